Background: an optimization exercise with open tools, aiming at small area. Do not read the settings as production practice. Where RTL was checked, it was by simulation tests only, not by an equivalence proof against the original. Runs are listed by start time; runs that overlapped did not see each other's results, and the first one shown may already differ from the original design. Some runs may be left out. An edit can pass the tests and still lose a function that they never use. Only the layout flow was run in runs 3 and 6; the RTL was not checked for function there. No activity file was given, so power comes from the tool's default toggle rates. The clock port is modelled as an ideal driver; clocking choices that lean on that would not hold on a real chip.

$ cat flow/design.v
`timescale 1ns / 1ps
module fifo #(
    parameter DATA_WIDTH = 8,
    parameter DEPTH_EXP = 8,
    parameter WRITE_WHEN_FULL = 1
) (
    input clk,
    input resetn,
    input in_tvalid,
    output in_tready,
    input [DATA_WIDTH-1:0] in_tdata,
    input in_tlast,
    output out_tvalid,
    input out_tready,
    output [DATA_WIDTH-1:0] out_tdata,
    output out_tlast,
    output [DEPTH_EXP-1:0] num_free,
    output [DEPTH_EXP-1:0] num_used
);
    reg [DATA_WIDTH - 1:0] mem [0: 2**DEPTH_EXP - 1];
    reg tlast [0:2**DEPTH_EXP - 1];
    reg [DEPTH_EXP - 1:0] top;
    reg [DEPTH_EXP - 1:0] bottom;
    assign num_used = top - bottom;
    assign num_free = 2**DEPTH_EXP - num_used - 1;
    assign in_tready = num_free > 0 || WRITE_WHEN_FULL;
    assign out_tvalid = num_used > 0;
    assign out_tdata = mem[bottom];
    assign out_tlast = tlast[bottom];
    always @(posedge clk)
    begin
        if (!resetn)
        begin
            top <= 0;
            bottom <= 0;
        end
        else
        begin
            if (in_tvalid && in_tready)
            begin
                mem[top] <= in_tdata;
                tlast[top] <= in_tlast;
                top <= top + 1;
                if (!num_free)
                    bottom <= bottom + 1;
            end
            if (out_tvalid && out_tready)
            begin
                bottom <= bottom + 1;
            end
        end
    end
endmodule
module axi_lite_split (
    input clk,
    input resetn,
    input         s_awvalid,
    output        s_awready,
    input  [6:0]  s_awaddr,
    input         s_wvalid,
    output        s_wready,
    input  [31:0] s_wdata,
    output        s_bvalid,
    input         s_bready,
    output [1:0]  s_bresp,
    input         s_arvalid,
    output        s_arready,
    input  [6:0]  s_araddr,
    output        s_rvalid,
    input         s_rready,
    output [31:0] s_rdata,
    output [1:0]  s_rresp,
    output [2:0]  m_awvalid,
    input  [2:0]  m_awready,
    output [4:0]  m_awaddr,
    output [2:0]  m_wvalid,
    input  [2:0]  m_wready,
    output [31:0] m_wdata,
    input  [2:0]  m_bvalid,
    output [2:0]  m_bready,
    input  [5:0]  m_bresp,
    output [2:0]  m_arvalid,
    input  [2:0]  m_arready,
    output [4:0]  m_araddr,
    input  [2:0]  m_rvalid,
    output [2:0]  m_rready,
    input  [95:0] m_rdata,
    input  [5:0]  m_rresp
);
    reg aw_full;
    reg w_full;
    reg [6:0] aw_addr;
    reg [31:0] w_data;
    reg aw_sent;
    reg w_sent;
    reg ar_full;
    reg [6:0] ar_addr;
    reg ar_sent;
    wire [1:0] wsel = aw_addr[6:5];
    wire [1:0] rsel = ar_addr[6:5];
    wire wr_unmapped = (wsel == 2'd3);
    wire rd_unmapped = (rsel == 2'd3);
    wire wr_ready_to_issue = aw_full && w_full && !wr_unmapped;
    wire rd_ready_to_issue = ar_full && !rd_unmapped;
    assign s_awready = !aw_full;
    assign s_wready = !w_full;
    assign s_arready = !ar_full;
    genvar i;
    generate
        for (i = 0; i < 3; i = i + 1)
        begin : port
            assign m_awvalid[i] = wr_ready_to_issue && !aw_sent && (wsel == i);
            assign m_wvalid[i] = wr_ready_to_issue && !w_sent && (wsel == i);
            assign m_bready[i] = aw_sent && w_sent && s_bready && (wsel == i);
            assign m_arvalid[i] = rd_ready_to_issue && !ar_sent && (rsel == i);
            assign m_rready[i] = ar_sent && s_rready && (rsel == i);
        end
    endgenerate
    assign m_awaddr = aw_addr[4:0];
    assign m_wdata = w_data;
    assign m_araddr = ar_addr[4:0];
    wire sel_bvalid = (wsel == 2'd0) ? m_bvalid[0] : (wsel == 2'd1) ? m_bvalid[1] : m_bvalid[2];
    wire [1:0] sel_bresp = (wsel == 2'd0) ? m_bresp[1:0] : (wsel == 2'd1) ? m_bresp[3:2] : m_bresp[5:4];
    wire sel_rvalid = (rsel == 2'd0) ? m_rvalid[0] : (rsel == 2'd1) ? m_rvalid[1] : m_rvalid[2];
    wire [31:0] sel_rdata = (rsel == 2'd0) ? m_rdata[31:0] : (rsel == 2'd1) ? m_rdata[63:32] : m_rdata[95:64];
    wire [1:0] sel_rresp = (rsel == 2'd0) ? m_rresp[1:0] : (rsel == 2'd1) ? m_rresp[3:2] : m_rresp[5:4];
    assign s_bvalid = wr_unmapped ? (aw_full && w_full) : (aw_sent && w_sent && sel_bvalid);
    assign s_bresp = wr_unmapped ? 2'b11 : sel_bresp;
    assign s_rvalid = rd_unmapped ? ar_full : (ar_sent && sel_rvalid);
    assign s_rdata = rd_unmapped ? 32'h0 : sel_rdata;
    assign s_rresp = rd_unmapped ? 2'b11 : sel_rresp;
    wire aw_issue = |(m_awvalid & m_awready);
    wire w_issue = |(m_wvalid & m_wready);
    wire ar_issue = |(m_arvalid & m_arready);
    always @(posedge clk)
    begin
        if (!resetn)
        begin
            aw_full <= 0;
            w_full <= 0;
            aw_sent <= 0;
            w_sent <= 0;
            ar_full <= 0;
            ar_sent <= 0;
        end
        else
        begin
            if (s_awvalid && s_awready)
            begin
                aw_full <= 1;
                aw_addr <= s_awaddr;
            end
            if (s_wvalid && s_wready)
            begin
                w_full <= 1;
                w_data <= s_wdata;
            end
            if (aw_issue)
                aw_sent <= 1;
            if (w_issue)
                w_sent <= 1;
            if (s_bvalid && s_bready)
            begin
                aw_full <= 0;
                w_full <= 0;
                aw_sent <= 0;
                w_sent <= 0;
            end
            if (s_arvalid && s_arready)
            begin
                ar_full <= 1;
                ar_addr <= s_araddr;
            end
            if (ar_issue)
                ar_sent <= 1;
            if (s_rvalid && s_rready)
            begin
                ar_full <= 0;
                ar_sent <= 0;
            end
        end
    end
endmodule
module axi_esdi_cmd_controller #(
    parameter DATA_SETUP = 6,  
    parameter ACK_TO_NREQ = 6,  
    parameter BIT_TIMEOUT = 10_000_00  
) (
    input csr_aclk,
    input csr_aresetn,
    input csr_awvalid,
    output csr_awready,
    input [4:0] csr_awaddr,
    input [2:0] csr_awprot,
    input csr_wvalid,
    output csr_wready,
    input [31:0] csr_wdata,
    input [3:0] csr_wstrb,
    output reg csr_bvalid,
    input csr_bready,
    output reg [1:0] csr_bresp,
    input csr_arvalid,
    output csr_arready,
    input [4:0] csr_araddr,
    input [2:0] csr_arprot,
    output reg csr_rvalid,
    input csr_rready,
    output reg [31:0] csr_rdata,
    output reg [1:0] csr_rresp,
    output reg esdi_transfer_req,
    output reg esdi_command_data,
    input esdi_transfer_ack,
    input esdi_confstat_data,
    input esdi_command_complete,
    input esdi_attention,
    input esdi_ready,
    input esdi_drive_selected,
    output reg [2:0] esdi_drive_select,
    output reg [3:0] esdi_head_select
);
    reg write_addr_valid;
    reg write_data_valid;
    reg [4:0] write_addr;
    reg [31:0] write_data;
    assign csr_awready = !write_addr_valid;
    assign csr_wready = !write_data_valid;
    assign csr_arready = !csr_rvalid || csr_rready;
    reg [31:0] control_register;
    reg buffered_data_out_valid;
    reg [31:0] buffered_data_out;
    reg buffered_data_in_valid;
    reg [31:0] buffered_data_in;
    reg [2:0] state;
    reg reading;
    reg [5:0] bit_count;
    reg [31:0] cycle_count;
    reg [16:0] data_out;     
    reg is_query;            
    reg [16:0] data_in;
    reg [2:0] esdi_transfer_ack_shift;
    reg [2:0] esdi_confstat_data_shift;
    reg [2:0] esdi_command_complete_shift;
    reg [2:0] esdi_attention_shift;
    reg [2:0] esdi_ready_shift;
    reg [2:0] esdi_drive_selected_shift;
    always @(posedge csr_aclk)
    begin
        if (!csr_aresetn)
        begin
            esdi_transfer_req <= 1;
            esdi_command_data <= 1;
            state <= 0;
            buffered_data_out_valid <= 0;
            buffered_data_in_valid <= 0;
            buffered_data_in <= 0;
            esdi_drive_select <= 0;
            esdi_head_select <= 0;
            esdi_transfer_ack_shift <= 0;
            esdi_confstat_data_shift <= 0;
            esdi_command_complete_shift <= 0;
            esdi_attention_shift <= 0;
            esdi_ready_shift <= 0;
            esdi_drive_selected_shift <= 0;
            write_addr_valid <= 0;
            write_data_valid <= 0;
            csr_bvalid <= 0;
            csr_rvalid <= 0;
        end
        else
        begin
            cycle_count <= cycle_count + 1;
            esdi_transfer_ack_shift <= {esdi_transfer_ack, esdi_transfer_ack_shift[2:1]};
            esdi_confstat_data_shift <= {esdi_confstat_data, esdi_confstat_data_shift[2:1]};
            esdi_command_complete_shift <= {esdi_command_complete, esdi_command_complete_shift[2:1]};
            esdi_attention_shift <= {esdi_attention, esdi_attention_shift[2:1]};
            esdi_ready_shift <= {esdi_ready, esdi_ready_shift[2:1]};
            esdi_drive_selected_shift <= {esdi_drive_selected, esdi_drive_selected_shift[2:1]};
            if (state == 0)
            begin
                if (buffered_data_out_valid)
                begin
                    buffered_data_out_valid <= 0;
                    data_out <= {buffered_data_out[15:0], ~^buffered_data_out[15:0]};
                    is_query <= buffered_data_out[16];
                    state <= 1;
                    reading <= 0;
                    bit_count <= 0;
                    cycle_count <= 0;
                end
                esdi_transfer_req <= 1;
                esdi_command_data <= 1;
            end
            else if (state == 1)
            begin
                if (cycle_count == 0)
                begin
                    if (!reading)
                    begin
                        esdi_command_data <= !data_out[16];
                        data_out <= data_out << 1;
                    end
                    bit_count <= bit_count + 1;
                end
                else if (cycle_count == DATA_SETUP)
                begin
                    esdi_transfer_req <= 0;
                    state <= 2;
                    cycle_count <= 0;
                end
            end
            else if (state == 2)
            begin
                if (!esdi_transfer_ack_shift[0])
                begin
                    state <= 3;
                    cycle_count <= 0;
                    if (reading)
                    begin
                        data_in <= {data_in[15:0], !esdi_confstat_data_shift[0]};
                    end
                end
                else if (cycle_count == BIT_TIMEOUT)
                begin
                    state <= 0;
                    if (is_query)
                    begin
                        buffered_data_in_valid <= 1;
                        buffered_data_in <= {15'h1, 17'h0};
                    end
                end
            end
            else if (state == 3)
            begin
                if (cycle_count == ACK_TO_NREQ)
                begin
                    esdi_transfer_req <= 1;
                    state <= 4;
                    cycle_count <= 0;
                end
            end
            else if (state == 4)
            begin
                if (esdi_transfer_ack_shift[0])
                begin
                    if (bit_count == 17)
                    begin
                        if (is_query)
                        begin
                            if (!reading)
                            begin
                                state <= 1;
                                reading <= 1;
                                bit_count <= 0;
                                cycle_count <= 0;
                            end
                            else
                            begin
                                state <= 0;
                                buffered_data_in_valid <= 1;
                                buffered_data_in <= {15'h0, (~^data_in[16:1] != data_in[0]), data_in[16:1]};
                            end
                        end
                        else
                        begin
                            state <= 0;
                        end
                    end
                    else
                    begin
                        state <= 1;
                        cycle_count <= 0;
                    end
                end
                else if (cycle_count == BIT_TIMEOUT)
                begin
                    state <= 0;
                    if (is_query)
                    begin
                        buffered_data_in_valid <= 1;
                        buffered_data_in <= {15'h1, 17'h0};
                    end
                end
            end
            if (csr_bready)
                csr_bvalid <= 0;
            if (csr_rready)
                csr_rvalid <= 0;
            if (csr_awvalid && csr_awready)
            begin
                write_addr_valid <= 1;
                write_addr <= csr_awaddr;
            end
            if (csr_wvalid && csr_wready)
            begin
                write_data_valid <= 1;
                write_data <= csr_wdata;
            end
            if (write_addr_valid && write_data_valid && (!csr_bvalid || csr_bready))
            begin
                write_addr_valid <= 0;
                write_data_valid <= 0;
                case (write_addr[4:2])
                    0 : control_register <= write_data;
                    1 : begin
                        buffered_data_out_valid <= 1;
                        buffered_data_out <= write_data;
                    end
                    2 : esdi_drive_select <= write_data[2:0];
                    3 : esdi_head_select <= write_data[3:0];
                endcase
                csr_bvalid <= 1;
                csr_bresp <= 2'b00;
            end
            if (csr_arvalid && (!csr_rvalid || csr_rready))
            begin
                case (csr_araddr[4:2])
                    0 : csr_rdata <= {30'h0, buffered_data_in_valid, buffered_data_out_valid};
                    1 : begin
                        csr_rdata <= buffered_data_in;
                        buffered_data_in_valid <= 0;
                    end
                    2 : csr_rdata <= {29'h0, esdi_drive_select};
                    3 : csr_rdata <= {28'h0, esdi_head_select};
                    4 : csr_rdata <= {28'h0, esdi_drive_selected_shift[0], esdi_command_complete_shift[0], esdi_attention_shift[0], esdi_ready_shift[0]};
                endcase
                csr_rvalid <= 1;
                csr_rresp <= 2'b00;
            end
        end
    end
endmodule
module axi_esdi_sector_timing (
    input csr_aclk,
    input csr_aresetn,
    input csr_awvalid,
    output csr_awready,
    input [4:0] csr_awaddr,
    input [2:0] csr_awprot,
    input csr_wvalid,
    output csr_wready,
    input [31:0] csr_wdata,
    input [3:0] csr_wstrb,
    output reg csr_bvalid,
    input csr_bready,
    output reg [1:0] csr_bresp,
    input csr_arvalid,
    output csr_arready,
    input [4:0] csr_araddr,
    input [2:0] csr_arprot,
    output reg csr_rvalid,
    input csr_rready,
    output reg [31:0] csr_rdata,
    output reg [1:0] csr_rresp,
    input esdi_index,
    input esdi_sector,
    output reg esdi_read_gate,
    output reg esdi_address_mark_enable
);
    reg write_addr_valid;
    reg write_data_valid;
    reg [4:0] write_addr;
    reg [31:0] write_data;
    assign csr_awready = !write_addr_valid;
    assign csr_wready = !write_data_valid;
    assign csr_arready = !csr_rvalid || csr_rready;
    reg [4:0] index_shift_reg;
    reg [4:0] sector_shift_reg;
    reg [31:0] control_register;
    reg [31:0] address_assert;
    reg [31:0] address_deassert;
    reg [31:0] data_area_assert;
    reg [31:0] data_area_deassert;
    reg [31:0] cycle_count;
    reg [15:0] sector_counter;
    reg [15:0] next_sector_counter;
    reg [31:0] next_ame_countdown;       
    reg sector_reached;
    wire enable;
    wire soft_reset;
    wire read_address_area;
    wire read_data_areas;
    wire read_without_tasking;
    wire soft_sector_enable;
    assign enable = control_register[0];
    assign soft_reset = control_register[1];
    assign read_address_area = control_register[2];
    assign read_data_areas = control_register[3];
    assign read_without_tasking = control_register[4];
    assign soft_sector_enable = control_register[5];
    reg task_write_valid;
    wire task_write_ready;
    reg [15:0] task_write_data;
    wire buffered_task_valid;
    wire [15:0] buffered_task_data;
    wire [6:0] tasks_pending;
    wire [5:0] fifo_num_used;
    assign tasks_pending = {1'b0, fifo_num_used};
    reg current_task_valid;
    reg [15:0] current_task_data;
    reg [15:0] max_sector_seen;
    wire filtered_esdi_index =  (index_shift_reg[1] && index_shift_reg[2]) ||
                                (index_shift_reg[1] && index_shift_reg[3]) ||
                                (index_shift_reg[2] && index_shift_reg[3]);
    wire filtered_esdi_sector = (sector_shift_reg[1] && sector_shift_reg[2]) ||
                                (sector_shift_reg[1] && sector_shift_reg[3]) ||
                                (sector_shift_reg[2] && sector_shift_reg[3]);
    fifo #(16, 6, 0) tasking_fifo (
        .clk            (csr_aclk),
        .resetn         (!(!csr_aresetn || soft_reset)),
        .in_tvalid      (task_write_valid),
        .in_tready      (task_write_ready),
        .in_tdata       (task_write_data),
        .in_tlast       (1'b0),
        .out_tvalid     (buffered_task_valid),
        .out_tready     (enable && !current_task_valid),
        .out_tdata      (buffered_task_data),
        .out_tlast      (),
        .num_free       (),
        .num_used       (fifo_num_used)
    );
    always @(posedge csr_aclk)
    begin
        if (!csr_aresetn)
        begin
            esdi_read_gate <= 0;
            esdi_address_mark_enable <= 0;
            index_shift_reg <= 5'b11111;
            sector_shift_reg <= 5'b11111;
            next_ame_countdown <= 0;
            sector_reached <= 0;
            max_sector_seen <= 16'hffff;
            cycle_count <= 0;
            sector_counter <= 0;
            address_assert <= 0;
            address_deassert <= 0;
            data_area_assert <= 0;
            data_area_deassert <= 0;
            control_register <= 32'b0000;
            task_write_valid <= 0;
            current_task_valid <= 0;
            write_addr_valid <= 0;
            write_data_valid <= 0;
            csr_bvalid <= 0;
            csr_rvalid <= 0;
        end
        else
        begin
            index_shift_reg <= {esdi_index, index_shift_reg[4:2], filtered_esdi_index};
            sector_shift_reg <= {esdi_sector, sector_shift_reg[4:2], filtered_esdi_sector};
            if (task_write_ready)
                task_write_valid <= 0;
            if (enable)
            begin
                if (soft_sector_enable && (next_ame_countdown == 0))
                begin
                    esdi_address_mark_enable <= 1;
                end
                if (next_ame_countdown)
                    next_ame_countdown <= next_ame_countdown - 1;
                if (buffered_task_valid && !current_task_valid)
                begin
                    current_task_valid <= 1;
                    current_task_data <= buffered_task_data;
                end
                cycle_count <= cycle_count + 1;
                if (index_shift_reg[0] && !filtered_esdi_index)
                begin
                    cycle_count <= 0;
                    max_sector_seen <= sector_counter;
                    if (!soft_sector_enable)
                    begin
                        sector_counter <= 0;
                        sector_reached <= 0;
                        if (current_task_valid && (current_task_data == 0))
                        begin
                            sector_reached <= 1;
                            current_task_valid <= 0;
                        end
                    end
                    else
                        sector_counter <= 16'hFFFF;
                end
                if (sector_shift_reg[0] && !filtered_esdi_sector)
                begin
                    cycle_count <= 0;
                    next_sector_counter = sector_counter + 1;
                    sector_counter <= next_sector_counter;
                    sector_reached <= 0;
                    if (current_task_valid && (current_task_data == next_sector_counter))
                    begin
                        sector_reached <= 1;
                        current_task_valid <= 0;
                    end
                    esdi_address_mark_enable <= 0;
                    next_ame_countdown <= data_area_deassert;
                end
                if ((cycle_count == address_assert) && read_address_area && (read_without_tasking || sector_reached))
                    esdi_read_gate <= 1;
                if (cycle_count == address_deassert)
                    esdi_read_gate <= 0;
                if ((cycle_count == data_area_assert) && read_data_areas && (read_without_tasking || sector_reached))
                    esdi_read_gate <= 1;
                if (cycle_count == data_area_deassert)
                    esdi_read_gate <= 0;
            end
            else
            begin
                esdi_read_gate <= 0;
                esdi_address_mark_enable <= 0;
                next_ame_countdown <= 0;
                sector_reached <= 0;
            end
            if (soft_reset)
            begin
                task_write_valid <= 0;
                current_task_valid <= 0;
            end
            if (csr_bready)
                csr_bvalid <= 0;
            if (csr_rready)
                csr_rvalid <= 0;
            if (csr_awvalid && csr_awready)
            begin
                write_addr_valid <= 1;
                write_addr <= csr_awaddr;
            end
            if (csr_wvalid && csr_wready)
            begin
                write_data_valid <= 1;
                write_data <= csr_wdata;
            end
            if (write_addr_valid && write_data_valid && (!csr_bvalid || csr_bready))
            begin
                write_addr_valid <= 0;
                write_data_valid <= 0;
                case (write_addr[4:2])
                    0 : control_register <= write_data;
                    2 : address_assert <= write_data;            
                    3 : address_deassert <= write_data;
                    4 : data_area_assert <= write_data;
                    5 : data_area_deassert <= write_data;
                    6 : begin
                        task_write_valid <= 1;
                        task_write_data <= write_data[15:0];
                    end
                endcase
                csr_bvalid <= 1;
                csr_bresp <= 2'b00;
            end
            if (csr_arvalid && (!csr_rvalid || csr_rready))
            begin
                case (csr_araddr[4:2])
                    0 : csr_rdata <= control_register;
                    1 : csr_rdata <= {30'b0, current_task_valid, task_write_valid};
                    2 : csr_rdata <= address_assert;
                    3 : csr_rdata <= address_deassert;
                    4 : csr_rdata <= data_area_assert;
                    5 : csr_rdata <= data_area_deassert;
                    6 : csr_rdata <= {25'b0, tasks_pending};
                    7 : csr_rdata <= {16'h0000, max_sector_seen};
                endcase
                csr_rvalid <= 1;
                csr_rresp <= 2'b00;
            end
        end
    end
endmodule
module axi_esdi_read_datapath #(
    parameter MAX_BYTES_PER_PACKET = 2048
) (
    input csr_aclk,
    input csr_aresetn,
    input parallel_aclk,
    input parallel_aresetn,
    input sector_aclk,
    input sector_aresetn,
    input csr_awvalid,
    output csr_awready,
    input [4:0] csr_awaddr,
    input [2:0] csr_awprot,
    input csr_wvalid,
    output csr_wready,
    input [31:0] csr_wdata,
    input [3:0] csr_wstrb,
    output reg csr_bvalid,
    input csr_bready,
    output reg [1:0] csr_bresp,
    input csr_arvalid,
    output csr_arready,
    input [4:0] csr_araddr,
    input [2:0] csr_arprot,
    output reg csr_rvalid,
    input csr_rready,
    output reg [31:0] csr_rdata,
    output reg [1:0] csr_rresp,
    input esdi_read_gate,
    input esdi_read_data,
    input esdi_read_clock,
    input gate_for_header,
    input gate_for_data,
    output reg parallel_tvalid,
    input parallel_tready,
    output reg [7:0] parallel_tdata,
    output reg parallel_tlast,
    output reg sector_tvalid,
    input sector_tready,
    output reg [7:0] sector_tdata
);
    reg write_addr_valid;
    reg write_data_valid;
    reg [4:0] write_addr;
    reg [31:0] write_data;
    assign csr_awready = !write_addr_valid;
    assign csr_wready = !write_data_valid;
    assign csr_arready = !csr_rvalid || csr_rready;
    reg [2:0] read_data_shift_reg;
    reg [2:0] read_clock_shift_reg;
    reg [31:0] control_register;
    reg [7:0] internal_clocks_per_bit;
    wire enable;
    wire decode_sectors;
    wire ignore_gate;
    wire use_internal_clock;
    assign enable = control_register[0];
    assign decode_sectors = control_register[1];
    assign ignore_gate = control_register[2];
    assign use_internal_clock = control_register[3];
    wire sample_pulse;
    reg [3:0] bit_count;
    reg internal_clock;
    reg [7:0] internal_clock_count;
    reg new_bit;
    reg new_bit_valid;
    reg [7:0] data_in;
    reg [15:0] byte_count;
    reg new_byte_valid;
    reg new_byte_is_last;
    reg [7:0] new_byte;
    reg pending_valid;
    reg pending_is_last;
    reg [7:0] pending_data;
    reg overflow;
    assign sample_pulse = (use_internal_clock) ? internal_clock : (!read_clock_shift_reg[0] && read_clock_shift_reg[1]);
    always @(posedge csr_aclk)
    begin
        if (!csr_aresetn)
        begin
            control_register <= {28'h0, 4'b0010};
            internal_clocks_per_bit <= 4;
            read_clock_shift_reg <= 3'b000;
            read_data_shift_reg <= 3'b000;
            data_in <= 0;
            new_bit <= 0;
            new_bit_valid <= 0;
            bit_count <= 0;
            internal_clock <= 0;
            internal_clock_count <= 0;
            byte_count <= 0;
            new_byte_valid <= 0;
            new_byte_is_last <= 0;
            pending_valid <= 0;
            pending_is_last <= 0;
            parallel_tvalid <= 0;
            sector_tvalid <= 0;
            overflow <= 0;
            write_addr_valid <= 0;
            write_data_valid <= 0;
            csr_bvalid <= 0;
            csr_rvalid <= 0;
        end
        else
        begin
            read_data_shift_reg <= {esdi_read_data, read_data_shift_reg[2:1]};
            read_clock_shift_reg <= {esdi_read_clock, read_clock_shift_reg[2:1]};
            if (parallel_tready)
                parallel_tvalid <= 0;
            if (sector_tready)
                sector_tvalid <= 0;
            internal_clock <= 0;
            new_bit_valid <= 0;
            new_byte_valid <= 0;
            if (enable)
            begin
                if (sample_pulse && (esdi_read_gate || ignore_gate))
                begin
                    new_bit_valid <= 1;
                    new_bit <= read_data_shift_reg[0];
                end
                if (internal_clock_count == internal_clocks_per_bit - 1)
                begin
                    internal_clock_count <= 0;
                    internal_clock <= 1;
                end
                else
                begin
                    internal_clock_count <= internal_clock_count + 1;
                end
                if (new_bit_valid)
                begin
                    data_in <= {data_in[6:0], new_bit};
                    if (bit_count == 7)
                    begin
                        bit_count <= 0;
                        new_byte_valid <= 1;
                        new_byte_is_last <= 0;
                        new_byte <= {data_in[6:0], new_bit};
                    end
                    else
                    begin
                        bit_count <= bit_count + 1;
                    end
                end
                if (pending_valid && (new_byte_valid || pending_is_last))
                begin
                    pending_valid <= 0;
                    parallel_tvalid <= 1;
                    parallel_tdata <= pending_data;
                    if (parallel_tvalid && !parallel_tready)
                        overflow <= 1; 
                    if ((byte_count == MAX_BYTES_PER_PACKET - 1) || pending_is_last)
                    begin
                        byte_count <= 0;
                        parallel_tlast <= 1;
                    end
                    else
                    begin
                        byte_count <= byte_count + 1;
                        parallel_tlast <= 0;
                    end
                end
                if (new_byte_valid)
                begin
                    pending_valid <= 1;
                    pending_data <= new_byte;
                    pending_is_last <= new_byte_is_last;
                end
                if (!esdi_read_gate && !ignore_gate && !new_bit_valid)
                begin
                    if (bit_count != 0)
                    begin
                        bit_count <= 0;
                        new_byte_valid <= 1;
                        new_byte_is_last <= 1;
                        new_byte <= data_in;
                    end
                    else
                    begin
                        pending_is_last <= 1;
                    end
                end
            end
            if (csr_bready)
                csr_bvalid <= 0;
            if (csr_rready)
                csr_rvalid <= 0;
            if (csr_awvalid && csr_awready)
            begin
                write_addr_valid <= 1;
                write_addr <= csr_awaddr;
            end
            if (csr_wvalid && csr_wready)
            begin
                write_data_valid <= 1;
                write_data <= csr_wdata;
            end
            if (write_addr_valid && write_data_valid && (!csr_bvalid || csr_bready))
            begin
                write_addr_valid <= 0;
                write_data_valid <= 0;
                case (write_addr[4:2])
                    0 : control_register <= write_data;
                    1 : internal_clocks_per_bit <= write_data[7:0];
                    2 : overflow <= write_data[0];
                endcase
                csr_bvalid <= 1;
                csr_bresp <= 2'b00;
            end
            if (csr_arvalid && (!csr_rvalid || csr_rready))
            begin
                case (csr_araddr[4:2])
                    0 : csr_rdata <= control_register;
                    1 : csr_rdata <= {24'h0, internal_clocks_per_bit};
                    2 : csr_rdata <= {31'h0, overflow};
                endcase
                csr_rvalid <= 1;
                csr_rresp <= 2'b00;
            end
        end
    end
endmodule
module esdi_interface (
    input         clk,
    input         resetn,
    input         s_awvalid,
    output        s_awready,
    input  [6:0]  s_awaddr,
    input         s_wvalid,
    output        s_wready,
    input  [31:0] s_wdata,
    output        s_bvalid,
    input         s_bready,
    output [1:0]  s_bresp,
    input         s_arvalid,
    output        s_arready,
    input  [6:0]  s_araddr,
    output        s_rvalid,
    input         s_rready,
    output [31:0] s_rdata,
    output [1:0]  s_rresp,
    output        parallel_tvalid,
    input         parallel_tready,
    output [7:0]  parallel_tdata,
    output        parallel_tlast,
    output        esdi_transfer_req,
    output        esdi_command_data,
    input         esdi_transfer_ack,
    input         esdi_confstat_data,
    input         esdi_index,
    input         esdi_sector,
    output        esdi_read_gate,
    input         esdi_read_clock,
    input         esdi_read_data,
    input         esdi_attention,
    input         esdi_ready,
    input         esdi_command_complete,
    input         esdi_drive_selected,
    output [3:0]  esdi_head_select,
    output [2:0]  esdi_drive_select,
    output        esdi_address_mark_enable
);
    wire [2:0]  m_awvalid;
    wire [2:0]  m_awready;
    wire [4:0]  m_awaddr;
    wire [2:0]  m_wvalid;
    wire [2:0]  m_wready;
    wire [31:0] m_wdata;
    wire [2:0]  m_bvalid;
    wire [2:0]  m_bready;
    wire [5:0]  m_bresp;
    wire [2:0]  m_arvalid;
    wire [2:0]  m_arready;
    wire [4:0]  m_araddr;
    wire [2:0]  m_rvalid;
    wire [2:0]  m_rready;
    wire [95:0] m_rdata;
    wire [5:0]  m_rresp;
    axi_lite_split csr_split (
        .clk        (clk),
        .resetn     (resetn),
        .s_awvalid  (s_awvalid),
        .s_awready  (s_awready),
        .s_awaddr   (s_awaddr),
        .s_wvalid   (s_wvalid),
        .s_wready   (s_wready),
        .s_wdata    (s_wdata),
        .s_bvalid   (s_bvalid),
        .s_bready   (s_bready),
        .s_bresp    (s_bresp),
        .s_arvalid  (s_arvalid),
        .s_arready  (s_arready),
        .s_araddr   (s_araddr),
        .s_rvalid   (s_rvalid),
        .s_rready   (s_rready),
        .s_rdata    (s_rdata),
        .s_rresp    (s_rresp),
        .m_awvalid  (m_awvalid),
        .m_awready  (m_awready),
        .m_awaddr   (m_awaddr),
        .m_wvalid   (m_wvalid),
        .m_wready   (m_wready),
        .m_wdata    (m_wdata),
        .m_bvalid   (m_bvalid),
        .m_bready   (m_bready),
        .m_bresp    (m_bresp),
        .m_arvalid  (m_arvalid),
        .m_arready  (m_arready),
        .m_araddr   (m_araddr),
        .m_rvalid   (m_rvalid),
        .m_rready   (m_rready),
        .m_rdata    (m_rdata),
        .m_rresp    (m_rresp)
    );
    wire esdi_transfer_reqn;
    wire esdi_command_datan;
    assign esdi_transfer_req = !esdi_transfer_reqn;
    assign esdi_command_data = !esdi_command_datan;
    axi_esdi_cmd_controller cmd_controller (
        .csr_aclk       (clk),
        .csr_aresetn    (resetn),
        .csr_awvalid    (m_awvalid[0]),
        .csr_awready    (m_awready[0]),
        .csr_awaddr     (m_awaddr),
        .csr_awprot     (3'b000),
        .csr_wvalid     (m_wvalid[0]),
        .csr_wready     (m_wready[0]),
        .csr_wdata      (m_wdata),
        .csr_wstrb      (4'hf),
        .csr_bvalid     (m_bvalid[0]),
        .csr_bready     (m_bready[0]),
        .csr_bresp      (m_bresp[1:0]),
        .csr_arvalid    (m_arvalid[0]),
        .csr_arready    (m_arready[0]),
        .csr_araddr     (m_araddr),
        .csr_arprot     (3'b000),
        .csr_rvalid     (m_rvalid[0]),
        .csr_rready     (m_rready[0]),
        .csr_rdata      (m_rdata[31:0]),
        .csr_rresp      (m_rresp[1:0]),
        .esdi_transfer_req      (esdi_transfer_reqn),
        .esdi_command_data      (esdi_command_datan),
        .esdi_transfer_ack      (esdi_transfer_ack),
        .esdi_confstat_data     (esdi_confstat_data),
        .esdi_command_complete  (esdi_command_complete),
        .esdi_attention         (esdi_attention),
        .esdi_ready             (esdi_ready),
        .esdi_drive_selected    (esdi_drive_selected),
        .esdi_drive_select      (esdi_drive_select),
        .esdi_head_select       (esdi_head_select)
    );
    axi_esdi_sector_timing sector_timing (
        .csr_aclk       (clk),
        .csr_aresetn    (resetn),
        .csr_awvalid    (m_awvalid[1]),
        .csr_awready    (m_awready[1]),
        .csr_awaddr     (m_awaddr),
        .csr_awprot     (3'b000),
        .csr_wvalid     (m_wvalid[1]),
        .csr_wready     (m_wready[1]),
        .csr_wdata      (m_wdata),
        .csr_wstrb      (4'hf),
        .csr_bvalid     (m_bvalid[1]),
        .csr_bready     (m_bready[1]),
        .csr_bresp      (m_bresp[3:2]),
        .csr_arvalid    (m_arvalid[1]),
        .csr_arready    (m_arready[1]),
        .csr_araddr     (m_araddr),
        .csr_arprot     (3'b000),
        .csr_rvalid     (m_rvalid[1]),
        .csr_rready     (m_rready[1]),
        .csr_rdata      (m_rdata[63:32]),
        .csr_rresp      (m_rresp[3:2]),
        .esdi_index             (esdi_index),
        .esdi_sector            (esdi_sector),
        .esdi_read_gate         (esdi_read_gate),
        .esdi_address_mark_enable (esdi_address_mark_enable)
    );
    axi_esdi_read_datapath read_datapath (
        .parallel_aclk          (clk),
        .parallel_aresetn       (resetn),
        .sector_aclk            (clk),
        .sector_aresetn         (resetn),
        .csr_aclk       (clk),
        .csr_aresetn    (resetn),
        .csr_awvalid    (m_awvalid[2]),
        .csr_awready    (m_awready[2]),
        .csr_awaddr     (m_awaddr),
        .csr_awprot     (3'b000),
        .csr_wvalid     (m_wvalid[2]),
        .csr_wready     (m_wready[2]),
        .csr_wdata      (m_wdata),
        .csr_wstrb      (4'hf),
        .csr_bvalid     (m_bvalid[2]),
        .csr_bready     (m_bready[2]),
        .csr_bresp      (m_bresp[5:4]),
        .csr_arvalid    (m_arvalid[2]),
        .csr_arready    (m_arready[2]),
        .csr_araddr     (m_araddr),
        .csr_arprot     (3'b000),
        .csr_rvalid     (m_rvalid[2]),
        .csr_rready     (m_rready[2]),
        .csr_rdata      (m_rdata[95:64]),
        .csr_rresp      (m_rresp[5:4]),
        .esdi_read_gate         (esdi_read_gate),
        .esdi_read_data         (esdi_read_data),
        .esdi_read_clock        (esdi_read_clock),
        .gate_for_header        (1'b0),
        .gate_for_data          (1'b0),
        .parallel_tvalid        (parallel_tvalid),
        .parallel_tready        (parallel_tready),
        .parallel_tdata         (parallel_tdata),
        .parallel_tlast         (parallel_tlast),
        .sector_tvalid          (),
        .sector_tready          (1'b1),
        .sector_tdata           ()
    );
endmodule
$ cat flow/run.sh
#!/bin/bash
# synth_recipe.tcl (not shown) runs the flow's synth.tcl, then flattens the netlist and writes it again
# the make line also repeats each setting of config.mk as NAME=value (left out here)
make -C /OpenROAD-flow-scripts/flow DESIGN_CONFIG=/design/flow/config.mk WORK_HOME=/design/flow/orfs CLKGATE_MAP_FILE= SYNTH_SCRIPT=/design/flow/synth_recipe.tcl finish
$ cat flow/config.mk
export PLATFORM = sky130hd
export DESIGN_NAME = esdi_interface
export DESIGN_NICKNAME = esdi_interface
export VERILOG_FILES = /design/flow/design.v
export SDC_FILE = /design/flow/constraint.sdc
export NUM_CORES = 4
export LEC_CHECK = 0
export CAP_MARGIN = 20
export CORE_MARGIN = 2
export CORE_UTILIZATION = 45
export PLACE_DENSITY = 0.6
export SLEW_MARGIN = 20
$ cat flow/constraint.sdc
create_clock -name core_clock -period 8.0 [get_ports {clk}]
set_input_delay 1.6000 -clock core_clock [delete_from_list [all_inputs] [get_ports {clk}]]
set_output_delay 1.6000 -clock core_clock [all_outputs]
set_load 0.01 [all_outputs]
==> results.sh, run 1 <==
export IMPL_outcome="complete, no violations"
export IMPL_drt_total_wl_mm=176
export IMPL_power_w=0.0194
export IMPL_max_stage_delay_ps=610
export IMPL_cts_buffers=188
export IMPL_setup_viol=0
export IMPL_fin_worst_skew_ps=56.4
export IMPL_drive_above_1_share_pct=15.2
export IMPL_grt_pass1_vias=41750
export IMPL_ys_warn_count=5
export IMPL_post_cts_resized=0
export IMPL_clk_pin_slew_worst_paths_ps=60
export IMPL_syn_avg_cell_area_um2=14.7
export IMPL_grtUsageMet1_pct=30.0
export IMPL_dp_hpwl_mm=114
export IMPL_yosysTopAreaCellShare_pct=56.3
export IMPL_grt_util_met2_pct=32.1
export IMPL_initial_core_util_pct=45.3
export IMPL_grt_max_degree=126
export IMPL_critPathBufInv=3
export IMPL_num_rows=149
export IMPL_cp_top_family="buffers and inverters"
export IMPL_root_buffer="clkbuf_16"
export IMPL_relSlewSlack_pct=18.6
export IMPL_die_w_um=411
export IMPL_use_met3_pct=3.20
export IMPL_routedWlPerCell_um=23.3
export IMPL_cts_tree="yes"
export IMPL_vias=42571
export IMPL_power_leakage_nw=27.9
export IMPL_antenna_cells=0
export IMPL_htreeDepth=4
export IMPL_ys_seq_elements=1856
export IMPL_ys_async_sr_fraction_pct=0
export IMPL_crit_fanout=38
export IMPL_grt_busiest_layer="met2"
export IMPL_dr_pass1_iters=6
export IMPL_cp_start_kind="flip-flop"
export IMPL_setup_worst_path_end_class="primary output"
export IMPL_cts_buffer_depth=3
export IMPL_grt_pass1_wl_mm=267
export IMPL_port_buffers=121
export IMPL_fin_crit_ps=4730
export IMPL_crit_path_frequent_cell="buf_4"
export IMPL_cap_violations=0
export IMPL_ir_worst_vdd_uv=220
export IMPL_antenna_found_initial=2
export IMPL_die_h_um=411
export IMPL_ys_seq_area_share_pct=68.5
export IMPL_critPathRequiredTime_ps=6400
export IMPL_final_max_slew_viol_count=0
export IMPL_gp_congestion=0.882
export IMPL_drc_errors=0
export IMPL_regMostFlops="sector_timing.tasking_fifo.mem"
export IMPL_hold_viol=0
export IMPL_grt_usage_pct=20.7
export IMPL_synth_nets=5159
export IMPL_postCtsHoldBufs=0
export IMPL_final_nets=5303
export IMPL_largest_reg_flops=1024
export IMPL_finalSetupTns_ps=0
export IMPL_synth_ff_type="edfxtp_1"
export IMPL_syn_area_um2=74700
export IMPL_fmax_ghz=0.211
export IMPL_critPathSlowestCell="clkdlybuf4s50_1"
export IMPL_synthTopCellsByArea="edfxtp_1 56%, dfxtp_1 12%, mux4_2 9.7%"
export IMPL_cp_data_arrival_time_ps=3130
export IMPL_ys_types=78
export IMPL_rsz0062_at_grt="false"
export IMPL_vias_per_cell=5.63
export IMPL_drtAntennaViolNets=0
export IMPL_syn_inst=5074
export IMPL_yosysTopAreaCell="edfxtp_1"
export IMPL_tightest_slew_ps=1220
export IMPL_hold_class="flip-flop to flip-flop"
export IMPL_criticalPathCategory="flip-flop to primary output"
export IMPL_die_area_um2=169000
export IMPL_cts_setup_buffers=0
export IMPL_path_cells="buf_4 > nor2b_2 > buf_4 > nand2_1 > o21ai_0 > clkdlybuf4s50_1"
export IMPL_insertion_delay_ps=830
export IMPL_clock_sinks=1856
export IMPL_core_um2=165000
export IMPL_post_route_period_util_pct=59.2
export IMPL_io_pins=126
export IMPL_synth_edf_count=1400
export IMPL_overflow=0
export IMPL_powerDensity_nw_per_um2=229
export IMPL_synthToLayoutAreaGrowth_pct=13.6
export IMPL_drtIter0Drc=4087
==> synthesized netlist by cell type (all sizes together), types with 14 or more instances <==
master / count
dfxtp: 456
mux4: 320
ha: 20
clkbuf: 235
and4: 15
o22ai: 23
nand2: 599
a221oi: 15
nand4: 50
nand2b: 27
buf: 73
nand3: 81
xor2: 180
o21ai: 116
xnor2: 122
mux2: 23
a21oi: 310
or3: 18
edfxtp: 1400
nor3: 40
and2: 111
and3: 32
nor2: 343
o21a: 15
a22oi: 47
nor4: 59
inv: 50
o221a: 14
mux2i: 124
a22o: 26
==> stage by stage <==
stage	instances	area [µm²]	worst slack [ps]	hold slack (ps)	utilization [%]
floorplan	5074	74700	2400	386	-
global placement	7215	78600	3270	394	47.7
detailed placement	7216	78600	3210	396	47.7
CTS	7565	84700	3190	385	51.4
global route	7566	84800	3110	407	51.4
finish	7566	84800	3270	385	51.4
==> logic make-up after synthesis <==
kind of cell,synth area share (%)
buffers and inverters,1.91
and+or+nand+nor,8.86
xor gates and xnor gates,3.54
muxes,11.7
adders and majority gates,0.389
DFF,68.5
AOI/OAI and AO/OA,5.09
==> final timing paths <==
check	startpoint	endpoint	slack (ps)	depth (start not counted)
max reg2reg	sector_timing.tasking_fifo.top[0]	sector_timing.tasking_fifo.mem[39][8]	3570	11
min	sector_timing.index_shift_reg[4]	sector_timing.index_shift_reg[3]	380	1
min reg2reg	sector_timing.index_shift_reg[4]	sector_timing.index_shift_reg[3]	380	1
max	csr_split.ar_addr[5]	s_rdata[3]	3270	6
==> worst register-to-register path: cells and delay by family, from the launching register on <==
family | cells | cell delay (ps)
XOR/XNOR | 1 | 620
adder cells (fa/ha/maj) | 2 | 680
AO/OA/AOI/OAI | 1 | 150
buffers and inverters | 2 | 460
AND/OR/NAND/NOR | 5 | 1760
flip-flops | 1 | 490
==> area by class of cell <==
cell class              instances  area (µm²)
clock buffers                 242        5000
clock inverters               107        1160
fillers                     13746       80000
inverters                      51         201
multi-input cells            2859       22200
flip-flops and latches       1856       51200
well taps                    2189        2740
repair buffers                262        2310
==> routing by layer <==
metal | vias to the layer above | share of wire, % | wire (µm)
li1 | 19341 | - | -
met1 | 21589 | 45 | 78900
met3 | 270 | 6.2 | 11000
met5 | - | 0 | 0
met4 | 0 | 3.1 | 5530
met2 | 1371 | 46 | 81000
==> power breakdown <==
part / total [W] / internal [W] / switching (W) / leakage (nW)
clock: 0.00873 / 0.00502 / 0.00371 / 3.01
sequential: 0.0104 / 0.0103 / 0.0000577 / 16.3
combinational: 0.000294 / 0.000109 / 0.000185 / 8.53
==> cells in the final DEF (no fill, tap or decap), types with 13 or more instances in the layout <==
cell	instances
o221a_2	14
bufinv_16	18
nor2_1	340
mux4_2	320
a21oi_1	310
o21a_1	15
mux2_2	23
and3_1	31
or3_1	17
a22oi_1	47
xnor2_1	122
edfxtp_1	1400
o22ai_1	22
clkinv_2	39
mux2i_1	124
nor3_1	32
nand2_1	598
nor4_1	56
inv_1	47
clkbuf_16	189
clkinv_1	34
o21ai_0	109
nand3_1	81
nand2b_1	26
ha_1	20
xor2_1	180
buf_4	138
dfxtp_1	453
nand4_1	50
a221oi_1	15
a22o_1	26
and4_1	15
clkbuf_1	46
a31oi_1	13
clkdlybuf4s50_1	120
and2_1	108
==> run 2: changes to the inputs <==
==> flow/design.v (replaced) <==
module fifo (
    input         clk,
    input         clear,
    input         push,
    input  [15:0] din,
    input         pop,
    output [5:0]  used,
    output [15:0] head
);
    reg [15:0] mem [0:62];
    reg [5:0] count;
    assign used = count;
    integer i;
    always @(posedge clk)
    begin
        if (push)
        begin
            mem[0] <= din;
            for (i = 1; i < 63; i = i + 1)
                mem[i] <= mem[i - 1];
        end
    end
    always @(posedge clk)
    begin
        if (clear)
            count <= 0;
        else if (push && !pop)
            count <= count + 1'b1;
        else if (pop && !push)
            count <= count - 1'b1;
    end
    wire [7:0] dlo = 8'd1 << count[2:0];
    wire [7:0] dhi = 8'd1 << count[5:3];
    reg [15:0] h;
    integer k;
    always @(*)
    begin
        h = 16'h0;
        for (k = 1; k < 64; k = k + 1)
            h = h | (mem[k - 1] & {16{dhi[k / 8] & dlo[k % 8]}});
    end
    assign head = h;
endmodule
module esdi_interface (
    input         clk,
    input         resetn,
    input         s_awvalid,
    output        s_awready,
    input  [6:0]  s_awaddr,
    input         s_wvalid,
    output        s_wready,
    input  [31:0] s_wdata,
    output        s_bvalid,
    input         s_bready,
    output [1:0]  s_bresp,
    input         s_arvalid,
    output        s_arready,
    input  [6:0]  s_araddr,
    output        s_rvalid,
    input         s_rready,
    output [31:0] s_rdata,
    output [1:0]  s_rresp,
    output        parallel_tvalid,
    input         parallel_tready,
    output [7:0]  parallel_tdata,
    output        parallel_tlast,
    output        esdi_transfer_req,
    output        esdi_command_data,
    input         esdi_transfer_ack,
    input         esdi_confstat_data,
    input         esdi_index,
    input         esdi_sector,
    output        esdi_read_gate,
    input         esdi_read_clock,
    input         esdi_read_data,
    input         esdi_attention,
    input         esdi_ready,
    input         esdi_command_complete,
    input         esdi_drive_selected,
    output [3:0]  esdi_head_select,
    output [2:0]  esdi_drive_select,
    output        esdi_address_mark_enable
);
    reg        aw_full;
    reg        w_full;
    reg        w_sent;       
    reg        b_pend;       
    reg  [4:0] wa;           
    reg [31:0] wd;
    reg        ar_full;
    reg        r_pend;       
    reg  [4:0] ra;           
    reg [31:0] rd;
    wire w_unm = wa[4] & wa[3];
    wire r_unm = ra[4] & ra[3];
    wire w_both = aw_full & w_full;
    wire w_commit = w_sent & ~b_pend;
    wire r_cap = ar_full & ~r_pend & ~r_unm;
    assign s_awready = ~aw_full;
    assign s_wready = ~w_full;
    assign s_arready = ~ar_full;
    assign s_bvalid = w_unm ? w_both : b_pend;
    assign s_bresp = {2{w_unm}};
    assign s_rvalid = r_unm ? ar_full : r_pend;
    assign s_rresp = {2{r_unm}};
    assign s_rdata = rd;
    wire b_done = s_bvalid & s_bready;
    wire r_done = s_rvalid & s_rready;
    always @(posedge clk)
    begin
        if (!resetn)
        begin
            aw_full <= 0;
            w_full <= 0;
            w_sent <= 0;
            b_pend <= 0;
            ar_full <= 0;
            r_pend <= 0;
        end
        else
        begin
            if (s_awvalid && !aw_full)
                aw_full <= 1;
            if (s_wvalid && !w_full)
                w_full <= 1;
            if (w_both && !w_unm && !w_sent)
                w_sent <= 1;
            if (w_commit)
                b_pend <= 1;
            if (b_done)
            begin
                aw_full <= 0;
                w_full <= 0;
                w_sent <= 0;
                b_pend <= 0;
            end
            if (s_arvalid && !ar_full)
                ar_full <= 1;
            if (r_cap)
                r_pend <= 1;
            if (r_done)
            begin
                ar_full <= 0;
                r_pend <= 0;
            end
        end
    end
    always @(posedge clk)
    begin
        if (s_awvalid && !aw_full)
            wa <= s_awaddr[6:2];
        if (s_wvalid && !w_full)
            wd <= s_wdata;
        if (s_arvalid && !ar_full)
            ra <= s_araddr[6:2];
    end
    wire wc_cmd = w_commit & (wa[4:3] == 2'd0);
    wire wc_st  = w_commit & (wa[4:3] == 2'd1);
    wire wc_rp  = w_commit & (wa[4:3] == 2'd2);
    wire [2:0] widx = wa[2:0];
    localparam DATA_SETUP = 6;
    localparam ACK_TO_NREQ = 6;
    localparam BIT_TIMEOUT = 1000000;
    reg  [2:0] c_state;
    reg        c_reading;
    reg  [4:0] c_bits;
    reg [19:0] c_cycles;
    reg [16:0] c_sr;             
    reg        c_query;
    reg        c_req;            
    reg        c_cmd;            
    reg        bdo_valid;
    reg [16:0] bdo;
    reg        bdi_valid;
    reg [17:0] bdi;
    reg  [2:0] drive_sel;
    reg  [3:0] head_sel;
    reg  [2:0] ack_s;
    reg  [2:0] csd_s;
    reg  [2:0] cc_s;
    reg  [2:0] att_s;
    reg  [2:0] rdy_s;
    reg  [2:0] dsl_s;
    assign esdi_transfer_req = c_req;
    assign esdi_command_data = c_cmd;
    assign esdi_drive_select = drive_sel;
    assign esdi_head_select = head_sel;
    wire c_cyc0 = (c_cycles == 20'd0);
    wire c_cyc6 = (c_cycles == 20'd6);
    wire c_tmo  = (c_cycles == BIT_TIMEOUT);
    wire rc_bdi = r_cap & (ra == 5'd1);     
    always @(posedge clk)
    begin
        ack_s <= {esdi_transfer_ack, ack_s[2:1]};
        csd_s <= {esdi_confstat_data, csd_s[2:1]};
    end
    always @(posedge clk)
    begin
        if (!resetn)
        begin
            c_req <= 0;
            c_cmd <= 0;
            c_state <= 0;
            bdo_valid <= 0;
            bdi_valid <= 0;
            bdi <= 0;
            drive_sel <= 0;
            head_sel <= 0;
            cc_s <= 0;
            att_s <= 0;
            rdy_s <= 0;
            dsl_s <= 0;
        end
        else
        begin
            cc_s <= {esdi_command_complete, cc_s[2:1]};
            att_s <= {esdi_attention, att_s[2:1]};
            rdy_s <= {esdi_ready, rdy_s[2:1]};
            dsl_s <= {esdi_drive_selected, dsl_s[2:1]};
            case (c_state)
            3'd0:
            begin
                if (bdo_valid)
                begin
                    bdo_valid <= 0;
                    c_state <= 1;
                end
                c_req <= 0;
                c_cmd <= 0;
            end
            3'd1:
            begin
                if (c_cyc0)
                begin
                    if (!c_reading)
                        c_cmd <= c_sr[16];
                end
                else if (c_cyc6)
                begin
                    c_req <= 1;
                    c_state <= 2;
                end
            end
            3'd2:
            begin
                if (!ack_s[0])
                    c_state <= 3;
                else if (c_tmo)
                begin
                    c_state <= 0;
                    if (c_query)
                    begin
                        bdi_valid <= 1;
                        bdi <= {1'b1, 17'h0};
                    end
                end
            end
            3'd3:
            begin
                if (c_cyc6)
                begin
                    c_req <= 0;
                    c_state <= 4;
                end
            end
            default:
            begin
                if (ack_s[0])
                begin
                    if (c_bits == 17)
                    begin
                        if (c_query && !c_reading)
                            c_state <= 1;
                        else
                            c_state <= 0;
                        if (c_query && c_reading)
                        begin
                            bdi_valid <= 1;
                            bdi <= {1'b0, ~^c_sr, c_sr[16:1]};
                        end
                    end
                    else
                        c_state <= 1;
                end
                else if (c_tmo)
                begin
                    c_state <= 0;
                    if (c_query)
                    begin
                        bdi_valid <= 1;
                        bdi <= {1'b1, 17'h0};
                    end
                end
            end
            endcase
            if (wc_cmd)
            begin
                case (widx)
                    3'd1: bdo_valid <= 1;
                    3'd2: drive_sel <= wd[2:0];
                    3'd3: head_sel <= wd[3:0];
                    default: ;
                endcase
            end
            if (rc_bdi)
                bdi_valid <= 0;
        end
    end
    always @(posedge clk)
    begin
        if (wc_cmd && widx == 3'd1)
            bdo <= wd[16:0];
    end
    always @(posedge clk)
    begin
        c_cycles <= c_cycles + 1'b1;
        case (c_state)
        3'd0:
        begin
            if (bdo_valid)
            begin
                c_sr <= {bdo[15:0], ~^bdo[15:0]};
                c_query <= bdo[16];
                c_reading <= 0;
                c_bits <= 0;
                c_cycles <= 0;
            end
        end
        3'd1:
        begin
            if (c_cyc0)
            begin
                if (!c_reading)
                    c_sr <= {c_sr[15:0], 1'b0};
                c_bits <= c_bits + 1'b1;
            end
            else if (c_cyc6)
                c_cycles <= 0;
        end
        3'd2:
        begin
            if (!ack_s[0])
            begin
                c_cycles <= 0;
                if (c_reading)
                    c_sr <= {c_sr[15:0], !csd_s[0]};
            end
        end
        3'd3:
        begin
            if (c_cyc6)
                c_cycles <= 0;
        end
        default:
        begin
            if (ack_s[0])
            begin
                if (c_bits == 17)
                begin
                    if (c_query && !c_reading)
                    begin
                        c_reading <= 1;
                        c_bits <= 0;
                        c_cycles <= 0;
                    end
                end
                else
                    c_cycles <= 0;
            end
        end
        endcase
    end
    reg  [4:0] idx_sh;
    reg  [4:0] sec_sh;
    reg [31:0] st_ctrl;
    reg [31:0] addr_assert;
    reg [31:0] addr_deassert;
    reg [31:0] data_assert;
    reg [31:0] data_deassert;
    reg [31:0] st_cycles;
    reg [15:0] sector_cnt;
    reg [31:0] ame_countdown;
    reg        sector_reached;
    reg [15:0] max_sector_seen;
    reg        task_wr_valid;
    reg [15:0] task_wr_data;
    reg        cur_task_valid;
    reg [15:0] cur_task;
    reg        read_gate;
    reg        ame;
    assign esdi_read_gate = read_gate;
    assign esdi_address_mark_enable = ame;
    wire st_en     = st_ctrl[0];
    wire st_srst   = st_ctrl[1];
    wire st_raa    = st_ctrl[2];
    wire st_rda    = st_ctrl[3];
    wire st_notask = st_ctrl[4];
    wire st_soft   = st_ctrl[5];
    wire f_index  = (idx_sh[1] & idx_sh[2]) | (idx_sh[1] & idx_sh[3]) | (idx_sh[2] & idx_sh[3]);
    wire f_sector = (sec_sh[1] & sec_sh[2]) | (sec_sh[1] & sec_sh[3]) | (sec_sh[2] & sec_sh[3]);
    wire ev_index  = idx_sh[0] & ~f_index;
    wire ev_sector = sec_sh[0] & ~f_sector;
    wire [15:0] next_sector = sector_cnt + 1'b1;
    wire go = st_notask | sector_reached;
    wire  [5:0] tasks_used;
    wire        task_full = &tasks_used;
    wire        task_push = task_wr_valid & ~task_full;
    wire        task_pop  = st_en & ~cur_task_valid & (tasks_used != 6'd0);
    wire [15:0] task_head;
    fifo tasking_fifo (
        .clk    (clk),
        .clear  (!resetn || st_srst),
        .push   (task_push),
        .din    (task_wr_data),
        .pop    (task_pop),
        .used   (tasks_used),
        .head   (task_head)
    );
    always @(posedge clk)
    begin
        if (!resetn)
        begin
            idx_sh <= 5'b11111;
            sec_sh <= 5'b11111;
            read_gate <= 0;
            ame <= 0;
            max_sector_seen <= 16'hffff;
            st_cycles <= 0;
            sector_cnt <= 0;
            addr_assert <= 0;
            addr_deassert <= 0;
            data_assert <= 0;
            data_deassert <= 0;
            st_ctrl <= 0;
            task_wr_valid <= 0;
            cur_task_valid <= 0;
        end
        else
        begin
            idx_sh <= {esdi_index, idx_sh[4:2], f_index};
            sec_sh <= {esdi_sector, sec_sh[4:2], f_sector};
            if (!task_full)
                task_wr_valid <= 0;
            if (st_en)
            begin
                if (st_soft && (ame_countdown == 0))
                    ame <= 1;
                if (task_pop)
                    cur_task_valid <= 1;
                st_cycles <= st_cycles + 1'b1;
                if (ev_index)
                begin
                    st_cycles <= 0;
                    max_sector_seen <= sector_cnt;
                    if (!st_soft)
                    begin
                        sector_cnt <= 0;
                        if (cur_task_valid && (cur_task == 0))
                            cur_task_valid <= 0;
                    end
                    else
                        sector_cnt <= 16'hffff;
                end
                if (ev_sector)
                begin
                    st_cycles <= 0;
                    sector_cnt <= next_sector;
                    if (cur_task_valid && (cur_task == next_sector))
                        cur_task_valid <= 0;
                    ame <= 0;
                end
                if ((st_cycles == addr_assert) && st_raa && go)
                    read_gate <= 1;
                if (st_cycles == addr_deassert)
                    read_gate <= 0;
                if ((st_cycles == data_assert) && st_rda && go)
                    read_gate <= 1;
                if (st_cycles == data_deassert)
                    read_gate <= 0;
            end
            else
            begin
                read_gate <= 0;
                ame <= 0;
            end
            if (st_srst)
            begin
                task_wr_valid <= 0;
                cur_task_valid <= 0;
            end
            if (wc_st)
            begin
                case (widx)
                    3'd0: st_ctrl <= wd;
                    3'd2: addr_assert <= wd;
                    3'd3: addr_deassert <= wd;
                    3'd4: data_assert <= wd;
                    3'd5: data_deassert <= wd;
                    3'd6: task_wr_valid <= 1;
                    default: ;
                endcase
            end
        end
    end
    always @(posedge clk)
    begin
        if (st_en)
        begin
            if (ame_countdown != 0)
                ame_countdown <= ame_countdown - 1'b1;
            if (ev_index && !st_soft)
                sector_reached <= cur_task_valid && (cur_task == 0);
            if (ev_sector)
            begin
                ame_countdown <= data_deassert;
                sector_reached <= cur_task_valid && (cur_task == next_sector);
            end
        end
        else
        begin
            ame_countdown <= 0;
            sector_reached <= 0;
        end
        if (!cur_task_valid)
            cur_task <= task_head;
        if (wc_st && widx == 3'd6)
            task_wr_data <= wd[15:0];
    end
    reg  [2:0] rdat_s;
    reg  [2:0] rclk_s;
    reg [31:0] rp_ctrl;
    reg  [7:0] clocks_per_bit;
    reg  [2:0] bit_cnt;
    reg        int_clk;
    reg  [7:0] int_cnt;
    reg        new_bit;
    reg        new_bit_valid;
    reg  [7:0] data_in;
    reg [10:0] byte_cnt;
    reg        new_byte_valid;
    reg        new_byte_is_last;
    reg        pend_valid;
    reg        pend_last;
    reg  [7:0] pend_data;
    reg        t_valid;
    reg  [7:0] t_data;
    reg        t_last;
    reg        overflow;
    assign parallel_tvalid = t_valid;
    assign parallel_tdata = t_data;
    assign parallel_tlast = t_last;
    wire rp_en     = rp_ctrl[0];
    wire rp_nogate = rp_ctrl[2];
    wire rp_intclk = rp_ctrl[3];
    wire sample_pulse = rp_intclk ? int_clk : (!rclk_s[0] && rclk_s[1]);
    wire int_wrap = (clocks_per_bit != 8'd0) && (int_cnt == clocks_per_bit - 1'b1);
    wire take_bit = sample_pulse && (read_gate || rp_nogate);
    wire flush = !read_gate && !rp_nogate && !new_bit_valid;
    wire send = pend_valid && (new_byte_valid || pend_last);
    always @(posedge clk)
    begin
        rdat_s <= {esdi_read_data, rdat_s[2:1]};
        rclk_s <= {esdi_read_clock, rclk_s[2:1]};
        int_clk <= rp_en && int_wrap;
        new_bit_valid <= rp_en && take_bit;
        if (take_bit)
            new_bit <= rdat_s[0];
        new_byte_valid <= rp_en && ((new_bit_valid && (&bit_cnt)) || (flush && bit_cnt != 0));
        new_byte_is_last <= !new_bit_valid;
        if (rp_en && send)
        begin
            t_data <= pend_data;
            t_last <= (&byte_cnt) || pend_last;
        end
        if (rp_en && new_byte_valid)
            pend_data <= data_in;
    end
    always @(posedge clk)
    begin
        if (!resetn)
        begin
            rp_ctrl <= 32'h2;
            clocks_per_bit <= 8'd4;
            bit_cnt <= 0;
            int_cnt <= 0;
            data_in <= 0;
            byte_cnt <= 0;
            pend_valid <= 0;
            pend_last <= 0;
            t_valid <= 0;
            overflow <= 0;
        end
        else
        begin
            if (parallel_tready)
                t_valid <= 0;
            if (rp_en)
            begin
                if (int_wrap)
                    int_cnt <= 0;
                else
                    int_cnt <= int_cnt + 1'b1;
                if (new_bit_valid)
                begin
                    data_in <= {data_in[6:0], new_bit};
                    bit_cnt <= bit_cnt + 1'b1;
                end
                if (send)
                begin
                    pend_valid <= 0;
                    t_valid <= 1;
                    if (t_valid && !parallel_tready)
                        overflow <= 1;
                    if ((&byte_cnt) || pend_last)
                        byte_cnt <= 0;
                    else
                        byte_cnt <= byte_cnt + 1'b1;
                end
                if (new_byte_valid)
                begin
                    pend_valid <= 1;
                    pend_last <= new_byte_is_last;
                end
                if (flush)
                begin
                    if (bit_cnt != 0)
                        bit_cnt <= 0;
                    else
                        pend_last <= 1;
                end
            end
            if (wc_rp)
            begin
                case (widx)
                    3'd0: rp_ctrl <= wd;
                    3'd1: clocks_per_bit <= wd[7:0];
                    3'd2: overflow <= wd[0];
                    default: ;
                endcase
            end
        end
    end
    reg [31:0] rsel_cmd;
    reg [31:0] rsel_st;
    reg [31:0] rsel_rp;
    always @(*)
    begin
        case (ra[2:0])
            3'd0: rsel_cmd = {30'h0, bdi_valid, bdo_valid};
            3'd1: rsel_cmd = {14'h0, bdi};
            3'd2: rsel_cmd = {29'h0, drive_sel};
            3'd3: rsel_cmd = {28'h0, head_sel};
            default: rsel_cmd = {28'h0, dsl_s[0], cc_s[0], att_s[0], rdy_s[0]};
        endcase
        case (ra[2:0])
            3'd0: rsel_st = st_ctrl;
            3'd1: rsel_st = {30'h0, cur_task_valid, task_wr_valid};
            3'd2: rsel_st = addr_assert;
            3'd3: rsel_st = addr_deassert;
            3'd4: rsel_st = data_assert;
            3'd5: rsel_st = data_deassert;
            3'd6: rsel_st = {26'h0, tasks_used};
            default: rsel_st = {16'h0, max_sector_seen};
        endcase
        if (ra[1])
            rsel_rp = {31'h0, overflow};
        else if (ra[0])
            rsel_rp = {24'h0, clocks_per_bit};
        else
            rsel_rp = rp_ctrl;
    end
    always @(posedge clk)
    begin
        if (s_arvalid && !ar_full)
            rd <= 32'h0;
        else if (r_cap)
            rd <= (ra[4:3] == 2'd0) ? rsel_cmd : (ra[4:3] == 2'd1) ? rsel_st : rsel_rp;
    end
endmodule
==> run 2 against run 1 <==
Effect of this change: sequential power is 13% lower; clock skew is 32 ps lower; flip-flop and latch count is 246 lower; synthesized cell count is 2.4% lower; largest cell class unchanged; final cell count is 6.5% lower; count of clock-buffer cells in the layout is 31 lower; power is 11% lower.
==> results.sh, run 2 <==
export IMPL_outcome="complete, no violations"
export IMPL_fin_area_um2=72100
export IMPL_worst_slack_ps=3950
export IMPL_yosysTopAreaCellShare_pct=54.4
export IMPL_power_w=0.0172
export IMPL_ys_types=81
export IMPL_cts_setup_buffers=0
export IMPL_drive_above_1_share_pct=9.83
export IMPL_htreeDepth=4
export IMPL_placed_cell_area_um2=66600
export IMPL_register_area_um2=43700
export IMPL_die_w_um=378
export IMPL_rsz0062_at_grt="false"
export IMPL_final_common_cell="edfxtp_1"
export IMPL_postCtsHoldBufs=0
export IMPL_wl_met2_mm=93.5
export IMPL_die_h_um=378
export IMPL_multi_input_area_um2=18400
export IMPL_synth_edf_count=1141
export IMPL_grt_usage_pct=28.7
export IMPL_post_route_period_util_pct=50.6
export IMPL_drtIter0Drc=7001
export IMPL_fin_crit_ps=4050
export IMPL_layout_cells_non_filler=7073
export IMPL_cts_buffer_depth=3
export IMPL_cts_tree="yes"
export IMPL_powerDensity_nw_per_um2=238
export IMPL_synth_nets=5035
export IMPL_ys_warn_count=3
export IMPL_gp_congestion=0.914
export IMPL_top_layer="met5"
export IMPL_cts_buffers=168
export IMPL_fin_worst_skew_ps=24.8
export IMPL_overflow=0
export IMPL_yosysMostFrequentCell="edfxtp_1"
export IMPL_drtAntennaViolNets=0
export IMPL_ys_seq_elements=1610
export IMPL_core_um2=139000
export IMPL_setup_viol=0
export IMPL_vias_per_cell=6.24
export IMPL_drc_errors=0
export IMPL_grt_pass1_vias=41373
export IMPL_clk_pin_slew_worst_paths_ps=60
export IMPL_ir_worst_vdd_uv=161
export IMPL_syn_area_um2=63000
export IMPL_antenna_found_initial=6
export IMPL_largest_reg_flops=1008
export IMPL_cp_start_kind="flip-flop"
export IMPL_final_nets=5142
export IMPL_dp_hpwl_mm=132
export IMPL_finalSetupTns_ps=0
export IMPL_ys_async_sr_fraction_pct=0
export IMPL_insertion_delay_ps=820
export IMPL_cap_violations=0
export IMPL_port_buffers=121
export IMPL_dr_pass1_iters=10
export IMPL_critPathRequiredTime_ps=6400
export IMPL_hold_viol=0
export IMPL_routedWlPerCell_um=29.5
export IMPL_crit_fanout=8
export IMPL_syn_avg_cell_area_um2=12.7
export IMPL_synthToLayoutAreaGrowth_pct=14.4
export IMPL_dp_slack_ps=3850
export IMPL_num_rows=137
export IMPL_drt_total_wl_mm=209
export IMPL_setup_worst_path_end_class="primary output"
export IMPL_criticalPathCategory="flip-flop to primary output"
export IMPL_dpl_cell_count=6760
export IMPL_final_max_slew_viol_count=0
export IMPL_root_buffer="clkbuf_16"
export IMPL_grt_pass1_wl_mm=295
export IMPL_syn_inst=4950
export IMPL_cp_data_arrival_time_ps=2450
export IMPL_synth_ff_type="edfxtp_1"
export IMPL_fmax_ghz=0.247
export IMPL_met3_length_mm=24.2
export IMPL_synthTopCellsByArea="edfxtp_1 54%, dfxtp_1 15%, a22oi_1 5.8%"
export IMPL_fill_cells=11968
export IMPL_drt_met1_wl_mm=82.3
export IMPL_clock_sinks=1610
export IMPL_initial_core_util_pct=45.3
export IMPL_yosysTopAreaCell="edfxtp_1"
export IMPL_ys_seq_area_share_pct=69.2
export IMPL_tightest_slew_ps=1240
export IMPL_synth_common_cells="1141 x edfxtp_1, 651 x nand2_1, 486 x a22oi_1"
export IMPL_regMostFlops="tasking_fifo.mem"
export IMPL_hold_class="flip-flop to flip-flop"
export IMPL_power_leakage_nw=23.7
export IMPL_post_cts_resized=0
export IMPL_relSlewSlack_pct=17.0
export IMPL_layout_common_cells="1141 x edfxtp_1, 649 x nand2_1, 486 x a22oi_1"
export IMPL_die_area_um2=143000
export IMPL_io_pins=126
export IMPL_vias=44143
export IMPL_grt_max_degree=206
## run 2: metal layers
layer	vias up	global-route usage (%)
met5	-	0
met4	2	11.4
met3	459	7.28
met2	2883	43.6
met1	21880	39.3
li1	18919	-
## run 2: worst paths after layout
kind | start | endpoint | slack, ps | cells after the start
min reg2reg | ack_s[1] | ack_s[0] | 330 | 0
max | ra[3] | s_rvalid | 3950 | 3
max reg2reg | tasking_fifo.count[3] | cur_task[9] | 4110 | 7
min | ack_s[1] | ack_s[0] | 330 | 0
## run 2: logic make-up (layout without fill, tap and decap cells)
group / count (synthesis) / in the layout / share of synthesized area, %
compound gates: 1080 / 1080 / 11.5
xor+xnor: 273 / 273 / 3.79
fa+ha+maj: 23 / 23 / 0.460
buf+inv: 338 / 584 / 2.06
flops: 1610 / 1610 / 69.2
mux: 88 / 88 / 1.53
other cells: 0 / 1 / 0
simple gates: 1538 / 1538 / 11.4
## run 2: metrics by stage
step,hold WS (ps),util (%)
after floorplan,310,-
after global placement,312,47.9
after detailed placement,314,47.9
after CTS,326,51.7
after global routing,327,51.8
final,326,51.8
## run 2: where the power goes
part | internal, W | switching, W
registers | 0.00892 | 0.000120
clock network | 0.00424 | 0.00341
logic | 0.000196 | 0.000282
## run 2: worst max-delay path, stage by stage (launching register included)
cell	delay (ps)
edfxtp_1	610
nand2_1	180
o21ai_0	270
clkdlybuf4s50_1	590
## run 2: layout make-up
type / count / area share, %
Timing Repair Buffer: 227 / 2.90
Multi-Input combinational cell: 3002 / 25.6
Inverter: 48 / 0.260
Clock inverter: 98 / 1.17
Antenna cell: 1 / 0.00347
Tap cell: 1876 / 3.26
Clock buffer: 211 / 6.28
Sequential cell: 1610 / 60.6
==> run 3: changes to the inputs <==
--- a/flow/design.v
+++ b/flow/design.v
@@ -158,6 +158,7 @@
     wire wc_st  = w_commit & (wa[4:3] == 2'd1);
     wire wc_rp  = w_commit & (wa[4:3] == 2'd2);
     wire [2:0] widx = wa[2:0];
+    wire [31:0] wdr = wd & {32{resetn}};
     localparam DATA_SETUP = 6;
     localparam ACK_TO_NREQ = 6;
     localparam BIT_TIMEOUT = 1000000;
@@ -204,8 +205,6 @@
             bdo_valid <= 0;
             bdi_valid <= 0;
             bdi <= 0;
-            drive_sel <= 0;
-            head_sel <= 0;
             cc_s <= 0;
             att_s <= 0;
             rdy_s <= 0;
@@ -297,8 +296,6 @@
             begin
                 case (widx)
                     3'd1: bdo_valid <= 1;
-                    3'd2: drive_sel <= wd[2:0];
-                    3'd3: head_sel <= wd[3:0];
                     default: ;
                 endcase
             end
@@ -310,6 +307,10 @@
     begin
         if (wc_cmd && widx == 3'd1)
             bdo <= wd[16:0];
+        if (!resetn || (wc_cmd && widx == 3'd2))
+            drive_sel <= wdr[2:0];
+        if (!resetn || (wc_cmd && widx == 3'd3))
+            head_sel <= wdr[3:0];
     end
     always @(posedge clk)
     begin
@@ -424,14 +425,8 @@
             sec_sh <= 5'b11111;
             read_gate <= 0;
             ame <= 0;
-            max_sector_seen <= 16'hffff;
             st_cycles <= 0;
             sector_cnt <= 0;
-            addr_assert <= 0;
-            addr_deassert <= 0;
-            data_assert <= 0;
-            data_deassert <= 0;
-            st_ctrl <= 0;
             task_wr_valid <= 0;
             cur_task_valid <= 0;
         end
@@ -451,7 +446,6 @@
                 if (ev_index)
                 begin
                     st_cycles <= 0;
-                    max_sector_seen <= sector_cnt;
                     if (!st_soft)
                     begin
                         sector_cnt <= 0;
@@ -491,11 +485,6 @@
             if (wc_st)
             begin
                 case (widx)
-                    3'd0: st_ctrl <= wd;
-                    3'd2: addr_assert <= wd;
-                    3'd3: addr_deassert <= wd;
-                    3'd4: data_assert <= wd;
-                    3'd5: data_deassert <= wd;
                     3'd6: task_wr_valid <= 1;
                     default: ;
                 endcase
@@ -525,6 +514,18 @@
             cur_task <= task_head;
         if (wc_st && widx == 3'd6)
             task_wr_data <= wd[15:0];
+        if (!resetn || (wc_st && widx == 3'd0))
+            st_ctrl <= wdr;
+        if (!resetn || (wc_st && widx == 3'd2))
+            addr_assert <= wdr;
+        if (!resetn || (wc_st && widx == 3'd3))
+            addr_deassert <= wdr;
+        if (!resetn || (wc_st && widx == 3'd4))
+            data_assert <= wdr;
+        if (!resetn || (wc_st && widx == 3'd5))
+            data_deassert <= wdr;
+        if (!resetn || (st_en && ev_index))
+            max_sector_seen <= sector_cnt | {16{!resetn}};
     end
     reg  [2:0] rdat_s;
     reg  [2:0] rclk_s;
@@ -574,13 +575,15 @@
         end
         if (rp_en && new_byte_valid)
             pend_data <= data_in;
+        if (!resetn || (wc_rp && widx == 3'd0))
+            rp_ctrl <= {wdr[31:2], wd[1] | !resetn, wdr[0]};
+        if (!resetn || (wc_rp && widx == 3'd1))
+            clocks_per_bit <= {wdr[7:3], wd[2] | !resetn, wdr[1:0]};
     end
     always @(posedge clk)
     begin
         if (!resetn)
         begin
-            rp_ctrl <= 32'h2;
-            clocks_per_bit <= 8'd4;
             bit_cnt <= 0;
             int_cnt <= 0;
             data_in <= 0;
@@ -632,8 +635,6 @@
             if (wc_rp)
             begin
                 case (widx)
-                    3'd0: rp_ctrl <= wd;
-                    3'd1: clocks_per_bit <= wd[7:0];
                     3'd2: overflow <= wd[0];
                     default: ;
                 endcase
@@ -669,11 +670,13 @@
         else
             rsel_rp = rp_ctrl;
     end
+    wire r_acc = s_arvalid & ~ar_full;
+    wire rs_cmd = r_cap & (ra[4:3] == 2'd0);
+    wire rs_st  = r_cap & (ra[4:3] == 2'd1);
+    wire rs_rp  = r_cap & (ra[4:3] == 2'd2);
     always @(posedge clk)
     begin
-        if (s_arvalid && !ar_full)
-            rd <= 32'h0;
-        else if (r_cap)
-            rd <= (ra[4:3] == 2'd0) ? rsel_cmd : (ra[4:3] == 2'd1) ? rsel_st : rsel_rp;
+        if (r_acc || r_cap)
+            rd <= ({32{rs_cmd}} & rsel_cmd) | ({32{rs_st}} & rsel_st) | ({32{rs_rp}} & rsel_rp);
     end
 endmodule
--- a/flow/config.mk
+++ b/flow/config.mk
@@ -8,5 +8,6 @@
 export CAP_MARGIN = 20
 export CORE_MARGIN = 2
 export CORE_UTILIZATION = 45
+export CTS_BUF_LIST = sky130_fd_sc_hd__clkbuf_8
 export PLACE_DENSITY = 0.6
 export SLEW_MARGIN = 20
==> run 3 against run 2 <==
Effect of this change: power rose by 3.5%; global-route usage fell by 1.3 points; synthesized area fell by 0.90%; register-to-register slack got worse by 300 ps; clock skew rose by 62 ps; sequential power rose by 5.6%; count of clock-buffer cells in the layout rose by 83; design area fell by 1.3%; clock power fell by 11%; critical path type is now flip-flop to flip-flop; critical path depth rose by 3.
==> results.sh, run 3 <==
export IMPL_routedWlPerCell_um=30.7
export IMPL_min_delay_start="rclk_s[2]"
export IMPL_outcome="complete, no violations"
export IMPL_critPathRequiredTime_ps=8580
export IMPL_drtIter0Drc=6335
export IMPL_rrSetupSlack_ps=3810
export IMPL_synth_common_cells="1396 x edfxtp_1, 484 x a22oi_1, 269 x nor2_1"
export IMPL_ys_types=74
export IMPL_largest_reg_flops=1008
export IMPL_tightest_slew_ps=1170
export IMPL_core_um2=138000
export IMPL_max_stage_delay_ps=910
export IMPL_drt_total_wl_mm=198
export IMPL_finalSetupTns_ps=0
export IMPL_crit_fanout=193
export IMPL_cts_tree="yes"
export IMPL_final_max_slew_viol_count=0
export IMPL_drt_met1_wl_mm=79.1
export IMPL_ir_worst_vdd_uv=198
export IMPL_cts_buffers=278
export IMPL_criticalPathCategory="flip-flop to flip-flop"
export IMPL_syn_avg_cell_area_um2=15.0
export IMPL_drive_above_1_share_pct=12.4
export IMPL_hold_viol=0
export IMPL_critPathSlowestCell="buf_4"
export IMPL_cp_data_arrival_time_ps=4780
export IMPL_gp_congestion=0.883
export IMPL_rsz0062_at_grt="false"
export IMPL_synth_ff_type="edfxtp_1"
export IMPL_vias_per_cell=6.28
export IMPL_synth_edf_count=1396
export IMPL_p_sw_w=0.00440
export IMPL_syn_inst=4175
export IMPL_antenna_found_initial=6
export IMPL_post_cts_resized=0
export IMPL_min_to="rclk_s[1]"
export IMPL_p_sw_share_pct=24.8
export IMPL_p_seq_share_pct=53.8
export IMPL_path_cells="nand3_4 > nor2_4 > nor2b_4 > buf_12 > buf_12 > buf_4"
export IMPL_hold_class="flip-flop to flip-flop"
export IMPL_final_common_cell="edfxtp_1"
export IMPL_yosysTopAreaCellShare_pct=67.1
export IMPL_top_layer="met5"
export IMPL_htreeDepth=5
export IMPL_grt_usage_pct=27.4
export IMPL_crit_path_frequent_cell="buf_12"
export IMPL_die_area_um2=142000
export IMPL_multi_input_area_um2=15600
export IMPL_fill_cells=11358
export IMPL_cts_buffer_depth=4
export IMPL_cp_start_kind="flip-flop"
export IMPL_yosysMostFrequentCell="edfxtp_1"
export IMPL_postCtsHoldBufs=0
export IMPL_clk_pin_slew_worst_paths_ps=60
export IMPL_dp_slack_ps=3860
export IMPL_overflow=0
export IMPL_fin_crit_ps=4190
export IMPL_vias=40536
export IMPL_final_nets=4542
export IMPL_power_frac_comb_pct=7.8
export IMPL_r2r_cells=6
export IMPL_relSlewSlack_pct=22.0
export IMPL_yosysTopAreaCell="edfxtp_1"
export IMPL_synth_nets=4260
export IMPL_io_pins=126
export IMPL_regMostFlops="tasking_fifo.mem"
export IMPL_synthToLayoutAreaGrowth_pct=13.9
export IMPL_ys_seq_area_share_pct=74.0
export IMPL_power_frac_clock_pct=38.4
export IMPL_cts_setup_buffers=0
export IMPL_register_area_um2=46200
export IMPL_power_leakage_nw=24.3
export IMPL_dp_hpwl_mm=122
export IMPL_drtAntennaViolNets=0
export IMPL_grt_pass1_wl_mm=277
export IMPL_ys_seq_elements=1610
export IMPL_synthTopCellsByArea="edfxtp_1 67%, dfxtp_1 6.9%, a22oi_1 5.8%"
export IMPL_post_route_period_util_pct=52.4
export IMPL_root_buffer="clkbuf_8"
export IMPL_num_rows=136
export IMPL_wl_met2_mm=86.4
export IMPL_cap_violations=0
export IMPL_grt_pass1_vias=38076
export IMPL_drc_errors=0
export IMPL_layout_common_cells="1396 x edfxtp_1, 484 x a22oi_1, 294 x clkbuf_8"
export IMPL_rr_startpoint="tasking_fifo.count[1]"
export IMPL_clock_sinks=1610
export IMPL_met3_length_mm=25.5
export IMPL_p_int_w=0.0134
export IMPL_die_h_um=377
export IMPL_setup_worst_path_end_class="flip-flop"
export IMPL_insertion_delay_ps=980
export IMPL_fmax_ghz=0.238
export IMPL_grt_max_degree=203
export IMPL_hold_depth=0
export IMPL_worst_slack_ps=3810
export IMPL_ys_async_sr_fraction_pct=0
export IMPL_setup_viol=0
export IMPL_ys_warn_count=3
export IMPL_fin_worst_skew_ps=86.3
export IMPL_r2r_end="tasking_fifo.mem[35][12]"
export IMPL_initial_core_util_pct=45.4
export IMPL_syn_area_um2=62500
export IMPL_port_buffers=121
export IMPL_powerDensity_nw_per_um2=250
export IMPL_dr_pass1_iters=8
export IMPL_die_w_um=377
run 3: cell types whose count changed after synthesis, sizes merged, moves of 27 or more:
| cell | previous run | this run |
|---|---|---|
| and2 | 21 | 53 |
| a21boi | 2 | 29 |
| nand3 | 131 | 101 |
| clkbuf | 270 | 203 |
| nor3 | 80 | 47 |
| dfxtp | 469 | 214 |
| o21ai | 84 | 55 |
| edfxtp | 1141 | 1396 |
| nand2 | 651 | 233 |
| a21oi | 319 | 74 |
run 3: cell type report:
| type | count | area share, % |
|---|---|---|
| flip-flops and latches | 1610 | 64.9 |
| multi-input cells | 2289 | 21.9 |
| clock buffers | 294 | 5.68 |
| well taps | 1794 | 3.15 |
| repair buffers | 222 | 2.82 |
| clock inverters | 180 | 1.18 |
| inverters | 56 | 0.295 |
| diodes | 9 | 0.0316 |
run 3: worst max path at each step:
stage,start,to,slack [ps],depth (start not counted)
final,tasking_fifo.count[1],tasking_fifo.mem[35][12],3810,6
after global routing,tasking_fifo.count[4],tasking_fifo.mem[56][12],3660,6
after global placement,tasking_fifo.count[1],tasking_fifo.mem[53][3],3920,6
after floorplan,tasking_fifo.count[5],tasking_fifo.count[5],-10500,15
after detailed placement,tasking_fifo.count[1],tasking_fifo.mem[62][3],3860,6
after CTS,ra[4],s_rvalid,3800,3
run 3: power by group through the flow:
stage | Sequential (W) | Combinational, W | Clock (W)
4_1_cts | 0.00955 | 0.00137 | 0.00692
2_1_floorplan | 0.00962 | 0.000967 | 0
3_3_place_gp | 0.00971 | 0.00135 | 0
5_1_grt | 0.00958 | 0.00150 | 0.00730
6_report | 0.00955 | 0.00139 | 0.00683
3_5_place_dp | 0.00972 | 0.00136 | 0
run 3: per-stage QoR:
stage | cell area, µm² | std cells | total power, W | utilization, % | hold WS [ps]
after detailed placement | 66300 | 5971 | 0.0111 | 48.1 | 312
final | 71200 | 6454 | 0.0178 | 51.7 | 326
after global placement | 66300 | 5971 | 0.0111 | 48.1 | 312
after global routing | 71200 | 6447 | 0.0184 | 51.7 | 336
after floorplan | 62600 | 4175 | 0.0106 | - | 310
after CTS | 71200 | 6445 | 0.0178 | 51.7 | 325
run 3: cell families (layout without fill, tap and decap cells):
family | count (synthesis) | after routing | share of synthesized area (%)
DFF | 1610 | 1610 | 74.0
and+or+nand+nor | 1074 | 1074 | 8.69
AOI/OAI and AO/OA | 826 | 826 | 9.71
xor gates and xnor gates | 291 | 291 | 4.10
buffers and inverters | 276 | 752 | 1.71
muxes | 75 | 75 | 1.36
adders and majority gates | 23 | 23 | 0.465
other | 0 | 9 | 0
run 3: per-layer routing:
layer	global-route usage [%]	vias up
met4	9.74	2
li1	-	16897
met3	8.20	431
met5	0.892	-
met2	40.1	2850
met1	38.8	20356
run 3: critical path, delay by kind of cell, from the launching register on:
kind          cells  cell delay, ps
buf+inv           3            2250
flops             1             580
simple gates      3             580
==> run 4: changes to the inputs <==
--- a/flow/design.v
+++ b/flow/design.v
@@ -167,6 +167,7 @@
     reg  [4:0] c_bits;
     reg [19:0] c_cycles;
     reg [16:0] c_sr;             
+    reg        c_par;            
     reg        c_query;
     reg        c_req;            
     reg        c_cmd;            
@@ -232,7 +233,7 @@
                 if (c_cyc0)
                 begin
                     if (!c_reading)
-                        c_cmd <= c_sr[16];
+                        c_cmd <= (c_bits == 16) ? c_par : c_sr[16];
                 end
                 else if (c_cyc6)
                 begin
@@ -275,7 +276,7 @@
                         if (c_query && c_reading)
                         begin
                             bdi_valid <= 1;
-                            bdi <= {1'b0, ~^c_sr, c_sr[16:1]};
+                            bdi <= {1'b0, c_par, c_sr[16:1]};
                         end
                     end
                     else
@@ -320,7 +321,8 @@
         begin
             if (bdo_valid)
             begin
-                c_sr <= {bdo[15:0], ~^bdo[15:0]};
+                c_sr <= {bdo[15:0], 1'b0};
+                c_par <= 1;
                 c_query <= bdo[16];
                 c_reading <= 0;
                 c_bits <= 0;
@@ -332,7 +334,10 @@
             if (c_cyc0)
             begin
                 if (!c_reading)
+                begin
                     c_sr <= {c_sr[15:0], 1'b0};
+                    c_par <= c_par ^ c_sr[16];
+                end
                 c_bits <= c_bits + 1'b1;
             end
             else if (c_cyc6)
@@ -344,7 +349,10 @@
             begin
                 c_cycles <= 0;
                 if (c_reading)
+                begin
                     c_sr <= {c_sr[15:0], !csd_s[0]};
+                    c_par <= c_par ^ !csd_s[0];
+                end
             end
         end
         3'd3:
@@ -363,6 +371,7 @@
                         c_reading <= 1;
                         c_bits <= 0;
                         c_cycles <= 0;
+                        c_par <= 1;
                     end
                 end
                 else
--- a/flow/config.mk
+++ b/flow/config.mk
@@ -8,6 +8,5 @@
 export CAP_MARGIN = 20
 export CORE_MARGIN = 2
 export CORE_UTILIZATION = 45
-export CTS_BUF_LIST = sky130_fd_sc_hd__clkbuf_8
 export PLACE_DENSITY = 0.6
 export SLEW_MARGIN = 20
==> run 4 against run 3 <==
Effect of this change: synthesized cell count decreased by 1.7%; largest cell class unchanged; count of clock-buffer cells in the layout shrank 72; critical endpoint is now tasking_fifo.mem[56][11]; power grew 6.4%; sequential power up 0.5%; fmax is 2.3% lower.
==> results.sh, run 4 <==
export IMPL_hold_viol=0
export IMPL_final_max_slew_viol_count=0
export IMPL_critPathRequiredTime_ps=8400
export IMPL_synth_ff_type="edfxtp_1"
export IMPL_critPathBufInv=3
export IMPL_min_to="csd_s[1]"
export IMPL_post_route_period_util_pct=53.6
export IMPL_relSlewSlack_pct=14.9
export IMPL_yosysTopAreaCell="edfxtp_1"
export IMPL_final_core_util_pct=52.0
export IMPL_io_pins=126
export IMPL_regMostFlops="tasking_fifo.mem"
export IMPL_outcome="complete, no violations"
export IMPL_hold_class="flip-flop to flip-flop"
export IMPL_fmax_ghz=0.233
export IMPL_min_delay_start="csd_s[2]"
export IMPL_rsz0062_at_grt="false"
export IMPL_synthTopCellsByArea="edfxtp_1 67%, dfxtp_1 6.9%, a22oi_1 6.1%"
export IMPL_largest_reg_flops=1008
export IMPL_htreeDepth=4
export IMPL_power_leakage_nw=24.0
export IMPL_layout_common_cells="1397 x edfxtp_1, 508 x a22oi_1, 212 x dfxtp_1"
export IMPL_cp_top_family="buffers and inverters"
export IMPL_ys_async_sr_fraction_pct=0
export IMPL_crit_path_frequent_cell="buf_12"
export IMPL_ys_seq_area_share_pct=74.3
export IMPL_synth_common_cells="1397 x edfxtp_1, 508 x a22oi_1, 258 x nor2_1"
export IMPL_setup_viol=0
export IMPL_drt_total_wl_mm=196
export IMPL_drive_above_1_share_pct=11.1
export IMPL_crit_fanout=193
export IMPL_final_common_cell="edfxtp_1"
export IMPL_grt_max_degree=196
export IMPL_cp_data_arrival_time_ps=4690
export IMPL_ir_worst_vdd_uv=178
export IMPL_synthToLayoutAreaGrowth_pct=14.8
export IMPL_yosysMostFrequentCell="edfxtp_1"
export IMPL_criticalPathCategory="flip-flop to flip-flop"
export IMPL_grt_pass1_vias=37105
export IMPL_rr_startpoint="tasking_fifo.count[3]"
export IMPL_hold_depth=0
export IMPL_synth_nets=4190
export IMPL_postCtsHoldBufs=0
export IMPL_fill_cells=11244
export IMPL_routedWlPerCell_um=31.5
export IMPL_dp_hpwl_mm=124
export IMPL_grt_pass1_wl_mm=272
export IMPL_dp_slack_ps=3740
export IMPL_overflow=0
export IMPL_fin_worst_skew_ps=37.3
export IMPL_drtIter0Drc=6212
export IMPL_rrSetupSlack_ps=3710
export IMPL_cts_tree="yes"
export IMPL_gp_congestion=0.893
export IMPL_yosysTopAreaCellShare_pct=67.4
export IMPL_die_area_um2=141000
export IMPL_powerDensity_nw_per_um2=265
export IMPL_r2r_end="tasking_fifo.mem[56][11]"
export IMPL_final_nets=4363
export IMPL_core_um2=137000
export IMPL_syn_avg_cell_area_um2=15.2
export IMPL_vias_per_cell=6.33
export IMPL_num_rows=136
export IMPL_cts_buffer_depth=3
export IMPL_drc_errors=0
export IMPL_dr_pass1_iters=6
export IMPL_antenna_found_initial=7
export IMPL_drtAntennaViolNets=0
export IMPL_clock_sinks=1611
export IMPL_worst_slack_ps=3710
export IMPL_r2r_cells=6
export IMPL_vias=39283
export IMPL_ys_types=74
export IMPL_root_buffer="clkbuf_16"
export IMPL_synth_edf_count=1397
export IMPL_clk_pin_slew_worst_paths_ps=60
export IMPL_cts_setup_buffers=0
export IMPL_syn_area_um2=62200
export IMPL_tightest_slew_ps=1270
export IMPL_path_cells="nand3_4 > nor2_4 > nor2b_4 > buf_12 > buf_12 > buf_4"
export IMPL_syn_inst=4104
export IMPL_initial_core_util_pct=45.3
export IMPL_port_buffers=121
export IMPL_ys_seq_elements=1611
export IMPL_fin_crit_ps=4290
export IMPL_critPathSlowestCell="buf_4"
export IMPL_max_stage_delay_ps=970
export IMPL_cap_violations=0
export IMPL_die_w_um=376
export IMPL_grt_usage_pct=27.1
export IMPL_post_cts_resized=0
export IMPL_cp_start_kind="flip-flop"
export IMPL_insertion_delay_ps=800
export IMPL_cts_buffers=166
export IMPL_setup_worst_path_end_class="flip-flop"
export IMPL_die_h_um=376
export IMPL_ys_warn_count=3
export IMPL_power_w=0.0189
## run 4: changes by cell type in the layout (fill, tap and decap cells not counted), moves of 23 or more
cell	previous run	this run
clkinv_1	51	28
inv_1	151	44
clkbuf_1	0	40
clkbuf_16	0	173
a22oi_1	484	508
xnor2_1	117	84
nand2_1	233	199
nor2b_1	7	32
clkbuf_8	294	9
## run 4: layout make-up
type / count / area (µm²) / area share (%)
multi-input cells: 2233 / 15300 / 21.5
inverters: 47 / 176 / 0.247
clock buffers: 222 / 4600 / 6.45
repair buffers: 218 / 1980 / 2.77
diodes: 2 / 5.00 / 0.00701
well taps: 1794 / 2240 / 3.14
flip-flops and latches: 1611 / 46200 / 64.8
clock inverters: 82 / 817 / 1.14
## run 4: routing by layer
metal	wire (µm)	vias up	global-route usage, %	part of all wire, %
li1	-	16482	-	-
met1	77500	19810	37.9	40
met3	25200	372	8.35	13
met4	6470	6	9.07	3.3
met2	86400	2613	40.2	44
met5	40	-	0	0.020
## run 4: where the power goes
part	switching, W	internal (W)
registers	0.000260	0.00934
logic	0.000898	0.000614
clock network	0.00330	0.00450
total	0.00446	0.0144
## run 4: logic make-up after synthesis
logic type | synth area share [%]
adders and majority gates | 0.487
AOI/OAI and AO/OA | 9.85
xor gates and xnor gates | 3.63
and+or+nand+nor | 8.54
buffers and inverters | 1.63
DFF | 74.3
muxes | 1.52
## run 4: worst max-delay path by stage
| stage | startpoint | cells past startpoint | endpoint | slack (ps) |
|---|---|---|---|---|
| final | tasking_fifo.count[3] | 6 | tasking_fifo.mem[56][11] | 3710 |
| after global routing | tasking_fifo.count[3] | 6 | tasking_fifo.mem[55][11] | 3460 |
| after CTS | tasking_fifo.count[3] | 6 | tasking_fifo.mem[49][11] | 3750 |
| after detailed placement | tasking_fifo.count[3] | 6 | tasking_fifo.mem[50][11] | 3740 |
| after global placement | tasking_fifo.count[3] | 6 | tasking_fifo.mem[30][11] | 3810 |
| after floorplan | tasking_fifo.count[1] | 14 | tasking_fifo.count[5] | -10260 |
## run 4: stage by stage
step / cell area, µm² / std cells / hold WS [ps] / TNS (ps)
floorplan: 62300 / 4104 / 310 / -8302860
global placement: 66000 / 5903 / 310 / 0
detailed placement: 66000 / 5903 / 313 / 0
CTS: 71400 / 6207 / 328 / 0
global route: 71400 / 6207 / 336 / 0
finish: 71400 / 6209 / 326 / 0
==> run 5: changes to the inputs <==
--- a/flow/config.mk
+++ b/flow/config.mk
@@ -8,5 +8,7 @@
 export CAP_MARGIN = 20
 export CORE_MARGIN = 2
 export CORE_UTILIZATION = 45
+export CTS_CLUSTER_DIAMETER = 100
+export CTS_CLUSTER_SIZE = 25
 export PLACE_DENSITY = 0.6
 export SLEW_MARGIN = 20
==> run 5 against run 4 <==
Effect of this change: clock power fell by 42%; largest cell class unchanged; still clean; highest routed layer unchanged; via count is 2.0% lower; fmax decreased by 0.15%; core utilization is 2.3 points lower; worst setup slack lost 6.3 ps; critical path depth is the same.
==> results.sh, run 5 <==
export IMPL_syn_inst=4104
export IMPL_setup_viol=0
export IMPL_dp_slack_ps=3740
export IMPL_setup_worst_path_end_class="flip-flop"
export IMPL_cp_data_arrival_time_ps=4660
export IMPL_ir_worst_vdd_uv=163
export IMPL_die_w_um=376
export IMPL_final_common_cell="edfxtp_1"
export IMPL_grt_pass1_vias=35958
export IMPL_ys_types=74
export IMPL_die_area_um2=141000
export IMPL_powerDensity_nw_per_um2=229
export IMPL_multi_input_area_um2=15300
export IMPL_ys_async_sr_fraction_pct=0
export IMPL_final_max_slew_viol_count=0
export IMPL_post_cts_resized=0
export IMPL_overflow=0
export IMPL_yosysMostFrequentCell="edfxtp_1"
export IMPL_cap_violations=0
export IMPL_dp_hpwl_mm=124
export IMPL_cts_buffers=76
export IMPL_yosysTopAreaCellShare_pct=67.4
export IMPL_worst_slack_ps=3700
export IMPL_crit_fanout=193
export IMPL_die_h_um=376
export IMPL_fin_worst_skew_ps=79.7
export IMPL_grt_pass1_wl_mm=268
export IMPL_synth_edf_count=1397
export IMPL_synthTopCellsByArea="edfxtp_1 67%, dfxtp_1 6.9%, a22oi_1 6.1%"
export IMPL_clk_pin_slew_worst_paths_ps=100
export IMPL_postCtsHoldBufs=0
export IMPL_yosysTopAreaCell="edfxtp_1"
export IMPL_cts_tree="yes"
export IMPL_hold_class="flip-flop to flip-flop"
export IMPL_final_core_util_pct=49.7
export IMPL_routedWlPerCell_um=32.0
export IMPL_ys_warn_count=3
export IMPL_criticalPathCategory="flip-flop to flip-flop"
export IMPL_post_route_period_util_pct=53.7
export IMPL_hold_viol=0
export IMPL_cts_buffer_depth=3
export IMPL_register_area_um2=46200
export IMPL_dr_pass1_iters=8
export IMPL_syn_area_um2=62200
export IMPL_insertion_delay_ps=740
export IMPL_vias=38497
export IMPL_core_um2=137000
export IMPL_htreeDepth=3
export IMPL_final_nets=4274
export IMPL_layout_common_cells="1397 x edfxtp_1, 508 x a22oi_1, 212 x dfxtp_1"
export IMPL_relSlewSlack_pct=16.3
export IMPL_syn_avg_cell_area_um2=15.2
export IMPL_port_buffers=121
export IMPL_grt_usage_pct=26.7
export IMPL_critPathRequiredTime_ps=8360
export IMPL_drtAntennaViolNets=0
export IMPL_regMostFlops="tasking_fifo.mem"
export IMPL_cp_start_kind="flip-flop"
export IMPL_synth_ff_type="edfxtp_1"
export IMPL_synthToLayoutAreaGrowth_pct=9.71
export IMPL_vias_per_cell=6.39
export IMPL_fin_crit_ps=4300
export IMPL_drtIter0Drc=6641
export IMPL_io_pins=126
export IMPL_gp_congestion=0.893
export IMPL_num_rows=136
export IMPL_antenna_found_initial=7
export IMPL_grt_max_degree=196
export IMPL_ys_seq_elements=1611
export IMPL_power_leakage_nw=22.4
export IMPL_root_buffer="clkbuf_16"
export IMPL_initial_core_util_pct=45.3
export IMPL_cts_setup_buffers=0
export IMPL_drc_errors=0
export IMPL_ys_seq_area_share_pct=74.3
export IMPL_rsz0062_at_grt="false"
export IMPL_synth_nets=4190
export IMPL_tightest_slew_ps=1250
export IMPL_outcome="complete, no violations"
export IMPL_fill_cells=11507
export IMPL_synth_common_cells="1397 x edfxtp_1, 508 x a22oi_1, 258 x nor2_1"
export IMPL_clock_sinks=1611
export IMPL_largest_reg_flops=1008
export IMPL_drt_total_wl_mm=193
export IMPL_drive_above_1_share_pct=8.03
export IMPL_fmax_ghz=0.233
==> run 5: power breakdown <==
part           internal [W]  switching (W)
combinational      0.000614       0.000888
sequential          0.00932       0.000261
clock               0.00185        0.00269
==> run 5: cells by family (layout without fill, tap and decap cells) <==
family,after synthesis,after routing,share of synthesized area [%]
DFF,1611,1611,74.3
and+or+nand+nor,1032,1032,8.54
AOI/OAI and AO/OA,837,837,9.85
buffers and inverters,260,388,1.63
xor gates and xnor gates,258,258,3.63
muxes,82,82,1.52
adders and majority gates,24,24,0.487
other,0,2,0
==> run 5: final timing paths <==
path,startpoint,end,slack (ps),depth (start not counted)
setup reg to reg,tasking_fifo.count[3],tasking_fifo.mem[55][11],3700,6
hold reg to reg,rdat_s[1],rdat_s[0],330,0
hold / removal,rdat_s[1],rdat_s[0],330,0
setup / recovery,tasking_fifo.count[3],tasking_fifo.mem[55][11],3700,6
==> run 5: area by class of cell <==
type | instances | area share [%]
antenna | 2 | 0.00733
clock buffer | 111 | 3.03
clock inverter | 11 | 0.248
inverter | 47 | 0.259
multi-input combinational | 2233 | 22.5
sequential | 1611 | 67.8
tap | 1794 | 3.29
timing repair buffer | 219 | 2.94
==> run 5: stage by stage <==
stage	setup TNS [ps]	total power, W	hold WS [ps]	cells	instance area, µm²
2_1_floorplan	-8302860	0.0107	310	4104	62300
3_3_place_gp	0	0.0112	310	5903	66000
3_5_place_dp	0	0.0113	313	5903	66000
4_1_cts	0	0.0157	336	6025	68200
5_1_grt	0	0.0161	342	6026	68200
6_report	0	0.0156	334	6028	68200
==> run 5: critical path, stage by stage (launching register included) <==
cell and delay (ps):
dfxtp_1 560, nand3_4 320, nor2_4 80, nor2b_4 180
buf_12 620, buf_12 700, buf_4 980
==> run 5: routing by layer <==
metal | vias up | global-route usage [%] | share of wire [%]
met1 | 19517 | 38.3 | 40
met5 | - | 0 | 0.020
met2 | 2493 | 39.9 | 44
li1 | 16175 | - | -
met3 | 306 | 6.77 | 13
met4 | 6 | 8.32 | 3.1
==> run 6: changes to the inputs <==
--- a/flow/design.v
+++ b/flow/design.v
@@ -31,15 +31,23 @@
     end
     wire [7:0] dlo = 8'd1 << count[2:0];
     wire [7:0] dhi = 8'd1 << count[5:3];
-    reg [15:0] h;
-    integer k;
-    always @(*)
-    begin
-        h = 16'h0;
-        for (k = 1; k < 64; k = k + 1)
-            h = h | (mem[k - 1] & {16{dhi[k / 8] & dlo[k % 8]}});
-    end
-    assign head = h;
+    wire [63:0] sel;
+    genvar gi;
+    generate for (gi = 0; gi < 64; gi = gi + 1) begin : s
+        assign sel[gi] = dhi[gi / 8] & dlo[gi % 8];
+    end endgenerate
+    wire [15:0] t [0:20];
+    generate for (gi = 0; gi < 21; gi = gi + 1) begin : grp
+        aoi222 g (.a(mem[3*gi]), .sa(sel[3*gi+1]), .b(mem[3*gi+1]), .sb(sel[3*gi+2]), .c(mem[3*gi+2]), .sc(sel[3*gi+3]), .y(t[gi]));
+    end endgenerate
+    wire [15:0] u [0:6];
+    generate for (gi = 0; gi < 7; gi = gi + 1) begin : grp2
+        assign u[gi] = ~(t[3*gi] & t[3*gi+1] & t[3*gi+2]);
+    end endgenerate
+    assign head = u[0] | u[1] | u[2] | u[3] | u[4] | u[5] | u[6];
+endmodule
+module aoi222 (input [15:0] a, input sa, input [15:0] b, input sb, input [15:0] c, input sc, output [15:0] y);
+    assign y = ~((a & {16{sa}}) | (b & {16{sb}}) | (c & {16{sc}}));
 endmodule
 module esdi_interface (
     input         clk,
==> flow/flow/run.sh (new file) <==
#!/bin/bash
# Layout flow: the standard layout (standard.sh, ORFS) with two changes:
#  - the port buffers are the smallest buffer cell (buf_1) instead of the
#    one ORFS picks; every input and output port still gets its own buffer;
#  - clock tree synthesis clusters up to 25 flip-flops within 100 um per
#    leaf buffer and inserts no dummy loads.
# Each ORFS step writes its own log under orfs/logs/; make's output goes to
# flow_make.log and the DEF export's to flow_def.log.
set -euo pipefail
cd "$(dirname "$0")/.."
export BUFFER_PORTS_ARGS="-buffer_cell sky130_fd_sc_hd__buf_1"
export CTS_ARGS="-sink_clustering_enable -repair_clock_nets -dont_use_dummy_load -sink_clustering_size 25 -sink_clustering_max_diameter 100"
bash standard.sh > flow_make.log 2>&1
test -s out/final.def
==> flow/standard.sh (new file) <==
#!/bin/bash
# synth_recipe.tcl (not shown) runs the flow's synth.tcl, then flattens the netlist and writes it again
# the make line also repeats each setting of config.mk as NAME=value (left out here)
make -C /OpenROAD-flow-scripts/flow DESIGN_CONFIG=/design/flow/config.mk WORK_HOME=/design/flow/orfs CLKGATE_MAP_FILE= SYNTH_SCRIPT=/design/flow/synth_recipe.tcl "${@:-finish}"
--- a/flow/config.mk
+++ b/flow/config.mk
@@ -8,7 +8,7 @@
 export CAP_MARGIN = 20
 export CORE_MARGIN = 2
 export CORE_UTILIZATION = 45
-export CTS_CLUSTER_DIAMETER = 100
-export CTS_CLUSTER_SIZE = 25
 export PLACE_DENSITY = 0.6
 export SLEW_MARGIN = 20
+export SYNTH_HIERARCHICAL = 1
+export SYNTH_MINIMUM_KEEP_SIZE = 0
removed: flow/run.sh
==> run 6 against run 5 <==
Effect of this change: final cell count shrank 5.3%; non-clock buffer count fell by 6; synthesized cell count decreased by 6.3%; register-to-register slack improved by 390 ps; clock power decreased by 8.6%; fmax is 10% higher; critical path depth up 1; via count decreased by 8.1%; power decreased by 2.6%; count of clock-buffer cells in the layout shrank 35; sequential share of layout area rose by 2.2 points; combinational power is essentially flat; highest routed layer unchanged.
==> results.sh, run 6 <==
export IMPL_regMostFlops="tasking_fifo.mem"
export IMPL_placed_cell_area_um2=64100
export IMPL_antenna_found_initial=2
export IMPL_grt_pass1_wl_mm=219
export IMPL_yosys_area_share_simple_pct=7.67
export IMPL_post_cts_resized=0
export IMPL_routedWlPerCell_um=26.1
export IMPL_ys_seq_area_share_pct=75.1
export IMPL_hold_class="flip-flop to flip-flop"
export IMPL_dr_pass1_iters=10
export IMPL_synth_ff_type="edfxtp_1"
export IMPL_overflow=0
export IMPL_synth_top_family_by_area="compound AO/OA/AOI/OAI gates"
export IMPL_yosysTopAreaCellShare_pct=68.2
export IMPL_port_buffers=121
export IMPL_synthMuxAreaShare_pct=1.41
export IMPL_ys_async_sr_fraction_pct=0
export IMPL_synth_nets=3933
export IMPL_drtAntennaViolNets=0
export IMPL_postCtsHoldBufs=0
export IMPL_crit_fanout=13
export IMPL_dpl_cell_count=5631
export IMPL_cts_buffer_depth=3
export IMPL_die_w_um=374
export IMPL_hold_viol=0
export IMPL_drive_above_1_share_pct=7.97
export IMPL_tightest_slew_ps=1250
export IMPL_clk_pin_slew_worst_paths_ps=100
export IMPL_multi_input_area_um2=14200
export IMPL_cts_tree="yes"
export IMPL_grt_usage_pct=20.7
export IMPL_layout_cells_non_filler=5709
export IMPL_dp_hpwl_mm=98.2
export IMPL_htreeDepth=3
export IMPL_ys_warn_count=10
export IMPL_critPathSlowestCell="nor4_1"
export IMPL_yosys_area_share_adder_pct=0.533
export IMPL_setup_viol=0
export IMPL_synthToLayoutAreaGrowth_pct=7.31
export IMPL_criticalPathCategory="flip-flop to flip-flop"
export IMPL_critPathRequiredTime_ps=8410
export IMPL_path_cells="nand3b_1 > nor2_1 > buf_4 > a222oi_1 > nand4_1 > nor4_1 > nand2_1"
export IMPL_num_rows=135
export IMPL_rsz0062_at_grt="false"
export IMPL_layout_common_cells="1397 x edfxtp_1, 344 x a222oi_1, 218 x nor2_1"
export IMPL_final_nets=4018
export IMPL_ys_types=80
export IMPL_die_area_um2=140000
export IMPL_antenna_cells=0
export IMPL_cap_violations=0
export IMPL_post_route_period_util_pct=48.8
export IMPL_drc_errors=0
export IMPL_cp_start_kind="flip-flop"
export IMPL_gp_congestion=0.893
export IMPL_ir_worst_vdd_uv=168
export IMPL_fin_crit_ps=3900
export IMPL_synth_compound_area_share_pct=9.40
export IMPL_register_area_um2=46200
export IMPL_fmax_ghz=0.256
export IMPL_synth_common_cells="1397 x edfxtp_1, 344 x a222oi_1, 266 x nor2_1"
export IMPL_grt_max_degree=220
export IMPL_power_leakage_nw=21.2
export IMPL_root_buffer="clkbuf_16"
export IMPL_relSlewSlack_pct=16.0
export IMPL_outcome="complete, no violations"
export IMPL_drt_total_wl_mm=149
export IMPL_die_h_um=374
export IMPL_syn_inst=3845
export IMPL_cts_setup_buffers=0
export IMPL_yosysTopAreaCell="edfxtp_1"
export IMPL_vias_per_cell=6.20
export IMPL_fill_cells=11346
export IMPL_drtIter0Drc=5770
export IMPL_synth_edf_count=1397
export IMPL_powerDensity_nw_per_um2=230
export IMPL_io_pins=126
export IMPL_max_stage_delay_ps=1020
export IMPL_ys_seq_elements=1611
export IMPL_syn_area_um2=61600
export IMPL_vias=35375
export IMPL_yosysMostFrequentCell="edfxtp_1"
export IMPL_syn_avg_cell_area_um2=16.0
export IMPL_largest_reg_flops=1008
export IMPL_fin_worst_skew_ps=58.4
export IMPL_core_um2=136000
export IMPL_final_max_slew_viol_count=0
export IMPL_power_w=0.0152
export IMPL_fin_area_um2=66000
export IMPL_worst_slack_ps=4100
export IMPL_synth_xor_area_share_pct=3.66
export IMPL_setup_worst_path_end_class="flip-flop"
export IMPL_grt_pass1_vias=33406
export IMPL_cts_buffers=76
export IMPL_synthTopCellsByArea="edfxtp_1 68%, dfxtp_1 7.0%, a222oi_1 5.6%"
export IMPL_cp_data_arrival_time_ps=4310
export IMPL_insertion_delay_ps=710
export IMPL_initial_core_util_pct=45.4
export IMPL_dp_slack_ps=4050
export IMPL_clock_sinks=1611
export IMPL_final_common_cell="edfxtp_1"
run 6: changes by cell type after synthesis, moves of 25 or more:
cell	delta
a222oi_1	+323
a22oi_1	-478
and3_1	-41
buf_6	+43
clkbuf_1	-72
xnor2_1	+25
xor2_1	-26
run 6: path summary, 6_finish.rpt:
kind	start	end	slack, ps	cells past startpoint
max	tasking_fifo.count[4]	cur_task[4]	4100	7
max reg2reg	tasking_fifo.count[4]	cur_task[4]	4100	7
min reg2reg	csd_s[2]	csd_s[1]	330	0
min	csd_s[2]	csd_s[1]	330	0
run 6: area by class of cell:
class                   count  share of cell area (%)
repair buffers            213                    1.89
multi-input cells        1975                    21.5
clock buffers              76                    2.88
inverters                  53                   0.301
well taps                1781                    3.37
flip-flops and latches   1611                    70.0
run 6: power by group:
part | total (W) | switching, W | internal [W]
logic | 0.00147 | 0.000880 | 0.000585
registers | 0.00960 | 0.000273 | 0.00932
clock network | 0.00416 | 0.00245 | 0.00171
run 6: per-layer routing:
metal / GRT usage, % / share of wire, % / routed length (µm) / up-vias
met2: 31.3 / 45 / 67000 / 1597
li1: - / - / - / 15585
met3: 3.51 / 8.3 / 12400 / 180
met4: 5.97 / 2.8 / 4190 / 2
met1: 30.8 / 44 / 65600 / 18011
met5: 0 / 0.0087 / 13 / -
run 6: modules after synthesis, one instance, submodules excluded:
module	cell area, µm²	cells inside	copies in the design	flip-flops and latches
aoi222	188	19	21	0
esdi_interface	25700	2153	1	597
fifo	31900	1293	1	1014
run 6: per-stage QoR:
step / hold WS [ps] / utilization (%) / setup TNS [ps]
after floorplan: 310 / - / -7956820
after global placement: 311 / 47.2 / 0
after global routing: 343 / 48.7 / 0
after CTS: 334 / 48.6 / 0
final: 332 / 48.7 / 0
after detailed placement: 314 / 47.2 / 0
run 6: critical path: cells and delay by family, from the launching register on:
kind	cells	cell delay (ps)
AND/OR/NAND/NOR	5	2130
flip-flops	1	770
AO/OA/AOI/OAI	1	460
buffers and inverters	1	270
run 6: cells by family (layout without fill, tap and decap cells):
logic type,count (synthesis),after routing
AND/OR/NAND/NOR,927,927
buffers and inverters,259,342
flip-flops,1611,1611
AO/OA/AOI/OAI,689,689
XOR/XNOR,257,257
multiplexers,76,76
adder cells (fa/ha/maj),26,26
==> run 7: changes to the inputs <==
--- a/flow/design.v
+++ b/flow/design.v
@@ -49,6 +49,30 @@
 module aoi222 (input [15:0] a, input sa, input [15:0] b, input sb, input [15:0] c, input sc, output [15:0] y);
     assign y = ~((a & {16{sa}}) | (b & {16{sb}}) | (c & {16{sc}}));
 endmodule
+module eq32 (
+    input  [31:0] a,
+    input  [31:0] b,
+    output        y
+);
+    assign y = (a == b);
+endmodule
+module rinc #(
+    parameter W = 32
+) (
+    input  [W-1:0] a,
+    output [W-1:0] y
+);
+    wire [W:0] c;
+    assign c[0] = 1'b1;
+    genvar i;
+    generate
+        for (i = 0; i < W; i = i + 1)
+        begin : bit_
+            assign y[i] = a[i] ^ c[i];
+            assign c[i + 1] = a[i] & c[i];
+        end
+    endgenerate
+endmodule
 module esdi_interface (
     input         clk,
     input         resetn,
@@ -195,6 +219,8 @@
     assign esdi_command_data = c_cmd;
     assign esdi_drive_select = drive_sel;
     assign esdi_head_select = head_sel;
+    wire [19:0] c_cycles_inc;
+    rinc #(20) inc_c_cycles (.a(c_cycles), .y(c_cycles_inc));
     wire c_cyc0 = (c_cycles == 20'd0);
     wire c_cyc6 = (c_cycles == 20'd6);
     wire c_tmo  = (c_cycles == BIT_TIMEOUT);
@@ -323,7 +349,7 @@
     end
     always @(posedge clk)
     begin
-        c_cycles <= c_cycles + 1'b1;
+        c_cycles <= c_cycles_inc;
         case (c_state)
         3'd0:
         begin
@@ -397,7 +423,7 @@
     reg [31:0] data_deassert;
     reg [31:0] st_cycles;
     reg [15:0] sector_cnt;
-    reg [31:0] ame_countdown;
+    reg [31:0] ame_countdown_n;      
     reg        sector_reached;
     reg [15:0] max_sector_seen;
     reg        task_wr_valid;
@@ -418,8 +444,19 @@
     wire f_sector = (sec_sh[1] & sec_sh[2]) | (sec_sh[1] & sec_sh[3]) | (sec_sh[2] & sec_sh[3]);
     wire ev_index  = idx_sh[0] & ~f_index;
     wire ev_sector = sec_sh[0] & ~f_sector;
-    wire [15:0] next_sector = sector_cnt + 1'b1;
+    wire [15:0] next_sector;
+    rinc #(16) inc_sector (.a(sector_cnt), .y(next_sector));
+    wire [31:0] st_cycles_inc;
+    rinc #(32) inc_st_cycles (.a(st_cycles), .y(st_cycles_inc));
+    wire [31:0] ame_countdown_n_inc;
+    rinc #(32) inc_ame (.a(ame_countdown_n), .y(ame_countdown_n_inc));
+    wire ame_zero = &ame_countdown_n;
     wire go = st_notask | sector_reached;
+    wire eq_aa, eq_ad, eq_da, eq_dd;
+    eq32 cmp_aa (.a(st_cycles), .b(addr_assert), .y(eq_aa));
+    eq32 cmp_ad (.a(st_cycles), .b(addr_deassert), .y(eq_ad));
+    eq32 cmp_da (.a(st_cycles), .b(data_assert), .y(eq_da));
+    eq32 cmp_dd (.a(st_cycles), .b(data_deassert), .y(eq_dd));
     wire  [5:0] tasks_used;
     wire        task_full = &tasks_used;
     wire        task_push = task_wr_valid & ~task_full;
@@ -455,11 +492,11 @@
                 task_wr_valid <= 0;
             if (st_en)
             begin
-                if (st_soft && (ame_countdown == 0))
+                if (st_soft && ame_zero)
                     ame <= 1;
                 if (task_pop)
                     cur_task_valid <= 1;
-                st_cycles <= st_cycles + 1'b1;
+                st_cycles <= st_cycles_inc;
                 if (ev_index)
                 begin
                     st_cycles <= 0;
@@ -480,13 +517,13 @@
                         cur_task_valid <= 0;
                     ame <= 0;
                 end
-                if ((st_cycles == addr_assert) && st_raa && go)
+                if (eq_aa && st_raa && go)
                     read_gate <= 1;
-                if (st_cycles == addr_deassert)
+                if (eq_ad)
                     read_gate <= 0;
-                if ((st_cycles == data_assert) && st_rda && go)
+                if (eq_da && st_rda && go)
                     read_gate <= 1;
-                if (st_cycles == data_deassert)
+                if (eq_dd)
                     read_gate <= 0;
             end
             else
@@ -512,19 +549,19 @@
     begin
         if (st_en)
         begin
-            if (ame_countdown != 0)
-                ame_countdown <= ame_countdown - 1'b1;
+            if (!ame_zero)
+                ame_countdown_n <= ame_countdown_n_inc;
             if (ev_index && !st_soft)
                 sector_reached <= cur_task_valid && (cur_task == 0);
             if (ev_sector)
             begin
-                ame_countdown <= data_deassert;
+                ame_countdown_n <= ~data_deassert;
                 sector_reached <= cur_task_valid && (cur_task == next_sector);
             end
         end
         else
         begin
-            ame_countdown <= 0;
+            ame_countdown_n <= 32'hffffffff;
             sector_reached <= 0;
         end
         if (!cur_task_valid)
@@ -571,7 +608,11 @@
     wire rp_nogate = rp_ctrl[2];
     wire rp_intclk = rp_ctrl[3];
     wire sample_pulse = rp_intclk ? int_clk : (!rclk_s[0] && rclk_s[1]);
-    wire int_wrap = (clocks_per_bit != 8'd0) && (int_cnt == clocks_per_bit - 1'b1);
+    wire [7:0] int_cnt_inc;
+    rinc #(8) inc_int_cnt (.a(int_cnt), .y(int_cnt_inc));
+    wire [10:0] byte_cnt_inc;
+    rinc #(11) inc_byte_cnt (.a(byte_cnt), .y(byte_cnt_inc));
+    wire int_wrap = (clocks_per_bit != 8'd0) && (int_cnt_inc == clocks_per_bit);
     wire take_bit = sample_pulse && (read_gate || rp_nogate);
     wire flush = !read_gate && !rp_nogate && !new_bit_valid;
     wire send = pend_valid && (new_byte_valid || pend_last);
@@ -619,7 +660,7 @@
                 if (int_wrap)
                     int_cnt <= 0;
                 else
-                    int_cnt <= int_cnt + 1'b1;
+                    int_cnt <= int_cnt_inc;
                 if (new_bit_valid)
                 begin
                     data_in <= {data_in[6:0], new_bit};
@@ -634,7 +675,7 @@
                     if ((&byte_cnt) || pend_last)
                         byte_cnt <= 0;
                     else
-                        byte_cnt <= byte_cnt + 1'b1;
+                        byte_cnt <= byte_cnt_inc;
                 end
                 if (new_byte_valid)
                 begin
==> run 7 against run 6 <==
Effect of this change: first-iteration DRC count decreased by 1.3%; via count shrank 3.2%; still clean on timing, DRC and antenna; routed wire length increased by 1.1%; largest cell class unchanged; highest routed layer is now met4; critical path type unchanged; die area is 0.71% lower; worst hold slack improved by 3.7 ps.
==> results.sh, run 7 <==
export IMPL_critPathSlowestCell="dfxtp_1"
export IMPL_critPathRequiredTime_ps=8590
export IMPL_setup_worst_path_end_class="flip-flop"
export IMPL_criticalPathCategory="flip-flop to flip-flop"
export IMPL_ys_seq_elements=1611
export IMPL_ys_seq_area_share_pct=75.7
export IMPL_yosysTopAreaCellShare_pct=68.7
export IMPL_antenna_cells=0
export IMPL_drt_total_wl_mm=151
export IMPL_tightest_slew_ps=1160
export IMPL_fin_worst_skew_ps=101
export IMPL_final_nets=3901
export IMPL_cts_setup_buffers=0
export IMPL_drc_errors=0
export IMPL_max_stage_delay_ps=340
export IMPL_power_leakage_nw=21.7
export IMPL_synth_compound_area_share_pct=9.20
export IMPL_cp_data_arrival_time_ps=7210
export IMPL_port_buffers=121
export IMPL_ir_worst_vdd_uv=192
export IMPL_synthMuxAreaShare_pct=1.97
export IMPL_synth_nets=3820
export IMPL_outcome="complete, no violations"
export IMPL_die_area_um2=139000
export IMPL_synthTopCellsByArea="edfxtp_1 69%, dfxtp_1 7.0%, a222oi_1 5.6%"
export IMPL_post_route_period_util_pct=82.8
export IMPL_grt_pass1_wl_mm=219
export IMPL_post_cts_resized=0
export IMPL_syn_inst=3636
export IMPL_root_buffer="clkbuf_16"
export IMPL_powerDensity_nw_per_um2=230
export IMPL_antenna_found_initial=5
export IMPL_die_w_um=373
export IMPL_insertion_delay_ps=720
export IMPL_syn_area_um2=61100
export IMPL_num_rows=135
export IMPL_r2r_end="ame_countdown_n[31]"
export IMPL_drive_above_1_share_pct=7.78
export IMPL_fill_cells=11437
export IMPL_dpl_cell_count=5421
export IMPL_multi_input_area_um2=13900
export IMPL_yosysTopAreaCell="edfxtp_1"
export IMPL_dp_hpwl_mm=96.6
export IMPL_grt_max_degree=183
export IMPL_cts_buffers=75
export IMPL_initial_core_util_pct=45.2
export IMPL_clock_sinks=1611
export IMPL_register_area_um2=46200
export IMPL_yosys_area_share_adder_pct=2.50
export IMPL_layout_common_cells="1397 x edfxtp_1, 341 x a222oi_1, 210 x dfxtp_1"
export IMPL_gp_congestion=0.879
export IMPL_critPathBufInv=0
export IMPL_overflow=0
export IMPL_final_common_cell="edfxtp_1"
export IMPL_fmax_ghz=0.151
export IMPL_grt_usage_pct=21.3
export IMPL_grt_pass1_vias=32311
export IMPL_io_pins=126
export IMPL_path_depth=33
export IMPL_setup_viol=0
export IMPL_drtIter0Drc=5694
export IMPL_regMostFlops="tasking_fifo.mem"
export IMPL_synthToLayoutAreaGrowth_pct=6.92
export IMPL_die_h_um=373
export IMPL_crit_path_frequent_cell="ha_1"
export IMPL_cts_buffer_depth=3
export IMPL_ys_warn_count=10
export IMPL_final_max_slew_viol_count=0
export IMPL_vias=34243
export IMPL_cap_violations=0
export IMPL_startpoint="ame_countdown_n[0]"
export IMPL_cp_top_family="adder cells"
export IMPL_synth_top_family_by_area="compound AO/OA/AOI/OAI gates"
export IMPL_postCtsHoldBufs=0
export IMPL_rsz0062_at_grt="false"
export IMPL_htreeDepth=3
export IMPL_yosysMostFrequentCell="edfxtp_1"
export IMPL_syn_avg_cell_area_um2=16.8
export IMPL_cp_start_kind="flip-flop"
export IMPL_drtAntennaViolNets=0
export IMPL_core_um2=135000
export IMPL_hold_class="flip-flop to flip-flop"
export IMPL_clk_pin_slew_worst_paths_ps=110
export IMPL_hold_viol=0
export IMPL_cts_tree="yes"
export IMPL_power_w=0.0150
export IMPL_ys_types=80
export IMPL_layout_cells_non_filler=5496
export IMPL_relSlewSlack_pct=22.3
export IMPL_crit_fanout=3
export IMPL_worstSetupEndpoint="ame_countdown_n[31]"
export IMPL_routedWlPerCell_um=27.4
export IMPL_vias_per_cell=6.23
export IMPL_synth_xor_area_share_pct=2.39
export IMPL_ys_async_sr_fraction_pct=0
export IMPL_rrSetupSlack_ps=1370
export IMPL_fin_crit_ps=6630
export IMPL_synth_ff_type="edfxtp_1"
export IMPL_synth_edf_count=1397
export IMPL_rr_startpoint="ame_countdown_n[0]"
export IMPL_largest_reg_flops=1008
export IMPL_synth_common_cells="1397 x edfxtp_1, 341 x a222oi_1, 214 x dfxtp_1"
export IMPL_yosys_area_share_simple_pct=6.24
export IMPL_dr_pass1_iters=10
export IMPL_r2r_cells=33
run 7: cell types whose count changed after synthesis, moves of 12 or more:
cell / delta
xnor2_1: -87
nand4_1: -25
ha_1: +96
mux2i_1: +32
nor3_1: -24
o31ai_1: +27
clkbuf_1: -69
o21ai_1: -14
and2_1: +17
o21ai_0: -24
nor2_1: -70
buf_2: +26
o22ai_1: +12
nand3_1: -27
run 7: final cells by class:
class,count,area share [%]
flip-flops and latches,1611,70.8
multi-input cells,1812,21.3
well taps,1781,3.41
clock buffers,75,2.87
repair buffers,176,1.42
inverters,41,0.236
run 7: kinds of logic (layout without fill, tap and decap cells):
kind of cell,count (synthesis),count (layout)
buffers and inverters,213,292
xor gates and xnor gates,167,167
DFF,1611,1611
AOI/OAI and AO/OA,656,656
muxes,110,110
and+or+nand+nor,757,757
adders and majority gates,122,122
run 7: modules after synthesis, one instance, submodules excluded, a selection:
module	area, µm²	flops+latches	cells inside	copies in the design
esdi_interface	22500	597	1653	1
fifo	31900	1014	1293	1
aoi222	188	0	19	21
eq32	347	0	43	4
run 7: stage by stage:
step / TNS, ps / hold WS (ps) / instance area [µm²] / worst slack (ps) / utilization (%)
2_1_floorplan: -7939150 / 310 / 61100 / -9790 / -
3_3_place_gp: 0 / 311 / 63400 / 1430 / 47.0
3_5_place_dp: 0 / 316 / 63400 / 1400 / 47.0
4_1_cts: 0 / 338 / 65300 / 1380 / 48.3
5_1_grt: 0 / 342 / 65300 / 1040 / 48.4
6_report: 0 / 336 / 65300 / 1370 / 48.4
run 7: worst min-delay path by stage:
stage | from | endpoint | cells after the start
detailed placement | rdat_s[1] | rdat_s[0] | 0
global placement | rdat_s[1] | rdat_s[0] | 0
finish | rdat_s[2] | rdat_s[1] | 0
floorplan | ack_s[1] | ack_s[0] | 0
global route | rdat_s[2] | rdat_s[1] | 0
CTS | rdat_s[1] | rdat_s[0] | 0
run 7: worst reg2reg max path: cells and delay by family, from the launching register on:
family | cells | cell delay [ps]
XOR/XNOR | 1 | 160
AO/OA/AOI/OAI | 1 | 230
AND/OR/NAND/NOR | 1 | 70
adder cells (fa/ha/maj) | 30 | 5710
flip-flops | 1 | 340
run 7: where the power goes:
group	internal [W]	leakage [nW]	switching, W
Combinational	0.000497	6.11	0.000761
Clock	0.00169	0.924	0.00249
Sequential	0.00935	14.7	0.000240
Total	0.0115	21.7	0.00349
run 7: routing by layer:
| metal | global-route usage (%) | routed length (µm) |
|---|---|---|
| met3 | 3.50 | 13600 |
| met1 | 31.7 | 65200 |
| met4 | 5.59 | 3790 |
| met5 | 0 | 0 |
| met2 | 32.5 | 68300 |
==> run 8: changes to the inputs <==
==> flow/flow/run.sh (replaced) <==
#!/bin/bash
# Layout flow: the standard layout (standard.sh, ORFS) with two changes:
#  - the port buffers are the smallest buffer cell (buf_1) instead of the
#    one ORFS picks; every input and output port still gets its own buffer;
#  - clock tree synthesis clusters up to 28 flip-flops within 120 um per
#    leaf buffer and inserts no dummy loads.
# Each ORFS step writes its own log under orfs/logs/; make's output goes to
# flow_make.log and the DEF export's to flow_def.log.
set -euo pipefail
cd "$(dirname "$0")/.."
export BUFFER_PORTS_ARGS="-buffer_cell sky130_fd_sc_hd__buf_1"
export CTS_ARGS="-sink_clustering_enable -repair_clock_nets -dont_use_dummy_load -sink_clustering_size 28 -sink_clustering_max_diameter 120"
bash standard.sh > flow_make.log 2>&1
test -s out/final.def
==> run 8 against run 7 <==
Effect of this change: core utilization shrank 0.15 points; fmax rose by 0.30%; first-iteration DRC count decreased by 0.63%; worst setup slack better by 20 ps; critical endpoint unchanged; largest cell class unchanged.
==> results.sh, run 8 <==
export IMPL_fin_worst_skew_ps=76.4
export IMPL_min_to="csd_s[0]"
export IMPL_final_nets=3893
export IMPL_critPathSlowestCell="dfxtp_1"
export IMPL_criticalPathCategory="flip-flop to flip-flop"
export IMPL_r2r_end="ame_countdown_n[31]"
export IMPL_die_area_um2=139000
export IMPL_setup_viol=0
export IMPL_tightest_slew_ps=1160
export IMPL_ys_async_sr_fraction_pct=0
export IMPL_clock_sinks=1611
export IMPL_powerDensity_nw_per_um2=227
export IMPL_postCtsHoldBufs=0
export IMPL_placed_cell_area_um2=63400
export IMPL_crit_fanout=3
export IMPL_syn_inst=3636
export IMPL_ys_seq_area_share_pct=75.7
export IMPL_synth_common_cells="1397 x edfxtp_1, 341 x a222oi_1, 214 x dfxtp_1"
export IMPL_power_leakage_nw=21.6
export IMPL_clk_pin_slew_worst_paths_ps=110
export IMPL_yosysTopAreaCell="edfxtp_1"
export IMPL_grt_usage_pct=21.2
export IMPL_vias=34199
export IMPL_fill_cells=11455
export IMPL_initial_core_util_pct=45.2
export IMPL_rr_startpoint="ame_countdown_n[0]"
export IMPL_cts_setup_buffers=0
export IMPL_ys_seq_elements=1611
export IMPL_overflow=0
export IMPL_synth_ff_type="edfxtp_1"
export IMPL_post_cts_resized=0
export IMPL_crit_path_frequent_cell="ha_1"
export IMPL_dp_slack_ps=1400
export IMPL_cts_buffer_depth=3
export IMPL_synthTopCellsByArea="edfxtp_1 69%, dfxtp_1 7.0%, a222oi_1 5.6%"
export IMPL_largest_reg_flops=1008
export IMPL_core_um2=135000
export IMPL_syn_area_um2=61100
export IMPL_relSlewSlack_pct=22.6
export IMPL_drtIter0Drc=5658
export IMPL_synth_edf_count=1397
export IMPL_port_buffers=121
export IMPL_cp_data_arrival_time_ps=7180
export IMPL_synth_nets=3820
export IMPL_antenna_found_initial=5
export IMPL_min_delay_start="csd_s[1]"
export IMPL_grt_max_degree=183
export IMPL_worst_slack_ps=1390
export IMPL_cp_start_kind="flip-flop"
export IMPL_drive_above_1_share_pct=7.55
export IMPL_dp_hpwl_mm=96.6
export IMPL_critPathRequiredTime_ps=8570
export IMPL_post_route_period_util_pct=82.6
export IMPL_hold_viol=0
export IMPL_io_pins=126
export IMPL_fmax_ghz=0.151
export IMPL_grt_pass1_wl_mm=218
export IMPL_num_rows=135
export IMPL_fin_area_um2=65100
export IMPL_drc_errors=0
export IMPL_die_w_um=373
export IMPL_vias_per_cell=6.23
export IMPL_dr_pass1_iters=12
export IMPL_synthToLayoutAreaGrowth_pct=6.59
export IMPL_drtAntennaViolNets=0
export IMPL_gp_congestion=0.879
export IMPL_ir_worst_vdd_uv=160
export IMPL_rrSetupSlack_ps=1390
export IMPL_routedWlPerCell_um=27.4
export IMPL_insertion_delay_ps=720
export IMPL_max_stage_delay_ps=340
export IMPL_ys_types=80
export IMPL_hold_depth=0
export IMPL_final_common_cell="edfxtp_1"
export IMPL_hold_class="flip-flop to flip-flop"
export IMPL_fin_crit_ps=6610
export IMPL_r2r_cells=33
export IMPL_regMostFlops="tasking_fifo.mem"
export IMPL_root_buffer="clkbuf_16"
export IMPL_yosysTopAreaCellShare_pct=68.7
export IMPL_yosysMostFrequentCell="edfxtp_1"
export IMPL_ys_warn_count=10
export IMPL_setup_worst_path_end_class="flip-flop"
export IMPL_outcome="complete, no violations"
export IMPL_rsz0062_at_grt="false"
export IMPL_layout_common_cells="1397 x edfxtp_1, 341 x a222oi_1, 210 x dfxtp_1"
export IMPL_die_h_um=373
export IMPL_cts_buffers=67
export IMPL_grt_pass1_vias=32169
export IMPL_final_max_slew_viol_count=0
export IMPL_syn_avg_cell_area_um2=16.8
export IMPL_cap_violations=0
export IMPL_htreeDepth=3
export IMPL_cts_tree="yes"
export IMPL_drt_total_wl_mm=150
-- run 8: worst max-delay path: cells and delay by family, from the launching register on --
family | cells | cell delay (ps)
AND/OR/NAND/NOR | 1 | 70
XOR/XNOR | 1 | 160
AO/OA/AOI/OAI | 1 | 230
adder cells (fa/ha/maj) | 30 | 5660
flip-flops | 1 | 340
-- run 8: per-stage QoR --
step,utilization (%),setup TNS [ps],hold WS [ps],std cells,total power [W]
4_1_cts,48.2,0,334,5488,0.0149
5_1_grt,48.2,0,338,5488,0.0153
2_1_floorplan,-,-7939150,310,3636,0.0105
3_3_place_gp,47.0,0,311,5421,0.0110
6_report,48.2,0,326,5489,0.0148
3_5_place_dp,47.0,0,316,5421,0.0110
-- run 8: worst max path at each step --
stage	startpoint	to	cells after the start	slack [ps]
finish	ame_countdown_n[0]	ame_countdown_n[31]	33	1390
global route	ame_countdown_n[0]	ame_countdown_n[31]	33	1040
CTS	ame_countdown_n[0]	ame_countdown_n[31]	33	1380
detailed placement	ame_countdown_n[0]	ame_countdown_n[31]	33	1400
global placement	ame_countdown_n[0]	ame_countdown_n[31]	33	1430
floorplan	tasking_fifo.count[2]	tasking_fifo.count[4]	10	-9790
-- run 8: power by group --
| part | switching (W) | internal [W] |
|---|---|---|
| logic | 0.000759 | 0.000496 |
| clock network | 0.00244 | 0.00152 |
| registers | 0.000240 | 0.00935 |
| total | 0.00344 | 0.0114 |
-- run 8: cell families after synthesis --
logic type               Yosys count  share of synthesized area [%]
AND/OR/NAND/NOR                  757                           6.24
buffers and inverters            213                           2.03
flip-flops                      1611                           75.7
XOR/XNOR                         167                           2.39
AO/OA/AOI/OAI                    656                           9.20
adder cells (fa/ha/maj)          122                           2.50
multiplexers                     110                           1.97
-- run 8: cell type report --
class | instances | area [µm²] | share of cell area [%]
multi-input cells | 1812 | 13900 | 21.3
inverters | 41 | 154 | 0.236
clock buffers | 67 | 1680 | 2.57
repair buffers | 176 | 925 | 1.42
diodes | 1 | 2.50 | 0.00384
flip-flops and latches | 1611 | 46200 | 71.0
well taps | 1781 | 2230 | 3.42
-- run 8: routing by layer --
| metal | global-route usage (%) | share of wire (%) | vias to the layer above |
|---|---|---|---|
| li1 | - | - | 14903 |
| met1 | 31.9 | 43 | 17419 |
| met2 | 32.5 | 45 | 1710 |
| met3 | 3.17 | 9.0 | 165 |
| met4 | 5.11 | 2.3 | 2 |
| met5 | 0 | 0.0087 | - |
-- run 8: per-module statistics from Yosys, one instance, submodules excluded, a selection --
module,area (µm²),cells inside,copies in the design,flops+latches
fifo,31900,1293,1,1014
esdi_interface,22500,1653,1,597
eq32,347,43,4,0
aoi222,188,19,21,0
==> run 9: changes to the inputs <==
--- a/flow/design.v
+++ b/flow/design.v
@@ -7,19 +7,21 @@
     output [5:0]  used,
     output [15:0] head
 );
-    reg [15:0] mem [0:62];
+    reg [16*63-1:0] mem;
     reg [5:0] count;
     assign used = count;
-    integer i;
-    always @(posedge clk)
-    begin
-        if (push)
-        begin
-            mem[0] <= din;
-            for (i = 1; i < 63; i = i + 1)
-                mem[i] <= mem[i - 1];
+    wire push_n = ~push;
+    wire [16*63-1:0] mem_nxt;
+    wire [16*64-1:0] mem_in = {mem, din};
+    genvar gi;
+    generate
+        for (gi = 0; gi < 16*63; gi = gi + 1)
+        begin : keep
+            hold2 h (.q(mem[gi]), .d(mem_in[gi]), .ld(push), .ld_n(push_n), .y(mem_nxt[gi]));
         end
-    end
+    endgenerate
+    always @(posedge clk)
+        mem <= mem_nxt;
     always @(posedge clk)
     begin
         if (clear)
@@ -32,13 +34,12 @@
     wire [7:0] dlo = 8'd1 << count[2:0];
     wire [7:0] dhi = 8'd1 << count[5:3];
     wire [63:0] sel;
-    genvar gi;
     generate for (gi = 0; gi < 64; gi = gi + 1) begin : s
         assign sel[gi] = dhi[gi / 8] & dlo[gi % 8];
     end endgenerate
     wire [15:0] t [0:20];
     generate for (gi = 0; gi < 21; gi = gi + 1) begin : grp
-        aoi222 g (.a(mem[3*gi]), .sa(sel[3*gi+1]), .b(mem[3*gi+1]), .sb(sel[3*gi+2]), .c(mem[3*gi+2]), .sc(sel[3*gi+3]), .y(t[gi]));
+        aoi222 g (.a(mem[16*(3*gi) +: 16]), .sa(sel[3*gi+1]), .b(mem[16*(3*gi+1) +: 16]), .sb(sel[3*gi+2]), .c(mem[16*(3*gi+2) +: 16]), .sc(sel[3*gi+3]), .y(t[gi]));
     end endgenerate
     wire [15:0] u [0:6];
     generate for (gi = 0; gi < 7; gi = gi + 1) begin : grp2
@@ -49,6 +50,15 @@
 module aoi222 (input [15:0] a, input sa, input [15:0] b, input sb, input [15:0] c, input sc, output [15:0] y);
     assign y = ~((a & {16{sa}}) | (b & {16{sb}}) | (c & {16{sc}}));
 endmodule
+module hold2 (
+    input  q,
+    input  d,
+    input  ld,
+    input  ld_n,
+    output y
+);
+    assign y = (q & ld_n) | (d & ld);
+endmodule
 module eq32 (
     input  [31:0] a,
     input  [31:0] b,
==> run 9 against run 8 <==
Effect of this change: synthesized area fell by 2.2%; worst hold slack improved by 10 ps; routed wire length rose by 9.3%; first-iteration DRC count rose by 0.27%; fmax rose by 1.9%; design area fell by 1.5%; global-route usage rose by 1.9 points; power fell by 9.2%; worst setup slack improved by 130 ps; clock skew fell by 17 ps; largest cell class unchanged.
==> results.sh, run 9 <==
export IMPL_outcome="complete, no violations"
export IMPL_routedWlPerCell_um=25.2
export IMPL_regMostFlops="tasking_fifo.mem"
export IMPL_ys_warn_count=8
export IMPL_grt_max_degree=271
export IMPL_htreeDepth=3
export IMPL_clock_sinks=1611
export IMPL_setup_viol=0
export IMPL_vias=41599
export IMPL_finalSetupTns_ps=0
export IMPL_synth_edf_count=389
export IMPL_drtIter0Drc=5673
export IMPL_grt_pass1_vias=38669
export IMPL_path_depth=33
export IMPL_critPathSlowestCell="dfxtp_1"
export IMPL_cp_data_arrival_time_ps=7010
export IMPL_die_h_um=369
export IMPL_drc_errors=0
export IMPL_antenna_found_initial=4
export IMPL_powerDensity_nw_per_um2=210
export IMPL_port_buffers=121
export IMPL_post_cts_resized=0
export IMPL_critPathRequiredTime_ps=8530
export IMPL_die_area_um2=136000
export IMPL_overflow=0
export IMPL_syn_avg_cell_area_um2=12.9
export IMPL_cp_start_kind="flip-flop"
export IMPL_root_buffer="clkbuf_16"
export IMPL_ys_async_sr_fraction_pct=0
export IMPL_crit_path_frequent_cell="ha_1"
export IMPL_dp_hpwl_mm=105
export IMPL_drtAntennaViolNets=0
export IMPL_grt_pass1_wl_mm=246
export IMPL_dp_slack_ps=1560
export IMPL_num_rows=133
export IMPL_gp_congestion=0.873
export IMPL_ys_types=76
export IMPL_hold_viol=0
export IMPL_final_nets=4952
export IMPL_power_w=0.0134
export IMPL_fin_crit_ps=6480
export IMPL_initial_core_util_pct=45.4
export IMPL_max_stage_delay_ps=410
export IMPL_relSlewSlack_pct=21.9
export IMPL_r2r_end="st_cycles[31]"
export IMPL_io_pins=126
export IMPL_insertion_delay_ps=690
export IMPL_fmax_ghz=0.154
export IMPL_worstSetupEndpoint="st_cycles[31]"
export IMPL_die_w_um=369
export IMPL_ys_seq_elements=1611
export IMPL_cts_buffers=67
export IMPL_cts_buffer_depth=3
export IMPL_rrSetupSlack_ps=1520
export IMPL_layout_common_cells="1218 x dfxtp_1, 1041 x a22o_1, 389 x edfxtp_1"
export IMPL_ys_seq_area_share_pct=60.5
export IMPL_syn_area_um2=59800
export IMPL_cts_setup_buffers=0
export IMPL_critPathBufInv=0
export IMPL_final_max_slew_viol_count=0
export IMPL_cp_top_family="adder cells"
export IMPL_fin_worst_skew_ps=59.2
export IMPL_criticalPathCategory="flip-flop to flip-flop"
export IMPL_setup_worst_path_end_class="flip-flop"
export IMPL_synth_nets=4835
export IMPL_hold_class="flip-flop to flip-flop"
export IMPL_worst_slack_ps=1520
export IMPL_drive_above_1_share_pct=6.11
export IMPL_post_route_period_util_pct=81.0
export IMPL_vias_per_cell=6.38
export IMPL_synthTopCellsByArea="dfxtp_1 41%, edfxtp_1 20%, a22o_1 15%"
export IMPL_ir_worst_vdd_uv=158
export IMPL_crit_fanout=7
export IMPL_startpoint="st_cycles[0]"
export IMPL_final_common_cell="dfxtp_1"
export IMPL_synth_ff_type="dfxtp_1"
export IMPL_cts_tree="yes"
export IMPL_syn_inst=4651
export IMPL_drt_total_wl_mm=164
export IMPL_synthToLayoutAreaGrowth_pct=7.28
export IMPL_final_core_util_pct=48.7
export IMPL_clk_pin_slew_worst_paths_ps=120
export IMPL_grt_usage_pct=23.2
export IMPL_dr_pass1_iters=7
export IMPL_yosysMostFrequentCell="dfxtp_1"
export IMPL_power_leakage_nw=23.8
export IMPL_synth_common_cells="1222 x dfxtp_1, 1041 x a22o_1, 389 x edfxtp_1"
export IMPL_r2r_cells=33
export IMPL_rr_startpoint="st_cycles[0]"
export IMPL_yosysTopAreaCellShare_pct=40.9
export IMPL_largest_reg_flops=1008
export IMPL_yosysTopAreaCell="dfxtp_1"
export IMPL_core_um2=132000
export IMPL_rsz0062_at_grt="false"
export IMPL_tightest_slew_ps=1170
export IMPL_cap_violations=0
export IMPL_postCtsHoldBufs=0
run 9: cell types whose count changed in the layout (fill, tap and decap cells not counted), sizes merged, moves of 27 or more:
cell and change:
o31ai -30, buf +43, edfxtp -1008, a22o +1009, dfxtp +1008, o21ai +27
run 9: per-layer routing:
layer / vias up / GRT usage, % / routed length [µm]
met4: 2 / 6.62 / 4510
met5: - / 0 / 12
met1: 20903 / 32.7 / 72900
met2: 1427 / 37.8 / 77600
met3: 199 / 2.27 / 9180
li1: 19068 / - / -
run 9: kinds of logic after synthesis:
logic type                 share of synthesized area [%]
muxes                                               2.05
xor gates and xnor gates                            2.45
and+or+nand+nor                                     6.40
DFF                                                 60.5
adders and majority gates                           2.56
buffers and inverters                               2.06
AOI/OAI and AO/OA                                   24.0
run 9: how the worst min path moves through the flow:
stage          cells after the start         to  startpoint  slack, ps
2_1_floorplan                      0   ack_s[0]    ack_s[1]        310
4_1_cts                            0  rdat_s[1]   rdat_s[2]        330
3_3_place_gp                       0  rdat_s[1]   rdat_s[2]        310
5_1_grt                            0  rdat_s[1]   rdat_s[2]        340
3_5_place_dp                       0  rdat_s[0]   rdat_s[1]        310
6_report                           0  rdat_s[1]   rdat_s[2]        340
run 9: modules after synthesis (local to each module, per instance), excerpt:
module	copies in the design	flops+latches	area (µm²)
esdi_interface	1	597	22400
hold2	1008	0	8.76
eq32	4	0	347
fifo	1	1014	21800
aoi222	21	0	188
run 9: cell type report:
cell class	count	area, µm²
antenna	1	2.50
clock buffer	67	1680
fill	11730	67500
inverter	38	150
multi-input combinational	2831	22700
sequential	1611	36200
tap	1755	2200
timing repair buffer	219	1300
run 9: through the flow:
step                      hold WS (ps)  std cells  area, µm²
after floorplan                    310       4651      59800
after global placement             311       6453      62400
after detailed placement           312       6453      62400
after CTS                          334       6520      64100
after global routing               343       6522      64100
final                              336       6522      64100
run 9: power by group:
| group | internal [W] | leakage (nW) | switching [W] |
|---|---|---|---|
| Clock | 0.00152 | 0.826 | 0.00244 |
| Sequential | 0.00853 | 13.7 | 0.000150 |
| Combinational | 0.000300 | 9.28 | 0.000507 |
| Total | 0.0103 | 23.8 | 0.00310 |
==> run 10: changes to the inputs <==
--- a/flow/design.v
+++ b/flow/design.v
@@ -59,6 +59,23 @@
 );
     assign y = (q & ld_n) | (d & ld);
 endmodule
+module holdw #(
+    parameter W = 32
+) (
+    input  [W-1:0] q,
+    input  [W-1:0] d,
+    input          ld,
+    input          ld_n,
+    output [W-1:0] y
+);
+    genvar i;
+    generate
+        for (i = 0; i < W; i = i + 1)
+        begin : bit_
+            hold2 h (.q(q[i]), .d(d[i]), .ld(ld), .ld_n(ld_n), .y(y[i]));
+        end
+    endgenerate
+endmodule
 module eq32 (
     input  [31:0] a,
     input  [31:0] b,
@@ -187,15 +204,6 @@
             end
         end
     end
-    always @(posedge clk)
-    begin
-        if (s_awvalid && !aw_full)
-            wa <= s_awaddr[6:2];
-        if (s_wvalid && !w_full)
-            wd <= s_wdata;
-        if (s_arvalid && !ar_full)
-            ra <= s_araddr[6:2];
-    end
     wire wc_cmd = w_commit & (wa[4:3] == 2'd0);
     wire wc_st  = w_commit & (wa[4:3] == 2'd1);
     wire wc_rp  = w_commit & (wa[4:3] == 2'd2);
@@ -350,12 +358,6 @@
     end
     always @(posedge clk)
     begin
-        if (wc_cmd && widx == 3'd1)
-            bdo <= wd[16:0];
-        if (!resetn || (wc_cmd && widx == 3'd2))
-            drive_sel <= wdr[2:0];
-        if (!resetn || (wc_cmd && widx == 3'd3))
-            head_sel <= wdr[3:0];
     end
     always @(posedge clk)
     begin
@@ -574,22 +576,6 @@
             ame_countdown_n <= 32'hffffffff;
             sector_reached <= 0;
         end
-        if (!cur_task_valid)
-            cur_task <= task_head;
-        if (wc_st && widx == 3'd6)
-            task_wr_data <= wd[15:0];
-        if (!resetn || (wc_st && widx == 3'd0))
-            st_ctrl <= wdr;
-        if (!resetn || (wc_st && widx == 3'd2))
-            addr_assert <= wdr;
-        if (!resetn || (wc_st && widx == 3'd3))
-            addr_deassert <= wdr;
-        if (!resetn || (wc_st && widx == 3'd4))
-            data_assert <= wdr;
-        if (!resetn || (wc_st && widx == 3'd5))
-            data_deassert <= wdr;
-        if (!resetn || (st_en && ev_index))
-            max_sector_seen <= sector_cnt | {16{!resetn}};
     end
     reg  [2:0] rdat_s;
     reg  [2:0] rclk_s;
@@ -637,16 +623,7 @@
         new_byte_valid <= rp_en && ((new_bit_valid && (&bit_cnt)) || (flush && bit_cnt != 0));
         new_byte_is_last <= !new_bit_valid;
         if (rp_en && send)
-        begin
-            t_data <= pend_data;
             t_last <= (&byte_cnt) || pend_last;
-        end
-        if (rp_en && new_byte_valid)
-            pend_data <= data_in;
-        if (!resetn || (wc_rp && widx == 3'd0))
-            rp_ctrl <= {wdr[31:2], wd[1] | !resetn, wdr[0]};
-        if (!resetn || (wc_rp && widx == 3'd1))
-            clocks_per_bit <= {wdr[7:3], wd[2] | !resetn, wdr[1:0]};
     end
     always @(posedge clk)
     begin
@@ -742,9 +719,99 @@
     wire rs_cmd = r_cap & (ra[4:3] == 2'd0);
     wire rs_st  = r_cap & (ra[4:3] == 2'd1);
     wire rs_rp  = r_cap & (ra[4:3] == 2'd2);
+    wire [4:0] wa_nxt;
+    wire wa_ld = s_awvalid && !aw_full;
+    holdw #(5) wa_hold (.q(wa), .d(s_awaddr[6:2]), .ld(wa_ld), .ld_n(!wa_ld), .y(wa_nxt));
+    always @(posedge clk)
+        wa <= wa_nxt;
+    wire [31:0] wd_nxt;
+    wire wd_ld = s_wvalid && !w_full;
+    holdw #(32) wd_hold (.q(wd), .d(s_wdata), .ld(wd_ld), .ld_n(!wd_ld), .y(wd_nxt));
+    always @(posedge clk)
+        wd <= wd_nxt;
+    wire [4:0] ra_nxt;
+    wire ra_ld = s_arvalid && !ar_full;
+    holdw #(5) ra_hold (.q(ra), .d(s_araddr[6:2]), .ld(ra_ld), .ld_n(!ra_ld), .y(ra_nxt));
+    always @(posedge clk)
+        ra <= ra_nxt;
+    wire [16:0] bdo_nxt;
+    wire bdo_ld = wc_cmd && widx == 3'd1;
+    holdw #(17) bdo_hold (.q(bdo), .d(wd[16:0]), .ld(bdo_ld), .ld_n(!bdo_ld), .y(bdo_nxt));
+    always @(posedge clk)
+        bdo <= bdo_nxt;
+    wire [2:0] drive_sel_nxt;
+    wire drive_sel_ld = !resetn || (wc_cmd && widx == 3'd2);
+    holdw #(3) drive_sel_hold (.q(drive_sel), .d(wdr[2:0]), .ld(drive_sel_ld), .ld_n(!drive_sel_ld), .y(drive_sel_nxt));
+    always @(posedge clk)
+        drive_sel <= drive_sel_nxt;
+    wire [3:0] head_sel_nxt;
+    wire head_sel_ld = !resetn || (wc_cmd && widx == 3'd3);
+    holdw #(4) head_sel_hold (.q(head_sel), .d(wdr[3:0]), .ld(head_sel_ld), .ld_n(!head_sel_ld), .y(head_sel_nxt));
+    always @(posedge clk)
+        head_sel <= head_sel_nxt;
+    wire [15:0] cur_task_nxt;
+    wire cur_task_ld = !cur_task_valid;
+    holdw #(16) cur_task_hold (.q(cur_task), .d(task_head), .ld(cur_task_ld), .ld_n(!cur_task_ld), .y(cur_task_nxt));
+    always @(posedge clk)
+        cur_task <= cur_task_nxt;
+    wire [15:0] task_wr_data_nxt;
+    wire task_wr_data_ld = wc_st && widx == 3'd6;
+    holdw #(16) task_wr_data_hold (.q(task_wr_data), .d(wd[15:0]), .ld(task_wr_data_ld), .ld_n(!task_wr_data_ld), .y(task_wr_data_nxt));
+    always @(posedge clk)
+        task_wr_data <= task_wr_data_nxt;
+    wire [31:0] st_ctrl_nxt;
+    wire st_ctrl_ld = !resetn || (wc_st && widx == 3'd0);
+    holdw #(32) st_ctrl_hold (.q(st_ctrl), .d(wdr), .ld(st_ctrl_ld), .ld_n(!st_ctrl_ld), .y(st_ctrl_nxt));
+    always @(posedge clk)
+        st_ctrl <= st_ctrl_nxt;
+    wire [31:0] addr_assert_nxt;
+    wire addr_assert_ld = !resetn || (wc_st && widx == 3'd2);
+    holdw #(32) addr_assert_hold (.q(addr_assert), .d(wdr), .ld(addr_assert_ld), .ld_n(!addr_assert_ld), .y(addr_assert_nxt));
+    always @(posedge clk)
+        addr_assert <= addr_assert_nxt;
+    wire [31:0] addr_deassert_nxt;
+    wire addr_deassert_ld = !resetn || (wc_st && widx == 3'd3);
+    holdw #(32) addr_deassert_hold (.q(addr_deassert), .d(wdr), .ld(addr_deassert_ld), .ld_n(!addr_deassert_ld), .y(addr_deassert_nxt));
+    always @(posedge clk)
+        addr_deassert <= addr_deassert_nxt;
+    wire [31:0] data_assert_nxt;
+    wire data_assert_ld = !resetn || (wc_st && widx == 3'd4);
+    holdw #(32) data_assert_hold (.q(data_assert), .d(wdr), .ld(data_assert_ld), .ld_n(!data_assert_ld), .y(data_assert_nxt));
+    always @(posedge clk)
+        data_assert <= data_assert_nxt;
+    wire [31:0] data_deassert_nxt;
+    wire data_deassert_ld = !resetn || (wc_st && widx == 3'd5);
+    holdw #(32) data_deassert_hold (.q(data_deassert), .d(wdr), .ld(data_deassert_ld), .ld_n(!data_deassert_ld), .y(data_deassert_nxt));
+    always @(posedge clk)
+        data_deassert <= data_deassert_nxt;
+    wire [15:0] max_sector_seen_nxt;
+    wire max_sector_seen_ld = !resetn || (st_en && ev_index);
+    holdw #(16) max_sector_seen_hold (.q(max_sector_seen), .d(sector_cnt | {16{!resetn}}), .ld(max_sector_seen_ld), .ld_n(!max_sector_seen_ld), .y(max_sector_seen_nxt));
+    always @(posedge clk)
+        max_sector_seen <= max_sector_seen_nxt;
+    wire [7:0] t_data_nxt;
+    wire t_data_ld = rp_en && send;
+    holdw #(8) t_data_hold (.q(t_data), .d(pend_data), .ld(t_data_ld), .ld_n(!t_data_ld), .y(t_data_nxt));
+    always @(posedge clk)
+        t_data <= t_data_nxt;
+    wire [7:0] pend_data_nxt;
+    wire pend_data_ld = rp_en && new_byte_valid;
+    holdw #(8) pend_data_hold (.q(pend_data), .d(data_in), .ld(pend_data_ld), .ld_n(!pend_data_ld), .y(pend_data_nxt));
+    always @(posedge clk)
+        pend_data <= pend_data_nxt;
+    wire [31:0] rp_ctrl_nxt;
+    wire rp_ctrl_ld = !resetn || (wc_rp && widx == 3'd0);
+    holdw #(32) rp_ctrl_hold (.q(rp_ctrl), .d({wdr[31:2], wd[1] | !resetn, wdr[0]}), .ld(rp_ctrl_ld), .ld_n(!rp_ctrl_ld), .y(rp_ctrl_nxt));
+    always @(posedge clk)
+        rp_ctrl <= rp_ctrl_nxt;
+    wire [7:0] clocks_per_bit_nxt;
+    wire clocks_per_bit_ld = !resetn || (wc_rp && widx == 3'd1);
+    holdw #(8) clocks_per_bit_hold (.q(clocks_per_bit), .d({wdr[7:3], wd[2] | !resetn, wdr[1:0]}), .ld(clocks_per_bit_ld), .ld_n(!clocks_per_bit_ld), .y(clocks_per_bit_nxt));
+    always @(posedge clk)
+        clocks_per_bit <= clocks_per_bit_nxt;
+    wire [31:0] rd_nxt;
+    wire rd_ld = r_acc || r_cap;
+    holdw #(32) rd_hold (.q(rd), .d(({32{rs_cmd}} & rsel_cmd) | ({32{rs_st}} & rsel_st) | ({32{rs_rp}} & rsel_rp)), .ld(rd_ld), .ld_n(!rd_ld), .y(rd_nxt));
     always @(posedge clk)
-    begin
-        if (r_acc || r_cap)
-            rd <= ({32{rs_cmd}} & rsel_cmd) | ({32{rs_st}} & rsel_st) | ({32{rs_rp}} & rsel_rp);
-    end
+        rd <= rd_nxt;
 endmodule
==> run 10 against run 9 <==
Effect of this change: still clean on timing, DRC and antenna; clock skew down 6.5 ps; clock power about the same; flip-flop and latch count unchanged; power up 3.1%; combinational power up 61%; worst hold slack better by 3.4 ps; synthesized area down 0.49%; core utilization about the same; synthesized cell count up 8.4%; sequential share of layout area down 5.5 points; register-to-register slack better by 70 ps; final cell count up 6.4%; largest power group unchanged.
==> results.sh, run 10 <==
export IMPL_grt_usage_pct=24.2
export IMPL_critPathBufInv=0
export IMPL_ys_async_sr_fraction_pct=0
export IMPL_htreeDepth=3
export IMPL_syn_avg_cell_area_um2=11.8
export IMPL_cts_buffers=67
export IMPL_criticalPathCategory="flip-flop to flip-flop"
export IMPL_powerDensity_nw_per_um2=217
export IMPL_finalSetupTns_ps=0
export IMPL_hold_class="flip-flop to flip-flop"
export IMPL_fill_cells=11896
export IMPL_syn_inst=5044
export IMPL_cp_data_arrival_time_ps=6940
export IMPL_cts_buffer_depth=3
export IMPL_outcome="complete, no violations"
export IMPL_port_buffers=121
export IMPL_initial_core_util_pct=45.3
export IMPL_whs_ps=340
export IMPL_yosysMostFrequentCell="dfxtp_1"
export IMPL_drt_total_wl_mm=171
export IMPL_cts_setup_buffers=0
export IMPL_drtIter0Drc=5744
export IMPL_drtAntennaViolNets=0
export IMPL_syn_area_um2=59500
export IMPL_cts_tree="yes"
export IMPL_final_nets=5366
export IMPL_rsz0062_at_grt="false"
export IMPL_vias_per_cell=6.43
export IMPL_synth_common_cells="1584 x dfxtp_1, 1401 x a22o_1, 336 x a222oi_1"
export IMPL_num_rows=133
export IMPL_root_buffer="clkbuf_16"
export IMPL_tightest_slew_ps=1140
export IMPL_insertion_delay_ps=690
export IMPL_fmax_ghz=0.156
export IMPL_grt_pass1_vias=40903
export IMPL_ys_warn_count=8
export IMPL_clk_pin_slew_worst_paths_ps=110
export IMPL_post_cts_resized=0
export IMPL_ys_seq_area_share_pct=54.7
export IMPL_synth_ff_type="dfxtp_1"
export IMPL_final_max_slew_viol_count=0
export IMPL_ir_worst_vdd_uv=149
export IMPL_hold_viol=0
export IMPL_antenna_found_initial=5
export IMPL_drive_above_1_share_pct=5.77
export IMPL_overflow=0
export IMPL_synth_edf_count=27
export IMPL_crit_path_frequent_cell="ha_1"
export IMPL_cp_start_kind="flip-flop"
export IMPL_cp_top_family="adder cells"
export IMPL_synthToLayoutAreaGrowth_pct=7.53
export IMPL_setup_worst_path_end_class="flip-flop"
export IMPL_drc_errors=0
export IMPL_largest_reg_flops=1008
export IMPL_cap_violations=0
export IMPL_layout_common_cells="1577 x dfxtp_1, 1401 x a22o_1, 336 x a222oi_1"
export IMPL_max_stage_delay_ps=410
export IMPL_fin_worst_skew_ps=52.6
export IMPL_dr_pass1_iters=9
export IMPL_postCtsHoldBufs=0
export IMPL_routedWlPerCell_um=24.7
export IMPL_io_pins=126
export IMPL_critPathRequiredTime_ps=8520
export IMPL_power_leakage_nw=24.9
export IMPL_regMostFlops="tasking_fifo.mem"
export IMPL_setup_viol=0
export IMPL_die_w_um=368
export IMPL_synthTopCellsByArea="dfxtp_1 53%, a22o_1 21%, a222oi_1 5.7%"
export IMPL_ys_seq_elements=1611
export IMPL_worst_slack_ps=1580
export IMPL_fin_crit_ps=6420
export IMPL_grt_pass1_wl_mm=258
export IMPL_clock_sinks=1611
export IMPL_vias=44588
export IMPL_die_area_um2=135000
export IMPL_placed_cell_area_um2=62200
export IMPL_relSlewSlack_pct=23.7
export IMPL_yosysTopAreaCellShare_pct=53.3
export IMPL_ys_types=72
export IMPL_grt_max_degree=251
export IMPL_crit_fanout=7
export IMPL_final_common_cell="dfxtp_1"
export IMPL_gp_congestion=0.912
export IMPL_fin_area_um2=64000
export IMPL_dp_hpwl_mm=111
export IMPL_dp_slack_ps=1610
export IMPL_post_route_period_util_pct=80.2
export IMPL_critPathSlowestCell="dfxtp_1"
export IMPL_synth_nets=5227
export IMPL_yosysTopAreaCell="dfxtp_1"
export IMPL_die_h_um=368
export IMPL_core_um2=131000
-- run 10: cell type report --
class	count	area, µm²	share of cell area, %
sequential	1611	32500	50.9
timing repair buffer	242	1490	2.33
clock buffer	67	1680	2.62
antenna	2	5.00	0.00782
multi-input combinational	3212	25900	40.5
tap	1755	2200	3.43
inverter	49	191	0.299
-- run 10: power by group --
group | internal [W] | leakage, nW | total, W | switching (W)
Sequential | 0.00829 | 13.1 | 0.00857 | 0.000279
Clock | 0.00152 | 0.826 | 0.00399 | 0.00247
Combinational | 0.000584 | 11.0 | 0.00130 | 0.000719
-- run 10: cells by family (layout without fill, tap and decap cells) --
family	after synthesis	count (layout)	synth area share (%)
XOR/XNOR	163	163	2.40
flip-flops	1611	1611	54.7
adder cells (fa/ha/maj)	121	121	2.55
AO/OA/AOI/OAI	2017	2017	29.5
buffers and inverters	221	358	2.09
other	0	2	0
multiplexers	114	114	2.13
AND/OR/NAND/NOR	797	797	6.69
-- run 10: Yosys stat by module (local to each module, per instance), excerpt --
module	area, µm²	cells inside	flops+latches
aoi222	188	19	0
eq32	347	43	0
esdi_interface	19000	1688	597
fifo	21800	1296	1014
hold2	8.76	1	0
-- run 10: per-stage QoR --
step	power, W	util [%]	instances
after floorplan	0.00958	-	5044
after global placement	0.0100	47.4	6865
after detailed placement	0.0100	47.4	6866
after CTS	0.0140	48.7	6933
after global routing	0.0144	48.7	6936
final	0.0139	48.7	6938
-- run 10: final timing paths --
| path | start | endpoint | slack (ps) | cells past startpoint |
|---|---|---|---|---|
| worst min-delay path | csd_s[1] | csd_s[0] | 340 | 0 |
| worst min register to register | csd_s[1] | csd_s[0] | 340 | 0 |
| worst max register to register | st_cycles[0] | st_cycles[31] | 1580 | 33 |
| worst max-delay path | st_cycles[0] | st_cycles[31] | 1580 | 33 |
-- run 10: metal layers --
metal  vias up  global-route usage (%)  part of all wire, %
met5         -                       0                0.019
met4         4                    8.43                  3.0
met3       241                    4.77                  7.5
met1     22240                    36.4                   48
li1      20721                       -                    -
met2      1382                    34.1                   42
==> run 11: changes to the inputs <==
==> flow/flow/run.sh (replaced) <==
#!/bin/bash
# Layout flow: the standard layout (standard.sh, ORFS) with two changes:
#  - the port buffers are the smallest buffer cell (buf_1) instead of the
#    one ORFS picks; every input and output port still gets its own buffer;
#  - clock tree synthesis clusters up to 30 flip-flops within 90 um per
#    leaf buffer and inserts no dummy loads.
# Each ORFS step writes its own log under orfs/logs/; the output of make and
# of the final DEF export goes to flow_make.log.
set -euo pipefail
cd "$(dirname "$0")/.."
export BUFFER_PORTS_ARGS="-buffer_cell sky130_fd_sc_hd__buf_1"
export CTS_ARGS="-sink_clustering_enable -repair_clock_nets -dont_use_dummy_load -sink_clustering_size 30 -sink_clustering_max_diameter 90"
bash standard.sh > flow_make.log 2>&1
test -s out/final.def
--- a/flow/config.mk
+++ b/flow/config.mk
@@ -7,8 +7,8 @@
 export LEC_CHECK = 0
 export CAP_MARGIN = 20
 export CORE_MARGIN = 2
-export CORE_UTILIZATION = 45
-export PLACE_DENSITY = 0.6
+export CORE_UTILIZATION = 60
+export PLACE_DENSITY = 0.75
 export SLEW_MARGIN = 20
 export SYNTH_HIERARCHICAL = 1
 export SYNTH_MINIMUM_KEEP_SIZE = 0
==> run 11 against run 10 <==
Effect of this change: via count rose by 1.4%; synthesized cell count stayed put; count of clock-buffer cells in the layout fell by 7; clock skew increased by 22 ps; largest power group unchanged.
==> results.sh, run 11 <==
export IMPL_yosysTopAreaCell="dfxtp_1"
export IMPL_syn_inst=5044
export IMPL_synth_common_cells="1584 x dfxtp_1, 1401 x a22o_1, 336 x a222oi_1"
export IMPL_ys_types=72
export IMPL_final_nets=5334
export IMPL_overflow=0
export IMPL_io_pins=126
export IMPL_relSlewSlack_pct=21.2
export IMPL_ys_seq_elements=1611
export IMPL_layout_common_cells="1577 x dfxtp_1, 1401 x a22o_1, 336 x a222oi_1"
export IMPL_powerDensity_nw_per_um2=216
export IMPL_fin_crit_ps=6460
export IMPL_cts_tree="yes"
export IMPL_grt_pass1_wl_mm=246
export IMPL_syn_area_um2=59500
export IMPL_yosysMostFrequentCell="dfxtp_1"
export IMPL_drt_met1_wl_mm=73.3
export IMPL_root_buffer="clkbuf_16"
export IMPL_fill_cells=7884
export IMPL_criticalPathCategory="flip-flop to flip-flop"
export IMPL_yosysTopAreaCellShare_pct=53.3
export IMPL_rsz0062_at_grt="false"
export IMPL_fin_area_um2=63000
export IMPL_grt_pass1_vias=41027
export IMPL_crit_path_frequent_cell="ha_1"
export IMPL_vias=45220
export IMPL_ir_worst_vdd_uv=185
export IMPL_htreeDepth=2
export IMPL_drive_above_1_share_pct=5.19
export IMPL_top_layer="met5"
export IMPL_finalSetupTns_ps=0
export IMPL_post_cts_resized=0
export IMPL_outcome="complete, no violations"
export IMPL_crit_fanout=3
export IMPL_core_um2=98300
export IMPL_cp_start_kind="flip-flop"
export IMPL_cts_buffers=60
export IMPL_fin_worst_skew_ps=75.1
export IMPL_port_buffers=121
export IMPL_ys_async_sr_fraction_pct=0
export IMPL_ys_warn_count=8
export IMPL_power_leakage_nw=24.7
export IMPL_antenna_cells=0
export IMPL_clock_sinks=1611
export IMPL_cts_setup_buffers=0
export IMPL_placed_cell_area_um2=61400
export IMPL_synth_edf_count=27
export IMPL_tightest_slew_ps=1180
export IMPL_routedWlPerCell_um=25.0
export IMPL_synth_nets=5227
export IMPL_max_stage_delay_ps=360
export IMPL_met3_length_mm=13.1
export IMPL_antenna_found_initial=1
export IMPL_dr_pass1_iters=14
export IMPL_wl_met2_mm=70.0
export IMPL_hold_viol=0
export IMPL_cap_violations=0
export IMPL_cp_data_arrival_time_ps=7000
export IMPL_grt_max_degree=257
export IMPL_ys_seq_area_share_pct=54.7
export IMPL_post_route_period_util_pct=80.8
export IMPL_cts_buffer_depth=3
export IMPL_final_max_slew_viol_count=0
export IMPL_initial_core_util_pct=60.5
export IMPL_drtIter0Drc=7259
export IMPL_insertion_delay_ps=750
export IMPL_die_w_um=319
export IMPL_grt_usage_pct=30.2
export IMPL_gp_congestion=0.958
export IMPL_regMostFlops="tasking_fifo.mem"
export IMPL_die_area_um2=102000
export IMPL_synthToLayoutAreaGrowth_pct=5.88
export IMPL_synth_ff_type="dfxtp_1"
export IMPL_power_w=0.0136
export IMPL_clk_pin_slew_worst_paths_ps=110
export IMPL_postCtsHoldBufs=0
export IMPL_drtAntennaViolNets=0
export IMPL_dp_hpwl_mm=105
export IMPL_final_common_cell="dfxtp_1"
export IMPL_hold_class="flip-flop to flip-flop"
export IMPL_syn_avg_cell_area_um2=11.8
export IMPL_critPathSlowestCell="dfxtp_1"
export IMPL_setup_worst_path_end_class="flip-flop"
export IMPL_whs_ps=329
export IMPL_drt_total_wl_mm=161
export IMPL_setup_viol=0
export IMPL_critPathRequiredTime_ps=8540
export IMPL_die_h_um=319
export IMPL_synthTopCellsByArea="dfxtp_1 53%, a22o_1 21%, a222oi_1 5.7%"
export IMPL_num_rows=115
export IMPL_fmax_ghz=0.155
export IMPL_largest_reg_flops=1008
export IMPL_vias_per_cell=7.03
export IMPL_drc_errors=0
run 11: logic make-up after synthesis:
family	synth area share, %
AO/OA/AOI/OAI	29.5
XOR/XNOR	2.40
adder cells (fa/ha/maj)	2.55
buffers and inverters	2.09
flip-flops	54.7
multiplexers	2.13
AND/OR/NAND/NOR	6.69
run 11: per-module statistics from Yosys, one instance, submodules excluded, a selection:
module | copies in the design | area (µm²) | flops+latches | cells
fifo | 1 | 21800 | 1014 | 1296
hold2 | 1370 | 8.76 | 0 | 1
eq32 | 4 | 347 | 0 | 43
aoi222 | 21 | 188 | 0 | 19
esdi_interface | 1 | 19000 | 597 | 1688
run 11: final timing paths:
check                        endpoint  cells after the start  slack (ps)                from
setup / recovery  ame_countdown_n[31]                     33        1540  ame_countdown_n[0]
hold / removal               csd_s[1]                      0         330            csd_s[2]
setup reg to reg  ame_countdown_n[31]                     33        1540  ame_countdown_n[0]
hold reg to reg              csd_s[1]                      0         330            csd_s[2]
run 11: critical path: cells and delay by family, from the launching register on:
| family | cells | cell delay [ps] |
|---|---|---|
| adder cells (fa/ha/maj) | 30 | 5490 |
| flip-flops | 1 | 360 |
| AND/OR/NAND/NOR | 1 | 80 |
| AO/OA/AOI/OAI | 1 | 230 |
| XOR/XNOR | 1 | 160 |
run 11: layer usage:
layer | up-vias | GRT usage [%]
met4 | 2 | 8.70
met3 | 254 | 4.13
met2 | 1842 | 44.5
met1 | 22481 | 45.9
li1 | 20641 | -
met5 | - | 0
run 11: cell type report:
| cell class | instances | area, µm² | share of cell area (%) |
|---|---|---|---|
| multi-input combinational | 3212 | 25900 | 41.1 |
| timing repair buffer | 217 | 1280 | 2.04 |
| inverter | 49 | 191 | 0.304 |
| clock buffer | 60 | 1500 | 2.38 |
| tap | 1287 | 1610 | 2.56 |
| sequential | 1611 | 32500 | 51.6 |
run 11: metrics by stage:
step,setup slack [ps],instances,utilization [%]
after floorplan,-49150,5044,-
after global placement,1710,6374,62.5
after detailed placement,1580,6374,62.5
after CTS,1530,6434,64.0
after global routing,1220,6436,64.1
final,1540,6436,64.1
run 11: report_power, final:
group	switching, W	leakage, nW	internal, W
sequential	0.000262	13.1	0.00829
clock	0.00237	0.739	0.00135
combinational	0.000722	10.8	0.000585

-- what the ideal ports hide --
How much do the figures lean on ideal ports? The routed layouts below were timed once more, with nothing changed but the port constraints. Step 1 sets driving cells, clkbuf_16 on the clock port and buf_2 on the other inputs (assumed; they add their load-dependent delay and slew). Step 2 also shifts input and output timing later by t, the mid clock arrival at the registers, as if the neighbouring blocks saw the same clock. Three values: ideal ports, drivers, drivers and shift; two values: the first two.
| run | t (ns) | slack for setup (ns) | worst hold slack (ns) | worst data-port slew with drivers (ns) |
|---|---|---|---|---|
| run 1 | 0.883 | 3.268 / 3.186 / 3.153 | 0.385 / 0.385 / 0.385 | 0.06 |
| run 2 | 0.889 | 3.953 / 3.866 / 4.115 | 0.326 / 0.326 / 0.326 | 0.05 |
| run 3 | 1.032 | 3.807 / 3.794 / 3.807 | 0.326 / 0.326 / 0.326 | 0.07 |
| run 4 | 0.861 | 3.710 / 3.710 / 3.710 | 0.326 / 0.326 / 0.326 | 0.09 |
| run 5 | 0.781 | 3.704 / 3.704 / 3.704 | 0.334 / 0.334 / 0.334 | 0.09 |
| run 6 | 0.762 | 4.099 / 4.099 / 4.035 | 0.332 / 0.332 / 0.332 | 0.08 |
| run 7 | 0.755 | 1.372 / 1.372 / 1.372 | 0.336 / 0.336 / 0.336 | 0.09 |
| run 8 | 0.764 | 1.392 / 1.392 / 1.392 | 0.326 / 0.326 / 0.326 | 0.09 |
| run 9 | 0.734 | 1.518 / 1.518 / 1.518 | 0.336 / 0.336 / 0.336 | 0.09 |
| run 10 | 0.732 | 1.585 / 1.585 / 1.585 | 0.340 / 0.340 / 0.340 | 0.06 |
| run 11 | 0.781 | 1.538 / 1.538 / 1.538 | 0.329 / 0.329 / 0.329 | 0.05 |
After both steps every run listed still meets setup and hold. The setup slack of run 1, which loses most, moves by -0.082 ns with the drivers and by -0.115 ns with both steps.
